What follows belongs to an exercise in optimizing a design on an open flow for small area, a short achievable clock period and few clock cycles per item; a production flow would make more cautious choices.
Where RTL was checked, it was by simulation tests only, not by an equivalence proof against the original.
The runs stand in the order in which they began. Some may have run side by side, so a run need not build on the results above it, and the first need not be the original design.
The series may have gaps, and a smaller design here may also do less where the tests do not look.
Function not checked in run 2: the RTL went through the layout flow alone.

===== design.v =====
module fp_multi_bb (
  input               aclk,
  input               areset,
  input               s_axis_a_tvalid,
  output              s_axis_a_tready,
  input      [31:0]   s_axis_a_tdata,
  input               s_axis_b_tvalid,
  output              s_axis_b_tready,
  input      [31:0]   s_axis_b_tdata,
  output reg          m_axis_result_tvalid,
  input               m_axis_result_tready,
  output reg [31:0]   m_axis_result_tdata
);
  wire        take = s_axis_a_tvalid && s_axis_b_tvalid &&
                     (!m_axis_result_tvalid || m_axis_result_tready);
  assign s_axis_a_tready = take;
  assign s_axis_b_tready = take;
  wire        sa = s_axis_a_tdata[31];
  wire [7:0]  ea = s_axis_a_tdata[30:23];
  wire [22:0] fa = s_axis_a_tdata[22:0];
  wire        sb = s_axis_b_tdata[31];
  wire [7:0]  eb = s_axis_b_tdata[30:23];
  wire [22:0] fb = s_axis_b_tdata[22:0];
  wire a_nan  = (ea == 8'hff) && (fa != 23'd0);
  wire b_nan  = (eb == 8'hff) && (fb != 23'd0);
  wire a_inf  = (ea == 8'hff) && (fa == 23'd0);
  wire b_inf  = (eb == 8'hff) && (fb == 23'd0);
  wire a_zero = (ea == 8'h00);
  wire b_zero = (eb == 8'h00);
  wire s      = sa ^ sb;
  wire [47:0] p = {1'b1, fa} * {1'b1, fb};
  wire [22:0] m_pre  = p[47] ? p[46:24] : p[45:23];
  wire        g      = p[47] ? p[23] : p[22];
  wire        st     = p[47] ? (|p[22:0]) : (|p[21:0]);
  wire        inc    = g && (st || m_pre[0]);
  wire [23:0] m_rnd  = {1'b0, m_pre} + {23'd0, inc};
  wire signed [10:0] e_res = $signed({3'b000, ea}) + $signed({3'b000, eb}) - 11'sd127
                           + $signed({10'd0, p[47]}) + $signed({10'd0, m_rnd[23]});
  reg [31:0] res;
  always @(*) begin
    if (a_nan || b_nan || (a_inf && b_zero) || (b_inf && a_zero))
      res = 32'h7fc00000;
    else if (a_inf || b_inf)
      res = {s, 8'hff, 23'd0};
    else if (a_zero || b_zero)
      res = {s, 31'd0};
    else if (e_res >= 11'sd255)
      res = {s, 8'hff, 23'd0};
    else if (e_res <= 11'sd0)
      res = {s, 31'd0};
    else
      res = {s, e_res[7:0], m_rnd[22:0]};
  end
  always @(posedge aclk or posedge areset) begin
    if (areset) begin
      m_axis_result_tvalid <= 1'b0;
    end else if (take) begin
      m_axis_result_tvalid <= 1'b1;
    end else if (m_axis_result_tready) begin
      m_axis_result_tvalid <= 1'b0;
    end
  end
  always @(posedge aclk) begin
    if (take) begin
      m_axis_result_tdata <= res;
    end
  end
endmodule
module fp_adder_bb (
  input               aclk,
  input               areset,
  input               s_axis_a_tvalid,
  output              s_axis_a_tready,
  input      [31:0]   s_axis_a_tdata,
  input               s_axis_b_tvalid,
  output              s_axis_b_tready,
  input      [31:0]   s_axis_b_tdata,
  output reg          m_axis_result_tvalid,
  input               m_axis_result_tready,
  output reg [31:0]   m_axis_result_tdata
);
  wire        take = s_axis_a_tvalid && s_axis_b_tvalid &&
                     (!m_axis_result_tvalid || m_axis_result_tready);
  assign s_axis_a_tready = take;
  assign s_axis_b_tready = take;
  wire        sa = s_axis_a_tdata[31];
  wire [7:0]  ea = s_axis_a_tdata[30:23];
  wire [22:0] fa = s_axis_a_tdata[22:0];
  wire        sb = s_axis_b_tdata[31];
  wire [7:0]  eb = s_axis_b_tdata[30:23];
  wire [22:0] fb = s_axis_b_tdata[22:0];
  wire a_nan  = (ea == 8'hff) && (fa != 23'd0);
  wire b_nan  = (eb == 8'hff) && (fb != 23'd0);
  wire a_inf  = (ea == 8'hff) && (fa == 23'd0);
  wire b_inf  = (eb == 8'hff) && (fb == 23'd0);
  wire a_zero = (ea == 8'h00);
  wire b_zero = (eb == 8'h00);
  wire        swap = {eb, fb} > {ea, fa};
  wire        sx = swap ? sb : sa;
  wire [7:0]  ex = swap ? eb : ea;
  wire [22:0] fx = swap ? fb : fa;
  wire        sy = swap ? sa : sb;
  wire [7:0]  ey = swap ? ea : eb;
  wire [22:0] fy = swap ? fa : fb;
  wire        sub = sx ^ sy;
  wire [7:0]  d = ex - ey;
  wire [26:0] x27 = {1'b1, fx, 3'b000};
  wire [26:0] y27_full = {1'b1, fy, 3'b000};
  wire [26:0] y27_sh = y27_full >> d;
  wire [26:0] lost_mask = ~(27'h7ffffff << d);
  wire        y_st = |(y27_full & lost_mask);
  wire [26:0] y27 = {y27_sh[26:1], y27_sh[0] | y_st};
  wire [27:0] sum = sub ? ({1'b0, x27} - {1'b0, y27}) : ({1'b0, x27} + {1'b0, y27});
  reg [4:0] lz;
  integer i;
  always @(*) begin
    lz = 5'd27;
    for (i = 0; i < 27; i = i + 1) begin
      if (sum[i]) lz = 5'd26 - i[4:0];
    end
  end
  wire [26:0] nrm_r = {sum[27:2], sum[1] | sum[0]};
  wire [26:0] nrm_l = sum[26:0] << lz;
  wire [26:0] nrm = sum[27] ? nrm_r : nrm_l;
  wire signed [10:0] e_nrm = sum[27] ? ($signed({3'b000, ex}) + 11'sd1)
                                     : ($signed({3'b000, ex}) - $signed({6'd0, lz}));
  wire [22:0] m_pre = nrm[25:3];
  wire        g     = nrm[2];
  wire        st    = nrm[1] | nrm[0];
  wire        inc   = g && (st || m_pre[0]);
  wire [23:0] m_rnd = {1'b0, m_pre} + {23'd0, inc};
  wire signed [10:0] e_res = e_nrm + $signed({10'd0, m_rnd[23]});
  reg [31:0] res;
  always @(*) begin
    if (a_nan || b_nan || (a_inf && b_inf && (sa != sb)))
      res = 32'h7fc00000;
    else if (a_inf)
      res = {sa, 8'hff, 23'd0};
    else if (b_inf)
      res = {sb, 8'hff, 23'd0};
    else if (a_zero && b_zero)
      res = {sa & sb, 31'd0};
    else if (a_zero)
      res = s_axis_b_tdata;
    else if (b_zero)
      res = s_axis_a_tdata;
    else if (sum == 28'd0)
      res = 32'h00000000;
    else if (e_res >= 11'sd255)
      res = {sx, 8'hff, 23'd0};
    else if (e_res <= 11'sd0)
      res = {sx, 31'd0};
    else
      res = {sx, e_res[7:0], m_rnd[22:0]};
  end
  always @(posedge aclk or posedge areset) begin
    if (areset) begin
      m_axis_result_tvalid <= 1'b0;
    end else if (take) begin
      m_axis_result_tvalid <= 1'b1;
    end else if (m_axis_result_tready) begin
      m_axis_result_tvalid <= 1'b0;
    end
  end
  always @(posedge aclk) begin
    if (take) begin
      m_axis_result_tdata <= res;
    end
  end
endmodule
module fp_multiply (
  input               ina_valid,
  output              ina_ready,
  input      [31:0]   ina_payload,
  input               inb_valid,
  output              inb_ready,
  input      [31:0]   inb_payload,
  output              out_valid,
  input               out_ready,
  output     [31:0]   out_payload,
  input               clk,
  input               reset
);
  wire                fp_multi_s_axis_a_tready;
  wire                fp_multi_s_axis_b_tready;
  wire                fp_multi_m_axis_result_tvalid;
  wire       [31:0]   fp_multi_m_axis_result_tdata;
  fp_multi_bb fp_multi (
    .aclk                    (clk                            ),  
    .areset                  (reset                          ),  
    .s_axis_a_tvalid         (ina_valid                      ),  
    .s_axis_a_tready         (fp_multi_s_axis_a_tready       ),  
    .s_axis_a_tdata          (ina_payload                    ),  
    .s_axis_b_tvalid         (inb_valid                      ),  
    .s_axis_b_tready         (fp_multi_s_axis_b_tready       ),  
    .s_axis_b_tdata          (inb_payload                    ),  
    .m_axis_result_tvalid    (fp_multi_m_axis_result_tvalid  ),  
    .m_axis_result_tready    (out_ready                      ),  
    .m_axis_result_tdata     (fp_multi_m_axis_result_tdata   )   
  );
  assign ina_ready = fp_multi_s_axis_a_tready;
  assign inb_ready = fp_multi_s_axis_b_tready;
  assign out_valid = fp_multi_m_axis_result_tvalid;
  assign out_payload = fp_multi_m_axis_result_tdata;
endmodule
module fp_adder (
  input               ina_valid,
  output              ina_ready,
  input      [31:0]   ina_payload,
  input               inb_valid,
  output              inb_ready,
  input      [31:0]   inb_payload,
  output              out_valid,
  input               out_ready,
  output     [31:0]   out_payload,
  input               clk,
  input               reset
);
  wire                fp_adder_64_s_axis_a_tready;
  wire                fp_adder_64_s_axis_b_tready;
  wire                fp_adder_64_m_axis_result_tvalid;
  wire       [31:0]   fp_adder_64_m_axis_result_tdata;
  fp_adder_bb fp_adder_64 (
    .aclk                    (clk                               ),  
    .areset                  (reset                             ),  
    .s_axis_a_tvalid         (ina_valid                         ),  
    .s_axis_a_tready         (fp_adder_64_s_axis_a_tready       ),  
    .s_axis_a_tdata          (ina_payload                       ),  
    .s_axis_b_tvalid         (inb_valid                         ),  
    .s_axis_b_tready         (fp_adder_64_s_axis_b_tready       ),  
    .s_axis_b_tdata          (inb_payload                       ),  
    .m_axis_result_tvalid    (fp_adder_64_m_axis_result_tvalid  ),  
    .m_axis_result_tready    (out_ready                         ),  
    .m_axis_result_tdata     (fp_adder_64_m_axis_result_tdata   )   
  );
  assign ina_ready = fp_adder_64_s_axis_a_tready;
  assign inb_ready = fp_adder_64_s_axis_b_tready;
  assign out_valid = fp_adder_64_m_axis_result_tvalid;
  assign out_payload = fp_adder_64_m_axis_result_tdata;
endmodule
module fp_acc (
  input               ina_valid,
  output reg          ina_ready,
  input      [31:0]   ina_payload,
  output reg          out_valid,
  input               out_ready,
  output     [31:0]   out_payload,
  input      [15:0]   par_acc_cnt,
  input               acc_enable,
  input               clk,
  input               reset
);
  wire                fp_adder_64_ina_valid;
  wire                fp_adder_64_inb_valid;
  reg                 fp_adder_64_out_ready;
  wire                fp_adder_64_ina_ready;
  wire                fp_adder_64_inb_ready;
  wire                fp_adder_64_out_valid;
  wire       [31:0]   fp_adder_64_out_payload;
  reg        [15:0]   accnt;
  reg        [15:0]   par_acc_cnt_1;
  reg        [31:0]   result;
  reg                 result_valid;
  wire                acc_fsm_wantExit;
  reg                 acc_fsm_wantStart;
  wire                acc_fsm_wantKill;
  reg        [2:0] acc_fsm_stateReg;
  reg        [2:0] acc_fsm_stateNext;
  wire                when_fp_acc_l64;
  wire                when_fp_acc_l73;
  wire                when_fp_acc_l81;
  wire                when_fp_acc_l90;
  fp_adder fp_adder_64 (
    .ina_valid      (fp_adder_64_ina_valid    ),  
    .ina_ready      (fp_adder_64_ina_ready    ),  
    .ina_payload    (ina_payload              ),  
    .inb_valid      (fp_adder_64_inb_valid    ),  
    .inb_ready      (fp_adder_64_inb_ready    ),  
    .inb_payload    (result                   ),  
    .out_valid      (fp_adder_64_out_valid    ),  
    .out_ready      (fp_adder_64_out_ready    ),  
    .out_payload    (fp_adder_64_out_payload  ),  
    .clk            (clk                      ),  
    .reset          (reset                    )   
  );
  always @(*) begin
    ina_ready = 1'b0;
    case(acc_fsm_stateReg)
      3'b001 : begin
      end
      3'b010 : begin
      end
      3'b011 : begin
        ina_ready = 1'b1;
      end
      3'b100 : begin
      end
      3'b101 : begin
      end
      3'b110 : begin
      end
      default : begin
      end
    endcase
  end
  assign fp_adder_64_ina_valid = (ina_valid && ina_ready);
  assign fp_adder_64_inb_valid = ((result_valid && ina_valid) && ina_ready);
  always @(*) begin
    fp_adder_64_out_ready = 1'b0;
    case(acc_fsm_stateReg)
      3'b001 : begin
      end
      3'b010 : begin
      end
      3'b011 : begin
      end
      3'b100 : begin
        fp_adder_64_out_ready = 1'b1;
      end
      3'b101 : begin
      end
      3'b110 : begin
      end
      default : begin
      end
    endcase
  end
  always @(*) begin
    out_valid = 1'b0;
    case(acc_fsm_stateReg)
      3'b001 : begin
      end
      3'b010 : begin
      end
      3'b011 : begin
      end
      3'b100 : begin
      end
      3'b101 : begin
      end
      3'b110 : begin
        out_valid = 1'b1;
      end
      default : begin
      end
    endcase
  end
  assign out_payload = result;
  assign acc_fsm_wantExit = 1'b0;
  always @(*) begin
    acc_fsm_wantStart = 1'b0;
    case(acc_fsm_stateReg)
      3'b001 : begin
      end
      3'b010 : begin
      end
      3'b011 : begin
      end
      3'b100 : begin
      end
      3'b101 : begin
      end
      3'b110 : begin
      end
      default : begin
        acc_fsm_wantStart = 1'b1;
      end
    endcase
  end
  assign acc_fsm_wantKill = 1'b0;
  always @(*) begin
    acc_fsm_stateNext = acc_fsm_stateReg;
    case(acc_fsm_stateReg)
      3'b001 : begin
        if(acc_enable) begin
          acc_fsm_stateNext = 3'b010;
        end
      end
      3'b010 : begin
        acc_fsm_stateNext = 3'b011;
      end
      3'b011 : begin
        if(when_fp_acc_l64) begin
          acc_fsm_stateNext = 3'b100;
        end
      end
      3'b100 : begin
        if(when_fp_acc_l73) begin
          acc_fsm_stateNext = 3'b101;
        end
      end
      3'b101 : begin
        if(when_fp_acc_l81) begin
          acc_fsm_stateNext = 3'b110;
        end else begin
          acc_fsm_stateNext = 3'b011;
        end
      end
      3'b110 : begin
        if(when_fp_acc_l90) begin
          acc_fsm_stateNext = 3'b001;
        end
      end
      default : begin
      end
    endcase
    if(acc_fsm_wantStart) begin
      acc_fsm_stateNext = 3'b001;
    end
    if(acc_fsm_wantKill) begin
      acc_fsm_stateNext = 3'b000;
    end
  end
  assign when_fp_acc_l64 = (ina_ready && ina_valid);
  assign when_fp_acc_l73 = (fp_adder_64_out_valid && fp_adder_64_out_ready);
  assign when_fp_acc_l81 = (accnt == par_acc_cnt_1);
  assign when_fp_acc_l90 = (out_valid && out_ready);
  always @(posedge clk or posedge reset) begin
    if(reset) begin
      accnt <= 16'h0;
      par_acc_cnt_1 <= 16'h0;
      result <= 32'h0;
      result_valid <= 1'b1;
      acc_fsm_stateReg <= 3'b000;
    end else begin
      acc_fsm_stateReg <= acc_fsm_stateNext;
      case(acc_fsm_stateReg)
        3'b001 : begin
        end
        3'b010 : begin
          par_acc_cnt_1 <= par_acc_cnt;
          accnt <= 16'h0;
          result <= 32'h0;
          result_valid <= 1'b1;
        end
        3'b011 : begin
          if(when_fp_acc_l64) begin
            accnt <= (accnt + 16'h0001);
            result_valid <= 1'b0;
          end
        end
        3'b100 : begin
          if(when_fp_acc_l73) begin
            result <= fp_adder_64_out_payload;
            result_valid <= 1'b1;
          end
        end
        3'b101 : begin
        end
        3'b110 : begin
        end
        default : begin
        end
      endcase
    end
  end
endmodule
module mac_acc_unit (
  input               io_ina_valid,
  output              io_ina_ready,
  input      [31:0]   io_ina_payload,
  input               io_inb_valid,
  output              io_inb_ready,
  input      [31:0]   io_inb_payload,
  output              io_out_valid,
  input               io_out_ready,
  output     [31:0]   io_out_payload,
  input               io_acc_enable,
  input      [15:0]   io_par_acc_cnt,
  input               clk,
  input               reset
);
  wire                multi_ina_ready;
  wire                multi_inb_ready;
  wire                multi_out_valid;
  wire       [31:0]   multi_out_payload;
  wire                acc_ina_ready;
  wire                acc_out_valid;
  wire       [31:0]   acc_out_payload;
  fp_multiply multi (
    .ina_valid      (io_ina_valid       ),  
    .ina_ready      (multi_ina_ready    ),  
    .ina_payload    (io_ina_payload     ),  
    .inb_valid      (io_inb_valid       ),  
    .inb_ready      (multi_inb_ready    ),  
    .inb_payload    (io_inb_payload     ),  
    .out_valid      (multi_out_valid    ),  
    .out_ready      (acc_ina_ready      ),  
    .out_payload    (multi_out_payload  ),  
    .clk            (clk                ),  
    .reset          (reset              )   
  );
  fp_acc acc (
    .ina_valid      (multi_out_valid    ),  
    .ina_ready      (acc_ina_ready      ),  
    .ina_payload    (multi_out_payload  ),  
    .out_valid      (acc_out_valid      ),  
    .out_ready      (io_out_ready       ),  
    .out_payload    (acc_out_payload    ),  
    .par_acc_cnt    (io_par_acc_cnt     ),  
    .acc_enable     (io_acc_enable      ),  
    .clk            (clk                ),  
    .reset          (reset              )   
  );
  assign io_ina_ready = multi_ina_ready;
  assign io_inb_ready = multi_inb_ready;
  assign io_out_valid = acc_out_valid;
  assign io_out_payload = acc_out_payload;
endmodule

===== run.sh =====
#!/bin/bash
# synth_recipe.tcl (not shown) runs the flow's synth.tcl, then flattens the netlist and writes it again
# the make line also repeats each setting of config.mk as NAME=value (left out here)
make -C /OpenROAD-flow-scripts/flow DESIGN_CONFIG=/design/flow/config.mk WORK_HOME=/design/flow/orfs CLKGATE_MAP_FILE= SYNTH_SCRIPT=/design/flow/synth_recipe.tcl finish

===== config.mk =====
export PLATFORM = sky130hd
export DESIGN_NAME = mac_acc_unit
export DESIGN_NICKNAME = mac_acc_unit
export VERILOG_FILES = /design/flow/design.v
export SDC_FILE = /design/flow/constraint.sdc
export NUM_CORES = 4
export LEC_CHECK = 0
export CAP_MARGIN = 20
export CORE_MARGIN = 2
export CORE_UTILIZATION = 40
export PLACE_DENSITY = 0.6
export SLEW_MARGIN = 20

===== constraint.sdc =====
create_clock -name core_clock -period 15.0 [get_ports {clk}]
set_input_delay 3.0000 -clock core_clock [delete_from_list [all_inputs] [get_ports {clk}]]
set_output_delay 3.0000 -clock core_clock [all_outputs]
set_load 0.01 [all_outputs]

==> summary.md, run 1 <==
| Metric | Value |
|---|---|
| Worst Setup Slack, final | `676 ps` |
| Worst-Margin Slew | `988 ps` |
| CTS tree | `built` |
| Fraction of layout cells with a size suffix above 1 | `under 10%` |
| Final Skew | `10.7 ps` |
| Sequential element share of the synthesized area | `around a tenth` |
| Post-route ant nets | `0` |
| Mapped Nets | `approximately 5500` |
| WHS | `459 ps` |
| Mapped Area | `37700 sq um` |
| Largest net degree at the start of global routing | `71` |
| Slew Limit Fails | `0` |
| Clock sink total | `~130` |
| Initial antenna violation count | `0` |
| Prevailing post-synth register cell | `dfrtp_1` |
| Starting Density | `between 40% and 50%` |
| Max frequency | `approximately 70 MHz` |
| Post-DP HPWL | `roughly 110000 um` |
| Final setup violation count | `0` |
| Outcome | `finished clean` |
| Number of synthesized flops with an enable pin | `64` |
| Die Ht | `between 300 and 400 um` |
| Die area | `~97000 sq um` |
| CTS Hold Bufs | `0` |
| Top-count cell post-synth | `inv_1` |
| Worst slack at placement | `-90.3 ps` |
| Placed inst area | `41700 sq um` |
| Pre-antenna DRT Iters | `7` |
| I/O Buffers | `120` |
| Final worst path period share | `between 90% and 100%` |
| Fraction of registers with async set/reset | `roughly 52%` |
| Clk slew on worst S/H paths | `60 ps` |
| Finished Cell Area | `~42000 sq um` |
| Crit Path Max Fanout | `32` |
| Syn Inst Count | `4653` |
| CP arrival | `14470 ps` |
| Tot GR Track Use | `between 20 and 30%` |
| Startpoint Class | `flop` |
| Area delta synth->final | `12.4%` |
| Vias after detailed routing | `approximately 35000` |
| Setup tns final | `0 ps` |
| First-pass GRT wire length | `between 200000 and 250000 um` |
| GRT Residual Overflow | `0` |
| Critical path's largest stage delay | `around 590 ps` |
| Root Buffer | `clkbuf_16` |
| Share of the synthesized area in the top cell type | `25.8%` |
| # diodes | `0` |
| Relative slew slack | `33.4%` |
| I/O pin cnt | `~120` |
| Top cells by area, synth | `fa_1, ha_1, inv_1, nand2_1, edfxtp_1` |
| # rows | `112` |
| Avg Inst Size Synth | `8.11 sq um` |
| Max Cap Violations | `0` |
| Final worst path period need | `14320 ps` |
| Cts bufs inserted | `17` |
| CP dominant cell by count | `a21oi_1` |
| Die Wd | `between 300 and 400 um` |
| Library cells used by synthesis | `between 100 and 150` |
| Post-synth top cells | `inv_1, nand2_1, fa_1, ha_1, nor2_1` |
| Final #Nets | `roughly 5700` |
| Hold Vio Cnt, Final | `0` |
| Slowest stage cell, crit path | `or4_1` |
| Via density | `a little under 6` |
| Drc violations | `0` |
| # fillers | `~9400` |
| Worst skew pair latency | `~430 ps` |
| Crit. End Element | `flop` |
| WP data required | `15140 ps` |
| Yosys reg bits | `about 130` |
| Vias in the first global route | `35300` |
| Max Root-Sink Buffers | `2` |
| Crit Path Class | `flop to flop` |
| Area of the core | `~93000 sq um` |
| CTS H-tree depth | `4` |
| GP Congestion | `1.01` |
| Synth area leader | `fa_1` |
| DRT Wirelength | `approximately 140000 um` |
| Syn. warnings | `3` |
| Worst Hold Class | `flop to flop` |
| WL/cell | `~22 um` |
| Starting DRC count in detailed routing | `3238` |
## metal layers
metal	global-route usage [%]	vias up	share of wire, %
li1	-	16100	-
met3	2.78	303	7.1
met1	36.8	17300	42
met4	12.8	0	5.2
met5	0	-	0
met2	45.3	1559	46
## layout by cell type (no fill, tap or decap), types with 29 or more instances in the layout
master	n
inv_1	673
nand2_1	566
fa_1	486
buf_4	295
ha_1	275
nor2_1	273
and2_1	244
a21oi_1	206
o21ai_0	190
clkdlybuf4s50_1	120
nor3_1	97
nand3_1	78
xnor2_1	77
xor2_1	76
mux2i_1	74
dfrtp_1	69
edfxtp_1	64
nand4_1	60
nor4_1	56
a211oi_1	56
a21o_1	52
a22o_1	40
o211ai_1	36
a31oi_1	36
mux2_2	30
nand2b_1	29
## logic make-up (layout without fill, tap and decap cells)
logic type               Yosys count  after routing  synth area share (%)
multiplexers                     119            119                  3.72
AND/OR/NAND/NOR                 1584           1584                  20.6
buffers and inverters            939           1137                  9.90
XOR/XNOR                         154            154                  3.57
flip-flops                       134            134                  9.74
AO/OA/AOI/OAI                    958            958                  17.5
adder cells (fa/ha/maj)          765            765                  35.0
## critical path, delay by kind of cell, from the launching register on
| family | cells | cell delay (ps) |
|---|---|---|
| DFF | 1 | 570 |
| and+or+nand+nor | 16 | 3850 |
| xor gates and xnor gates | 1 | 140 |
| adders and majority gates | 4 | 1150 |
| AOI/OAI and AO/OA | 31 | 6690 |
| buffers and inverters | 9 | 1580 |
## repair_timing
action,4_1_cts,5_1_grt
setup buffers,0,3
resized for setup,0,28
endpoints found under the setup margin,0,60
## layout make-up
class	count	area [sq um]	share of cell area, %
Multi-Input combinational cell	3580	30500	71.9
Sequential cell	134	3670	8.67
Timing Repair Buffer	425	3610	8.51
Inverter	680	2550	6.02
Tap cell	1254	1570	3.70
Clock buffer	19	433	1.02
Clock inverter	13	90.1	0.212
## final timing paths
kind / start / endpoint / slack (ps) / cells after the start
max: multi.fp_multi.m_axis_result_tdata[2] / flop / 680 / 61
min: flop / acc.result[1] / 460 / 1
max reg2reg: multi.fp_multi.m_axis_result_tdata[2] / flop / 680 / 61
min reg2reg: flop / acc.result[1] / 460 / 1
max in group asynchronous: reset / acc.result[19] / 11190 / 3
min in group asynchronous: reset / acc.par_acc_cnt_1[13] / 3190 / 3
## metrics by stage
step,util (%),cells
4_1_cts,45.2,6102
3_3_place_gp,44.7,6070
6_report,45.4,6105
3_5_place_dp,44.7,6070
2_1_floorplan,-,4653
5_1_grt,45.4,6105
## flip-flops by register name, summed over array words and instances (netlist names)
register,cells
acc.result_valid,1
acc.result,32
acc.par_acc_cnt_1,16
multi.fp_multi.m_axis_result_tvalid,1
acc.acc_fsm_stateReg,3
acc.fp_adder_64.fp_adder_64.m_axis_result_tvalid,1
acc.fp_adder_64.fp_adder_64.m_axis_result_tdata,32
acc.accnt,16
multi.fp_multi.m_axis_result_tdata,32
Testbench counts, summed over its fixed seeds: cycles 64,182, items 20,434.
Power of run 1 is not shown: default switching activity piles up to over one toggle a cycle in this logic, so the estimate is an artifact.
==> run 2, diff against run 1 <==
==> design.v (replaced) <==
module fp_mul_prod (
  input      [31:0]   a,
  input      [31:0]   b,
  output              s,
  output     [9:0]    esum,     
  output     [25:0]   ph,       
  output              pl,       
  output              cn,       
  output              ci,       
  output              cz        
);
  wire [7:0]  ea = a[30:23];
  wire [7:0]  eb = b[30:23];
  wire a_ff = &ea;
  wire b_ff = &eb;
  wire a_fz = ~|a[22:0];
  wire b_fz = ~|b[22:0];
  wire a_zero = ~|ea;
  wire b_zero = ~|eb;
  wire a_nan = a_ff & ~a_fz;
  wire b_nan = b_ff & ~b_fz;
  wire a_inf = a_ff & a_fz;
  wire b_inf = b_ff & b_fz;
  assign s = a[31] ^ b[31];
  assign esum = {2'b00, ea} + {2'b00, eb} - 10'd127;
  wire [47:0] p = {1'b1, a[22:0]} * {1'b1, b[22:0]};
  assign ph = p[47:22];
  assign pl = |p[21:0];
  assign cn = a_nan | b_nan | (a_inf & b_zero) | (b_inf & a_zero);
  assign ci = a_inf | b_inf;
  assign cz = a_zero | b_zero;
endmodule
module fp_mul_round (
  input               s,
  input      [9:0]    esum,
  input      [25:0]   ph,
  input               pl,
  input               cn,
  input               ci,
  input               cz,
  output     [31:0]   res,
  output              rz,
  output              ri,
  output              rn
);
  wire        hi    = ph[25];
  wire [22:0] m_pre = hi ? ph[24:2] : ph[23:1];
  wire        g     = hi ? ph[1] : ph[0];
  wire        st    = hi ? (ph[0] | pl) : pl;
  wire        inc   = g & (st | m_pre[0]);
  wire [23:0] m_rnd = {1'b0, m_pre} + {23'd0, inc};
  wire signed [9:0] e_res = $signed(esum) + $signed({9'd0, hi}) + $signed({9'd0, m_rnd[23]});
  wire ovf = ~e_res[9] & (e_res[8] | (&e_res[7:0]));
  wire unf = e_res[9] | ~|e_res[8:0];
  assign rn = cn;
  assign ri = ~cn & (ci | (~cz & ovf));
  assign rz = ~cn & ~ci & (cz | unf);
  assign res = rn ? 32'h7fc00000 :
               ri ? {s, 8'hff, 23'd0} :
               rz ? {s, 31'd0} :
                    {s, e_res[7:0], m_rnd[22:0]};
endmodule
module fp_add_core (
  input               sa,
  input      [7:0]    ea,
  input      [23:0]   ma,
  input               za,
  input               ia,
  input               na,
  input               sb,
  input      [7:0]    eb,
  input      [23:0]   mb,
  input               zb,
  input               ib,
  input               nb,
  output reg [31:0]   res,
  output reg          rz,
  output reg          ri,
  output reg          rn
);
  wire        swap = {eb, mb[22:0]} > {ea, ma[22:0]};
  wire [7:0]  d_ab = ea - eb;
  wire [7:0]  d_ba = eb - ea;
  wire [7:0]  d    = swap ? d_ba : d_ab;
  wire        sx = swap ? sb : sa;
  wire [7:0]  ex = swap ? eb : ea;
  wire [23:0] mx = swap ? mb : ma;
  wire [23:0] my = swap ? ma : mb;
  wire        sub = sa ^ sb;
  wire [26:0] x27 = {mx, 3'b000};
  wire [26:0] yf  = {my, 3'b000};
  wire        far = |d[7:5];
  wire [26:0] ysh = far ? 27'd0 : (yf >> d[4:0]);
  wire [26:0] lost_mask = far ? 27'h7ffffff : ~(27'h7ffffff << d[4:0]);
  wire        y_st = |(yf & lost_mask);
  wire [26:0] y27 = {ysh[26:1], ysh[0] | y_st};
  wire [27:0] sum = sub ? ({1'b0, x27} - {1'b0, y27}) : ({1'b0, x27} + {1'b0, y27});
  reg [4:0] lz;
  integer i;
  always @(*) begin
    lz = 5'd27;
    for (i = 0; i < 27; i = i + 1) begin
      if (sum[i]) lz = 5'd26 - i[4:0];
    end
  end
  wire [26:0] nrm_r = {sum[27:2], sum[1] | sum[0]};
  wire [26:0] nrm_l = sum[26:0] << lz;
  wire [26:0] nrm = sum[27] ? nrm_r : nrm_l;
  wire signed [9:0] e_nrm = sum[27] ? ($signed({2'b00, ex}) + 10'sd1)
                                    : ($signed({2'b00, ex}) - $signed({5'd0, lz}));
  wire [22:0] m_pre = nrm[25:3];
  wire        g     = nrm[2];
  wire        st    = nrm[1] | nrm[0];
  wire        inc   = g && (st || m_pre[0]);
  wire [23:0] m_rnd = {1'b0, m_pre} + {23'd0, inc};
  wire signed [9:0] e_res = e_nrm + $signed({9'd0, m_rnd[23]});
  always @(*) begin
    rz = 1'b0; ri = 1'b0; rn = 1'b0;
    if (na || nb || (ia && ib && (sa != sb))) begin
      res = 32'h7fc00000; rn = 1'b1;
    end else if (ia) begin
      res = {sa, 8'hff, 23'd0}; ri = 1'b1;
    end else if (ib) begin
      res = {sb, 8'hff, 23'd0}; ri = 1'b1;
    end else if (za && zb) begin
      res = {sa & sb, 31'd0}; rz = 1'b1;
    end else if (za) begin
      res = {sb, eb, mb[22:0]};
    end else if (zb) begin
      res = {sa, ea, ma[22:0]};
    end else if (sum == 28'd0) begin
      res = 32'h00000000; rz = 1'b1;
    end else if (e_res >= 10'sd255) begin
      res = {sx, 8'hff, 23'd0}; ri = 1'b1;
    end else if (e_res <= 10'sd0) begin
      res = {sx, 31'd0}; rz = 1'b1;
    end else begin
      res = {sx, e_res[7:0], m_rnd[22:0]};
    end
  end
endmodule
module mac_acc_unit (
  input               io_ina_valid,
  output              io_ina_ready,
  input      [31:0]   io_ina_payload,
  input               io_inb_valid,
  output              io_inb_ready,
  input      [31:0]   io_inb_payload,
  output              io_out_valid,
  input               io_out_ready,
  output     [31:0]   io_out_payload,
  input               io_acc_enable,
  input      [15:0]   io_par_acc_cnt,
  input               clk,
  input               reset
);
  reg         a_v, b_v;
  reg  [31:0] a_r, b_r;
  reg         m_v;
  reg         m_s;
  reg  [9:0]  m_e;
  reg  [25:0] m_ph;
  reg         m_pl, m_cn, m_ci, m_cz;
  reg         q_v;
  reg  [31:0] q_r;
  reg         q_z, q_i, q_n;
  reg         s_s;
  reg  [30:0] s_r;
  reg         s_z, s_i, s_n;
  reg         emp;         
  reg         js;          
  reg         acc_rdy;     
  reg         lastf;       
  reg         donef;       
  reg  [15:0] cnt;         
  reg         o_v;
  reg  [31:0] o_r;
  wire consume  = q_v & acc_rdy;
  wire m_adv    = m_v & (~q_v | acc_rdy);
  wire ab_adv   = a_v & b_v & (~m_v | ~q_v | acc_rdy);
  assign io_ina_ready = ~a_v | ab_adv;
  assign io_inb_ready = ~b_v | ab_adv;
  wire start    = ~js & io_acc_enable & ~o_v;
  wire complete = js & (donef | (consume & lastf));
  wire js_n     = (js & ~complete) | start;
  wire emp_n    = complete | (emp & ~consume);
  wire [15:0] cnt_n = complete ? 16'd0 : (cnt + {15'd0, consume});
  wire donef_n  = ~emp_n & (cnt_n == io_par_acc_cnt);
  wire lastf_n  = ((cnt_n + 16'd1) == io_par_acc_cnt);
  wire acc_rdy_n = emp_n | (js_n & ~donef_n);
  wire        p_s;
  wire [9:0]  p_e;
  wire [25:0] p_ph;
  wire        p_pl, p_cn, p_ci, p_cz;
  fp_mul_prod u_prod (
    .a(a_r), .b(b_r), .s(p_s), .esum(p_e), .ph(p_ph), .pl(p_pl),
    .cn(p_cn), .ci(p_ci), .cz(p_cz));
  wire [31:0] r_w;
  wire        r_z, r_i, r_n;
  fp_mul_round u_round (
    .s(m_s), .esum(m_e), .ph(m_ph), .pl(m_pl), .cn(m_cn), .ci(m_ci), .cz(m_cz),
    .res(r_w), .rz(r_z), .ri(r_i), .rn(r_n));
  wire [31:0] add_w;
  wire        add_z, add_i, add_n;
  fp_add_core u_add (
    .sa(q_r[31]), .ea(q_r[30:23]), .ma({~q_z, q_r[22:0]}), .za(q_z), .ia(q_i), .na(q_n),
    .sb(s_s), .eb(s_r[30:23]), .mb({~s_z, s_r[22:0]}), .zb(s_z), .ib(s_i), .nb(s_n),
    .res(add_w), .rz(add_z), .ri(add_i), .rn(add_n));
  always @(posedge clk or posedge reset) begin
    if (reset) begin
      a_v <= 1'b0;
      b_v <= 1'b0;
      m_v <= 1'b0;
      q_v <= 1'b0;
      emp <= 1'b1;
      js <= 1'b0;
      acc_rdy <= 1'b1;
      lastf <= 1'b0;
      donef <= 1'b0;
      cnt <= 16'd0;
      o_v <= 1'b0;
      s_s <= 1'b0;
      s_z <= 1'b1;
      s_i <= 1'b0;
      s_n <= 1'b0;
    end else begin
      if (io_ina_ready) a_v <= io_ina_valid;
      if (io_inb_ready) b_v <= io_inb_valid;
      if (ab_adv) m_v <= 1'b1; else if (m_adv) m_v <= 1'b0;
      if (m_adv) q_v <= 1'b1; else if (consume) q_v <= 1'b0;
      emp <= emp_n;
      js <= js_n;
      acc_rdy <= acc_rdy_n;
      lastf <= lastf_n;
      donef <= donef_n;
      cnt <= cnt_n;
      if (complete) o_v <= 1'b1; else if (io_out_ready) o_v <= 1'b0;
      if (complete) begin
        s_s <= 1'b0; s_z <= 1'b1; s_i <= 1'b0; s_n <= 1'b0;
      end else if (consume) begin
        s_s <= add_w[31]; s_z <= add_z; s_i <= add_i; s_n <= add_n;
      end
    end
  end
  always @(posedge clk) begin
    if (io_ina_ready) a_r <= io_ina_payload;
    if (io_inb_ready) b_r <= io_inb_payload;
    if (ab_adv) begin
      m_s <= p_s; m_e <= p_e; m_ph <= p_ph; m_pl <= p_pl;
      m_cn <= p_cn; m_ci <= p_ci; m_cz <= p_cz;
    end
    if (m_adv) begin
      q_r <= r_w; q_z <= r_z; q_i <= r_i; q_n <= r_n;
    end
    if (consume) begin
      s_r <= add_w[30:0];
    end
    if (complete) o_r <= consume ? add_w : {s_s, s_r};
  end
  assign io_out_valid = o_v;
  assign io_out_payload = o_r;
endmodule
==> summary.md, run 2 <==
| Metric | Value |
|---|---|
| CP delay by family, top | `compound AO/OA/AOI/OAI gates` |
| Final worst path period share | `a little over nine tenths` |
| DRT Wirelength | `approximately 130000 um` |
| Placed inst area | `approximately 44000 sq um` |
| Die Wd | `323 um` |
| Finished Layout Cells | `6110` |
| Post-DP HPWL | `105000 um` |
| Area delta synth->final | `10.5%` |
| Clock sink total | `between 200 and 250` |
| Vias after detailed routing | `~35000` |
| Via density | `5.71` |
| Cts bufs inserted | `31` |
| # rows | `about 120` |
| Hold Path End | `q_v` |
| Final worst path period need | `14060 ps` |
| Final #Nets | `between 5000 and 6000` |
| Initial antenna violation count | `2` |
| WHS | `487 ps` |
| Max frequency | `71.1 MHz` |
| Max Root-Sink Buffers | `3` |
| I/O pin cnt | `roughly 120` |
| Slack of the worst reg-to-reg path | `around 940 ps` |
| GRT Residual Overflow | `0` |
| Commonest non-fill, non-tap cell in the layout | `inv_1` |
| Hold Vio Cnt, Final | `0` |
| Area of the core | `slightly above 100000 sq um` |
| Outcome | `finished clean` |
| Tot GR Track Use | `25.9%` |
| Worst Reg-to-Reg Cells | `55` |
| Slowest stage cell, crit path | `nor3_4` |
| Worst-Margin Slew | `1100 ps` |
| CTS H-tree depth | `1` |
| CP arrival | `~15000 ps` |
| Library cells used by synthesis | `111` |
| # diodes | `0` |
| Worst r2r dst | `s_r[21]` |
| Die Ht | `323 um` |
| Largest net degree at the start of global routing | `55` |
| Final Util | `between 40 and 50%` |
| Most frequent cells in the layout | `inv_1, nand2_1, fa_1, ha_1, nor2_1` |
| CP dominant cell by count | `buf_4` |
| Slew Limit Fails | `0` |
| WP data required | `around 15000 ps` |
| Fraction of layout cells with a size suffix above 1 | `about 7.4%` |
| Relative slew slack | `a little over a quarter` |
| Final setup violation count | `0` |
| Final Skew | `roughly 56 ps` |
| Synth area leader | `fa_1` |
| Drc violations | `0` |
| Startpoint Class | `flop` |
| WL/cell | `about 22 um` |
| Prevailing post-synth register cell | `edfxtp_1` |
| Share of the synthesized area in the top cell type | `roughly a quarter` |
| Top cells by area, synth | `fa_1, edfxtp_1, ha_1, inv_1, nand2_1` |
| Fraction of registers with async set/reset | `12.9%` |
| I/O Buffers | `120` |
| Vias in the first global route | `34900` |
| Syn. warnings | `2` |
| Root Buffer | `clkbuf_16` |
| Avg Inst Size Synth | `approximately 8.7 sq um` |
| Sequential element share of the synthesized area | `between 10% and 20%` |
| Die area | `around 100000 sq um` |
| Clk slew on worst S/H paths | `around 60 ps` |
| Post-synth top cells | `inv_1, nand2_1, fa_1, ha_1, nor2_1` |
| Syn Inst Count | `between 4000 and 5000` |
| Starting Density | `~40%` |
| Number of synthesized flops with an enable pin | `203` |
| Worst Hold Class | `flop to flop` |
| Critical path's largest stage delay | `approximately 630 ps` |
| Starting DRC count in detailed routing | `3311` |
| Finished Cell Area | `45000 sq um` |
| CTS tree | `built` |
| Max Cap Violations | `0` |
| Buf/Inv on CP | `7` |
| Hold depth | `1` |
| Crit Path Max Fanout | `21` |
| Crit. End Element | `flop` |
| Startpoint of the worst register-to-register path | `s_r[29]` |
| Yosys reg bits | `233` |
| First-pass GRT wire length | `approximately 210000 um` |
| Crit Path Class | `flop to flop` |
| GP Congestion | `~1.0` |
| Hold wc startpoint | `m_v` |
| DP Cell Count | `~6100` |
| Worst skew pair latency | `640 ps` |
| Top-count cell post-synth | `inv_1` |
| Post-route ant nets | `0` |
| Mapped Nets | `5528` |
| Pre-antenna DRT Iters | `6` |
| Mapped Area | `approximately 40000 sq um` |
run 2: cell count changes in the layout (fill, tap and decap cells not counted), sizes merged, moves of 12 or more:
cell    previous run  this run
a211oi            60        48
a22o              40        11
and3              28        40
buf              305       144
clkbuf            19        34
dfrtp             69        27
edfxtp            64       203
mux2              31        43
mux2i             74       112
nor2             278       249
nor4              56        43
o21ai            201       171
xnor2             78       111
run 2: worst max-delay path by stage:
stage | startpoint | to | slack [ps] | depth (start not counted)
floorplan | s_r[25] | s_r[20] | 2420 | 57
global placement | s_r[25] | o_r[7] | 1060 | 52
detailed placement | s_r[25] | s_r[21] | 850 | 55
CTS | s_r[25] | s_r[21] | 770 | 55
global route | s_r[27] | o_r[27] | -20 | 54
finish | s_r[29] | s_r[21] | 940 | 55
run 2: kinds of logic (layout without fill, tap and decap cells):
group	after synthesis	after routing	share of synthesized area, %
AOI/OAI and AO/OA	835	835	14.0
buffers and inverters	929	1003	8.69
muxes	179	179	5.28
and+or+nand+nor	1540	1541	18.6
xor gates and xnor gates	176	176	3.80
DFF	233	233	16.8
adders and majority gates	775	775	32.8
run 2: area by class of cell:
| cell class | count | area (sq um) |
|---|---|---|
| inverter | 681 | 2560 |
| clock inverter | 24 | 369 |
| clock buffer | 34 | 787 |
| sequential | 233 | 6850 |
| tap | 1368 | 1710 |
| timing repair buffer | 264 | 2290 |
| fill | 10100 | 56400 |
| multi-input combinational | 3506 | 30400 |
run 2: metal layers:
layer  vias to the layer above  global-route usage, %  routed length [um]
li1                      15800                      -                   -
met1                     17200                   34.2               56000
met2                      1578                   42.4               61800
met3                       288                   3.60               10200
met4                         0                   11.3                6820
met5                         -                      0                   0
run 2: repair_timing:
action | CTS | global route
gates resized for setup | 0 | 12
hold buffers | 0 | 0
setup buffers | 0 | 0
endpoints found under the setup margin | 0 | 55
hold endpoints to repair | 0 | 0
run 2: metrics by stage:
stage / TNS, ps / setup WS (ps)
CTS: 0 / 771
global placement: 0 / 1060
finish: 0 / 937
global route: -19.8 / -19.8
floorplan: 0 / 2420
detailed placement: 0 / 850
Power of run 2 is left out for the same reason.
==> run 3, diff against run 2 <==
--- a/design.v
+++ b/design.v
@@ -23,7 +23,8 @@
   wire b_inf = b_ff & b_fz;
   assign s = a[31] ^ b[31];
   assign esum = {2'b00, ea} + {2'b00, eb} - 10'd127;
-  wire [47:0] p = {1'b1, a[22:0]} * {1'b1, b[22:0]};
+  wire [47:0] p;
+  booth24 u_mul (.a({1'b1, a[22:0]}), .b({1'b1, b[22:0]}), .p(p));
   assign ph = p[47:22];
   assign pl = |p[21:0];
   assign cn = a_nan | b_nan | (a_inf & b_zero) | (b_inf & a_zero);
@@ -60,6 +61,26 @@
                rz ? {s, 31'd0} :
                     {s, e_res[7:0], m_rnd[22:0]};
 endmodule
+module booth24 (input [23:0] a, input [23:0] b, output [47:0] p);
+  wire [26:0] bb = {2'b00, b, 1'b0};
+  reg  [47:0] acc;
+  integer i;
+  reg n, o, t;
+  reg [24:0] mag;
+  always @(*) begin
+    acc = 48'd0;
+    for (i = 0; i < 12; i = i + 1) begin
+      n = bb[2*i+2] & ~(bb[2*i+1] & bb[2*i]);
+      o = bb[2*i+1] ^ bb[2*i];
+      t = (bb[2*i+2] & ~bb[2*i+1] & ~bb[2*i]) | (~bb[2*i+2] & bb[2*i+1] & bb[2*i]);
+      mag = o ? {1'b0, a} : t ? {a, 1'b0} : 25'd0;
+      acc = acc + ({22'd0, ~n, mag ^ {25{n}}} << (2*i)) + ({47'd0, n} << (2*i));
+    end
+    acc = acc + ({24'd0, bb[24] ? a : 24'd0} << 24);
+    acc = acc + 48'h555556000000 ;
+  end
+  assign p = acc;
+endmodule
 module fp_add_core (
   input               sa,
   input      [7:0]    ea,
@@ -73,50 +94,83 @@
   input               zb,
   input               ib,
   input               nb,
+  input      [9:0]    v,        
+  input      [9:0]    nv,       
+  input      [7:0]    en,       
   output reg [31:0]   res,
   output reg          rz,
   output reg          ri,
-  output reg          rn
+  output reg          rn,
+  output reg [9:0]    vn,       
+  output reg [9:0]    nvn       
 );
-  wire        swap = {eb, mb[22:0]} > {ea, ma[22:0]};
-  wire [7:0]  d_ab = ea - eb;
-  wire [7:0]  d_ba = eb - ea;
-  wire [7:0]  d    = swap ? d_ba : d_ab;
-  wire        sx = swap ? sb : sa;
-  wire [7:0]  ex = swap ? eb : ea;
-  wire [23:0] mx = swap ? mb : ma;
-  wire [23:0] my = swap ? ma : mb;
-  wire        sub = sa ^ sb;
-  wire [26:0] x27 = {mx, 3'b000};
-  wire [26:0] yf  = {my, 3'b000};
-  wire        far = |d[7:5];
-  wire [26:0] ysh = far ? 27'd0 : (yf >> d[4:0]);
-  wire [26:0] lost_mask = far ? 27'h7ffffff : ~(27'h7ffffff << d[4:0]);
+  wire        sub  = sa ^ sb;
+  wire        a_ge = ~v[9];                     
+  wire [9:0]  d    = a_ge ? v : nv;             
+  wire        d0   = ~|v;
+  wire        d1   = (v == 10'd1) | (nv == 10'd1);
+  wire        near = sub & (d0 | d1);
+  wire [7:0]  emax = a_ge ? ea : eb;
+  wire        fsx = a_ge ? sa : sb;
+  wire [23:0] fmx = a_ge ? ma : mb;
+  wire [23:0] fmy = a_ge ? mb : ma;
+  wire [26:0] yf  = {fmy, 3'b000};
+  wire        dbig = |d[9:5];
+  wire [26:0] ysh = dbig ? 27'd0 : (yf >> d[4:0]);
+  wire [26:0] lost_mask = dbig ? 27'h7ffffff : ~(27'h7ffffff << d[4:0]);
   wire        y_st = |(yf & lost_mask);
   wire [26:0] y27 = {ysh[26:1], ysh[0] | y_st};
-  wire [27:0] sum = sub ? ({1'b0, x27} - {1'b0, y27}) : ({1'b0, x27} + {1'b0, y27});
-  reg [4:0] lz;
-  integer i;
+  wire [26:0] x27 = {fmx, 3'b000};
+  wire [27:0] fsum = {1'b0, x27} + ({1'b0, y27} ^ {28{sub}}) + {27'd0, sub};
+  reg  [22:0] f_pre;
+  reg         f_g, f_st;
   always @(*) begin
-    lz = 5'd27;
-    for (i = 0; i < 27; i = i + 1) begin
-      if (sum[i]) lz = 5'd26 - i[4:0];
+    if (fsum[27]) begin
+      f_pre = fsum[26:4]; f_g = fsum[3]; f_st = |fsum[2:0];
+    end else if (fsum[26]) begin
+      f_pre = fsum[25:3]; f_g = fsum[2]; f_st = |fsum[1:0];
+    end else begin
+      f_pre = fsum[24:2]; f_g = fsum[1]; f_st = fsum[0];
     end
   end
-  wire [26:0] nrm_r = {sum[27:2], sum[1] | sum[0]};
-  wire [26:0] nrm_l = sum[26:0] << lz;
-  wire [26:0] nrm = sum[27] ? nrm_r : nrm_l;
-  wire signed [9:0] e_nrm = sum[27] ? ($signed({2'b00, ex}) + 10'sd1)
-                                    : ($signed({2'b00, ex}) - $signed({5'd0, lz}));
-  wire [22:0] m_pre = nrm[25:3];
-  wire        g     = nrm[2];
-  wire        st    = nrm[1] | nrm[0];
-  wire        inc   = g && (st || m_pre[0]);
-  wire [23:0] m_rnd = {1'b0, m_pre} + {23'd0, inc};
-  wire signed [9:0] e_res = e_nrm + $signed({9'd0, m_rnd[23]});
+  wire        f_inc = f_g & (f_st | f_pre[0]);
+  wire [23:0] f_rnd = {1'b0, f_pre} + {23'd0, f_inc};
+  wire        f_cy  = f_rnd[23];
+  wire [9:0]  f_e   = {2'b00, emax} + (fsum[27] ? 10'd1 : fsum[26] ? 10'd0 : 10'h3ff);
+  wire [9:0]  f_er  = f_e + {9'd0, f_cy};
+  wire        f_ovf = ~f_er[9] & (f_er[8] | (&f_er[7:0]));
+  wire        f_unf = f_er[9] | ~|f_er[8:0];
+  wire [25:0] n_ab = {1'b0, ma, 1'b0} - (d0 ? {1'b0, mb, 1'b0} : {2'b00, mb});
+  wire [25:0] n_ba = {1'b0, mb, 1'b0} - (d0 ? {1'b0, ma, 1'b0} : {2'b00, ma});
+  wire        n_pick_a = d0 ? ~n_ab[25] : a_ge;
+  wire [24:0] nd  = n_pick_a ? n_ab[24:0] : n_ba[24:0];
+  wire        nsx = n_pick_a ? sa : sb;
+  wire [31:0] nd32 = {nd, 7'h7f};
+  wire        z16 = ~|nd32[31:16];
+  wire [15:0] t16 = z16 ? nd32[15:0] : nd32[31:16];
+  wire        z8  = ~|t16[15:8];
+  wire [7:0]  t8  = z8 ? t16[7:0] : t16[15:8];
+  wire        z4  = ~|t8[7:4];
+  wire [3:0]  t4  = z4 ? t8[3:0] : t8[7:4];
+  wire        z2  = ~|t4[3:2];
+  wire [1:0]  t2  = z2 ? t4[1:0] : t4[3:2];
+  wire        z1  = ~t2[1];
+  wire [4:0]  nlz = {z16, z8, z4, z2, z1};
+  wire [24:0] ns1 = z16 ? {nd[8:0], 16'd0} : nd;
+  wire [24:0] ns2 = z8  ? {ns1[16:0], 8'd0} : ns1;
+  wire [24:0] ns3 = z4  ? {ns2[20:0], 4'd0} : ns2;
+  wire [24:0] ns4 = z2  ? {ns3[22:0], 2'd0} : ns3;
+  wire [24:0] nsh = z1  ? {ns4[23:0], 1'd0} : ns4;
+  wire        n_inc = nd[0] & nd[1];                  
+  wire [22:0] n_m  = (nlz == 5'd0) ? (nd[23:1] + {22'd0, n_inc}) : nsh[23:1];
+  wire [9:0]  n_e  = {2'b00, emax} - {5'd0, nlz};
+  wire        n_zero = ~|nd;
+  wire        n_unf = n_e[9] | ~|n_e[8:0];
+  wire c_nan  = na | nb | (ia & ib & (sa != sb));
+  wire c_spec = c_nan | ia | ib | (za & zb);
   always @(*) begin
     rz = 1'b0; ri = 1'b0; rn = 1'b0;
-    if (na || nb || (ia && ib && (sa != sb))) begin
+    if (c_nan) begin
       res = 32'h7fc00000; rn = 1'b1;
     end else if (ia) begin
       res = {sa, 8'hff, 23'd0}; ri = 1'b1;
@@ -128,14 +182,47 @@
       res = {sb, eb, mb[22:0]};
     end else if (zb) begin
       res = {sa, ea, ma[22:0]};
-    end else if (sum == 28'd0) begin
-      res = 32'h00000000; rz = 1'b1;
-    end else if (e_res >= 10'sd255) begin
-      res = {sx, 8'hff, 23'd0}; ri = 1'b1;
-    end else if (e_res <= 10'sd0) begin
-      res = {sx, 31'd0}; rz = 1'b1;
+    end else if (near) begin
+      if (n_zero) begin
+        res = 32'h00000000; rz = 1'b1;
+      end else if (n_unf) begin
+        res = {nsx, 31'd0}; rz = 1'b1;
+      end else begin
+        res = {nsx, n_e[7:0], n_m};
+      end
+    end else begin
+      if (f_ovf) begin
+        res = {fsx, 8'hff, 23'd0}; ri = 1'b1;
+      end else if (f_unf) begin
+        res = {fsx, 31'd0}; rz = 1'b1;
+      end else begin
+        res = {fsx, f_er[7:0], f_rnd[22:0]};
+      end
+    end
+  end
+  wire [9:0] t  = {2'b00, en} - {2'b00, emax};
+  wire [9:0] nt = {2'b00, emax} - {2'b00, en};
+  wire [1:0] fsel = fsum[27] ? 2'd2 : fsum[26] ? 2'd1 : 2'd0;    
+  reg  [9:0] vf, nvf;
+  always @(*) begin
+    case ({fsel, f_cy})
+      3'b000:  begin vf = t + 10'd1;   nvf = nt - 10'd1; end
+      3'b001:  begin vf = t;           nvf = nt;         end
+      3'b010:  begin vf = t;           nvf = nt;         end
+      3'b011:  begin vf = t - 10'd1;   nvf = nt + 10'd1; end
+      3'b100:  begin vf = t - 10'd1;   nvf = nt + 10'd1; end
+      default: begin vf = t - 10'd2;   nvf = nt + 10'd2; end
+    endcase
+  end
+  always @(*) begin
+    if (za) begin
+      vn = {2'b00, en} - {2'b00, eb}; nvn = {2'b00, eb} - {2'b00, en};
+    end else if (zb) begin
+      vn = {2'b00, en} - {2'b00, ea}; nvn = {2'b00, ea} - {2'b00, en};
+    end else if (near) begin
+      vn = t + {5'd0, nlz}; nvn = nt - {5'd0, nlz};
     end else begin
-      res = {sx, e_res[7:0], m_rnd[22:0]};
+      vn = vf; nvn = nvf;
     end
   end
 endmodule
@@ -161,7 +248,11 @@
   reg  [9:0]  m_e;
   reg  [25:0] m_ph;
   reg         m_pl, m_cn, m_ci, m_cz;
+  reg         r_v;
+  reg  [31:0] r_r;
+  reg         r_z, r_i, r_n;
   reg         q_v;
+  reg  [9:0]  q_d, q_nd;   
   reg  [31:0] q_r;
   reg         q_z, q_i, q_n;
   reg         s_s;
@@ -176,8 +267,9 @@
   reg         o_v;
   reg  [31:0] o_r;
   wire consume  = q_v & acc_rdy;
-  wire m_adv    = m_v & (~q_v | acc_rdy);
-  wire ab_adv   = a_v & b_v & (~m_v | ~q_v | acc_rdy);
+  wire q_adv    = r_v & (~q_v | acc_rdy);
+  wire m_adv    = m_v & (~r_v | ~q_v | acc_rdy);
+  wire ab_adv   = a_v & b_v & (~m_v | ~r_v | ~q_v | acc_rdy);
   assign io_ina_ready = ~a_v | ab_adv;
   assign io_inb_ready = ~b_v | ab_adv;
   wire start    = ~js & io_acc_enable & ~o_v;
@@ -196,21 +288,24 @@
     .a(a_r), .b(b_r), .s(p_s), .esum(p_e), .ph(p_ph), .pl(p_pl),
     .cn(p_cn), .ci(p_ci), .cz(p_cz));
   wire [31:0] r_w;
-  wire        r_z, r_i, r_n;
+  wire        r_z_w, r_i_w, r_n_w;
   fp_mul_round u_round (
     .s(m_s), .esum(m_e), .ph(m_ph), .pl(m_pl), .cn(m_cn), .ci(m_ci), .cz(m_cz),
-    .res(r_w), .rz(r_z), .ri(r_i), .rn(r_n));
+    .res(r_w), .rz(r_z_w), .ri(r_i_w), .rn(r_n_w));
   wire [31:0] add_w;
   wire        add_z, add_i, add_n;
+  wire [9:0]  add_vn, add_nvn;
   fp_add_core u_add (
     .sa(q_r[31]), .ea(q_r[30:23]), .ma({~q_z, q_r[22:0]}), .za(q_z), .ia(q_i), .na(q_n),
     .sb(s_s), .eb(s_r[30:23]), .mb({~s_z, s_r[22:0]}), .zb(s_z), .ib(s_i), .nb(s_n),
-    .res(add_w), .rz(add_z), .ri(add_i), .rn(add_n));
+    .v(q_d), .nv(q_nd), .en(r_r[30:23]),
+    .res(add_w), .rz(add_z), .ri(add_i), .rn(add_n), .vn(add_vn), .nvn(add_nvn));
   always @(posedge clk or posedge reset) begin
     if (reset) begin
       a_v <= 1'b0;
       b_v <= 1'b0;
       m_v <= 1'b0;
+      r_v <= 1'b0;
       q_v <= 1'b0;
       emp <= 1'b1;
       js <= 1'b0;
@@ -227,7 +322,8 @@
       if (io_ina_ready) a_v <= io_ina_valid;
       if (io_inb_ready) b_v <= io_inb_valid;
       if (ab_adv) m_v <= 1'b1; else if (m_adv) m_v <= 1'b0;
-      if (m_adv) q_v <= 1'b1; else if (consume) q_v <= 1'b0;
+      if (m_adv) r_v <= 1'b1; else if (q_adv) r_v <= 1'b0;
+      if (q_adv) q_v <= 1'b1; else if (consume) q_v <= 1'b0;
       emp <= emp_n;
       js <= js_n;
       acc_rdy <= acc_rdy_n;
@@ -250,7 +346,16 @@
       m_cn <= p_cn; m_ci <= p_ci; m_cz <= p_cz;
     end
     if (m_adv) begin
-      q_r <= r_w; q_z <= r_z; q_i <= r_i; q_n <= r_n;
+      r_r <= r_w; r_z <= r_z_w; r_i <= r_i_w; r_n <= r_n_w;
+    end
+    if (q_adv) begin
+      q_r <= r_r; q_z <= r_z; q_i <= r_i; q_n <= r_n;
+    end
+    if (consume) begin
+      q_d <= add_vn; q_nd <= add_nvn;
+    end else if (q_adv) begin
+      q_d <= {2'b00, r_r[30:23]} - {2'b00, s_r[30:23]};
+      q_nd <= {2'b00, s_r[30:23]} - {2'b00, r_r[30:23]};
     end
     if (consume) begin
       s_r <= add_w[30:0];
--- a/config.mk
+++ b/config.mk
@@ -7,6 +7,7 @@
 export LEC_CHECK = 0
 export CAP_MARGIN = 20
 export CORE_MARGIN = 2
-export CORE_UTILIZATION = 40
-export PLACE_DENSITY = 0.6
+export CORE_UTILIZATION = 55
+export PLACE_DENSITY = 0.7
+export SETUP_SLACK_MARGIN = 5
 export SLEW_MARGIN = 20
==> summary.md, run 3 <==
| Metric | Value |
|---|---|
| Crit. End Element | `flop` |
| CTS Hold Bufs | `0` |
| Slowest stage cell, crit path | `fa_1` |
| Pre-antenna DRT Iters | `9` |
| Syn Inst Count | `~5500` |
| Final Skew | `38.9 ps` |
| Worst r2r dst | `m_ph[25]` |
| CP arrival | `between 10000 and 15000 ps` |
| # rows | `between 100 and 150` |
| WP data required | `15300 ps` |
| Library cells used by synthesis | `~110` |
| Via density | `approximately 7` |
| Hold Vio Cnt, Final | `0` |
| Worst-Margin Slew | `1170 ps` |
| I/O pin cnt | `approximately 120` |
| Startpoint Class | `flop` |
| Fraction of registers with async set/reset | `10.8%` |
| CP delay by family, top | `adder cells` |
| Sequential element share of the synthesized area | `between 10% and 20%` |
| Mapped Nets | `6199` |
| RSZ-0062 raised after global routing | `true` |
| Area delta synth->final | `17.2%` |
| Vias after detailed routing | `approximately 46000` |
| Worst skew pair latency | `between 500 and 600 ps` |
| Mapped Area | `roughly 46000 sq um` |
| Crit Path Max Fanout | `5` |
| Setup tns final | `0 ps` |
| Max Cap Violations | `0` |
| Avg Inst Size Synth | `8.44 sq um` |
| Final Util | `65.1%` |
| Critical path's largest stage delay | `between 500 and 600 ps` |
| Root Buffer | `clkbuf_16` |
| Starting Density | `between 50 and 60%` |
| Fraction of layout cells with a size suffix above 1 | `around 15%` |
| Most frequent cells in the layout | `nand2_1, inv_1, nor2_1, xnor2_1, ha_1` |
| Cts bufs inserted | `34` |
| Max frequency | `between 90 and 100 MHz` |
| Slew Limit Fails | `0` |
| Clock sink total | `288` |
| Post-DP HPWL | `approximately 130000 um` |
| Vias in the first global route | `43100` |
| CTS tree | `built` |
| Startpoint of the worst register-to-register path | `b_r[5]` |
| Hold depth | `0` |
| Number of synthesized flops with an enable pin | `257` |
| Final setup violation count | `0` |
| Prevailing post-synth register cell | `edfxtp_1` |
| Crit Path Class | `flop to flop` |
| Top cells by area, synth | `edfxtp_1, fa_1, ha_1, xnor2_1, xor2_1` |
| Slack of the worst reg-to-reg path | `between 4000 and 5000 ps` |
| Yosys reg bits | `~290` |
| Final worst path period need | `around 10000 ps` |
| Largest net degree at the start of global routing | `54` |
| GP Congestion | `just over 1` |
| Synth area leader | `edfxtp_1` |
| Top-count cell post-synth | `nand2_1` |
| Share of the synthesized area in the top cell type | `between 10% and 20%` |
| Die Ht | `294 um` |
| Buf/Inv on CP | `8` |
| GRT Residual Overflow | `0` |
| Max Root-Sink Buffers | `3` |
| Hold Path End | `q_z` |
| Final #Nets | `6342` |
| I/O Buffers | `120` |
| Syn. warnings | `3` |
| Relative slew slack | `just under 20%` |
| Initial antenna violation count | `5` |
| Die area | `about 87000 sq um` |
| Worst Hold Class | `flop to flop` |
| Drc violations | `0` |
| DRT Wirelength | `around 190000 um` |
| Tot GR Track Use | `41.1%` |
| Hold wc startpoint | `r_z` |
| Worst Reg-to-Reg Cells | `between 40 and 50` |
| Commonest non-fill, non-tap cell in the layout | `nand2_1` |
| Post-synth top cells | `nand2_1, ha_1, inv_1, xnor2_1, nor2_1` |
| Outcome | `finished clean` |
| Clk slew on worst S/H paths | `roughly 70 ps` |
| Die Wd | `294 um` |
| Post-route ant nets | `0` |
| Reg area | `around 8500 sq um` |
| Starting DRC count in detailed routing | `roughly 5000` |
| Final worst path period share | `~70%` |
| First-pass GRT wire length | `270000 um` |
| # fillers | `~6900` |
| Footprint of the multi-input gates | `roughly 37000 sq um` |
| CTS H-tree depth | `2` |
| Area of the core | `approximately 84000 sq um` |
| WL/cell | `approximately 28 um` |
[run 3: changes by cell type in the layout (fill, tap and decap cells not counted), moves of 51 or more]
cell,delta
inv_1,-326
fa_1,-258
and2_1,-216
xnor2_1,+211
xor2_1,+209
a22oi_1,+201
nand2_1,-164
buf_4,+129
o21ai_0,+92
nor2_1,+79
a21o_1,+59
edfxtp_1,+54
ha_4,+54
a21oi_1,+51
[run 3: what timing repair did]
| item | in CTS | in global routing |
|---|---|---|
| endpoints found under the hold margin | 0 | 0 |
| pin swaps | 120 | 111 |
| cloned | 12 | 11 |
| gates resized for setup | 289 | 220 |
| endpoints found under the setup margin | 95 | 84 |
| setup buffers | 96 | 105 |
[run 3: worst max path at each step]
stage	start	slack, ps	cells after the start	end
floorplan	b_r[15]	5000	45	m_ph[25]
global placement	b_r[15]	3220	41	m_ph[25]
detailed placement	b_r[15]	3170	41	m_ph[25]
CTS	b_r[5]	4980	41	m_ph[25]
global route	b_r[5]	4430	46	m_ph[25]
finish	b_r[5]	4660	41	m_ph[25]
[run 3: cell families (layout without fill, tap and decap cells)]
kind of cell    count (synthesis)  count (layout)  synth area share (%)
xor+xnor                      622             622                  11.7
other cells                     0               4                     0
simple gates                 1479            1479                  15.6
fa+ha+maj                     620             620                  20.7
compound gates               1507            1508                  21.7
flops                         288             288                  18.3
buf+inv                       733             900                  6.18
mux                           244             244                  5.73
[run 3: area by class of cell]
class,count,share of cell area (%)
inverters,371,2.61
diodes,4,0.0184
clock buffers,38,1.64
well taps,1080,2.49
multi-input cells,4473,68.4
clock inverters,23,0.548
flip-flops and latches,288,15.6
repair buffers,468,8.66
[run 3: per-layer routing]
layer  global-route usage, %  routed length, um
met4                    34.5              20300
met2                    65.6              82700
met5                       0                 25
met3                    7.99              18700
met1                    47.8              65600
[run 3: metrics by stage]
stage	cell area (sq um)	setup WS, ps	hold WS [ps]	std cells
6_report	54400	4660	405	6745
5_1_grt	54300	4430	416	6741
4_1_cts	52300	4980	404	6625
3_5_place_dp	48500	3170	405	6456
3_3_place_gp	48500	3220	400	6456
2_1_floorplan	46400	5000	400	5493
Testbench counts for the RTL of run 3, summed over its fixed seeds: cycles 21,443, items 20,434.
Power of run 3 is left out for the same reason.
==> run 4, diff against run 3 <==
==> flow/run.sh (new file) <==
#!/bin/bash
set -euo pipefail
bash standard.sh synth > synth.log 2>&1
bash standard.sh SETUP_SLACK_MARGIN=8 finish > layout.log 2>&1
==> standard.sh (new file) <==
#!/bin/bash
# synth_recipe.tcl (not shown) runs the flow's synth.tcl, then flattens the netlist and writes it again
# the make line also repeats each setting of config.mk as NAME=value (left out here)
make -C /OpenROAD-flow-scripts/flow DESIGN_CONFIG=/design/flow/config.mk WORK_HOME=/design/flow/orfs CLKGATE_MAP_FILE= SYNTH_SCRIPT=/design/flow/synth_recipe.tcl "${@:-finish}"
removed: run.sh
==> summary.md, run 4 <==
| Metric | Value |
|---|---|
| Post-route ant nets | `0` |
| Final setup violation count | `0` |
| Relative slew slack | `16.0%` |
| Worst Hold Class | `flop to flop` |
| Synth area leader | `edfxtp_1` |
| Fraction of registers with async set/reset | `around 11%` |
| Vias after detailed routing | `47700` |
| Fraction of layout cells with a size suffix above 1 | `between 20 and 30%` |
| Post-synth top cells | `nand2_1, ha_1, inv_1, xnor2_1, nor2_1` |
| Final worst path period share | `68.3%` |
| Setup tns final | `0 ps` |
| Crit. End Element | `flop` |
| Outcome | `finished clean` |
| Prevailing post-synth register cell | `edfxtp_1` |
| Slowest stage cell, crit path | `fa_1` |
| Area of the core | `between 80000 and 90000 sq um` |
| I/O Buffers | `120` |
| Final #Nets | `around 6600` |
| Slew Limit Fails | `0` |
| Worst-Margin Slew | `between 1000 and 1500 ps` |
| Clock sink total | `288` |
| Mapped Area | `46400 sq um` |
| CTS tree | `built` |
| Die Wd | `294 um` |
| Starting DRC count in detailed routing | `~5700` |
| Tot GR Track Use | `a little over two fifths` |
| Syn Inst Count | `5493` |
| Final worst path period need | `just over 10000 ps` |
| Vias in the first global route | `between 40000 and 50000` |
| Top cells by area, synth | `edfxtp_1, fa_1, ha_1, xnor2_1, xor2_1` |
| Initial antenna violation count | `6` |
| Avg Inst Size Synth | `8.44 sq um` |
| CTS Hold Bufs | `0` |
| Die area | `a little under 90000 sq um` |
| GRT Residual Overflow | `0` |
| # rows | `around 110` |
| Final Skew | `about 30 ps` |
| First-pass GRT wire length | `281000 um` |
| Max Root-Sink Buffers | `3` |
| Cts bufs inserted | `40` |
| I/O pin cnt | `about 120` |
| Sequential element share of the synthesized area | `18.3%` |
| Area delta synth->final | `28.9%` |
| Crit Path Class | `flop to flop` |
| WP data required | `roughly 15000 ps` |
| RSZ-0062 raised after global routing | `true` |
| Hold Vio Cnt, Final | `0` |
| Via density | `~6.8` |
| Max frequency | `between 90 and 100 MHz` |
| Max Cap Violations | `0` |
| Number of synthesized flops with an enable pin | `approximately 260` |
| Mapped Nets | `6199` |
| Worst skew pair latency | `around 600 ps` |
| Clk slew on worst S/H paths | `roughly 60 ps` |
| Drc violations | `0` |
| Top-count cell post-synth | `nand2_1` |
| Commonest non-fill, non-tap cell in the layout | `buf_4` |
| Largest net degree at the start of global routing | `between 60 and 70` |
| GP Congestion | `1.06` |
| Die Ht | `a little under 300 um` |
| Yosys reg bits | `approximately 290` |
| Pre-antenna DRT Iters | `8` |
| Startpoint Class | `flop` |
| CTS H-tree depth | `2` |
| WL/cell | `approximately 27 um` |
| Starting Density | `between 50 and 60%` |
| Crit Path Max Fanout | `11` |
| DRT Wirelength | `approximately 190000 um` |
| Post-DP HPWL | `roughly 130000 um` |
| Library cells used by synthesis | `approximately 110` |
| Most frequent cells in the layout | `buf_4, nand2_1, inv_1, nor2_1, xnor2_1` |
| Syn. warnings | `3` |
| Root Buffer | `clkbuf_16` |
| Critical path's largest stage delay | `roughly 570 ps` |
| CP arrival | `between 10000 and 15000 ps` |
| Share of the synthesized area in the top cell type | `16.6%` |
run 4: worst paths after layout:
kind                       slack [ps]  cells past startpoint        to    from
setup / recovery                 4750                     40  m_ph[25]  b_r[5]
max in group asynchronous       11810                      3       s_z   reset
hold / removal                    420                      0    q_r[8]  r_r[8]
hold reg to reg                   420                      0    q_r[8]  r_r[8]
min in group asynchronous        2800                      3     lastf   reset
setup reg to reg                 4750                     40  m_ph[25]  b_r[5]
run 4: metal layers:
metal / track usage, % / wire [um] / vias to the layer above
met5: 0 / 28 / -
met4: 33.0 / 18700 / 4
met3: 9.94 / 21700 / 1059
met2: 67.3 / 85500 / 3419
met1: 49.8 / 66900 / 22500
li1: - / - / 20700
run 4: repair_timing:
| item | in CTS | in global routing |
|---|---|---|
| setup buffers | 325 | 118 |
| resized for setup | 701 | 334 |
| gates cloned | 31 | 6 |
| setup endpoints to repair | 137 | 141 |
| pin swaps | 366 | 289 |
run 4: kinds of logic (layout without fill, tap and decap cells):
logic type      after synthesis  after routing  synth area share (%)
fa+ha+maj                   620            620                  20.7
compound gates             1507           1509                  21.7
flops                       288            288                  18.3
buf+inv                     733           1162                  6.18
xor+xnor                    622            622                  11.7
mux                         244            245                  5.73
simple gates               1479           1481                  15.6
other cells                   0              9                     0
run 4: stage by stage:
stage / worst slack [ps] / utilization (%) / std cells / cell area, sq um / hold slack [ps]
after floorplan: 5530 / - / 5493 / 47300 / 400
after global placement: 3580 / 58.7 / 6452 / 49100 / 401
after detailed placement: 3660 / 58.7 / 6453 / 49100 / 405
after CTS: 4970 / 68.3 / 6883 / 57000 / 419
after global routing: 4440 / 71.5 / 7007 / 59800 / 424
final: 4750 / 71.5 / 7016 / 59800 / 420
run 4: critical path, delay by kind of cell (launching register included):
kind | cells | cell delay (ps)
adders and majority gates | 10 | 4290
AOI/OAI and AO/OA | 16 | 2850
buffers and inverters | 8 | 930
and+or+nand+nor | 3 | 920
DFF | 1 | 520
xor gates and xnor gates | 3 | 420
run 4: final cells by class:
cell class              count  area [sq um]
repair buffers            717          7050
diodes                      9          22.5
well taps                1080          1350
flip-flops and latches    288          8500
fillers                  6189         23800
clock buffers              51          1080
inverters                 371          1450
clock inverters            23           254
multi-input cells        4477         40100
Power of run 4 is left out for the same reason.
==> run 5, diff against run 4 <==
--- a/design.v
+++ b/design.v
@@ -63,23 +63,965 @@
 endmodule
 module booth24 (input [23:0] a, input [23:0] b, output [47:0] p);
   wire [26:0] bb = {2'b00, b, 1'b0};
-  reg  [47:0] acc;
-  integer i;
-  reg n, o, t;
-  reg [24:0] mag;
-  always @(*) begin
-    acc = 48'd0;
-    for (i = 0; i < 12; i = i + 1) begin
-      n = bb[2*i+2] & ~(bb[2*i+1] & bb[2*i]);
-      o = bb[2*i+1] ^ bb[2*i];
-      t = (bb[2*i+2] & ~bb[2*i+1] & ~bb[2*i]) | (~bb[2*i+2] & bb[2*i+1] & bb[2*i]);
-      mag = o ? {1'b0, a} : t ? {a, 1'b0} : 25'd0;
-      acc = acc + ({22'd0, ~n, mag ^ {25{n}}} << (2*i)) + ({47'd0, n} << (2*i));
-    end
-    acc = acc + ({24'd0, bb[24] ? a : 24'd0} << 24);
-    acc = acc + 48'h555556000000 ;
-  end
-  assign p = acc;
+  wire n0 = bb[2] & ~(bb[1] & bb[0]);
+  wire o0 = bb[1] ^ bb[0];
+  wire t0 = (bb[2] & ~bb[1] & ~bb[0]) | (~bb[2] & bb[1] & bb[0]);
+  wire w0 = ((o0 & a[0])) ^ n0;
+  wire w1 = ((o0 & a[1]) | (t0 & a[0])) ^ n0;
+  wire w2 = ((o0 & a[2]) | (t0 & a[1])) ^ n0;
+  wire w3 = ((o0 & a[3]) | (t0 & a[2])) ^ n0;
+  wire w4 = ((o0 & a[4]) | (t0 & a[3])) ^ n0;
+  wire w5 = ((o0 & a[5]) | (t0 & a[4])) ^ n0;
+  wire w6 = ((o0 & a[6]) | (t0 & a[5])) ^ n0;
+  wire w7 = ((o0 & a[7]) | (t0 & a[6])) ^ n0;
+  wire w8 = ((o0 & a[8]) | (t0 & a[7])) ^ n0;
+  wire w9 = ((o0 & a[9]) | (t0 & a[8])) ^ n0;
+  wire w10 = ((o0 & a[10]) | (t0 & a[9])) ^ n0;
+  wire w11 = ((o0 & a[11]) | (t0 & a[10])) ^ n0;
+  wire w12 = ((o0 & a[12]) | (t0 & a[11])) ^ n0;
+  wire w13 = ((o0 & a[13]) | (t0 & a[12])) ^ n0;
+  wire w14 = ((o0 & a[14]) | (t0 & a[13])) ^ n0;
+  wire w15 = ((o0 & a[15]) | (t0 & a[14])) ^ n0;
+  wire w16 = ((o0 & a[16]) | (t0 & a[15])) ^ n0;
+  wire w17 = ((o0 & a[17]) | (t0 & a[16])) ^ n0;
+  wire w18 = ((o0 & a[18]) | (t0 & a[17])) ^ n0;
+  wire w19 = ((o0 & a[19]) | (t0 & a[18])) ^ n0;
+  wire w20 = ((o0 & a[20]) | (t0 & a[19])) ^ n0;
+  wire w21 = ((o0 & a[21]) | (t0 & a[20])) ^ n0;
+  wire w22 = ((o0 & a[22]) | (t0 & a[21])) ^ n0;
+  wire w23 = ((o0 & a[23]) | (t0 & a[22])) ^ n0;
+  wire w24 = ((t0 & a[23])) ^ n0;
+  wire n1 = bb[4] & ~(bb[3] & bb[2]);
+  wire o1 = bb[3] ^ bb[2];
+  wire t1 = (bb[4] & ~bb[3] & ~bb[2]) | (~bb[4] & bb[3] & bb[2]);
+  wire w25 = ((o1 & a[0])) ^ n1;
+  wire w26 = ((o1 & a[1]) | (t1 & a[0])) ^ n1;
+  wire w27 = ((o1 & a[2]) | (t1 & a[1])) ^ n1;
+  wire w28 = ((o1 & a[3]) | (t1 & a[2])) ^ n1;
+  wire w29 = ((o1 & a[4]) | (t1 & a[3])) ^ n1;
+  wire w30 = ((o1 & a[5]) | (t1 & a[4])) ^ n1;
+  wire w31 = ((o1 & a[6]) | (t1 & a[5])) ^ n1;
+  wire w32 = ((o1 & a[7]) | (t1 & a[6])) ^ n1;
+  wire w33 = ((o1 & a[8]) | (t1 & a[7])) ^ n1;
+  wire w34 = ((o1 & a[9]) | (t1 & a[8])) ^ n1;
+  wire w35 = ((o1 & a[10]) | (t1 & a[9])) ^ n1;
+  wire w36 = ((o1 & a[11]) | (t1 & a[10])) ^ n1;
+  wire w37 = ((o1 & a[12]) | (t1 & a[11])) ^ n1;
+  wire w38 = ((o1 & a[13]) | (t1 & a[12])) ^ n1;
+  wire w39 = ((o1 & a[14]) | (t1 & a[13])) ^ n1;
+  wire w40 = ((o1 & a[15]) | (t1 & a[14])) ^ n1;
+  wire w41 = ((o1 & a[16]) | (t1 & a[15])) ^ n1;
+  wire w42 = ((o1 & a[17]) | (t1 & a[16])) ^ n1;
+  wire w43 = ((o1 & a[18]) | (t1 & a[17])) ^ n1;
+  wire w44 = ((o1 & a[19]) | (t1 & a[18])) ^ n1;
+  wire w45 = ((o1 & a[20]) | (t1 & a[19])) ^ n1;
+  wire w46 = ((o1 & a[21]) | (t1 & a[20])) ^ n1;
+  wire w47 = ((o1 & a[22]) | (t1 & a[21])) ^ n1;
+  wire w48 = ((o1 & a[23]) | (t1 & a[22])) ^ n1;
+  wire w49 = ((t1 & a[23])) ^ n1;
+  wire n2 = bb[6] & ~(bb[5] & bb[4]);
+  wire o2 = bb[5] ^ bb[4];
+  wire t2 = (bb[6] & ~bb[5] & ~bb[4]) | (~bb[6] & bb[5] & bb[4]);
+  wire w50 = ((o2 & a[0])) ^ n2;
+  wire w51 = ((o2 & a[1]) | (t2 & a[0])) ^ n2;
+  wire w52 = ((o2 & a[2]) | (t2 & a[1])) ^ n2;
+  wire w53 = ((o2 & a[3]) | (t2 & a[2])) ^ n2;
+  wire w54 = ((o2 & a[4]) | (t2 & a[3])) ^ n2;
+  wire w55 = ((o2 & a[5]) | (t2 & a[4])) ^ n2;
+  wire w56 = ((o2 & a[6]) | (t2 & a[5])) ^ n2;
+  wire w57 = ((o2 & a[7]) | (t2 & a[6])) ^ n2;
+  wire w58 = ((o2 & a[8]) | (t2 & a[7])) ^ n2;
+  wire w59 = ((o2 & a[9]) | (t2 & a[8])) ^ n2;
+  wire w60 = ((o2 & a[10]) | (t2 & a[9])) ^ n2;
+  wire w61 = ((o2 & a[11]) | (t2 & a[10])) ^ n2;
+  wire w62 = ((o2 & a[12]) | (t2 & a[11])) ^ n2;
+  wire w63 = ((o2 & a[13]) | (t2 & a[12])) ^ n2;
+  wire w64 = ((o2 & a[14]) | (t2 & a[13])) ^ n2;
+  wire w65 = ((o2 & a[15]) | (t2 & a[14])) ^ n2;
+  wire w66 = ((o2 & a[16]) | (t2 & a[15])) ^ n2;
+  wire w67 = ((o2 & a[17]) | (t2 & a[16])) ^ n2;
+  wire w68 = ((o2 & a[18]) | (t2 & a[17])) ^ n2;
+  wire w69 = ((o2 & a[19]) | (t2 & a[18])) ^ n2;
+  wire w70 = ((o2 & a[20]) | (t2 & a[19])) ^ n2;
+  wire w71 = ((o2 & a[21]) | (t2 & a[20])) ^ n2;
+  wire w72 = ((o2 & a[22]) | (t2 & a[21])) ^ n2;
+  wire w73 = ((o2 & a[23]) | (t2 & a[22])) ^ n2;
+  wire w74 = ((t2 & a[23])) ^ n2;
+  wire n3 = bb[8] & ~(bb[7] & bb[6]);
+  wire o3 = bb[7] ^ bb[6];
+  wire t3 = (bb[8] & ~bb[7] & ~bb[6]) | (~bb[8] & bb[7] & bb[6]);
+  wire w75 = ((o3 & a[0])) ^ n3;
+  wire w76 = ((o3 & a[1]) | (t3 & a[0])) ^ n3;
+  wire w77 = ((o3 & a[2]) | (t3 & a[1])) ^ n3;
+  wire w78 = ((o3 & a[3]) | (t3 & a[2])) ^ n3;
+  wire w79 = ((o3 & a[4]) | (t3 & a[3])) ^ n3;
+  wire w80 = ((o3 & a[5]) | (t3 & a[4])) ^ n3;
+  wire w81 = ((o3 & a[6]) | (t3 & a[5])) ^ n3;
+  wire w82 = ((o3 & a[7]) | (t3 & a[6])) ^ n3;
+  wire w83 = ((o3 & a[8]) | (t3 & a[7])) ^ n3;
+  wire w84 = ((o3 & a[9]) | (t3 & a[8])) ^ n3;
+  wire w85 = ((o3 & a[10]) | (t3 & a[9])) ^ n3;
+  wire w86 = ((o3 & a[11]) | (t3 & a[10])) ^ n3;
+  wire w87 = ((o3 & a[12]) | (t3 & a[11])) ^ n3;
+  wire w88 = ((o3 & a[13]) | (t3 & a[12])) ^ n3;
+  wire w89 = ((o3 & a[14]) | (t3 & a[13])) ^ n3;
+  wire w90 = ((o3 & a[15]) | (t3 & a[14])) ^ n3;
+  wire w91 = ((o3 & a[16]) | (t3 & a[15])) ^ n3;
+  wire w92 = ((o3 & a[17]) | (t3 & a[16])) ^ n3;
+  wire w93 = ((o3 & a[18]) | (t3 & a[17])) ^ n3;
+  wire w94 = ((o3 & a[19]) | (t3 & a[18])) ^ n3;
+  wire w95 = ((o3 & a[20]) | (t3 & a[19])) ^ n3;
+  wire w96 = ((o3 & a[21]) | (t3 & a[20])) ^ n3;
+  wire w97 = ((o3 & a[22]) | (t3 & a[21])) ^ n3;
+  wire w98 = ((o3 & a[23]) | (t3 & a[22])) ^ n3;
+  wire w99 = ((t3 & a[23])) ^ n3;
+  wire n4 = bb[10] & ~(bb[9] & bb[8]);
+  wire o4 = bb[9] ^ bb[8];
+  wire t4 = (bb[10] & ~bb[9] & ~bb[8]) | (~bb[10] & bb[9] & bb[8]);
+  wire w100 = ((o4 & a[0])) ^ n4;
+  wire w101 = ((o4 & a[1]) | (t4 & a[0])) ^ n4;
+  wire w102 = ((o4 & a[2]) | (t4 & a[1])) ^ n4;
+  wire w103 = ((o4 & a[3]) | (t4 & a[2])) ^ n4;
+  wire w104 = ((o4 & a[4]) | (t4 & a[3])) ^ n4;
+  wire w105 = ((o4 & a[5]) | (t4 & a[4])) ^ n4;
+  wire w106 = ((o4 & a[6]) | (t4 & a[5])) ^ n4;
+  wire w107 = ((o4 & a[7]) | (t4 & a[6])) ^ n4;
+  wire w108 = ((o4 & a[8]) | (t4 & a[7])) ^ n4;
+  wire w109 = ((o4 & a[9]) | (t4 & a[8])) ^ n4;
+  wire w110 = ((o4 & a[10]) | (t4 & a[9])) ^ n4;
+  wire w111 = ((o4 & a[11]) | (t4 & a[10])) ^ n4;
+  wire w112 = ((o4 & a[12]) | (t4 & a[11])) ^ n4;
+  wire w113 = ((o4 & a[13]) | (t4 & a[12])) ^ n4;
+  wire w114 = ((o4 & a[14]) | (t4 & a[13])) ^ n4;
+  wire w115 = ((o4 & a[15]) | (t4 & a[14])) ^ n4;
+  wire w116 = ((o4 & a[16]) | (t4 & a[15])) ^ n4;
+  wire w117 = ((o4 & a[17]) | (t4 & a[16])) ^ n4;
+  wire w118 = ((o4 & a[18]) | (t4 & a[17])) ^ n4;
+  wire w119 = ((o4 & a[19]) | (t4 & a[18])) ^ n4;
+  wire w120 = ((o4 & a[20]) | (t4 & a[19])) ^ n4;
+  wire w121 = ((o4 & a[21]) | (t4 & a[20])) ^ n4;
+  wire w122 = ((o4 & a[22]) | (t4 & a[21])) ^ n4;
+  wire w123 = ((o4 & a[23]) | (t4 & a[22])) ^ n4;
+  wire w124 = ((t4 & a[23])) ^ n4;
+  wire n5 = bb[12] & ~(bb[11] & bb[10]);
+  wire o5 = bb[11] ^ bb[10];
+  wire t5 = (bb[12] & ~bb[11] & ~bb[10]) | (~bb[12] & bb[11] & bb[10]);
+  wire w125 = ((o5 & a[0])) ^ n5;
+  wire w126 = ((o5 & a[1]) | (t5 & a[0])) ^ n5;
+  wire w127 = ((o5 & a[2]) | (t5 & a[1])) ^ n5;
+  wire w128 = ((o5 & a[3]) | (t5 & a[2])) ^ n5;
+  wire w129 = ((o5 & a[4]) | (t5 & a[3])) ^ n5;
+  wire w130 = ((o5 & a[5]) | (t5 & a[4])) ^ n5;
+  wire w131 = ((o5 & a[6]) | (t5 & a[5])) ^ n5;
+  wire w132 = ((o5 & a[7]) | (t5 & a[6])) ^ n5;
+  wire w133 = ((o5 & a[8]) | (t5 & a[7])) ^ n5;
+  wire w134 = ((o5 & a[9]) | (t5 & a[8])) ^ n5;
+  wire w135 = ((o5 & a[10]) | (t5 & a[9])) ^ n5;
+  wire w136 = ((o5 & a[11]) | (t5 & a[10])) ^ n5;
+  wire w137 = ((o5 & a[12]) | (t5 & a[11])) ^ n5;
+  wire w138 = ((o5 & a[13]) | (t5 & a[12])) ^ n5;
+  wire w139 = ((o5 & a[14]) | (t5 & a[13])) ^ n5;
+  wire w140 = ((o5 & a[15]) | (t5 & a[14])) ^ n5;
+  wire w141 = ((o5 & a[16]) | (t5 & a[15])) ^ n5;
+  wire w142 = ((o5 & a[17]) | (t5 & a[16])) ^ n5;
+  wire w143 = ((o5 & a[18]) | (t5 & a[17])) ^ n5;
+  wire w144 = ((o5 & a[19]) | (t5 & a[18])) ^ n5;
+  wire w145 = ((o5 & a[20]) | (t5 & a[19])) ^ n5;
+  wire w146 = ((o5 & a[21]) | (t5 & a[20])) ^ n5;
+  wire w147 = ((o5 & a[22]) | (t5 & a[21])) ^ n5;
+  wire w148 = ((o5 & a[23]) | (t5 & a[22])) ^ n5;
+  wire w149 = ((t5 & a[23])) ^ n5;
+  wire n6 = bb[14] & ~(bb[13] & bb[12]);
+  wire o6 = bb[13] ^ bb[12];
+  wire t6 = (bb[14] & ~bb[13] & ~bb[12]) | (~bb[14] & bb[13] & bb[12]);
+  wire w150 = ((o6 & a[0])) ^ n6;
+  wire w151 = ((o6 & a[1]) | (t6 & a[0])) ^ n6;
+  wire w152 = ((o6 & a[2]) | (t6 & a[1])) ^ n6;
+  wire w153 = ((o6 & a[3]) | (t6 & a[2])) ^ n6;
+  wire w154 = ((o6 & a[4]) | (t6 & a[3])) ^ n6;
+  wire w155 = ((o6 & a[5]) | (t6 & a[4])) ^ n6;
+  wire w156 = ((o6 & a[6]) | (t6 & a[5])) ^ n6;
+  wire w157 = ((o6 & a[7]) | (t6 & a[6])) ^ n6;
+  wire w158 = ((o6 & a[8]) | (t6 & a[7])) ^ n6;
+  wire w159 = ((o6 & a[9]) | (t6 & a[8])) ^ n6;
+  wire w160 = ((o6 & a[10]) | (t6 & a[9])) ^ n6;
+  wire w161 = ((o6 & a[11]) | (t6 & a[10])) ^ n6;
+  wire w162 = ((o6 & a[12]) | (t6 & a[11])) ^ n6;
+  wire w163 = ((o6 & a[13]) | (t6 & a[12])) ^ n6;
+  wire w164 = ((o6 & a[14]) | (t6 & a[13])) ^ n6;
+  wire w165 = ((o6 & a[15]) | (t6 & a[14])) ^ n6;
+  wire w166 = ((o6 & a[16]) | (t6 & a[15])) ^ n6;
+  wire w167 = ((o6 & a[17]) | (t6 & a[16])) ^ n6;
+  wire w168 = ((o6 & a[18]) | (t6 & a[17])) ^ n6;
+  wire w169 = ((o6 & a[19]) | (t6 & a[18])) ^ n6;
+  wire w170 = ((o6 & a[20]) | (t6 & a[19])) ^ n6;
+  wire w171 = ((o6 & a[21]) | (t6 & a[20])) ^ n6;
+  wire w172 = ((o6 & a[22]) | (t6 & a[21])) ^ n6;
+  wire w173 = ((o6 & a[23]) | (t6 & a[22])) ^ n6;
+  wire w174 = ((t6 & a[23])) ^ n6;
+  wire n7 = bb[16] & ~(bb[15] & bb[14]);
+  wire o7 = bb[15] ^ bb[14];
+  wire t7 = (bb[16] & ~bb[15] & ~bb[14]) | (~bb[16] & bb[15] & bb[14]);
+  wire w175 = ((o7 & a[0])) ^ n7;
+  wire w176 = ((o7 & a[1]) | (t7 & a[0])) ^ n7;
+  wire w177 = ((o7 & a[2]) | (t7 & a[1])) ^ n7;
+  wire w178 = ((o7 & a[3]) | (t7 & a[2])) ^ n7;
+  wire w179 = ((o7 & a[4]) | (t7 & a[3])) ^ n7;
+  wire w180 = ((o7 & a[5]) | (t7 & a[4])) ^ n7;
+  wire w181 = ((o7 & a[6]) | (t7 & a[5])) ^ n7;
+  wire w182 = ((o7 & a[7]) | (t7 & a[6])) ^ n7;
+  wire w183 = ((o7 & a[8]) | (t7 & a[7])) ^ n7;
+  wire w184 = ((o7 & a[9]) | (t7 & a[8])) ^ n7;
+  wire w185 = ((o7 & a[10]) | (t7 & a[9])) ^ n7;
+  wire w186 = ((o7 & a[11]) | (t7 & a[10])) ^ n7;
+  wire w187 = ((o7 & a[12]) | (t7 & a[11])) ^ n7;
+  wire w188 = ((o7 & a[13]) | (t7 & a[12])) ^ n7;
+  wire w189 = ((o7 & a[14]) | (t7 & a[13])) ^ n7;
+  wire w190 = ((o7 & a[15]) | (t7 & a[14])) ^ n7;
+  wire w191 = ((o7 & a[16]) | (t7 & a[15])) ^ n7;
+  wire w192 = ((o7 & a[17]) | (t7 & a[16])) ^ n7;
+  wire w193 = ((o7 & a[18]) | (t7 & a[17])) ^ n7;
+  wire w194 = ((o7 & a[19]) | (t7 & a[18])) ^ n7;
+  wire w195 = ((o7 & a[20]) | (t7 & a[19])) ^ n7;
+  wire w196 = ((o7 & a[21]) | (t7 & a[20])) ^ n7;
+  wire w197 = ((o7 & a[22]) | (t7 & a[21])) ^ n7;
+  wire w198 = ((o7 & a[23]) | (t7 & a[22])) ^ n7;
+  wire w199 = ((t7 & a[23])) ^ n7;
+  wire n8 = bb[18] & ~(bb[17] & bb[16]);
+  wire o8 = bb[17] ^ bb[16];
+  wire t8 = (bb[18] & ~bb[17] & ~bb[16]) | (~bb[18] & bb[17] & bb[16]);
+  wire w200 = ((o8 & a[0])) ^ n8;
+  wire w201 = ((o8 & a[1]) | (t8 & a[0])) ^ n8;
+  wire w202 = ((o8 & a[2]) | (t8 & a[1])) ^ n8;
+  wire w203 = ((o8 & a[3]) | (t8 & a[2])) ^ n8;
+  wire w204 = ((o8 & a[4]) | (t8 & a[3])) ^ n8;
+  wire w205 = ((o8 & a[5]) | (t8 & a[4])) ^ n8;
+  wire w206 = ((o8 & a[6]) | (t8 & a[5])) ^ n8;
+  wire w207 = ((o8 & a[7]) | (t8 & a[6])) ^ n8;
+  wire w208 = ((o8 & a[8]) | (t8 & a[7])) ^ n8;
+  wire w209 = ((o8 & a[9]) | (t8 & a[8])) ^ n8;
+  wire w210 = ((o8 & a[10]) | (t8 & a[9])) ^ n8;
+  wire w211 = ((o8 & a[11]) | (t8 & a[10])) ^ n8;
+  wire w212 = ((o8 & a[12]) | (t8 & a[11])) ^ n8;
+  wire w213 = ((o8 & a[13]) | (t8 & a[12])) ^ n8;
+  wire w214 = ((o8 & a[14]) | (t8 & a[13])) ^ n8;
+  wire w215 = ((o8 & a[15]) | (t8 & a[14])) ^ n8;
+  wire w216 = ((o8 & a[16]) | (t8 & a[15])) ^ n8;
+  wire w217 = ((o8 & a[17]) | (t8 & a[16])) ^ n8;
+  wire w218 = ((o8 & a[18]) | (t8 & a[17])) ^ n8;
+  wire w219 = ((o8 & a[19]) | (t8 & a[18])) ^ n8;
+  wire w220 = ((o8 & a[20]) | (t8 & a[19])) ^ n8;
+  wire w221 = ((o8 & a[21]) | (t8 & a[20])) ^ n8;
+  wire w222 = ((o8 & a[22]) | (t8 & a[21])) ^ n8;
+  wire w223 = ((o8 & a[23]) | (t8 & a[22])) ^ n8;
+  wire w224 = ((t8 & a[23])) ^ n8;
+  wire n9 = bb[20] & ~(bb[19] & bb[18]);
+  wire o9 = bb[19] ^ bb[18];
+  wire t9 = (bb[20] & ~bb[19] & ~bb[18]) | (~bb[20] & bb[19] & bb[18]);
+  wire w225 = ((o9 & a[0])) ^ n9;
+  wire w226 = ((o9 & a[1]) | (t9 & a[0])) ^ n9;
+  wire w227 = ((o9 & a[2]) | (t9 & a[1])) ^ n9;
+  wire w228 = ((o9 & a[3]) | (t9 & a[2])) ^ n9;
+  wire w229 = ((o9 & a[4]) | (t9 & a[3])) ^ n9;
+  wire w230 = ((o9 & a[5]) | (t9 & a[4])) ^ n9;
+  wire w231 = ((o9 & a[6]) | (t9 & a[5])) ^ n9;
+  wire w232 = ((o9 & a[7]) | (t9 & a[6])) ^ n9;
+  wire w233 = ((o9 & a[8]) | (t9 & a[7])) ^ n9;
+  wire w234 = ((o9 & a[9]) | (t9 & a[8])) ^ n9;
+  wire w235 = ((o9 & a[10]) | (t9 & a[9])) ^ n9;
+  wire w236 = ((o9 & a[11]) | (t9 & a[10])) ^ n9;
+  wire w237 = ((o9 & a[12]) | (t9 & a[11])) ^ n9;
+  wire w238 = ((o9 & a[13]) | (t9 & a[12])) ^ n9;
+  wire w239 = ((o9 & a[14]) | (t9 & a[13])) ^ n9;
+  wire w240 = ((o9 & a[15]) | (t9 & a[14])) ^ n9;
+  wire w241 = ((o9 & a[16]) | (t9 & a[15])) ^ n9;
+  wire w242 = ((o9 & a[17]) | (t9 & a[16])) ^ n9;
+  wire w243 = ((o9 & a[18]) | (t9 & a[17])) ^ n9;
+  wire w244 = ((o9 & a[19]) | (t9 & a[18])) ^ n9;
+  wire w245 = ((o9 & a[20]) | (t9 & a[19])) ^ n9;
+  wire w246 = ((o9 & a[21]) | (t9 & a[20])) ^ n9;
+  wire w247 = ((o9 & a[22]) | (t9 & a[21])) ^ n9;
+  wire w248 = ((o9 & a[23]) | (t9 & a[22])) ^ n9;
+  wire w249 = ((t9 & a[23])) ^ n9;
+  wire n10 = bb[22] & ~(bb[21] & bb[20]);
+  wire o10 = bb[21] ^ bb[20];
+  wire t10 = (bb[22] & ~bb[21] & ~bb[20]) | (~bb[22] & bb[21] & bb[20]);
+  wire w250 = ((o10 & a[0])) ^ n10;
+  wire w251 = ((o10 & a[1]) | (t10 & a[0])) ^ n10;
+  wire w252 = ((o10 & a[2]) | (t10 & a[1])) ^ n10;
+  wire w253 = ((o10 & a[3]) | (t10 & a[2])) ^ n10;
+  wire w254 = ((o10 & a[4]) | (t10 & a[3])) ^ n10;
+  wire w255 = ((o10 & a[5]) | (t10 & a[4])) ^ n10;
+  wire w256 = ((o10 & a[6]) | (t10 & a[5])) ^ n10;
+  wire w257 = ((o10 & a[7]) | (t10 & a[6])) ^ n10;
+  wire w258 = ((o10 & a[8]) | (t10 & a[7])) ^ n10;
+  wire w259 = ((o10 & a[9]) | (t10 & a[8])) ^ n10;
+  wire w260 = ((o10 & a[10]) | (t10 & a[9])) ^ n10;
+  wire w261 = ((o10 & a[11]) | (t10 & a[10])) ^ n10;
+  wire w262 = ((o10 & a[12]) | (t10 & a[11])) ^ n10;
+  wire w263 = ((o10 & a[13]) | (t10 & a[12])) ^ n10;
+  wire w264 = ((o10 & a[14]) | (t10 & a[13])) ^ n10;
+  wire w265 = ((o10 & a[15]) | (t10 & a[14])) ^ n10;
+  wire w266 = ((o10 & a[16]) | (t10 & a[15])) ^ n10;
+  wire w267 = ((o10 & a[17]) | (t10 & a[16])) ^ n10;
+  wire w268 = ((o10 & a[18]) | (t10 & a[17])) ^ n10;
+  wire w269 = ((o10 & a[19]) | (t10 & a[18])) ^ n10;
+  wire w270 = ((o10 & a[20]) | (t10 & a[19])) ^ n10;
+  wire w271 = ((o10 & a[21]) | (t10 & a[20])) ^ n10;
+  wire w272 = ((o10 & a[22]) | (t10 & a[21])) ^ n10;
+  wire w273 = ((o10 & a[23]) | (t10 & a[22])) ^ n10;
+  wire w274 = ((t10 & a[23])) ^ n10;
+  wire n11 = bb[24] & ~(bb[23] & bb[22]);
+  wire o11 = bb[23] ^ bb[22];
+  wire t11 = (bb[24] & ~bb[23] & ~bb[22]) | (~bb[24] & bb[23] & bb[22]);
+  wire w275 = ((o11 & a[0])) ^ n11;
+  wire w276 = ((o11 & a[1]) | (t11 & a[0])) ^ n11;
+  wire w277 = ((o11 & a[2]) | (t11 & a[1])) ^ n11;
+  wire w278 = ((o11 & a[3]) | (t11 & a[2])) ^ n11;
+  wire w279 = ((o11 & a[4]) | (t11 & a[3])) ^ n11;
+  wire w280 = ((o11 & a[5]) | (t11 & a[4])) ^ n11;
+  wire w281 = ((o11 & a[6]) | (t11 & a[5])) ^ n11;
+  wire w282 = ((o11 & a[7]) | (t11 & a[6])) ^ n11;
+  wire w283 = ((o11 & a[8]) | (t11 & a[7])) ^ n11;
+  wire w284 = ((o11 & a[9]) | (t11 & a[8])) ^ n11;
+  wire w285 = ((o11 & a[10]) | (t11 & a[9])) ^ n11;
+  wire w286 = ((o11 & a[11]) | (t11 & a[10])) ^ n11;
+  wire w287 = ((o11 & a[12]) | (t11 & a[11])) ^ n11;
+  wire w288 = ((o11 & a[13]) | (t11 & a[12])) ^ n11;
+  wire w289 = ((o11 & a[14]) | (t11 & a[13])) ^ n11;
+  wire w290 = ((o11 & a[15]) | (t11 & a[14])) ^ n11;
+  wire w291 = ((o11 & a[16]) | (t11 & a[15])) ^ n11;
+  wire w292 = ((o11 & a[17]) | (t11 & a[16])) ^ n11;
+  wire w293 = ((o11 & a[18]) | (t11 & a[17])) ^ n11;
+  wire w294 = ((o11 & a[19]) | (t11 & a[18])) ^ n11;
+  wire w295 = ((o11 & a[20]) | (t11 & a[19])) ^ n11;
+  wire w296 = ((o11 & a[21]) | (t11 & a[20])) ^ n11;
+  wire w297 = ((o11 & a[22]) | (t11 & a[21])) ^ n11;
+  wire w298 = ((o11 & a[23]) | (t11 & a[22])) ^ n11;
+  wire w299 = ((t11 & a[23])) ^ n11;
+  wire w300 = bb[24] & a[0];
+  wire w301 = bb[24] & a[1];
+  wire w302 = bb[24] & a[2];
+  wire w303 = bb[24] & a[3];
+  wire w304 = bb[24] & a[4];
+  wire w305 = bb[24] & a[5];
+  wire w306 = bb[24] & a[6];
+  wire w307 = bb[24] & a[7];
+  wire w308 = bb[24] & a[8];
+  wire w309 = bb[24] & a[9];
+  wire w310 = bb[24] & a[10];
+  wire w311 = bb[24] & a[11];
+  wire w312 = bb[24] & a[12];
+  wire w313 = bb[24] & a[13];
+  wire w314 = bb[24] & a[14];
+  wire w315 = bb[24] & a[15];
+  wire w316 = bb[24] & a[16];
+  wire w317 = bb[24] & a[17];
+  wire w318 = bb[24] & a[18];
+  wire w319 = bb[24] & a[19];
+  wire w320 = bb[24] & a[20];
+  wire w321 = bb[24] & a[21];
+  wire w322 = bb[24] & a[22];
+  wire w323 = bb[24] & a[23];
+  wire w324 = ~n0 ^ w48;
+  wire w325 = ~n0 & w48;
+  wire w326 = w49 ^ w72;
+  wire w327 = w49 & w72;
+  wire w328 = w16 ^ w39;
+  wire w329 = w16 & w39;
+  wire w330 = w17 ^ w40;
+  wire w331 = w17 & w40;
+  wire w332 = w18 ^ w41 ^ w64;
+  wire w333 = (w18 & w41) | (w18 & w64) | (w41 & w64);
+  wire w334 = w87 ^ w110;
+  wire w335 = w87 & w110;
+  wire w336 = w19 ^ w42 ^ w65;
+  wire w337 = (w19 & w42) | (w19 & w65) | (w42 & w65);
+  wire w338 = w88 ^ w111;
+  wire w339 = w88 & w111;
+  wire w340 = w20 ^ w43 ^ w66;
+  wire w341 = (w20 & w43) | (w20 & w66) | (w43 & w66);
+  wire w342 = w89 ^ w112 ^ w135;
+  wire w343 = (w89 & w112) | (w89 & w135) | (w112 & w135);
+  wire w344 = w158 ^ w181;
+  wire w345 = w158 & w181;
+  wire w346 = w21 ^ w44 ^ w67;
+  wire w347 = (w21 & w44) | (w21 & w67) | (w44 & w67);
+  wire w348 = w90 ^ w113 ^ w136;
+  wire w349 = (w90 & w113) | (w90 & w136) | (w113 & w136);
+  wire w350 = w159 ^ w182;
+  wire w351 = w159 & w182;
+  wire w352 = w22 ^ w45 ^ w68;
+  wire w353 = (w22 & w45) | (w22 & w68) | (w45 & w68);
+  wire w354 = w91 ^ w114 ^ w137;
+  wire w355 = (w91 & w114) | (w91 & w137) | (w114 & w137);
+  wire w356 = w160 ^ w183 ^ w206;
+  wire w357 = (w160 & w183) | (w160 & w206) | (w183 & w206);
+  wire w358 = w229 ^ w252;
+  wire w359 = w229 & w252;
+  wire w360 = w23 ^ w46 ^ w69;
+  wire w361 = (w23 & w46) | (w23 & w69) | (w46 & w69);
+  wire w362 = w92 ^ w115 ^ w138;
+  wire w363 = (w92 & w115) | (w92 & w138) | (w115 & w138);
+  wire w364 = w161 ^ w184 ^ w207;
+  wire w365 = (w161 & w184) | (w161 & w207) | (w184 & w207);
+  wire w366 = w230 ^ w253;
+  wire w367 = w230 & w253;
+  wire w368 = w24 ^ w47 ^ w70;
+  wire w369 = (w24 & w47) | (w24 & w70) | (w47 & w70);
+  wire w370 = w93 ^ w116 ^ w139;
+  wire w371 = (w93 & w116) | (w93 & w139) | (w116 & w139);
+  wire w372 = w162 ^ w185 ^ w208;
+  wire w373 = (w162 & w185) | (w162 & w208) | (w185 & w208);
+  wire w374 = w231 ^ w254 ^ w277;
+  wire w375 = (w231 & w254) | (w231 & w277) | (w254 & w277);
+  wire w376 = w324 ^ w71 ^ w94;
+  wire w377 = (w324 & w71) | (w324 & w94) | (w71 & w94);
+  wire w378 = w117 ^ w140 ^ w163;
+  wire w379 = (w117 & w140) | (w117 & w163) | (w140 & w163);
+  wire w380 = w186 ^ w209 ^ w232;
+  wire w381 = (w186 & w209) | (w186 & w232) | (w209 & w232);
+  wire w382 = w255 ^ w278 ^ w301;
+  wire w383 = (w255 & w278) | (w255 & w301) | (w278 & w301);
+  wire w384 = w325 ^ w326 ^ w95;
+  wire w385 = (w325 & w326) | (w325 & w95) | (w326 & w95);
+  wire w386 = w118 ^ w141 ^ w164;
+  wire w387 = (w118 & w141) | (w118 & w164) | (w141 & w164);
+  wire w388 = w187 ^ w210 ^ w233;
+  wire w389 = (w187 & w210) | (w187 & w233) | (w210 & w233);
+  wire w390 = w256 ^ w279 ^ w302;
+  wire w391 = (w256 & w279) | (w256 & w302) | (w279 & w302);
+  wire w392 = w327 ^ ~n1 ^ w73;
+  wire w393 = (w327 & ~n1) | (w327 & w73) | (~n1 & w73);
+  wire w394 = w96 ^ w119 ^ w142;
+  wire w395 = (w96 & w119) | (w96 & w142) | (w119 & w142);
+  wire w396 = w165 ^ w188 ^ w211;
+  wire w397 = (w165 & w188) | (w165 & w211) | (w188 & w211);
+  wire w398 = w234 ^ w257 ^ w280;
+  wire w399 = (w234 & w257) | (w234 & w280) | (w257 & w280);
+  wire w400 = w74 ^ w97 ^ w120;
+  wire w401 = (w74 & w97) | (w74 & w120) | (w97 & w120);
+  wire w402 = w143 ^ w166 ^ w189;
+  wire w403 = (w143 & w166) | (w143 & w189) | (w166 & w189);
+  wire w404 = w212 ^ w235 ^ w258;
+  wire w405 = (w212 & w235) | (w212 & w258) | (w235 & w258);
+  wire w406 = w281 ^ w304;
+  wire w407 = w281 & w304;
+  wire w408 = ~n2 ^ w98 ^ w121;
+  wire w409 = (~n2 & w98) | (~n2 & w121) | (w98 & w121);
+  wire w410 = w144 ^ w167 ^ w190;
+  wire w411 = (w144 & w167) | (w144 & w190) | (w167 & w190);
+  wire w412 = w213 ^ w236 ^ w259;
+  wire w413 = (w213 & w236) | (w213 & w259) | (w236 & w259);
+  wire w414 = w99 ^ w122 ^ w145;
+  wire w415 = (w99 & w122) | (w99 & w145) | (w122 & w145);
+  wire w416 = w168 ^ w191 ^ w214;
+  wire w417 = (w168 & w191) | (w168 & w214) | (w191 & w214);
+  wire w418 = w237 ^ w260;
+  wire w419 = w237 & w260;
+  wire w420 = ~n3 ^ w123 ^ w146;
+  wire w421 = (~n3 & w123) | (~n3 & w146) | (w123 & w146);
+  wire w422 = w169 ^ w192 ^ w215;
+  wire w423 = (w169 & w192) | (w169 & w215) | (w192 & w215);
+  wire w424 = w124 ^ w147 ^ w170;
+  wire w425 = (w124 & w147) | (w124 & w170) | (w147 & w170);
+  wire w426 = w193 ^ w216;
+  wire w427 = w193 & w216;
+  wire w428 = ~n4 ^ w148 ^ w171;
+  wire w429 = (~n4 & w148) | (~n4 & w171) | (w148 & w171);
+  wire w430 = w149 ^ w172;
+  wire w431 = w149 & w172;
+  wire w432 = w10 ^ w33;
+  wire w433 = w10 & w33;
+  wire w434 = w11 ^ w34;
+  wire w435 = w11 & w34;
+  wire w436 = w12 ^ w35 ^ w58;
+  wire w437 = (w12 & w35) | (w12 & w58) | (w35 & w58);
+  wire w438 = w81 ^ w104;
+  wire w439 = w81 & w104;
+  wire w440 = w13 ^ w36 ^ w59;
+  wire w441 = (w13 & w36) | (w13 & w59) | (w36 & w59);
+  wire w442 = w82 ^ w105;
+  wire w443 = w82 & w105;
+  wire w444 = w14 ^ w37 ^ w60;
+  wire w445 = (w14 & w37) | (w14 & w60) | (w37 & w60);
+  wire w446 = w83 ^ w106 ^ w129;
+  wire w447 = (w83 & w106) | (w83 & w129) | (w106 & w129);
+  wire w448 = w152 ^ w175;
+  wire w449 = w152 & w175;
+  wire w450 = w15 ^ w38 ^ w61;
+  wire w451 = (w15 & w38) | (w15 & w61) | (w38 & w61);
+  wire w452 = w84 ^ w107 ^ w130;
+  wire w453 = (w84 & w107) | (w84 & w130) | (w107 & w130);
+  wire w454 = w153 ^ w176;
+  wire w455 = w153 & w176;
+  wire w456 = w328 ^ w62 ^ w85;
+  wire w457 = (w328 & w62) | (w328 & w85) | (w62 & w85);
+  wire w458 = w108 ^ w131 ^ w154;
+  wire w459 = (w108 & w131) | (w108 & w154) | (w131 & w154);
+  wire w460 = w177 ^ w200 ^ n8;
+  wire w461 = (w177 & w200) | (w177 & n8) | (w200 & n8);
+  wire w462 = w329 ^ w330 ^ w63;
+  wire w463 = (w329 & w330) | (w329 & w63) | (w330 & w63);
+  wire w464 = w86 ^ w109 ^ w132;
+  wire w465 = (w86 & w109) | (w86 & w132) | (w109 & w132);
+  wire w466 = w155 ^ w178 ^ w201;
+  wire w467 = (w155 & w178) | (w155 & w201) | (w178 & w201);
+  wire w468 = w331 ^ w332 ^ w334;
+  wire w469 = (w331 & w332) | (w331 & w334) | (w332 & w334);
+  wire w470 = w133 ^ w156 ^ w179;
+  wire w471 = (w133 & w156) | (w133 & w179) | (w156 & w179);
+  wire w472 = w202 ^ w225 ^ n9;
+  wire w473 = (w202 & w225) | (w202 & n9) | (w225 & n9);
+  wire w474 = w333 ^ w335 ^ w336;
+  wire w475 = (w333 & w335) | (w333 & w336) | (w335 & w336);
+  wire w476 = w338 ^ w134 ^ w157;
+  wire w477 = (w338 & w134) | (w338 & w157) | (w134 & w157);
+  wire w478 = w180 ^ w203 ^ w226;
+  wire w479 = (w180 & w203) | (w180 & w226) | (w203 & w226);
+  wire w480 = w337 ^ w339 ^ w340;
+  wire w481 = (w337 & w339) | (w337 & w340) | (w339 & w340);
+  wire w482 = w342 ^ w344 ^ w204;
+  wire w483 = (w342 & w344) | (w342 & w204) | (w344 & w204);
+  wire w484 = w227 ^ w250 ^ n10;
+  wire w485 = (w227 & w250) | (w227 & n10) | (w250 & n10);
+  wire w486 = w341 ^ w343 ^ w345;
+  wire w487 = (w341 & w343) | (w341 & w345) | (w343 & w345);
+  wire w488 = w346 ^ w348 ^ w350;
+  wire w489 = (w346 & w348) | (w346 & w350) | (w348 & w350);
+  wire w490 = w205 ^ w228 ^ w251;
+  wire w491 = (w205 & w228) | (w205 & w251) | (w228 & w251);
+  wire w492 = w347 ^ w349 ^ w351;
+  wire w493 = (w347 & w349) | (w347 & w351) | (w349 & w351);
+  wire w494 = w352 ^ w354 ^ w356;
+  wire w495 = (w352 & w354) | (w352 & w356) | (w354 & w356);
+  wire w496 = w358 ^ w275 ^ n11;
+  wire w497 = (w358 & w275) | (w358 & n11) | (w275 & n11);
+  wire w498 = w353 ^ w355 ^ w357;
+  wire w499 = (w353 & w355) | (w353 & w357) | (w355 & w357);
+  wire w500 = w359 ^ w360 ^ w362;
+  wire w501 = (w359 & w360) | (w359 & w362) | (w360 & w362);
+  wire w502 = w364 ^ w366 ^ w276;
+  wire w503 = (w364 & w366) | (w364 & w276) | (w366 & w276);
+  wire w504 = w361 ^ w363 ^ w365;
+  wire w505 = (w361 & w363) | (w361 & w365) | (w363 & w365);
+  wire w506 = w367 ^ w368 ^ w370;
+  wire w507 = (w367 & w368) | (w367 & w370) | (w368 & w370);
+  wire w508 = w372 ^ w374 ^ w300;
+  wire w509 = (w372 & w374) | (w372 & w300) | (w374 & w300);
+  wire w510 = w369 ^ w371 ^ w373;
+  wire w511 = (w369 & w371) | (w369 & w373) | (w371 & w373);
+  wire w512 = w375 ^ w376 ^ w378;
+  wire w513 = (w375 & w376) | (w375 & w378) | (w376 & w378);
+  wire w514 = w380 ^ w382 ^ 1'b1;
+  wire w515 = (w380 & w382) | (w380 & 1'b1) | (w382 & 1'b1);
+  wire w516 = w377 ^ w379 ^ w381;
+  wire w517 = (w377 & w379) | (w377 & w381) | (w379 & w381);
+  wire w518 = w383 ^ w384 ^ w386;
+  wire w519 = (w383 & w384) | (w383 & w386) | (w384 & w386);
+  wire w520 = w388 ^ w390 ^ 1'b1;
+  wire w521 = (w388 & w390) | (w388 & 1'b1) | (w390 & 1'b1);
+  wire w522 = w385 ^ w387 ^ w389;
+  wire w523 = (w385 & w387) | (w385 & w389) | (w387 & w389);
+  wire w524 = w391 ^ w392 ^ w394;
+  wire w525 = (w391 & w392) | (w391 & w394) | (w392 & w394);
+  wire w526 = w396 ^ w398 ^ w303;
+  wire w527 = (w396 & w398) | (w396 & w303) | (w398 & w303);
+  wire w528 = w393 ^ w395 ^ w397;
+  wire w529 = (w393 & w395) | (w393 & w397) | (w395 & w397);
+  wire w530 = w399 ^ w400 ^ w402;
+  wire w531 = (w399 & w400) | (w399 & w402) | (w400 & w402);
+  wire w532 = w404 ^ w406 ^ 1'b1;
+  wire w533 = (w404 & w406) | (w404 & 1'b1) | (w406 & 1'b1);
+  wire w534 = w401 ^ w403 ^ w405;
+  wire w535 = (w401 & w403) | (w401 & w405) | (w403 & w405);
+  wire w536 = w407 ^ w408 ^ w410;
+  wire w537 = (w407 & w408) | (w407 & w410) | (w408 & w410);
+  wire w538 = w412 ^ w282 ^ w305;
+  wire w539 = (w412 & w282) | (w412 & w305) | (w282 & w305);
+  wire w540 = w409 ^ w411 ^ w413;
+  wire w541 = (w409 & w411) | (w409 & w413) | (w411 & w413);
+  wire w542 = w414 ^ w416 ^ w418;
+  wire w543 = (w414 & w416) | (w414 & w418) | (w416 & w418);
+  wire w544 = w283 ^ w306 ^ 1'b1;
+  wire w545 = (w283 & w306) | (w283 & 1'b1) | (w306 & 1'b1);
+  wire w546 = w415 ^ w417 ^ w419;
+  wire w547 = (w415 & w417) | (w415 & w419) | (w417 & w419);
+  wire w548 = w420 ^ w422 ^ w238;
+  wire w549 = (w420 & w422) | (w420 & w238) | (w422 & w238);
+  wire w550 = w261 ^ w284 ^ w307;
+  wire w551 = (w261 & w284) | (w261 & w307) | (w284 & w307);
+  wire w552 = w421 ^ w423 ^ w424;
+  wire w553 = (w421 & w423) | (w421 & w424) | (w423 & w424);
+  wire w554 = w426 ^ w239 ^ w262;
+  wire w555 = (w426 & w239) | (w426 & w262) | (w239 & w262);
+  wire w556 = w285 ^ w308 ^ 1'b1;
+  wire w557 = (w285 & w308) | (w285 & 1'b1) | (w308 & 1'b1);
+  wire w558 = w425 ^ w427 ^ w428;
+  wire w559 = (w425 & w427) | (w425 & w428) | (w427 & w428);
+  wire w560 = w194 ^ w217 ^ w240;
+  wire w561 = (w194 & w217) | (w194 & w240) | (w217 & w240);
+  wire w562 = w263 ^ w286 ^ w309;
+  wire w563 = (w263 & w286) | (w263 & w309) | (w286 & w309);
+  wire w564 = w429 ^ w430 ^ w195;
+  wire w565 = (w429 & w430) | (w429 & w195) | (w430 & w195);
+  wire w566 = w218 ^ w241 ^ w264;
+  wire w567 = (w218 & w241) | (w218 & w264) | (w241 & w264);
+  wire w568 = w287 ^ w310 ^ 1'b1;
+  wire w569 = (w287 & w310) | (w287 & 1'b1) | (w310 & 1'b1);
+  wire w570 = w431 ^ ~n5 ^ w173;
+  wire w571 = (w431 & ~n5) | (w431 & w173) | (~n5 & w173);
+  wire w572 = w196 ^ w219 ^ w242;
+  wire w573 = (w196 & w219) | (w196 & w242) | (w219 & w242);
+  wire w574 = w265 ^ w288 ^ w311;
+  wire w575 = (w265 & w288) | (w265 & w311) | (w288 & w311);
+  wire w576 = w174 ^ w197 ^ w220;
+  wire w577 = (w174 & w197) | (w174 & w220) | (w197 & w220);
+  wire w578 = w243 ^ w266 ^ w289;
+  wire w579 = (w243 & w266) | (w243 & w289) | (w266 & w289);
+  wire w580 = w312 ^ 1'b1;
+  wire w581 = w312 & 1'b1;
+  wire w582 = ~n6 ^ w198 ^ w221;
+  wire w583 = (~n6 & w198) | (~n6 & w221) | (w198 & w221);
+  wire w584 = w244 ^ w267 ^ w290;
+  wire w585 = (w244 & w267) | (w244 & w290) | (w267 & w290);
+  wire w586 = w199 ^ w222 ^ w245;
+  wire w587 = (w199 & w222) | (w199 & w245) | (w222 & w245);
+  wire w588 = w268 ^ w291;
+  wire w589 = w268 & w291;
+  wire w590 = ~n7 ^ w223 ^ w246;
+  wire w591 = (~n7 & w223) | (~n7 & w246) | (w223 & w246);
+  wire w592 = w224 ^ w247;
+  wire w593 = w224 & w247;
+  wire w594 = w6 ^ w29;
+  wire w595 = w6 & w29;
+  wire w596 = w7 ^ w30;
+  wire w597 = w7 & w30;
+  wire w598 = w8 ^ w31 ^ w54;
+  wire w599 = (w8 & w31) | (w8 & w54) | (w31 & w54);
+  wire w600 = w77 ^ w100;
+  wire w601 = w77 & w100;
+  wire w602 = w9 ^ w32 ^ w55;
+  wire w603 = (w9 & w32) | (w9 & w55) | (w32 & w55);
+  wire w604 = w78 ^ w101;
+  wire w605 = w78 & w101;
+  wire w606 = w432 ^ w56 ^ w79;
+  wire w607 = (w432 & w56) | (w432 & w79) | (w56 & w79);
+  wire w608 = w102 ^ w125 ^ n5;
+  wire w609 = (w102 & w125) | (w102 & n5) | (w125 & n5);
+  wire w610 = w433 ^ w434 ^ w57;
+  wire w611 = (w433 & w434) | (w433 & w57) | (w434 & w57);
+  wire w612 = w80 ^ w103 ^ w126;
+  wire w613 = (w80 & w103) | (w80 & w126) | (w103 & w126);
+  wire w614 = w435 ^ w436 ^ w438;
+  wire w615 = (w435 & w436) | (w435 & w438) | (w436 & w438);
+  wire w616 = w127 ^ w150 ^ n6;
+  wire w617 = (w127 & w150) | (w127 & n6) | (w150 & n6);
+  wire w618 = w437 ^ w439 ^ w440;
+  wire w619 = (w437 & w439) | (w437 & w440) | (w439 & w440);
+  wire w620 = w442 ^ w128 ^ w151;
+  wire w621 = (w442 & w128) | (w442 & w151) | (w128 & w151);
+  wire w622 = w441 ^ w443 ^ w444;
+  wire w623 = (w441 & w443) | (w441 & w444) | (w443 & w444);
+  wire w624 = w446 ^ w448 ^ n7;
+  wire w625 = (w446 & w448) | (w446 & n7) | (w448 & n7);
+  wire w626 = w445 ^ w447 ^ w449;
+  wire w627 = (w445 & w447) | (w445 & w449) | (w447 & w449);
+  wire w628 = w450 ^ w452 ^ w454;
+  wire w629 = (w450 & w452) | (w450 & w454) | (w452 & w454);
+  wire w630 = w451 ^ w453 ^ w455;
+  wire w631 = (w451 & w453) | (w451 & w455) | (w453 & w455);
+  wire w632 = w456 ^ w458 ^ w460;
+  wire w633 = (w456 & w458) | (w456 & w460) | (w458 & w460);
+  wire w634 = w457 ^ w459 ^ w461;
+  wire w635 = (w457 & w459) | (w457 & w461) | (w459 & w461);
+  wire w636 = w462 ^ w464 ^ w466;
+  wire w637 = (w462 & w464) | (w462 & w466) | (w464 & w466);
+  wire w638 = w463 ^ w465 ^ w467;
+  wire w639 = (w463 & w465) | (w463 & w467) | (w465 & w467);
+  wire w640 = w468 ^ w470 ^ w472;
+  wire w641 = (w468 & w470) | (w468 & w472) | (w470 & w472);
+  wire w642 = w469 ^ w471 ^ w473;
+  wire w643 = (w469 & w471) | (w469 & w473) | (w471 & w473);
+  wire w644 = w474 ^ w476 ^ w478;
+  wire w645 = (w474 & w476) | (w474 & w478) | (w476 & w478);
+  wire w646 = w475 ^ w477 ^ w479;
+  wire w647 = (w475 & w477) | (w475 & w479) | (w477 & w479);
+  wire w648 = w480 ^ w482 ^ w484;
+  wire w649 = (w480 & w482) | (w480 & w484) | (w482 & w484);
+  wire w650 = w481 ^ w483 ^ w485;
+  wire w651 = (w481 & w483) | (w481 & w485) | (w483 & w485);
+  wire w652 = w486 ^ w488 ^ w490;
+  wire w653 = (w486 & w488) | (w486 & w490) | (w488 & w490);
+  wire w654 = w487 ^ w489 ^ w491;
+  wire w655 = (w487 & w489) | (w487 & w491) | (w489 & w491);
+  wire w656 = w492 ^ w494 ^ w496;
+  wire w657 = (w492 & w494) | (w492 & w496) | (w494 & w496);
+  wire w658 = w493 ^ w495 ^ w497;
+  wire w659 = (w493 & w495) | (w493 & w497) | (w495 & w497);
+  wire w660 = w498 ^ w500 ^ w502;
+  wire w661 = (w498 & w500) | (w498 & w502) | (w500 & w502);
+  wire w662 = w499 ^ w501 ^ w503;
+  wire w663 = (w499 & w501) | (w499 & w503) | (w501 & w503);
+  wire w664 = w504 ^ w506 ^ w508;
+  wire w665 = (w504 & w506) | (w504 & w508) | (w506 & w508);
+  wire w666 = w505 ^ w507 ^ w509;
+  wire w667 = (w505 & w507) | (w505 & w509) | (w507 & w509);
+  wire w668 = w510 ^ w512 ^ w514;
+  wire w669 = (w510 & w512) | (w510 & w514) | (w512 & w514);
+  wire w670 = w511 ^ w513 ^ w515;
+  wire w671 = (w511 & w513) | (w511 & w515) | (w513 & w515);
+  wire w672 = w516 ^ w518 ^ w520;
+  wire w673 = (w516 & w518) | (w516 & w520) | (w518 & w520);
+  wire w674 = w517 ^ w519 ^ w521;
+  wire w675 = (w517 & w519) | (w517 & w521) | (w519 & w521);
+  wire w676 = w522 ^ w524 ^ w526;
+  wire w677 = (w522 & w524) | (w522 & w526) | (w524 & w526);
+  wire w678 = w523 ^ w525 ^ w527;
+  wire w679 = (w523 & w525) | (w523 & w527) | (w525 & w527);
+  wire w680 = w528 ^ w530 ^ w532;
+  wire w681 = (w528 & w530) | (w528 & w532) | (w530 & w532);
+  wire w682 = w529 ^ w531 ^ w533;
+  wire w683 = (w529 & w531) | (w529 & w533) | (w531 & w533);
+  wire w684 = w534 ^ w536 ^ w538;
+  wire w685 = (w534 & w536) | (w534 & w538) | (w536 & w538);
+  wire w686 = w535 ^ w537 ^ w539;
+  wire w687 = (w535 & w537) | (w535 & w539) | (w537 & w539);
+  wire w688 = w540 ^ w542 ^ w544;
+  wire w689 = (w540 & w542) | (w540 & w544) | (w542 & w544);
+  wire w690 = w541 ^ w543 ^ w545;
+  wire w691 = (w541 & w543) | (w541 & w545) | (w543 & w545);
+  wire w692 = w546 ^ w548 ^ w550;
+  wire w693 = (w546 & w548) | (w546 & w550) | (w548 & w550);
+  wire w694 = w547 ^ w549 ^ w551;
+  wire w695 = (w547 & w549) | (w547 & w551) | (w549 & w551);
+  wire w696 = w552 ^ w554 ^ w556;
+  wire w697 = (w552 & w554) | (w552 & w556) | (w554 & w556);
+  wire w698 = w553 ^ w555 ^ w557;
+  wire w699 = (w553 & w555) | (w553 & w557) | (w555 & w557);
+  wire w700 = w558 ^ w560 ^ w562;
+  wire w701 = (w558 & w560) | (w558 & w562) | (w560 & w562);
+  wire w702 = w559 ^ w561 ^ w563;
+  wire w703 = (w559 & w561) | (w559 & w563) | (w561 & w563);
+  wire w704 = w564 ^ w566 ^ w568;
+  wire w705 = (w564 & w566) | (w564 & w568) | (w566 & w568);
+  wire w706 = w565 ^ w567 ^ w569;
+  wire w707 = (w565 & w567) | (w565 & w569) | (w567 & w569);
+  wire w708 = w570 ^ w572 ^ w574;
+  wire w709 = (w570 & w572) | (w570 & w574) | (w572 & w574);
+  wire w710 = w571 ^ w573 ^ w575;
+  wire w711 = (w571 & w573) | (w571 & w575) | (w573 & w575);
+  wire w712 = w576 ^ w578 ^ w580;
+  wire w713 = (w576 & w578) | (w576 & w580) | (w578 & w580);
+  wire w714 = w577 ^ w579 ^ w581;
+  wire w715 = (w577 & w579) | (w577 & w581) | (w579 & w581);
+  wire w716 = w582 ^ w584 ^ w313;
+  wire w717 = (w582 & w584) | (w582 & w313) | (w584 & w313);
+  wire w718 = w583 ^ w585 ^ w586;
+  wire w719 = (w583 & w585) | (w583 & w586) | (w585 & w586);
+  wire w720 = w588 ^ w314 ^ 1'b1;
+  wire w721 = (w588 & w314) | (w588 & 1'b1) | (w314 & 1'b1);
+  wire w722 = w587 ^ w589 ^ w590;
+  wire w723 = (w587 & w589) | (w587 & w590) | (w589 & w590);
+  wire w724 = w269 ^ w292 ^ w315;
+  wire w725 = (w269 & w292) | (w269 & w315) | (w292 & w315);
+  wire w726 = w591 ^ w592 ^ w270;
+  wire w727 = (w591 & w592) | (w591 & w270) | (w592 & w270);
+  wire w728 = w293 ^ w316 ^ 1'b1;
+  wire w729 = (w293 & w316) | (w293 & 1'b1) | (w316 & 1'b1);
+  wire w730 = w593 ^ ~n8 ^ w248;
+  wire w731 = (w593 & ~n8) | (w593 & w248) | (~n8 & w248);
+  wire w732 = w271 ^ w294 ^ w317;
+  wire w733 = (w271 & w294) | (w271 & w317) | (w294 & w317);
+  wire w734 = w249 ^ w272 ^ w295;
+  wire w735 = (w249 & w272) | (w249 & w295) | (w272 & w295);
+  wire w736 = w318 ^ 1'b1;
+  wire w737 = w318 & 1'b1;
+  wire w738 = ~n9 ^ w273 ^ w296;
+  wire w739 = (~n9 & w273) | (~n9 & w296) | (w273 & w296);
+  wire w740 = w274 ^ w297;
+  wire w741 = w274 & w297;
+  wire w742 = w4 ^ w27;
+  wire w743 = w4 & w27;
+  wire w744 = w5 ^ w28;
+  wire w745 = w5 & w28;
+  wire w746 = w594 ^ w52 ^ w75;
+  wire w747 = (w594 & w52) | (w594 & w75) | (w52 & w75);
+  wire w748 = w595 ^ w596 ^ w53;
+  wire w749 = (w595 & w596) | (w595 & w53) | (w596 & w53);
+  wire w750 = w597 ^ w598 ^ w600;
+  wire w751 = (w597 & w598) | (w597 & w600) | (w598 & w600);
+  wire w752 = w599 ^ w601 ^ w602;
+  wire w753 = (w599 & w601) | (w599 & w602) | (w601 & w602);
+  wire w754 = w603 ^ w605 ^ w606;
+  wire w755 = (w603 & w605) | (w603 & w606) | (w605 & w606);
+  wire w756 = w607 ^ w609 ^ w610;
+  wire w757 = (w607 & w609) | (w607 & w610) | (w609 & w610);
+  wire w758 = w611 ^ w613 ^ w614;
+  wire w759 = (w611 & w613) | (w611 & w614) | (w613 & w614);
+  wire w760 = w615 ^ w617 ^ w618;
+  wire w761 = (w615 & w617) | (w615 & w618) | (w617 & w618);
+  wire w762 = w619 ^ w621 ^ w622;
+  wire w763 = (w619 & w621) | (w619 & w622) | (w621 & w622);
+  wire w764 = w623 ^ w625 ^ w626;
+  wire w765 = (w623 & w625) | (w623 & w626) | (w625 & w626);
+  wire w766 = w627 ^ w629 ^ w630;
+  wire w767 = (w627 & w629) | (w627 & w630) | (w629 & w630);
+  wire w768 = w631 ^ w633 ^ w634;
+  wire w769 = (w631 & w633) | (w631 & w634) | (w633 & w634);
+  wire w770 = w635 ^ w637 ^ w638;
+  wire w771 = (w635 & w637) | (w635 & w638) | (w637 & w638);
+  wire w772 = w639 ^ w641 ^ w642;
+  wire w773 = (w639 & w641) | (w639 & w642) | (w641 & w642);
+  wire w774 = w643 ^ w645 ^ w646;
+  wire w775 = (w643 & w645) | (w643 & w646) | (w645 & w646);
+  wire w776 = w647 ^ w649 ^ w650;
+  wire w777 = (w647 & w649) | (w647 & w650) | (w649 & w650);
+  wire w778 = w651 ^ w653 ^ w654;
+  wire w779 = (w651 & w653) | (w651 & w654) | (w653 & w654);
+  wire w780 = w655 ^ w657 ^ w658;
+  wire w781 = (w655 & w657) | (w655 & w658) | (w657 & w658);
+  wire w782 = w659 ^ w661 ^ w662;
+  wire w783 = (w659 & w661) | (w659 & w662) | (w661 & w662);
+  wire w784 = w663 ^ w665 ^ w666;
+  wire w785 = (w663 & w665) | (w663 & w666) | (w665 & w666);
+  wire w786 = w667 ^ w669 ^ w670;
+  wire w787 = (w667 & w669) | (w667 & w670) | (w669 & w670);
+  wire w788 = w671 ^ w673 ^ w674;
+  wire w789 = (w671 & w673) | (w671 & w674) | (w673 & w674);
+  wire w790 = w675 ^ w677 ^ w678;
+  wire w791 = (w675 & w677) | (w675 & w678) | (w677 & w678);
+  wire w792 = w679 ^ w681 ^ w682;
+  wire w793 = (w679 & w681) | (w679 & w682) | (w681 & w682);
+  wire w794 = w683 ^ w685 ^ w686;
+  wire w795 = (w683 & w685) | (w683 & w686) | (w685 & w686);
+  wire w796 = w687 ^ w689 ^ w690;
+  wire w797 = (w687 & w689) | (w687 & w690) | (w689 & w690);
+  wire w798 = w691 ^ w693 ^ w694;
+  wire w799 = (w691 & w693) | (w691 & w694) | (w693 & w694);
+  wire w800 = w695 ^ w697 ^ w698;
+  wire w801 = (w695 & w697) | (w695 & w698) | (w697 & w698);
+  wire w802 = w699 ^ w701 ^ w702;
+  wire w803 = (w699 & w701) | (w699 & w702) | (w701 & w702);
+  wire w804 = w703 ^ w705 ^ w706;
+  wire w805 = (w703 & w705) | (w703 & w706) | (w705 & w706);
+  wire w806 = w707 ^ w709 ^ w710;
+  wire w807 = (w707 & w709) | (w707 & w710) | (w709 & w710);
+  wire w808 = w711 ^ w713 ^ w714;
+  wire w809 = (w711 & w713) | (w711 & w714) | (w713 & w714);
+  wire w810 = w715 ^ w717 ^ w718;
+  wire w811 = (w715 & w717) | (w715 & w718) | (w717 & w718);
+  wire w812 = w719 ^ w721 ^ w722;
+  wire w813 = (w719 & w721) | (w719 & w722) | (w721 & w722);
+  wire w814 = w723 ^ w725 ^ w726;
+  wire w815 = (w723 & w725) | (w723 & w726) | (w725 & w726);
+  wire w816 = w727 ^ w729 ^ w730;
+  wire w817 = (w727 & w729) | (w727 & w730) | (w729 & w730);
+  wire w818 = w731 ^ w733 ^ w734;
+  wire w819 = (w731 & w733) | (w731 & w734) | (w733 & w734);
+  wire w820 = w735 ^ w737 ^ w738;
+  wire w821 = (w735 & w737) | (w735 & w738) | (w737 & w738);
+  wire w822 = w739 ^ w740 ^ w320;
+  wire w823 = (w739 & w740) | (w739 & w320) | (w740 & w320);
+  wire w824 = w741 ^ ~n10 ^ w298;
+  wire w825 = (w741 & ~n10) | (w741 & w298) | (~n10 & w298);
+  wire w826 = w299 ^ w322;
+  wire w827 = w299 & w322;
+  wire w828 = w2 ^ w25;
+  wire w829 = w2 & w25;
+  wire w830 = w3 ^ w26;
+  wire w831 = w3 & w26;
+  wire w832 = w742 ^ w50 ^ n2;
+  wire w833 = (w742 & w50) | (w742 & n2) | (w50 & n2);
+  wire w834 = w743 ^ w744 ^ w51;
+  wire w835 = (w743 & w744) | (w743 & w51) | (w744 & w51);
+  wire w836 = w745 ^ w746 ^ n3;
+  wire w837 = (w745 & w746) | (w745 & n3) | (w746 & n3);
+  wire w838 = w747 ^ w748 ^ w76;
+  wire w839 = (w747 & w748) | (w747 & w76) | (w748 & w76);
+  wire w840 = w749 ^ w750 ^ n4;
+  wire w841 = (w749 & w750) | (w749 & n4) | (w750 & n4);
+  wire w842 = w751 ^ w752 ^ w604;
+  wire w843 = (w751 & w752) | (w751 & w604) | (w752 & w604);
+  wire w844 = w753 ^ w754 ^ w608;
+  wire w845 = (w753 & w754) | (w753 & w608) | (w754 & w608);
+  wire w846 = w755 ^ w756 ^ w612;
+  wire w847 = (w755 & w756) | (w755 & w612) | (w756 & w612);
+  wire w848 = w757 ^ w758 ^ w616;
+  wire w849 = (w757 & w758) | (w757 & w616) | (w758 & w616);
+  wire w850 = w759 ^ w760 ^ w620;
+  wire w851 = (w759 & w760) | (w759 & w620) | (w760 & w620);
+  wire w852 = w761 ^ w762 ^ w624;
+  wire w853 = (w761 & w762) | (w761 & w624) | (w762 & w624);
+  wire w854 = w763 ^ w764 ^ w628;
+  wire w855 = (w763 & w764) | (w763 & w628) | (w764 & w628);
+  wire w856 = w765 ^ w766 ^ w632;
+  wire w857 = (w765 & w766) | (w765 & w632) | (w766 & w632);
+  wire w858 = w767 ^ w768 ^ w636;
+  wire w859 = (w767 & w768) | (w767 & w636) | (w768 & w636);
+  wire w860 = w769 ^ w770 ^ w640;
+  wire w861 = (w769 & w770) | (w769 & w640) | (w770 & w640);
+  wire w862 = w771 ^ w772 ^ w644;
+  wire w863 = (w771 & w772) | (w771 & w644) | (w772 & w644);
+  wire w864 = w773 ^ w774 ^ w648;
+  wire w865 = (w773 & w774) | (w773 & w648) | (w774 & w648);
+  wire w866 = w775 ^ w776 ^ w652;
+  wire w867 = (w775 & w776) | (w775 & w652) | (w776 & w652);
+  wire w868 = w777 ^ w778 ^ w656;
+  wire w869 = (w777 & w778) | (w777 & w656) | (w778 & w656);
+  wire w870 = w779 ^ w780 ^ w660;
+  wire w871 = (w779 & w780) | (w779 & w660) | (w780 & w660);
+  wire w872 = w781 ^ w782 ^ w664;
+  wire w873 = (w781 & w782) | (w781 & w664) | (w782 & w664);
+  wire w874 = w783 ^ w784 ^ w668;
+  wire w875 = (w783 & w784) | (w783 & w668) | (w784 & w668);
+  wire w876 = w785 ^ w786 ^ w672;
+  wire w877 = (w785 & w786) | (w785 & w672) | (w786 & w672);
+  wire w878 = w787 ^ w788 ^ w676;
+  wire w879 = (w787 & w788) | (w787 & w676) | (w788 & w676);
+  wire w880 = w789 ^ w790 ^ w680;
+  wire w881 = (w789 & w790) | (w789 & w680) | (w790 & w680);
+  wire w882 = w791 ^ w792 ^ w684;
+  wire w883 = (w791 & w792) | (w791 & w684) | (w792 & w684);
+  wire w884 = w793 ^ w794 ^ w688;
+  wire w885 = (w793 & w794) | (w793 & w688) | (w794 & w688);
+  wire w886 = w795 ^ w796 ^ w692;
+  wire w887 = (w795 & w796) | (w795 & w692) | (w796 & w692);
+  wire w888 = w797 ^ w798 ^ w696;
+  wire w889 = (w797 & w798) | (w797 & w696) | (w798 & w696);
+  wire w890 = w799 ^ w800 ^ w700;
+  wire w891 = (w799 & w800) | (w799 & w700) | (w800 & w700);
+  wire w892 = w801 ^ w802 ^ w704;
+  wire w893 = (w801 & w802) | (w801 & w704) | (w802 & w704);
+  wire w894 = w803 ^ w804 ^ w708;
+  wire w895 = (w803 & w804) | (w803 & w708) | (w804 & w708);
+  wire w896 = w805 ^ w806 ^ w712;
+  wire w897 = (w805 & w806) | (w805 & w712) | (w806 & w712);
+  wire w898 = w807 ^ w808 ^ w716;
+  wire w899 = (w807 & w808) | (w807 & w716) | (w808 & w716);
+  wire w900 = w809 ^ w810 ^ w720;
+  wire w901 = (w809 & w810) | (w809 & w720) | (w810 & w720);
+  wire w902 = w811 ^ w812 ^ w724;
+  wire w903 = (w811 & w812) | (w811 & w724) | (w812 & w724);
+  wire w904 = w813 ^ w814 ^ w728;
+  wire w905 = (w813 & w814) | (w813 & w728) | (w814 & w728);
+  wire w906 = w815 ^ w816 ^ w732;
+  wire w907 = (w815 & w816) | (w815 & w732) | (w816 & w732);
+  wire w908 = w817 ^ w818 ^ w736;
+  wire w909 = (w817 & w818) | (w817 & w736) | (w818 & w736);
+  wire w910 = w819 ^ w820 ^ w319;
+  wire w911 = (w819 & w820) | (w819 & w319) | (w820 & w319);
+  wire w912 = w821 ^ w822 ^ 1'b1;
+  wire w913 = (w821 & w822) | (w821 & 1'b1) | (w822 & 1'b1);
+  wire w914 = w823 ^ w824 ^ w321;
+  wire w915 = (w823 & w824) | (w823 & w321) | (w824 & w321);
+  wire w916 = w825 ^ w826 ^ 1'b1;
+  wire w917 = (w825 & w826) | (w825 & 1'b1) | (w826 & 1'b1);
+  wire w918 = w827 ^ ~n11 ^ w323;
+  wire w919 = (w827 & ~n11) | (w827 & w323) | (~n11 & w323);
+  wire [47:0] r0 = {w917, w915, w913, w911, w909, w907, w905, w903, w901, w899, w897, w895, w893, w891, w889, w887, w885, w883, w881, w879, w877, w875, w873, w871, w869, w867, w865, w863, w861, w859, w857, w855, w853, w851, w849, w847, w845, w843, w841, w839, w837, w835, w833, w831, w829, w828, w1, w0};
+  wire [47:0] r1 = {w918, w916, w914, w912, w910, w908, w906, w904, w902, w900, w898, w896, w894, w892, w890, w888, w886, w884, w882, w880, w878, w876, w874, w872, w870, w868, w866, w864, w862, w860, w858, w856, w854, w852, w850, w848, w846, w844, w842, w840, w838, w836, w834, w832, w830, n1, 1'b0, n0};
+  assign p = r0 + r1;
 endmodule
 module fp_add_core (
   input               sa,
@@ -94,26 +1036,29 @@
   input               zb,
   input               ib,
   input               nb,
-  input      [9:0]    v,        
-  input      [9:0]    nv,       
+  input      [9:0]    d,        
+  input               a_ge,     
+  input               b_gt,     
+  input               d0,       
+  input               d1,       
   input      [7:0]    en,       
+  input      [9:0]    dz,       
+  input               dz_ge,    
   output reg [31:0]   res,
   output reg          rz,
   output reg          ri,
   output reg          rn,
-  output reg [9:0]    vn,       
-  output reg [9:0]    nvn       
+  output     [9:0]    dn,       
+  output              dn_ge,    
+  output              dn0,      
+  output              dn1       
 );
   wire        sub  = sa ^ sb;
-  wire        a_ge = ~v[9];                     
-  wire [9:0]  d    = a_ge ? v : nv;             
-  wire        d0   = ~|v;
-  wire        d1   = (v == 10'd1) | (nv == 10'd1);
   wire        near = sub & (d0 | d1);
-  wire [7:0]  emax = a_ge ? ea : eb;
-  wire        fsx = a_ge ? sa : sb;
+  wire [7:0]  emax = b_gt ? eb : ea;
+  wire        fsx = b_gt ? sb : sa;
   wire [23:0] fmx = a_ge ? ma : mb;
-  wire [23:0] fmy = a_ge ? mb : ma;
+  wire [23:0] fmy = b_gt ? ma : mb;
   wire [26:0] yf  = {fmy, 3'b000};
   wire        dbig = |d[9:5];
   wire [26:0] ysh = dbig ? 27'd0 : (yf >> d[4:0]);
@@ -121,7 +1066,8 @@
   wire        y_st = |(yf & lost_mask);
   wire [26:0] y27 = {ysh[26:1], ysh[0] | y_st};
   wire [26:0] x27 = {fmx, 3'b000};
-  wire [27:0] fsum = {1'b0, x27} + ({1'b0, y27} ^ {28{sub}}) + {27'd0, sub};
+  wire [28:0] fs2  = {1'b0, x27, 1'b1} + {sub, y27 ^ {27{sub}}, sub};
+  wire [27:0] fsum = fs2[28:1];
   reg  [22:0] f_pre;
   reg         f_g, f_st;
   always @(*) begin
@@ -200,31 +1146,37 @@
       end
     end
   end
-  wire [9:0] t  = {2'b00, en} - {2'b00, emax};
-  wire [9:0] nt = {2'b00, emax} - {2'b00, en};
+  wire [7:0] ebase = zb ? ea : emax;
+  wire [9:0] t  = {2'b00, en} - {2'b00, ebase};
+  wire [9:0] nt = {2'b00, ebase} - {2'b00, en};
   wire [1:0] fsel = fsum[27] ? 2'd2 : fsum[26] ? 2'd1 : 2'd0;    
   reg  [9:0] vf, nvf;
   always @(*) begin
-    case ({fsel, f_cy})
-      3'b000:  begin vf = t + 10'd1;   nvf = nt - 10'd1; end
-      3'b001:  begin vf = t;           nvf = nt;         end
-      3'b010:  begin vf = t;           nvf = nt;         end
-      3'b011:  begin vf = t - 10'd1;   nvf = nt + 10'd1; end
-      3'b100:  begin vf = t - 10'd1;   nvf = nt + 10'd1; end
-      default: begin vf = t - 10'd2;   nvf = nt + 10'd2; end
+    case ({zb, fsel, f_cy})
+      4'b0000: begin vf = t + 10'd1;   nvf = nt - 10'd1; end
+      4'b0011: begin vf = t - 10'd1;   nvf = nt + 10'd1; end
+      4'b0100: begin vf = t - 10'd1;   nvf = nt + 10'd1; end
+      4'b0101: begin vf = t - 10'd2;   nvf = nt + 10'd2; end
+      default: begin vf = t;           nvf = nt;         end
     endcase
   end
+  reg  [9:0] dm;
+  reg        dm_ge;
   always @(*) begin
     if (za) begin
-      vn = {2'b00, en} - {2'b00, eb}; nvn = {2'b00, eb} - {2'b00, en};
-    end else if (zb) begin
-      vn = {2'b00, en} - {2'b00, ea}; nvn = {2'b00, ea} - {2'b00, en};
-    end else if (near) begin
-      vn = t + {5'd0, nlz}; nvn = nt - {5'd0, nlz};
+      dm = dz; dm_ge = dz_ge;
+    end else if (near & ~zb) begin
+      dm_ge = ~t[9] | (nt <= {5'd0, nlz});
+      dm = dm_ge ? t + {5'd0, nlz} : nt - {5'd0, nlz};
     end else begin
-      vn = vf; nvn = nvf;
+      dm_ge = ~vf[9];
+      dm = vf[9] ? nvf : vf;
     end
   end
+  assign dn = dm;
+  assign dn_ge = dm_ge;
+  assign dn0 = ~|dm;
+  assign dn1 = (dm == 10'd1);
 endmodule
 module mac_acc_unit (
   input               io_ina_valid,
@@ -252,7 +1204,9 @@
   reg  [31:0] r_r;
   reg         r_z, r_i, r_n;
   reg         q_v;
-  reg  [9:0]  q_d, q_nd;   
+  reg  [9:0]  q_d;         
+  reg         q_ge, q_lt;  
+  reg         q_d0, q_d1;  
   reg  [31:0] q_r;
   reg         q_z, q_i, q_n;
   reg         s_s;
@@ -294,12 +1248,17 @@
     .res(r_w), .rz(r_z_w), .ri(r_i_w), .rn(r_n_w));
   wire [31:0] add_w;
   wire        add_z, add_i, add_n;
-  wire [9:0]  add_vn, add_nvn;
+  wire [9:0]  add_dn;
+  wire        add_dn_ge, add_dn0, add_dn1;
+  wire [9:0]  rs_d  = {2'b00, r_r[30:23]} - {2'b00, s_r[30:23]};
+  wire [9:0]  rs_nd = {2'b00, s_r[30:23]} - {2'b00, r_r[30:23]};
+  wire [9:0]  rs_abs = rs_d[9] ? rs_nd : rs_d;
   fp_add_core u_add (
     .sa(q_r[31]), .ea(q_r[30:23]), .ma({~q_z, q_r[22:0]}), .za(q_z), .ia(q_i), .na(q_n),
     .sb(s_s), .eb(s_r[30:23]), .mb({~s_z, s_r[22:0]}), .zb(s_z), .ib(s_i), .nb(s_n),
-    .v(q_d), .nv(q_nd), .en(r_r[30:23]),
-    .res(add_w), .rz(add_z), .ri(add_i), .rn(add_n), .vn(add_vn), .nvn(add_nvn));
+    .d(q_d), .a_ge(q_ge), .b_gt(q_lt), .d0(q_d0), .d1(q_d1), .en(r_r[30:23]),
+    .dz(rs_abs), .dz_ge(~rs_d[9]),
+    .res(add_w), .rz(add_z), .ri(add_i), .rn(add_n), .dn(add_dn), .dn_ge(add_dn_ge), .dn0(add_dn0), .dn1(add_dn1));
   always @(posedge clk or posedge reset) begin
     if (reset) begin
       a_v <= 1'b0;
@@ -352,10 +1311,11 @@
       q_r <= r_r; q_z <= r_z; q_i <= r_i; q_n <= r_n;
     end
     if (consume) begin
-      q_d <= add_vn; q_nd <= add_nvn;
+      q_d <= add_dn; q_ge <= add_dn_ge; q_lt <= ~add_dn_ge;
+      q_d0 <= add_dn0; q_d1 <= add_dn1;
     end else if (q_adv) begin
-      q_d <= {2'b00, r_r[30:23]} - {2'b00, s_r[30:23]};
-      q_nd <= {2'b00, s_r[30:23]} - {2'b00, r_r[30:23]};
+      q_d <= rs_abs; q_ge <= ~rs_d[9]; q_lt <= rs_d[9];
+      q_d0 <= ~|rs_abs; q_d1 <= (rs_abs == 10'd1);
     end
     if (consume) begin
       s_r <= add_w[30:0];
==> run.sh (new file) <==
#!/bin/bash
# synth_recipe.tcl (not shown) runs the flow's synth.tcl, then flattens the netlist and writes it again
# the make line also repeats each setting of config.mk as NAME=value (left out here)
make -C /OpenROAD-flow-scripts/flow DESIGN_CONFIG=/design/flow/config.mk WORK_HOME=/design/flow/orfs CLKGATE_MAP_FILE= SYNTH_SCRIPT=/design/flow/synth_recipe.tcl finish
removed: flow/run.sh
removed: standard.sh
==> summary.md, run 5 <==
| Metric | Value |
|---|---|
| Outcome | `finished clean` |
| Worst-Margin Slew | `between 1000 and 1500 ps` |
| Drc violations | `0` |
| Final #Nets | `5596` |
| Initial antenna violation count | `1` |
| Fraction of registers with async set/reset | `a little over a tenth` |
| Prevailing post-synth register cell | `edfxtp_1` |
| I/O pin cnt | `121` |
| Hold Vio Cnt, Final | `0` |
| Area of the core | `roughly 77000 sq um` |
| Share of the synthesized area in the top cell type | `between 10% and 20%` |
| Cts bufs inserted | `37` |
| Post-synth top cells | `inv_1, xnor2_1, nand2_1, a21oi_1, nor2_1` |
| CTS Hold Bufs | `0` |
| Final worst path period need | `9710 ps` |
| RSZ-0062 raised after global routing | `false` |
| Mapped Area | `between 40000 and 50000 sq um` |
| First-pass GRT wire length | `roughly 230000 um` |
| CTS H-tree depth | `2` |
| Setup tns final | `0 ps` |
| Syn Inst Count | `between 4000 and 5000` |
| Clock sink total | `~280` |
| Post-DP HPWL | `roughly 110000 um` |
| Placed inst area | `roughly 45000 sq um` |
| CP dominant cell by count | `nor2_1` |
| WL/cell | `roughly 25 um` |
| Top cells by area, synth | `edfxtp_1, fa_1, ha_1, xnor2_1, a22oi_1` |
| Max Root-Sink Buffers | `3` |
| CP arrival | `10020 ps` |
| Synth area leader | `edfxtp_1` |
| Crit Path Class | `flop to flop` |
| Final setup violation count | `0` |
| Library cells used by synthesis | `roughly 100` |
| Die area | `between 80000 and 90000 sq um` |
| Slew Limit Fails | `0` |
| Via density | `between 6 and 7` |
| Vias after detailed routing | `a little under 40000` |
| Slowest stage cell, crit path | `edfxtp_1` |
| CTS tree | `built` |
| Clk slew on worst S/H paths | `around 60 ps` |
| GRT Residual Overflow | `0` |
| Max frequency | `~100 MHz` |
| Finished Cell Area | `roughly 48000 sq um` |
| Avg Inst Size Synth | `slightly below 9 sq um` |
| # rows | `roughly 100` |
| Sequential element share of the synthesized area | `around a fifth` |
| Tot GR Track Use | `between 30% and 40%` |
| Starting DRC count in detailed routing | `about 4600` |
| DRT Wirelength | `between 150000 and 200000 um` |
| Worst skew pair latency | `between 500 and 600 ps` |
| Starting Density | `between 50 and 60%` |
| Critical path's largest stage delay | `780 ps` |
| Commonest non-fill, non-tap cell in the layout | `xnor2_1` |
| Final worst path period share | `between 60% and 70%` |
| Post-route ant nets | `0` |
| WP data required | `between 15000 and 20000 ps` |
| Crit. End Element | `flop` |
| Crit Path Max Fanout | `18` |
| Most frequent cells in the layout | `xnor2_1, inv_1, nand2_1, a21oi_1, nor2_1` |
| Final Skew | `around 27 ps` |
| Die Ht | `between 200 and 300 um` |
| Worst Hold Class | `flop to flop` |
| Number of synthesized flops with an enable pin | `252` |
| Yosys reg bits | `roughly 280` |
| Startpoint Class | `flop` |
| Mapped Nets | `roughly 5600` |
| Vias in the first global route | `between 30000 and 40000` |
| Area delta synth->final | `11.1%` |
| GP Congestion | `slightly above 1` |
| Syn. warnings | `2` |
| Die Wd | `roughly 280 um` |
| Relative slew slack | `roughly a quarter` |
| Fraction of layout cells with a size suffix above 1 | `between 10% and 20%` |
| Max Cap Violations | `0` |
| Root Buffer | `clkbuf_16` |
| Pre-antenna DRT Iters | `8` |
| I/O Buffers | `120` |
| Largest net degree at the start of global routing | `58` |
[run 5: cell families after synthesis]
group,synth area share [%]
buffers and inverters,6.32
adders and majority gates,19.7
and+or+nand+nor,13.8
xor gates and xnor gates,11.7
DFF,19.4
AOI/OAI and AO/OA,21.1
muxes,8.01
[run 5: final timing paths]
| path | from | to | slack [ps] | cells past startpoint |
|---|---|---|---|---|
| setup reg to reg | s_r[14] | o_r[5] | 5290 | 40 |
| hold reg to reg | r_r[14] | q_r[14] | 400 | 0 |
| min in group asynchronous | reset | cnt[15] | 2830 | 3 |
| max in group asynchronous | reset | acc_rdy | 11830 | 3 |
| hold / removal | r_r[14] | q_r[14] | 400 | 0 |
| setup / recovery | s_r[14] | o_r[5] | 5290 | 40 |
[run 5: cell type report]
cell class | count | area (sq um)
diodes | 1 | 2.50
multi-input cells | 3954 | 32500
repair buffers | 323 | 3040
inverters | 386 | 1480
clock buffers | 46 | 970
clock inverters | 21 | 260
repair inverters | 3 | 20.0
well taps | 1040 | 1300
flip-flops and latches | 283 | 8350
fillers | 6835 | 29600
[run 5: timing repair]
| item | CTS | global route |
|---|---|---|
| setup endpoints to repair | 76 | 72 |
| setup buffers | 10 | 75 |
| pin swaps | 6 | 14 |
| gates cloned | 5 | 4 |
| resized for setup | 41 | 85 |
[run 5: through the flow]
step | utilization, % | hold slack [ps] | setup slack, ps | instances
after CTS | 60.4 | 396 | 4990 | 5977
after detailed placement | 58.4 | 405 | 3340 | 5895
final | 61.8 | 402 | 5290 | 6057
after global placement | 58.4 | 401 | 3410 | 5895
after global routing | 61.8 | 409 | 4820 | 6056
after floorplan | - | 400 | 5320 | 4947
[run 5: layer usage]
| metal | up-vias | global-route usage [%] | wire length (um) |
|---|---|---|---|
| li1 | 17900 | - | - |
| met1 | 18800 | 47.2 | 58900 |
| met2 | 2376 | 56.9 | 67100 |
| met3 | 608 | 6.61 | 14800 |
| met4 | 2 | 20.4 | 10900 |
| met5 | - | 0 | 8 |
[run 5: worst max-delay path: cells and delay by family (launching register included)]
kind	cells	cell delay (ps)
adder cells (fa/ha/maj)	3	1230
multiplexers	4	1710
AO/OA/AOI/OAI	15	3320
AND/OR/NAND/NOR	10	1380
buffers and inverters	5	760
flip-flops	1	780
XOR/XNOR	3	240
Testbench counts for the RTL of run 5, summed over its fixed seeds: cycles 21,443, items 20,434.
Power of run 5 is left out for the same reason.
==> run 6, diff against run 5 <==
--- a/design.v
+++ b/design.v
@@ -1068,28 +1068,33 @@
   wire [26:0] x27 = {fmx, 3'b000};
   wire [28:0] fs2  = {1'b0, x27, 1'b1} + {sub, y27 ^ {27{sub}}, sub};
   wire [27:0] fsum = fs2[28:1];
-  reg  [22:0] f_pre;
-  reg         f_g, f_st;
-  always @(*) begin
-    if (fsum[27]) begin
-      f_pre = fsum[26:4]; f_g = fsum[3]; f_st = |fsum[2:0];
-    end else if (fsum[26]) begin
-      f_pre = fsum[25:3]; f_g = fsum[2]; f_st = |fsum[1:0];
-    end else begin
-      f_pre = fsum[24:2]; f_g = fsum[1]; f_st = fsum[0];
-    end
-  end
-  wire        f_inc = f_g & (f_st | f_pre[0]);
-  wire [23:0] f_rnd = {1'b0, f_pre} + {23'd0, f_inc};
-  wire        f_cy  = f_rnd[23];
-  wire [9:0]  f_e   = {2'b00, emax} + (fsum[27] ? 10'd1 : fsum[26] ? 10'd0 : 10'h3ff);
-  wire [9:0]  f_er  = f_e + {9'd0, f_cy};
-  wire        f_ovf = ~f_er[9] & (f_er[8] | (&f_er[7:0]));
-  wire        f_unf = f_er[9] | ~|f_er[8:0];
-  wire [25:0] n_ab = {1'b0, ma, 1'b0} - (d0 ? {1'b0, mb, 1'b0} : {2'b00, mb});
-  wire [25:0] n_ba = {1'b0, mb, 1'b0} - (d0 ? {1'b0, ma, 1'b0} : {2'b00, ma});
-  wire        n_pick_a = d0 ? ~n_ab[25] : a_ge;
-  wire [24:0] nd  = n_pick_a ? n_ab[24:0] : n_ba[24:0];
+  wire        selA = fsum[27];
+  wire        selB = ~fsum[27] & fsum[26];
+  wire        selC = ~fsum[27] & ~fsum[26];
+  wire        incA = fsum[3] & ((|fsum[2:0]) | fsum[4]);
+  wire        incB = fsum[2] & ((|fsum[1:0]) | fsum[3]);
+  wire        incC = fsum[1] & (fsum[0] | fsum[2]);
+  wire [23:0] rndA = {1'b0, fsum[26:4]} + {23'd0, incA};
+  wire [23:0] rndB = {1'b0, fsum[25:3]} + {23'd0, incB};
+  wire [23:0] rndC = {1'b0, fsum[24:2]} + {23'd0, incC};
+  wire [22:0] f_man = ({23{selA}} & rndA[22:0]) | ({23{selB}} & rndB[22:0]) | ({23{selC}} & rndC[22:0]);
+  wire        fdm1 = selC & ~rndC[23];
+  wire        fd0  = (selC & rndC[23]) | (selB & ~rndB[23]);
+  wire        fd1  = (selB & rndB[23]) | (selA & ~rndA[23]);
+  wire        fd2  = selA & rndA[23];
+  wire [9:0]  em1 = {2'b00, emax} - 10'd1;
+  wire [9:0]  ep1 = {2'b00, emax} + 10'd1;
+  wire [9:0]  ep2 = {2'b00, emax} + 10'd2;
+  wire [7:0]  f_exp = ({8{fdm1}} & em1[7:0]) | ({8{fd0}} & emax) | ({8{fd1}} & ep1[7:0]) | ({8{fd2}} & ep2[7:0]);
+  wire        f_ovf = (fd1 & (emax == 8'd254)) | (fd2 & (emax >= 8'd253));
+  wire        f_unf = (fdm1 & (emax == 8'd1)) | (fd0 & (emax == 8'd0));
+  wire [24:0] n_ab0 = {1'b0, ma} - {1'b0, mb};           
+  wire [24:0] n_ba0 = {1'b0, mb} - {1'b0, ma};
+  wire [25:0] n_ab1 = {1'b0, ma, 1'b0} - {2'b00, mb};    
+  wire [25:0] n_ba1 = {1'b0, mb, 1'b0} - {2'b00, ma};    
+  wire        n_pick_a = d0 ? ~n_ab0[24] : a_ge;
+  wire [24:0] nd  = d0 ? (n_ab0[24] ? {n_ba0[23:0], 1'b0} : {n_ab0[23:0], 1'b0})
+                       : (a_ge ? n_ab1[24:0] : n_ba1[24:0]);
   wire        nsx = n_pick_a ? sa : sb;
   wire [31:0] nd32 = {nd, 7'h7f};
   wire        z16 = ~|nd32[31:16];
@@ -1111,7 +1116,7 @@
   wire [22:0] n_m  = (nlz == 5'd0) ? (nd[23:1] + {22'd0, n_inc}) : nsh[23:1];
   wire [9:0]  n_e  = {2'b00, emax} - {5'd0, nlz};
   wire        n_zero = ~|nd;
-  wire        n_unf = n_e[9] | ~|n_e[8:0];
+  wire        n_unf = ~|emax[7:5] & (emax[4:0] <= nlz);    
   wire c_nan  = na | nb | (ia & ib & (sa != sb));
   wire c_spec = c_nan | ia | ib | (za & zb);
   always @(*) begin
@@ -1142,41 +1147,37 @@
       end else if (f_unf) begin
         res = {fsx, 31'd0}; rz = 1'b1;
       end else begin
-        res = {fsx, f_er[7:0], f_rnd[22:0]};
+        res = {fsx, f_exp, f_man};
       end
     end
   end
   wire [7:0] ebase = zb ? ea : emax;
-  wire [9:0] t  = {2'b00, en} - {2'b00, ebase};
-  wire [9:0] nt = {2'b00, ebase} - {2'b00, en};
-  wire [1:0] fsel = fsum[27] ? 2'd2 : fsum[26] ? 2'd1 : 2'd0;    
-  reg  [9:0] vf, nvf;
-  always @(*) begin
-    case ({zb, fsel, f_cy})
-      4'b0000: begin vf = t + 10'd1;   nvf = nt - 10'd1; end
-      4'b0011: begin vf = t - 10'd1;   nvf = nt + 10'd1; end
-      4'b0100: begin vf = t - 10'd1;   nvf = nt + 10'd1; end
-      4'b0101: begin vf = t - 10'd2;   nvf = nt + 10'd2; end
-      default: begin vf = t;           nvf = nt;         end
-    endcase
-  end
-  reg  [9:0] dm;
-  reg        dm_ge;
-  always @(*) begin
-    if (za) begin
-      dm = dz; dm_ge = dz_ge;
-    end else if (near & ~zb) begin
-      dm_ge = ~t[9] | (nt <= {5'd0, nlz});
-      dm = dm_ge ? t + {5'd0, nlz} : nt - {5'd0, nlz};
-    end else begin
-      dm_ge = ~vf[9];
-      dm = vf[9] ? nvf : vf;
-    end
-  end
-  assign dn = dm;
-  assign dn_ge = dm_ge;
-  assign dn0 = ~|dm;
-  assign dn1 = (dm == 10'd1);
+  wire [9:0] t   = {2'b00, en} - {2'b00, ebase};
+  wire [9:0] nt  = {2'b00, ebase} - {2'b00, en};
+  wire [9:0] tm1 = t + 10'd1,  ntm1 = nt - 10'd1;      
+  wire [9:0] tp1 = t - 10'd1,  ntp1 = nt + 10'd1;      
+  wire [9:0] tp2 = t - 10'd2,  ntp2 = nt + 10'd2;      
+  wire [9:0] am1 = tm1[9] ? ntm1 : tm1;
+  wire [9:0] a0  = t[9]   ? nt   : t;
+  wire [9:0] ap1 = tp1[9] ? ntp1 : tp1;
+  wire [9:0] ap2 = tp2[9] ? ntp2 : tp2;
+  wire [9:0] tn  = t + {5'd0, nlz};
+  wire [9:0] ntn = nt - {5'd0, nlz};
+  wire [9:0] an  = tn[9] ? ntn : tn;
+  wire       s_z  = za;
+  wire       s_n  = ~za & near & ~zb;
+  wire       s_f  = ~za & ~s_n;
+  wire       s_m1 = s_f & ~zb & fdm1;
+  wire       s_0  = s_f & (zb | fd0);
+  wire       s_p1 = s_f & ~zb & fd1;
+  wire       s_p2 = s_f & ~zb & fd2;
+  assign dn = ({10{s_z}} & dz) | ({10{s_n}} & an) | ({10{s_m1}} & am1) | ({10{s_0}} & a0) |
+              ({10{s_p1}} & ap1) | ({10{s_p2}} & ap2);
+  assign dn_ge = (s_z & dz_ge) | (s_n & ~tn[9]) | (s_m1 & ~tm1[9]) | (s_0 & ~t[9]) |
+                 (s_p1 & ~tp1[9]) | (s_p2 & ~tp2[9]);
+  assign dn0 = (s_z & ~|dz) | (s_n & ~|tn) | (s_m1 & ~|tm1) | (s_0 & ~|t) | (s_p1 & ~|tp1) | (s_p2 & ~|tp2);
+  assign dn1 = (s_z & (dz == 10'd1)) | (s_n & (an == 10'd1)) | (s_m1 & (am1 == 10'd1)) | (s_0 & (a0 == 10'd1)) |
+               (s_p1 & (ap1 == 10'd1)) | (s_p2 & (ap2 == 10'd1));
 endmodule
 module mac_acc_unit (
   input               io_ina_valid,
==> summary.md, run 6 <==
| Metric | Value |
|---|---|
| Outcome | `finished clean` |
| Die Ht | `between 200 and 300 um` |
| Worst skew pair latency | `620 ps` |
| Root Buffer | `clkbuf_16` |
| Hold Vio Cnt, Final | `0` |
| Slack of the worst reg-to-reg path | `~5300 ps` |
| Yosys reg bits | `283` |
| I/O Buffers | `120` |
| Largest net degree at the start of global routing | `63` |
| Tot GR Track Use | `slightly below 40%` |
| Final setup violation count | `0` |
| CP arrival | `10140 ps` |
| CTS tree | `built` |
| Syn Inst Count | `between 5000 and 6000` |
| Slew Limit Fails | `0` |
| Syn. warnings | `2` |
| Max Root-Sink Buffers | `3` |
| Startpoint Class | `flop` |
| Relative slew slack | `12.0%` |
| Most frequent cells in the layout | `inv_1, nand2_1, xnor2_1, nor2_1, a21oi_1` |
| Crit Path Max Fanout | `20` |
| Fraction of layout cells with a size suffix above 1 | `under 10%` |
| GP Congestion | `around 1.1` |
| First-pass GRT wire length | `~260000 um` |
| Worst-Margin Slew | `about 1300 ps` |
| I/O pin cnt | `about 120` |
| Vias after detailed routing | `around 45000` |
| Crit Path Class | `flop to flop` |
| Via density | `about 6.7` |
| Synth area leader | `edfxtp_1` |
| Final worst path period share | `64.5%` |
| Top-count cell post-synth | `inv_1` |
| Cts bufs inserted | `38` |
| Top cells by area, synth | `edfxtp_1, fa_1, ha_1, xnor2_1, a22oi_1` |
| Number of synthesized flops with an enable pin | `between 200 and 300` |
| Starting Density | `approximately 56%` |
| DRT Wirelength | `about 180000 um` |
| Max Cap Violations | `0` |
| Post-route ant nets | `0` |
| Clk slew on worst S/H paths | `60 ps` |
| Setup tns final | `0 ps` |
| Library cells used by synthesis | `~110` |
| Final #Nets | `roughly 6200` |
| Vias in the first global route | `between 40000 and 50000` |
| Final worst path period need | `9670 ps` |
| Avg Inst Size Synth | `just over 8 sq um` |
| RSZ-0062 raised after global routing | `false` |
| Share of the synthesized area in the top cell type | `approximately 16%` |
| Worst Hold Class | `flop to flop` |
| Prevailing post-synth register cell | `edfxtp_1` |
| # rows | `about 110` |
| Initial antenna violation count | `3` |
| Mapped Area | `approximately 46000 sq um` |
| Post-DP HPWL | `around 140000 um` |
| Die Wd | `between 200 and 300 um` |
| Fraction of registers with async set/reset | `roughly 11%` |
| Slowest stage cell, crit path | `edfxtp_1` |
| Critical path's largest stage delay | `about 580 ps` |
| Area of the core | `about 84000 sq um` |
| WP data required | `approximately 15000 ps` |
| Max frequency | `~100 MHz` |
| Area delta synth->final | `8.25%` |
| Clock sink total | `approximately 280` |
| Final Skew | `roughly 37 ps` |
| Footprint of the multi-input gates | `35200 sq um` |
| Crit. End Element | `flop` |
| GRT Residual Overflow | `0` |
| Starting DRC count in detailed routing | `about 5200` |
| Post-synth top cells | `inv_1, nand2_1, xnor2_1, nor2_1, a21oi_1` |
| Mapped Nets | `roughly 6300` |
| Reg area | `roughly 8300 sq um` |
| CTS H-tree depth | `2` |
| Die area | `a little under 90000 sq um` |
| Sequential element share of the synthesized area | `between 10% and 20%` |
| # fillers | `roughly 7600` |
| WL/cell | `approximately 26 um` |
| Commonest non-fill, non-tap cell in the layout | `inv_1` |
| Drc violations | `0` |
| Pre-antenna DRT Iters | `8` |
==> run 6: per-stage QoR <==
stage | instance area (sq um) | worst slack, ps | std cells | utilization (%) | hold slack, ps
after floorplan | 46500 | 6990 | 5633 | - | 400
after global placement | 48800 | 3920 | 6670 | 58.4 | 400
after detailed placement | 48800 | 3540 | 6670 | 58.4 | 405
after CTS | 50100 | 4940 | 6739 | 59.9 | 418
after global routing | 50300 | 5000 | 6746 | 60.1 | 433
final | 50300 | 5330 | 6747 | 60.1 | 418
==> run 6: layout make-up <==
cell class,instances,share of cell area [%]
clock inverters,19,0.415
flip-flops and latches,283,16.6
inverters,485,3.64
repair buffers,268,4.60
diodes,1,0.00498
multi-input cells,4508,69.9
well taps,1134,2.82
clock buffers,49,2.03
==> run 6: kinds of logic (layout without fill, tap and decap cells) <==
family / count (synthesis) / after routing / share of synthesized area (%)
xor+xnor: 618 / 618 / 11.6
flops: 283 / 283 / 18.0
simple gates: 1529 / 1529 / 15.9
mux: 218 / 218 / 5.74
buf+inv: 842 / 821 / 6.89
fa+ha+maj: 570 / 570 / 19.4
compound gates: 1573 / 1573 / 22.4
other cells: 0 / 1 / 0
==> run 6: metal layers <==
metal  up-vias  share of wire (%)  GRT usage [%]  routed length (um)
li1      20100                  -              -                   -
met1     21500                 39           51.7               68500
met2      2754                 43           60.7               75600
met3       648                 11           7.59               18700
met4         4                7.3           23.9               12900
met5         -              0.018              0                  32
==> run 6: final timing paths <==
path,start,to,depth (start not counted)
hold / removal,r_r[31],q_r[31],0
setup / recovery,s_r[0],o_r[28],36
min in group asynchronous,reset,js,2
hold reg to reg,r_r[31],q_r[31],0
max in group asynchronous,reset,q_v,2
setup reg to reg,s_r[0],o_r[28],36
==> run 6: critical path, delay by kind of cell (launching register included) <==
family                     cells  cell delay [ps]
DFF                            1              580
adders and majority gates      3              880
buffers and inverters          7             1610
xor gates and xnor gates       1              170
AOI/OAI and AO/OA             17             4490
and+or+nand+nor                8             1770
==> run 6: repair_timing <==
action | 4_1_cts | 5_1_grt
hold buffers | 0 | 0
pin swaps | 1 | 1
endpoints found under the setup margin | 76 | 75
buffers inserted | 1 | 7
gates resized for setup | 12 | 22
Testbench counts for the RTL of run 6, summed over its fixed seeds: cycles 21,443, items 20,434.
Power of run 6 is left out for the same reason.
==> run 7, diff against run 6 <==
--- a/design.v
+++ b/design.v
@@ -42,7 +42,8 @@
   output     [31:0]   res,
   output              rz,
   output              ri,
-  output              rn
+  output              rn,
+  output     [7:0]    en        
 );
   wire        hi    = ph[25];
   wire [22:0] m_pre = hi ? ph[24:2] : ph[23:1];
@@ -51,6 +52,9 @@
   wire        inc   = g & (st | m_pre[0]);
   wire [23:0] m_rnd = {1'b0, m_pre} + {23'd0, inc};
   wire signed [9:0] e_res = $signed(esum) + $signed({9'd0, hi}) + $signed({9'd0, m_rnd[23]});
+  wire        cy    = inc & (&m_pre);
+  wire [7:0]  en_hi = esum[7:0] + 8'd1;
+  assign en = (hi ? en_hi : esum[7:0]) + {7'd0, cy};
   wire ovf = ~e_res[9] & (e_res[8] | (&e_res[7:0]));
   wire unf = e_res[9] | ~|e_res[8:0];
   assign rn = cn;
@@ -1114,42 +1118,41 @@
   wire [24:0] nsh = z1  ? {ns4[23:0], 1'd0} : ns4;
   wire        n_inc = nd[0] & nd[1];                  
   wire [22:0] n_m  = (nlz == 5'd0) ? (nd[23:1] + {22'd0, n_inc}) : nsh[23:1];
-  wire [9:0]  n_e  = {2'b00, emax} - {5'd0, nlz};
+  wire [7:0]  e8  = emax - 8'd8;
+  wire [7:0]  e16 = emax - 8'd16;
+  wire [7:0]  e24 = emax - 8'd24;
+  wire [7:0]  eh  = z16 ? (z8 ? e24 : e16) : (z8 ? e8 : emax);
+  wire [4:0]  ehm = z16 ? (z8 ? e24[7:3] - 5'd1 : e16[7:3] - 5'd1) : (z8 ? e8[7:3] - 5'd1 : emax[7:3] - 5'd1);
+  wire [3:0]  el  = {1'b0, eh[2:0]} - {1'b0, z4, z2, z1};
+  wire [7:0]  n_e = {el[3] ? ehm : eh[7:3], el[2:0]};
   wire        n_zero = ~|nd;
   wire        n_unf = ~|emax[7:5] & (emax[4:0] <= nlz);    
   wire c_nan  = na | nb | (ia & ib & (sa != sb));
   wire c_spec = c_nan | ia | ib | (za & zb);
+  wire k_nan  = c_nan;
+  wire k_ia   = ~c_nan & ia;
+  wire k_ib   = ~c_nan & ~ia & ib;
+  wire k_zz   = ~c_nan & ~ia & ~ib & za & zb;
+  wire k_cb   = ~c_spec & za;                  
+  wire k_ca   = ~c_spec & ~za & zb;            
+  wire k_near = ~c_spec & ~za & ~zb & near;
+  wire k_far  = ~c_spec & ~za & ~zb & ~near;
+  wire        n_ok   = ~n_zero & ~n_unf;
+  wire [31:0] n_word = {nsx & ~n_zero, {8{n_ok}} & n_e, {23{n_ok}} & n_m};
+  wire        f_ok   = ~f_ovf & ~f_unf;
+  wire [31:0] f_word = {fsx, {8{f_ovf}} | ({8{~f_unf}} & f_exp), {23{f_ok}} & f_man};
   always @(*) begin
-    rz = 1'b0; ri = 1'b0; rn = 1'b0;
-    if (c_nan) begin
-      res = 32'h7fc00000; rn = 1'b1;
-    end else if (ia) begin
-      res = {sa, 8'hff, 23'd0}; ri = 1'b1;
-    end else if (ib) begin
-      res = {sb, 8'hff, 23'd0}; ri = 1'b1;
-    end else if (za && zb) begin
-      res = {sa & sb, 31'd0}; rz = 1'b1;
-    end else if (za) begin
-      res = {sb, eb, mb[22:0]};
-    end else if (zb) begin
-      res = {sa, ea, ma[22:0]};
-    end else if (near) begin
-      if (n_zero) begin
-        res = 32'h00000000; rz = 1'b1;
-      end else if (n_unf) begin
-        res = {nsx, 31'd0}; rz = 1'b1;
-      end else begin
-        res = {nsx, n_e[7:0], n_m};
-      end
-    end else begin
-      if (f_ovf) begin
-        res = {fsx, 8'hff, 23'd0}; ri = 1'b1;
-      end else if (f_unf) begin
-        res = {fsx, 31'd0}; rz = 1'b1;
-      end else begin
-        res = {fsx, f_exp, f_man};
-      end
-    end
+    res = ({32{k_nan}} & 32'h7fc00000) |
+          ({32{k_ia}}  & {sa, 8'hff, 23'd0}) |
+          ({32{k_ib}}  & {sb, 8'hff, 23'd0}) |
+          ({32{k_zz}}  & {sa & sb, 31'd0}) |
+          ({32{k_cb}}  & {sb, eb, mb[22:0]}) |
+          ({32{k_ca}}  & {sa, ea, ma[22:0]}) |
+          ({32{k_near}} & n_word) |
+          ({32{k_far}} & f_word);
+    rn = k_nan;
+    ri = k_ia | k_ib | (k_far & f_ovf);
+    rz = k_zz | (k_near & ~n_ok) | (k_far & f_unf);
   end
   wire [7:0] ebase = zb ? ea : emax;
   wire [9:0] t   = {2'b00, en} - {2'b00, ebase};
@@ -1161,9 +1164,17 @@
   wire [9:0] a0  = t[9]   ? nt   : t;
   wire [9:0] ap1 = tp1[9] ? ntp1 : tp1;
   wire [9:0] ap2 = tp2[9] ? ntp2 : tp2;
-  wire [9:0] tn  = t + {5'd0, nlz};
-  wire [9:0] ntn = nt - {5'd0, nlz};
-  wire [9:0] an  = tn[9] ? ntn : tn;
+  wire [9:0] ut8   = t + 10'd8,   ut16  = t + 10'd16,  ut24  = t + 10'd24;
+  wire [9:0] unt8  = nt - 10'd8,  unt16 = nt - 10'd16, unt24 = nt - 10'd24;
+  wire [9:0] th   = z16 ? (z8 ? ut24 : ut16) : (z8 ? ut8 : t);
+  wire [9:0] nth  = z16 ? (z8 ? unt24 : unt16) : (z8 ? unt8 : nt);
+  wire [6:0] thp  = z16 ? (z8 ? ut24[9:3] + 7'd1 : ut16[9:3] + 7'd1) : (z8 ? ut8[9:3] + 7'd1 : t[9:3] + 7'd1);
+  wire [6:0] nthm = z16 ? (z8 ? unt24[9:3] - 7'd1 : unt16[9:3] - 7'd1) : (z8 ? unt8[9:3] - 7'd1 : nt[9:3] - 7'd1);
+  wire [3:0] tl   = {1'b0, th[2:0]} + {1'b0, z4, z2, z1};
+  wire [3:0] ntl  = {1'b0, nth[2:0]} - {1'b0, z4, z2, z1};
+  wire [9:0] tn   = {tl[3] ? thp : th[9:3], tl[2:0]};
+  wire [9:0] ntn  = {ntl[3] ? nthm : nth[9:3], ntl[2:0]};
+  wire [9:0] an   = tn[9] ? ntn : tn;
   wire       s_z  = za;
   wire       s_n  = ~za & near & ~zb;
   wire       s_f  = ~za & ~s_n;
@@ -1201,9 +1212,6 @@
   reg  [9:0]  m_e;
   reg  [25:0] m_ph;
   reg         m_pl, m_cn, m_ci, m_cz;
-  reg         r_v;
-  reg  [31:0] r_r;
-  reg         r_z, r_i, r_n;
   reg         q_v;
   reg  [9:0]  q_d;         
   reg         q_ge, q_lt;  
@@ -1222,9 +1230,8 @@
   reg         o_v;
   reg  [31:0] o_r;
   wire consume  = q_v & acc_rdy;
-  wire q_adv    = r_v & (~q_v | acc_rdy);
-  wire m_adv    = m_v & (~r_v | ~q_v | acc_rdy);
-  wire ab_adv   = a_v & b_v & (~m_v | ~r_v | ~q_v | acc_rdy);
+  wire q_adv    = m_v & (~q_v | acc_rdy);
+  wire ab_adv   = a_v & b_v & (~m_v | ~q_v | acc_rdy);
   assign io_ina_ready = ~a_v | ab_adv;
   assign io_inb_ready = ~b_v | ab_adv;
   wire start    = ~js & io_acc_enable & ~o_v;
@@ -1244,20 +1251,21 @@
     .cn(p_cn), .ci(p_ci), .cz(p_cz));
   wire [31:0] r_w;
   wire        r_z_w, r_i_w, r_n_w;
+  wire [7:0]  r_en;
   fp_mul_round u_round (
     .s(m_s), .esum(m_e), .ph(m_ph), .pl(m_pl), .cn(m_cn), .ci(m_ci), .cz(m_cz),
-    .res(r_w), .rz(r_z_w), .ri(r_i_w), .rn(r_n_w));
+    .res(r_w), .rz(r_z_w), .ri(r_i_w), .rn(r_n_w), .en(r_en));
   wire [31:0] add_w;
   wire        add_z, add_i, add_n;
   wire [9:0]  add_dn;
   wire        add_dn_ge, add_dn0, add_dn1;
-  wire [9:0]  rs_d  = {2'b00, r_r[30:23]} - {2'b00, s_r[30:23]};
-  wire [9:0]  rs_nd = {2'b00, s_r[30:23]} - {2'b00, r_r[30:23]};
+  wire [9:0]  rs_d  = {2'b00, r_en} - {2'b00, s_r[30:23]};
+  wire [9:0]  rs_nd = {2'b00, s_r[30:23]} - {2'b00, r_en};
   wire [9:0]  rs_abs = rs_d[9] ? rs_nd : rs_d;
   fp_add_core u_add (
     .sa(q_r[31]), .ea(q_r[30:23]), .ma({~q_z, q_r[22:0]}), .za(q_z), .ia(q_i), .na(q_n),
     .sb(s_s), .eb(s_r[30:23]), .mb({~s_z, s_r[22:0]}), .zb(s_z), .ib(s_i), .nb(s_n),
-    .d(q_d), .a_ge(q_ge), .b_gt(q_lt), .d0(q_d0), .d1(q_d1), .en(r_r[30:23]),
+    .d(q_d), .a_ge(q_ge), .b_gt(q_lt), .d0(q_d0), .d1(q_d1), .en(r_en),
     .dz(rs_abs), .dz_ge(~rs_d[9]),
     .res(add_w), .rz(add_z), .ri(add_i), .rn(add_n), .dn(add_dn), .dn_ge(add_dn_ge), .dn0(add_dn0), .dn1(add_dn1));
   always @(posedge clk or posedge reset) begin
@@ -1265,7 +1273,6 @@
       a_v <= 1'b0;
       b_v <= 1'b0;
       m_v <= 1'b0;
-      r_v <= 1'b0;
       q_v <= 1'b0;
       emp <= 1'b1;
       js <= 1'b0;
@@ -1281,8 +1288,7 @@
     end else begin
       if (io_ina_ready) a_v <= io_ina_valid;
       if (io_inb_ready) b_v <= io_inb_valid;
-      if (ab_adv) m_v <= 1'b1; else if (m_adv) m_v <= 1'b0;
-      if (m_adv) r_v <= 1'b1; else if (q_adv) r_v <= 1'b0;
+      if (ab_adv) m_v <= 1'b1; else if (q_adv) m_v <= 1'b0;
       if (q_adv) q_v <= 1'b1; else if (consume) q_v <= 1'b0;
       emp <= emp_n;
       js <= js_n;
@@ -1305,11 +1311,8 @@
       m_s <= p_s; m_e <= p_e; m_ph <= p_ph; m_pl <= p_pl;
       m_cn <= p_cn; m_ci <= p_ci; m_cz <= p_cz;
     end
-    if (m_adv) begin
-      r_r <= r_w; r_z <= r_z_w; r_i <= r_i_w; r_n <= r_n_w;
-    end
     if (q_adv) begin
-      q_r <= r_r; q_z <= r_z; q_i <= r_i; q_n <= r_n;
+      q_r <= r_w; q_z <= r_z_w; q_i <= r_i_w; q_n <= r_n_w;
     end
     if (consume) begin
       q_d <= add_dn; q_ge <= add_dn_ge; q_lt <= ~add_dn_ge;
==> flow/run.sh (new file) <==
#!/bin/bash
set -euo pipefail
bash standard.sh synth > synth.log 2>&1
bash standard.sh SETUP_SLACK_MARGIN=9 finish > layout.log 2>&1
==> standard.sh (new file) <==
#!/bin/bash
# synth_recipe.tcl (not shown) runs the flow's synth.tcl, then flattens the netlist and writes it again
# the make line also repeats each setting of config.mk as NAME=value (left out here)
make -C /OpenROAD-flow-scripts/flow DESIGN_CONFIG=/design/flow/config.mk WORK_HOME=/design/flow/orfs CLKGATE_MAP_FILE= SYNTH_SCRIPT=/design/flow/synth_recipe.tcl "${@:-finish}"
--- a/config.mk
+++ b/config.mk
@@ -11,3 +11,4 @@
 export PLACE_DENSITY = 0.7
 export SETUP_SLACK_MARGIN = 5
 export SLEW_MARGIN = 20
+export TNS_END_PERCENT = 0
removed: run.sh
==> summary.md, run 7 <==
| Metric | Value |
|---|---|
| Outcome | `finished clean` |
| Sequential element share of the synthesized area | `roughly 16%` |
| WP data required | `about 15000 ps` |
| Die Wd | `a little under 300 um` |
| Setup tns final | `0 ps` |
| Via density | `6.72` |
| Final Skew | `about 22 ps` |
| Hold Vio Cnt, Final | `0` |
| Slowest stage cell, crit path | `edfxtp_1` |
| Library cells used by synthesis | `around 120` |
| Crit. End Element | `flop` |
| Crit Path Class | `flop to flop` |
| Post-synth top cells | `nand2_1, xnor2_1, inv_1, nor2_1, ha_1` |
| Worst skew pair latency | `approximately 610 ps` |
| Relative slew slack | `14.9%` |
| Final setup violation count | `0` |
| Mapped Nets | `about 6400` |
| WL/cell | `~26 um` |
| Final #Nets | `6586` |
| CTS H-tree depth | `1` |
| Max Cap Violations | `0` |
| Max frequency | `between 100 and 150 MHz` |
| Area delta synth->final | `15.4%` |
| # rows | `approximately 110` |
| RSZ-0062 raised after global routing | `true` |
| Starting Density | `between 50% and 60%` |
| Prevailing post-synth register cell | `edfxtp_1` |
| Root Buffer | `clkbuf_16` |
| Critical path's largest stage delay | `~640 ps` |
| CP arrival | `slightly below 8000 ps` |
| Post-DP HPWL | `between 100000 and 150000 um` |
| Final Util | `a little under two thirds` |
| CTS tree | `built` |
| Final worst path period share | `~50%` |
| Clock sink total | `~250` |
| Slew Limit Fails | `0` |
| CTS Hold Bufs | `0` |
| Most frequent cells in the layout | `xnor2_1, nand2_1, inv_1, nor2_1, buf_4` |
| CP dominant cell by count | `buf_4` |
| Yosys reg bits | `about 250` |
| Starting DRC count in detailed routing | `between 6000 and 7000` |
| Commonest non-fill, non-tap cell in the layout | `xnor2_1` |
| Syn. warnings | `2` |
| WHS | `roughly 470 ps` |
| Die area | `just under 90000 sq um` |
| GP Congestion | `~1.1` |
| Vias in the first global route | `44600` |
| Fraction of layout cells with a size suffix above 1 | `14.0%` |
| Clk slew on worst S/H paths | `about 70 ps` |
| I/O pin cnt | `approximately 120` |
| DRT Wirelength | `between 150000 and 200000 um` |
| Top cells by area, synth | `edfxtp_1, fa_1, ha_1, xnor2_1, a22oi_1` |
| Cts bufs inserted | `30` |
| Share of the synthesized area in the top cell type | `13.9%` |
| Die Ht | `approximately 300 um` |
| Initial antenna violation count | `6` |
| Pre-antenna DRT Iters | `7` |
| I/O Buffers | `120` |
| Drc violations | `0` |
| Tot GR Track Use | `40.9%` |
| Largest net degree at the start of global routing | `93` |
| GRT Residual Overflow | `0` |
| Worst Hold Class | `flop to flop` |
| Startpoint Class | `flop` |
| Max Root-Sink Buffers | `3` |
| Final worst path period need | `around 7400 ps` |
| First-pass GRT wire length | `between 200000 and 300000 um` |
| Vias after detailed routing | `between 40000 and 50000` |
| Post-route ant nets | `0` |
| Crit Path Max Fanout | `11` |
| Avg Inst Size Synth | `8.14 sq um` |
| Area of the core | `between 80000 and 90000 sq um` |
| Synth area leader | `edfxtp_1` |
| # fillers | `7468` |
| Syn Inst Count | `roughly 5800` |
| Mapped Area | `46900 sq um` |
| Fraction of registers with async set/reset | `between 10 and 15%` |
| Worst-Margin Slew | `approximately 1300 ps` |
| Number of synthesized flops with an enable pin | `roughly 220` |
## run 7: cell count changes in the layout (fill, tap and decap cells not counted), sizes merged, moves of 26 or more
cell / before / now
xnor2: 421 / 455
nand3: 122 / 168
inv: 485 / 434
edfxtp: 252 / 217
buf: 148 / 357
mux2: 66 / 40
## run 7: cell families after synthesis
group | count (synthesis) | share of synthesized area (%)
fa+ha+maj | 589 | 19.8
flops | 247 | 15.5
xor+xnor | 640 | 12.0
simple gates | 1647 | 17.0
buf+inv | 803 | 6.61
compound gates | 1618 | 23.6
mux | 213 | 5.49
## run 7: area by class of cell
| class | count | area [sq um] | share of cell area, % |
|---|---|---|---|
| Inverter | 442 | 1700 | 3.15 |
| Clock buffer | 36 | 795 | 1.47 |
| Timing Repair inverter | 2 | 16.3 | 0.0301 |
| Clock inverter | 20 | 133 | 0.245 |
| Tap cell | 1144 | 1430 | 2.65 |
| Timing Repair Buffer | 481 | 4340 | 8.02 |
| Multi-Input combinational cell | 4710 | 38400 | 71.0 |
| Sequential cell | 247 | 7270 | 13.4 |
| Antenna cell | 5 | 12.5 | 0.0231 |
## run 7: path summary, 6_finish.rpt
path / from / slack, ps / cells past startpoint / to
setup / recovery: s_r[20] / 7560 / 33 / q_d1
max in group asynchronous: reset / 11840 / 3 / s_z
setup reg to reg: s_r[20] / 7560 / 33 / q_d1
hold reg to reg: m_v / 470 / 2 / q_v
hold / removal: m_v / 470 / 2 / q_v
min in group asynchronous: reset / 2800 / 3 / js
## run 7: through the flow
stage	instances	setup slack, ps	area [sq um]
after detailed placement	6791	5260	49300
after global routing	7084	7410	54100
after CTS	7014	7630	52600
final	7087	7560	54100
after floorplan	5757	7780	47100
after global placement	6791	5470	49300
## run 7: what timing repair did
action | in CTS | in global routing
setup buffers | 158 | 67
pin swaps | 69 | 94
cloned | 9 | 1
endpoints found under the setup margin | 139 | 137
resized for setup | 235 | 186
## run 7: metal layers
| metal | GRT usage (%) | wire, um | vias up |
|---|---|---|---|
| met5 | 0.166 | 21 | - |
| met4 | 26.6 | 14300 | 4 |
| met3 | 6.72 | 19200 | 641 |
| met2 | 64.7 | 82600 | 3107 |
| met1 | 52.0 | 69700 | 22700 |
| li1 | - | - | 21200 |
## run 7: worst max-delay path, delay by kind of cell (launching register included)
kind / cells / cell delay [ps]
AO/OA/AOI/OAI: 12 / 2440
AND/OR/NAND/NOR: 7 / 1600
buffers and inverters: 10 / 1370
adder cells (fa/ha/maj): 2 / 710
flip-flops: 1 / 640
multiplexers: 2 / 400
Testbench counts for the RTL of run 7, summed over its fixed seeds: cycles 21,435, items 20,434.
Power of run 7 is left out for the same reason.
==> run 8, diff against run 7 <==
==> flow/run.sh (replaced) <==
#!/bin/bash
set -euo pipefail
bash standard.sh synth > synth.log 2>&1
bash standard.sh SETUP_SLACK_MARGIN=8 finish > layout.log 2>&1
--- a/config.mk
+++ b/config.mk
@@ -7,8 +7,8 @@
 export LEC_CHECK = 0
 export CAP_MARGIN = 20
 export CORE_MARGIN = 2
-export CORE_UTILIZATION = 55
-export PLACE_DENSITY = 0.7
+export CORE_UTILIZATION = 60
+export PLACE_DENSITY = 0.75
 export SETUP_SLACK_MARGIN = 5
 export SLEW_MARGIN = 20
 export TNS_END_PERCENT = 0
==> summary.md, run 8 <==
| Metric | Value |
|---|---|
| Yosys reg bits | `approximately 250` |
| Initial antenna violation count | `8` |
| Startpoint of the worst register-to-register path | `q_d[1]` |
| CP cell instances | `buf_4, clkinvlp_4, mux2_4, o21ai_2, o22a_1, a21oi_1, nor4_2, a21oi_2, nor4_2, ha_2, inv_1, or4_4, a2111oi_4, and4_4, nand3_4, nor4b_4, nand3_2, nor4b_4, mux2_4, o21ai_4, buf_12, a21bo_2, a221o_1, o32a_1` |
| Final #Nets | `roughly 6600` |
| Crit Path Max Fanout | `25` |
| Max frequency | `roughly 130 MHz` |
| Worst Setup SP | `q_d[1]` |
| Clock sink total | `247` |
| Worst-Margin Slew | `roughly 1200 ps` |
| Slowest stage cell, crit path | `or4_4` |
| Mapped Nets | `6429` |
| Outcome | `finished clean` |
| Avg Inst Size Synth | `~8 sq um` |
| Mapped Area | `about 47000 sq um` |
| Vias in the first global route | `~46000` |
| Hold Vio Cnt, Final | `0` |
| Final worst path period need | `around 7600 ps` |
| Post-route ant nets | `0` |
| Root Buffer | `clkbuf_16` |
| Pre-antenna DRT Iters | `9` |
| Area delta synth->final | `14.5%` |
| RSZ-0062 raised after global routing | `true` |
| Fraction of registers with async set/reset | `about an eighth` |
| Final Skew | `31.9 ps` |
| Drc violations | `0` |
| Most frequent cells in the layout | `xnor2_1, nand2_1, inv_1, nor2_1, buf_4` |
| Hold wc startpoint | `m_v` |
| Share of the synthesized area in the top cell type | `roughly 14%` |
| Syn Inst Count | `5757` |
| GRT Residual Overflow | `0` |
| CTS Hold Bufs | `0` |
| Startpoint Class | `flop` |
| Prevailing post-synth register cell | `edfxtp_1` |
| Largest net degree at the start of global routing | `80` |
| First-pass GRT wire length | `276000 um` |
| Number of synthesized flops with an enable pin | `approximately 220` |
| Commonest non-fill, non-tap cell in the layout | `xnor2_1` |
| Starting Density | `60.5%` |
| CP arrival | `7910 ps` |
| Final setup violation count | `0` |
| Final worst path period share | `just over 50%` |
| Cts bufs inserted | `34` |
| Die Ht | `284 um` |
| CTS tree | `built` |
| I/O pin cnt | `about 120` |
| Max Cap Violations | `0` |
| Critical path's largest stage delay | `580 ps` |
| WL/cell | `between 20 and 30 um` |
| Top cells by area, synth | `edfxtp_1, fa_1, ha_1, xnor2_1, a22oi_1` |
| Die area | `roughly 80000 sq um` |
| Setup tns final | `0 ps` |
| Max Root-Sink Buffers | `3` |
| I/O Buffers | `120` |
| Post-DP HPWL | `136000 um` |
| Relative slew slack | `a little over a fifth` |
| WP data required | `~15000 ps` |
| Crit. End Element | `flop` |
| Fraction of layout cells with a size suffix above 1 | `~13%` |
| Syn. warnings | `2` |
| Library cells used by synthesis | `approximately 120` |
| Reg area | `7270 sq um` |
| Die Wd | `about 280 um` |
| Footprint of the multi-input gates | `between 30000 and 40000 sq um` |
| CTS H-tree depth | `2` |
| Via density | `6.97` |
| Tot GR Track Use | `a little over two fifths` |
| Slew Limit Fails | `0` |
| Sequential element share of the synthesized area | `between 15 and 20%` |
| GP Congestion | `about 1.1` |
| Crit Path Class | `flop to flop` |
| Post-synth top cells | `nand2_1, xnor2_1, inv_1, nor2_1, ha_1` |
| Synth area leader | `edfxtp_1` |
| # fillers | `around 6300` |
| Starting DRC count in detailed routing | `6924` |
| Area of the core | `about 77000 sq um` |
| Slack of the worst reg-to-reg path | `roughly 7400 ps` |
| Vias after detailed routing | `about 49000` |
| Worst Hold Class | `flop to flop` |
| Worst skew pair latency | `between 500 and 600 ps` |
| DRT Wirelength | `between 150000 and 200000 um` |
| Clk slew on worst S/H paths | `approximately 60 ps` |
| # rows | `102` |
-- run 8: cell counts after synthesis --
No cell type changed its count.
-- run 8: final timing paths --
check,cells past startpoint,end
setup / recovery,24,o_r[23]
hold / removal,2,q_v
setup reg to reg,24,o_r[23]
hold reg to reg,2,q_v
max in group asynchronous,3,s_z
min in group asynchronous,3,cnt[4]
-- run 8: cell families (layout without fill, tap and decap cells) --
| group | after synthesis | in the layout | share of synthesized area, % |
|---|---|---|---|
| flip-flops | 247 | 247 | 15.5 |
| XOR/XNOR | 640 | 640 | 12.0 |
| buffers and inverters | 803 | 965 | 6.61 |
| adder cells (fa/ha/maj) | 589 | 589 | 19.8 |
| other | 0 | 4 | 0 |
| AND/OR/NAND/NOR | 1647 | 1647 | 17.0 |
| AO/OA/AOI/OAI | 1618 | 1620 | 23.6 |
| multiplexers | 213 | 213 | 5.49 |
-- run 8: what timing repair did --
action | CTS | global route
gates cloned | 8 | 2
setup buffers | 117 | 88
resized for setup | 211 | 135
setup endpoints to repair | 98 | 115
pin swaps | 66 | 80
-- run 8: layout make-up --
class / instances / area share [%]
tap: 1040 / 2.43
timing repair inverter: 3 / 0.0396
clock inverter: 23 / 0.424
antenna: 4 / 0.0187
sequential: 247 / 13.6
multi-input combinational: 4709 / 71.1
clock buffer: 38 / 1.65
timing repair buffer: 459 / 7.59
inverter: 442 / 3.15
-- run 8: critical path, delay by kind of cell (launching register included) --
kind	cells	cell delay [ps]
muxes	2	640
AOI/OAI and AO/OA	9	2040
adders and majority gates	1	300
buffers and inverters	4	1090
and+or+nand+nor	8	2870
DFF	1	340
-- run 8: layer usage --
layer	vias up	global-route usage, %	routed length [um]
met5	-	0.417	87
met4	10	26.6	14200
met3	849	11.0	23200
met2	3544	68.0	80500
met1	23000	55.3	67900
li1	21100	-	-
-- run 8: metrics by stage --
stage	hold WS, ps	utilization [%]	cell area, sq um	std cells	setup slack, ps
final	475	69.3	53700	6965	7350
after CTS	475	67.5	52300	6871	7520
after detailed placement	462	63.4	49100	6685	4960
after floorplan	435	-	47100	5757	7780
after global placement	447	63.4	49100	6685	5170
after global routing	496	69.3	53600	6962	7170
Power of run 8 is left out for the same reason.
==> run 9, diff against run 8 <==
--- a/design.v
+++ b/design.v
@@ -1174,7 +1174,10 @@
   wire [3:0] ntl  = {1'b0, nth[2:0]} - {1'b0, z4, z2, z1};
   wire [9:0] tn   = {tl[3] ? thp : th[9:3], tl[2:0]};
   wire [9:0] ntn  = {ntl[3] ? nthm : nth[9:3], ntl[2:0]};
-  wire [9:0] an   = tn[9] ? ntn : tn;
+  wire       n_ge = nt[9] | ~|nt | (~|nt[9:5] & (nlz >= nt[4:0]));
+  wire       n_z0 = ~|nt[9:5] & (nlz == nt[4:0]);
+  wire       n_z1 = (~|ntp1[9:5] & (nlz == ntp1[4:0])) | (~|ntm1[9:5] & (nlz == ntm1[4:0]));
+  wire [9:0] an   = n_ge ? tn : ntn;
   wire       s_z  = za;
   wire       s_n  = ~za & near & ~zb;
   wire       s_f  = ~za & ~s_n;
@@ -1184,10 +1187,10 @@
   wire       s_p2 = s_f & ~zb & fd2;
   assign dn = ({10{s_z}} & dz) | ({10{s_n}} & an) | ({10{s_m1}} & am1) | ({10{s_0}} & a0) |
               ({10{s_p1}} & ap1) | ({10{s_p2}} & ap2);
-  assign dn_ge = (s_z & dz_ge) | (s_n & ~tn[9]) | (s_m1 & ~tm1[9]) | (s_0 & ~t[9]) |
+  assign dn_ge = (s_z & dz_ge) | (s_n & n_ge) | (s_m1 & ~tm1[9]) | (s_0 & ~t[9]) |
                  (s_p1 & ~tp1[9]) | (s_p2 & ~tp2[9]);
-  assign dn0 = (s_z & ~|dz) | (s_n & ~|tn) | (s_m1 & ~|tm1) | (s_0 & ~|t) | (s_p1 & ~|tp1) | (s_p2 & ~|tp2);
-  assign dn1 = (s_z & (dz == 10'd1)) | (s_n & (an == 10'd1)) | (s_m1 & (am1 == 10'd1)) | (s_0 & (a0 == 10'd1)) |
+  assign dn0 = (s_z & ~|dz) | (s_n & n_z0) | (s_m1 & ~|tm1) | (s_0 & ~|t) | (s_p1 & ~|tp1) | (s_p2 & ~|tp2);
+  assign dn1 = (s_z & (dz == 10'd1)) | (s_n & n_z1) | (s_m1 & (am1 == 10'd1)) | (s_0 & (a0 == 10'd1)) |
                (s_p1 & (ap1 == 10'd1)) | (s_p2 & (ap2 == 10'd1));
 endmodule
 module mac_acc_unit (
@@ -1263,7 +1266,7 @@
   wire [9:0]  rs_nd = {2'b00, s_r[30:23]} - {2'b00, r_en};
   wire [9:0]  rs_abs = rs_d[9] ? rs_nd : rs_d;
   fp_add_core u_add (
-    .sa(q_r[31]), .ea(q_r[30:23]), .ma({~q_z, q_r[22:0]}), .za(q_z), .ia(q_i), .na(q_n),
+    .sa(q_r[31]), .ea(q_r[30:23]), .ma({~q_z, q_r[22:0]}), .za(q_z | donef), .ia(q_i & ~donef), .na(q_n & ~donef),
     .sb(s_s), .eb(s_r[30:23]), .mb({~s_z, s_r[22:0]}), .zb(s_z), .ib(s_i), .nb(s_n),
     .d(q_d), .a_ge(q_ge), .b_gt(q_lt), .d0(q_d0), .d1(q_d1), .en(r_en),
     .dz(rs_abs), .dz_ge(~rs_d[9]),
@@ -1324,7 +1327,7 @@
     if (consume) begin
       s_r <= add_w[30:0];
     end
-    if (complete) o_r <= consume ? add_w : {s_s, s_r};
+    if (complete) o_r <= add_w;
   end
   assign io_out_valid = o_v;
   assign io_out_payload = o_r;
==> flow/run.sh (replaced) <==
#!/bin/bash
set -euo pipefail
bash standard.sh synth > synth.log 2>&1
bash standard.sh SETUP_SLACK_MARGIN=9 finish > layout.log 2>&1
--- a/config.mk
+++ b/config.mk
@@ -7,8 +7,8 @@
 export LEC_CHECK = 0
 export CAP_MARGIN = 20
 export CORE_MARGIN = 2
-export CORE_UTILIZATION = 60
-export PLACE_DENSITY = 0.75
+export CORE_UTILIZATION = 55
+export PLACE_DENSITY = 0.7
 export SETUP_SLACK_MARGIN = 5
 export SLEW_MARGIN = 20
 export TNS_END_PERCENT = 0
==> summary.md, run 9 <==
| Metric | Value |
|---|---|
| Synth area leader | `edfxtp_1` |
| Commonest non-fill, non-tap cell in the layout | `nand2_1` |
| Syn Inst Count | `~5700` |
| Hold Vio Cnt, Final | `0` |
| Clk slew on worst S/H paths | `roughly 60 ps` |
| Synth Area in Compound Gates | `about 23%` |
| DRT Wirelength | `roughly 190000 um` |
| Die area | `between 80000 and 90000 sq um` |
| Fraction of layout cells with a size suffix above 1 | `approximately an eighth` |
| Critical path's largest stage delay | `approximately 450 ps` |
| Starting DRC count in detailed routing | `approximately 5600` |
| Max frequency | `roughly 130 MHz` |
| Post-Synth XOR/XNOR Area | `about an eighth` |
| Via density | `~6.7` |
| Outcome | `finished clean` |
| Final Skew | `between 30 and 40 ps` |
| Startpoint Class | `flop` |
| GRT Residual Overflow | `0` |
| Die Ht | `between 200 and 300 um` |
| Area delta synth->final | `13.9%` |
| WP data required | `approximately 15000 ps` |
| Clock sink total | `between 200 and 250` |
| Drc violations | `0` |
| CP dominant cell by count | `nor2_1` |
| Yosys reg bits | `around 250` |
| Prevailing post-synth register cell | `edfxtp_1` |
| Starting Density | `between 50% and 60%` |
| WL/cell | `~27 um` |
| Fraction of registers with async set/reset | `roughly an eighth` |
| Root Buffer | `clkbuf_16` |
| I/O Buffers | `120` |
| Area of the core | `~84000 sq um` |
| Hold depth | `2` |
| Initial antenna violation count | `5` |
| Post-synth top cells | `nand2_1, xnor2_1, inv_1, nor2_1, a21oi_1` |
| Slew Limit Fails | `0` |
| Setup tns final | `0 ps` |
| Mapped Nets | `roughly 6400` |
| Die Wd | `approximately 300 um` |
| Final worst path period need | `between 7000 and 8000 ps` |
| Slowest stage cell, crit path | `a2111oi_0` |
| Final Util | `63.4%` |
| Largest net degree at the start of global routing | `75` |
| # rows | `~110` |
| Post-route ant nets | `0` |
| Post-DP HPWL | `between 100000 and 150000 um` |
| Cts bufs inserted | `34` |
| Mapped Area | `46600 sq um` |
| Sequential element share of the synthesized area | `between 10% and 20%` |
| Relative slew slack | `around a fifth` |
| # fillers | `~7500` |
| Tot GR Track Use | `41.9%` |
| Final setup violation count | `0` |
| Top cells by area, synth | `edfxtp_1, fa_1, ha_1, xnor2_1, a22oi_1` |
| Synthesized-area fraction occupied by adder cells | `between 20% and 30%` |
| RSZ-0062 raised after global routing | `true` |
| Final worst path period share | `50.6%` |
| Worst Setup Slack, final | `7410 ps` |
| CTS tree | `built` |
| Number of synthesized flops with an enable pin | `217` |
| Post-synthesis mux area share | `5.94%` |
| CP arrival | `7870 ps` |
| Crit Path Class | `flop to flop` |
| Simple-Gate Fraction of Synth Area | `16.6%` |
| Largest family of logic cells by synthesized area | `compound AO/OA/AOI/OAI gates` |
| Max Cap Violations | `0` |
| Syn. warnings | `2` |
| Most frequent cells in the layout | `nand2_1, xnor2_1, inv_1, nor2_1, a21oi_1` |
| Worst skew pair latency | `about 600 ps` |
| Vias in the first global route | `~44000` |
| Worst slack at placement | `4060 ps` |
| Final #Nets | `6466` |
| Max Root-Sink Buffers | `3` |
| Share of the synthesized area in the top cell type | `14.0%` |
| I/O pin cnt | `about 120` |
| Worst Reg-to-Reg Cells | `29` |
| Worst-Margin Slew | `approximately 1200 ps` |
| First-pass GRT wire length | `278000 um` |
| Crit Path Max Fanout | `32` |
| CTS H-tree depth | `2` |
| Worst Hold Class | `flop to flop` |
| Vias after detailed routing | `around 47000` |
| Top-count cell post-synth | `nand2_1` |
| Library cells used by synthesis | `about 120` |
| Crit. End Element | `flop` |
| Pre-antenna DRT Iters | `7` |
| Avg Inst Size Synth | `roughly 8.2 sq um` |
| GP Congestion | `1.14` |
## run 9: cell types whose count changed after synthesis, sizes merged, moves of 13 or more
cell / before / now
a22oi: 268 / 284
a21oi: 326 / 352
nand2: 455 / 487
and3: 68 / 43
nor4: 60 / 37
o21ai: 302 / 289
a2111oi: 20 / 7
nor3: 138 / 113
nand3: 168 / 145
xor2: 185 / 206
nand2b: 55 / 69
a211oi: 61 / 48
## run 9: per-layer routing
layer | wire, um | part of all wire (%) | up-vias | global-route usage (%)
met5 | 33 | 0.018 | - | 0
met1 | 70400 | 38 | 22400 | 51.7
met2 | 81700 | 44 | 2907 | 65.3
met3 | 19800 | 11 | 740 | 10.0
li1 | - | - | 20600 | -
met4 | 15100 | 8.1 | 4 | 27.8
## run 9: final cells by class
cell class	count	area, sq um	area share [%]
clock buffers	35	855	1.61
multi-input cells	4656	37700	71.0
repair inverters	2	21.3	0.0400
diodes	2	5.00	0.00942
well taps	1134	1420	2.67
repair buffers	408	3690	6.94
inverters	439	1710	3.21
clock inverters	27	439	0.827
flip-flops and latches	247	7270	13.7
## run 9: critical path: cells and delay by family, from the launching register on
family | cells | cell delay, ps
AOI/OAI and AO/OA | 9 | 2440
xor gates and xnor gates | 1 | 250
adders and majority gates | 1 | 280
buffers and inverters | 3 | 600
DFF | 1 | 410
and+or+nand+nor | 15 | 3280
## run 9: worst paths after layout
| check | slack, ps | endpoint | from |
|---|---|---|---|
| min in group asynchronous | 2820 | cnt[15] | reset |
| max in group asynchronous | 11780 | s_z | reset |
| setup reg to reg | 7410 | q_d1 | q_lt |
| hold reg to reg | 500 | q_v | m_v |
| hold / removal | 500 | q_v | m_v |
| setup / recovery | 7410 | q_d1 | q_lt |
## run 9: logic make-up after synthesis
group | Yosys count
simple gates | 1607
compound gates | 1568
buf+inv | 800
xor+xnor | 668
fa+ha+maj | 595
flops | 247
mux | 213
## run 9: repair_timing
action | in CTS | in global routing
resized for setup | 266 | 35
gates cloned | 11 | 0
hold buffers | 0 | 0
pin swaps | 60 | 25
setup endpoints to repair | 129 | 130
buffers inserted | 140 | 17
## run 9: stage by stage
step	area, sq um	cells	hold WS, ps
finish	53100	6950	500
global route	53100	6948	558
CTS	52800	6930	494
detailed placement	49000	6717	463
global placement	49000	6716	457
floorplan	46800	5698	435
Testbench counts for the RTL of run 9, summed over its fixed seeds: cycles 21,435, items 20,434.
Power of run 9 is left out for the same reason.
==> run 10, diff against run 9 <==
--- a/design.v
+++ b/design.v
@@ -1174,10 +1174,7 @@
   wire [3:0] ntl  = {1'b0, nth[2:0]} - {1'b0, z4, z2, z1};
   wire [9:0] tn   = {tl[3] ? thp : th[9:3], tl[2:0]};
   wire [9:0] ntn  = {ntl[3] ? nthm : nth[9:3], ntl[2:0]};
-  wire       n_ge = nt[9] | ~|nt | (~|nt[9:5] & (nlz >= nt[4:0]));
-  wire       n_z0 = ~|nt[9:5] & (nlz == nt[4:0]);
-  wire       n_z1 = (~|ntp1[9:5] & (nlz == ntp1[4:0])) | (~|ntm1[9:5] & (nlz == ntm1[4:0]));
-  wire [9:0] an   = n_ge ? tn : ntn;
+  wire [9:0] an   = tn[9] ? ntn : tn;
   wire       s_z  = za;
   wire       s_n  = ~za & near & ~zb;
   wire       s_f  = ~za & ~s_n;
@@ -1187,10 +1184,10 @@
   wire       s_p2 = s_f & ~zb & fd2;
   assign dn = ({10{s_z}} & dz) | ({10{s_n}} & an) | ({10{s_m1}} & am1) | ({10{s_0}} & a0) |
               ({10{s_p1}} & ap1) | ({10{s_p2}} & ap2);
-  assign dn_ge = (s_z & dz_ge) | (s_n & n_ge) | (s_m1 & ~tm1[9]) | (s_0 & ~t[9]) |
+  assign dn_ge = (s_z & dz_ge) | (s_n & ~tn[9]) | (s_m1 & ~tm1[9]) | (s_0 & ~t[9]) |
                  (s_p1 & ~tp1[9]) | (s_p2 & ~tp2[9]);
-  assign dn0 = (s_z & ~|dz) | (s_n & n_z0) | (s_m1 & ~|tm1) | (s_0 & ~|t) | (s_p1 & ~|tp1) | (s_p2 & ~|tp2);
-  assign dn1 = (s_z & (dz == 10'd1)) | (s_n & n_z1) | (s_m1 & (am1 == 10'd1)) | (s_0 & (a0 == 10'd1)) |
+  assign dn0 = (s_z & ~|dz) | (s_n & ~|tn) | (s_m1 & ~|tm1) | (s_0 & ~|t) | (s_p1 & ~|tp1) | (s_p2 & ~|tp2);
+  assign dn1 = (s_z & (dz == 10'd1)) | (s_n & (an == 10'd1)) | (s_m1 & (am1 == 10'd1)) | (s_0 & (a0 == 10'd1)) |
                (s_p1 & (ap1 == 10'd1)) | (s_p2 & (ap2 == 10'd1));
 endmodule
 module mac_acc_unit (
@@ -1266,7 +1263,7 @@
   wire [9:0]  rs_nd = {2'b00, s_r[30:23]} - {2'b00, r_en};
   wire [9:0]  rs_abs = rs_d[9] ? rs_nd : rs_d;
   fp_add_core u_add (
-    .sa(q_r[31]), .ea(q_r[30:23]), .ma({~q_z, q_r[22:0]}), .za(q_z | donef), .ia(q_i & ~donef), .na(q_n & ~donef),
+    .sa(q_r[31]), .ea(q_r[30:23]), .ma({~q_z, q_r[22:0]}), .za(q_z), .ia(q_i), .na(q_n),
     .sb(s_s), .eb(s_r[30:23]), .mb({~s_z, s_r[22:0]}), .zb(s_z), .ib(s_i), .nb(s_n),
     .d(q_d), .a_ge(q_ge), .b_gt(q_lt), .d0(q_d0), .d1(q_d1), .en(r_en),
     .dz(rs_abs), .dz_ge(~rs_d[9]),
@@ -1327,7 +1324,7 @@
     if (consume) begin
       s_r <= add_w[30:0];
     end
-    if (complete) o_r <= add_w;
+    if (complete) o_r <= consume ? add_w : {s_s, s_r};
   end
   assign io_out_valid = o_v;
   assign io_out_payload = o_r;
--- a/config.mk
+++ b/config.mk
@@ -7,8 +7,8 @@
 export LEC_CHECK = 0
 export CAP_MARGIN = 20
 export CORE_MARGIN = 2
-export CORE_UTILIZATION = 55
-export PLACE_DENSITY = 0.7
+export CORE_UTILIZATION = 45
+export PLACE_DENSITY = 0.65
 export SETUP_SLACK_MARGIN = 5
 export SLEW_MARGIN = 20
 export TNS_END_PERCENT = 0
==> summary.md, run 10 <==
| Metric | Value |
|---|---|
| Drc violations | `0` |
| Final setup violation count | `0` |
| Syn Inst Count | `roughly 5800` |
| GRT Residual Overflow | `0` |
| Mapped Nets | `6429` |
| Commonest non-fill, non-tap cell in the layout | `xnor2_1` |
| Cts bufs inserted | `35` |
| Final Skew | `between 30 and 40 ps` |
| Slowest stage cell, crit path | `a2111oi_1` |
| First-pass GRT wire length | `289000 um` |
| Die Wd | `327 um` |
| Fraction of layout cells with a size suffix above 1 | `about 14%` |
| Vias in the first global route | `roughly 45000` |
| Starting Density | `45.3%` |
| Final worst path period share | `about half` |
| WP data required | `between 15000 and 20000 ps` |
| Footprint of the multi-input gates | `38300 sq um` |
| Crit Path Class | `flop to flop` |
| Most frequent cells in the layout | `xnor2_1, nand2_1, inv_1, nor2_1, buf_4` |
| CTS tree | `built` |
| Setup tns final | `0 ps` |
| Mapped Area | `46900 sq um` |
| Slack of the worst reg-to-reg path | `between 7000 and 8000 ps` |
| Starting DRC count in detailed routing | `5639` |
| DRT Wirelength | `around 200000 um` |
| Share of the synthesized area in the top cell type | `approximately 14%` |
| Die Ht | `about 330 um` |
| Die area | `~110000 sq um` |
| GP Congestion | `between 1 and 1.5` |
| Final #Nets | `6617` |
| Hold Vio Cnt, Final | `0` |
| Startpoint Class | `flop` |
| Crit. End Element | `flop` |
| Fraction of registers with async set/reset | `between 10% and 20%` |
| Via density | `roughly 6.5` |
| Top cells by area, synth | `edfxtp_1, fa_1, ha_1, xnor2_1, a22oi_1` |
| Vias after detailed routing | `around 47000` |
| Max Cap Violations | `0` |
| Clk slew on worst S/H paths | `about 60 ps` |
| Root Buffer | `clkbuf_16` |
| Clock sink total | `~250` |
| Number of synthesized flops with an enable pin | `217` |
| Post-route ant nets | `0` |
| Synth area leader | `edfxtp_1` |
| Max Root-Sink Buffers | `3` |
| Crit Path Max Fanout | `13` |
| Post-DP HPWL | `roughly 150000 um` |
| Post-synth top cells | `nand2_1, xnor2_1, inv_1, nor2_1, ha_1` |
| # fillers | `around 9800` |
| Relative slew slack | `about a quarter` |
| Largest net degree at the start of global routing | `80` |
| Worst-Margin Slew | `between 1000 and 1500 ps` |
| Pre-antenna DRT Iters | `10` |
| CP arrival | `around 8000 ps` |
| Avg Inst Size Synth | `about 8.1 sq um` |
| Syn. warnings | `2` |
| Area of the core | `roughly 100000 sq um` |
| I/O pin cnt | `around 120` |
| Worst skew pair latency | `~600 ps` |
| Critical path's largest stage delay | `730 ps` |
| Area delta synth->final | `16.7%` |
| WL/cell | `26.5 um` |
| RSZ-0062 raised after global routing | `true` |
| Tot GR Track Use | `about a third` |
| Worst Hold Class | `flop to flop` |
| # rows | `roughly 120` |
| CTS H-tree depth | `2` |
| I/O Buffers | `between 100 and 150` |
| Library cells used by synthesis | `between 100 and 150` |
| Prevailing post-synth register cell | `edfxtp_1` |
| Final worst path period need | `approximately 7600 ps` |
| Outcome | `finished clean` |
| Initial antenna violation count | `3` |
| Yosys reg bits | `around 250` |
| Reg area | `between 7000 and 8000 sq um` |
| Slew Limit Fails | `0` |
| Max frequency | `132 MHz` |
| Sequential element share of the synthesized area | `between 10% and 20%` |
run 10: layer usage:
layer	vias up	global-route usage [%]	wire length, um
met3	567	4.98	17100
li1	21200	-	-
met4	4	16.7	11400
met5	-	0	30
met1	22900	46.0	77600
met2	2711	57.2	88500
run 10: final timing paths:
check	from	to	cells past startpoint
setup / recovery	q_r[4]	o_r[2]	28
hold / removal	m_v	q_v	2
setup reg to reg	q_r[4]	o_r[2]	28
hold reg to reg	m_v	q_v	2
max in group asynchronous	reset	s_z	3
min in group asynchronous	reset	cnt[10]	3
run 10: kinds of logic (layout without fill, tap and decap cells):
| logic type | Yosys count | in the layout | share of synthesized area (%) |
|---|---|---|---|
| muxes | 213 | 213 | 5.49 |
| AOI/OAI and AO/OA | 1618 | 1620 | 23.6 |
| xor gates and xnor gates | 640 | 640 | 12.0 |
| and+or+nand+nor | 1647 | 1647 | 17.0 |
| buffers and inverters | 803 | 1013 | 6.61 |
| adders and majority gates | 589 | 589 | 19.8 |
| DFF | 247 | 247 | 15.5 |
| other | 0 | 2 | 0 |
run 10: stage by stage:
step           hold WS [ps]  area [sq um]  worst slack (ps)  utilization, %  std cells
2_1_floorplan           435         47100              7780               -       5757
3_3_place_gp            478         49600              3390            47.9       7030
3_5_place_dp            491         49600              3980            47.9       7031
4_1_cts                 506         53100              7340            51.3       7249
5_1_grt                 551         54700              7230            52.9       7349
6_report                500         54700              7430            52.9       7351
run 10: area by class of cell:
| class | count | share of cell area, % |
|---|---|---|
| clock buffers | 38 | 1.62 |
| repair buffers | 508 | 8.29 |
| well taps | 1380 | 3.16 |
| repair inverters | 2 | 0.0297 |
| clock inverters | 23 | 0.471 |
| flip-flops and latches | 247 | 13.3 |
| multi-input cells | 4709 | 70.0 |
| diodes | 2 | 0.00914 |
| inverters | 442 | 3.10 |
run 10: timing repair:
| action | 4_1_cts | 5_1_grt |
|---|---|---|
| hold buffers | 0 | 0 |
| cloned | 9 | 1 |
| gates resized for setup | 219 | 162 |
| pin swaps | 71 | 75 |
| buffers inserted | 148 | 99 |
| endpoints found under the setup margin | 140 | 138 |
run 10: worst max-delay path, delay by kind of cell, from the launching register on:
| family | cells | cell delay (ps) |
|---|---|---|
| AOI/OAI and AO/OA | 11 | 3080 |
| muxes | 1 | 150 |
| DFF | 1 | 480 |
| and+or+nand+nor | 8 | 1900 |
| buffers and inverters | 6 | 1030 |
| adders and majority gates | 2 | 750 |
Testbench counts for the RTL of run 10, summed over its fixed seeds: cycles 21,435, items 20,434.
Power of run 10 is left out for the same reason.
==> run 11, diff against run 10 <==
--- a/design.v
+++ b/design.v
@@ -1227,21 +1227,34 @@
   reg         lastf;       
   reg         donef;       
   reg  [15:0] cnt;         
+  reg         overf;       
+  reg         sv;          
+  reg  [31:0] st_r;
+  reg         st_z, st_i, st_n;
   reg         o_v;
   reg  [31:0] o_r;
   wire consume  = q_v & acc_rdy;
-  wire q_adv    = m_v & (~q_v | acc_rdy);
-  wire ab_adv   = a_v & b_v & (~m_v | ~q_v | acc_rdy);
+  wire restore  = js & overf;
+  wire q_free   = ~q_v | acc_rdy;
+  wire q_adv_s  = sv & ~q_v & ~restore;               
+  wire q_adv    = m_v & ~sv & q_free & ~restore;      
+  wire ab_adv   = a_v & b_v & (~m_v | (~sv & q_free & ~restore));
+  wire spec2    = consume & ~js & ~emp;               
   assign io_ina_ready = ~a_v | ab_adv;
   assign io_inb_ready = ~b_v | ab_adv;
   wire start    = ~js & io_acc_enable & ~o_v;
-  wire complete = js & (donef | (consume & lastf));
+  wire done_j   = js & (donef | (consume & lastf));  
+  wire complete = done_j | restore;                  
   wire js_n     = (js & ~complete) | start;
   wire emp_n    = complete | (emp & ~consume);
   wire [15:0] cnt_n = complete ? 16'd0 : (cnt + {15'd0, consume});
   wire donef_n  = ~emp_n & (cnt_n == io_par_acc_cnt);
   wire lastf_n  = ((cnt_n + 16'd1) == io_par_acc_cnt);
-  wire acc_rdy_n = emp_n | (js_n & ~donef_n);
+  wire overf_n  = (cnt_n == 16'd2) & (io_par_acc_cnt == 16'd1);
+  wire o_v_n    = complete | (o_v & ~io_out_ready);
+  wire sv_n     = restore ? q_v : (sv & ~q_adv_s);
+  wire acc_rdy_n = emp_n | (js_n & ~donef_n & ~overf_n) |
+                   (~js_n & (cnt_n == 16'd1) & ~o_v_n & ~sv_n);
   wire        p_s;
   wire [9:0]  p_e;
   wire [25:0] p_ph;
@@ -1259,8 +1272,9 @@
   wire        add_z, add_i, add_n;
   wire [9:0]  add_dn;
   wire        add_dn_ge, add_dn0, add_dn1;
-  wire [9:0]  rs_d  = {2'b00, r_en} - {2'b00, s_r[30:23]};
-  wire [9:0]  rs_nd = {2'b00, s_r[30:23]} - {2'b00, r_en};
+  wire [7:0]  q_en  = sv ? st_r[30:23] : r_en;        
+  wire [9:0]  rs_d  = {2'b00, q_en} - {2'b00, s_r[30:23]};
+  wire [9:0]  rs_nd = {2'b00, s_r[30:23]} - {2'b00, q_en};
   wire [9:0]  rs_abs = rs_d[9] ? rs_nd : rs_d;
   fp_add_core u_add (
     .sa(q_r[31]), .ea(q_r[30:23]), .ma({~q_z, q_r[22:0]}), .za(q_z), .ia(q_i), .na(q_n),
@@ -1280,6 +1294,8 @@
       lastf <= 1'b0;
       donef <= 1'b0;
       cnt <= 16'd0;
+      overf <= 1'b0;
+      sv <= 1'b0;
       o_v <= 1'b0;
       s_s <= 1'b0;
       s_z <= 1'b1;
@@ -1289,14 +1305,16 @@
       if (io_ina_ready) a_v <= io_ina_valid;
       if (io_inb_ready) b_v <= io_inb_valid;
       if (ab_adv) m_v <= 1'b1; else if (q_adv) m_v <= 1'b0;
-      if (q_adv) q_v <= 1'b1; else if (consume) q_v <= 1'b0;
+      if (restore | q_adv | q_adv_s) q_v <= 1'b1; else if (consume) q_v <= 1'b0;
+      sv <= sv_n;
+      overf <= overf_n;
       emp <= emp_n;
       js <= js_n;
       acc_rdy <= acc_rdy_n;
       lastf <= lastf_n;
       donef <= donef_n;
       cnt <= cnt_n;
-      if (complete) o_v <= 1'b1; else if (io_out_ready) o_v <= 1'b0;
+      o_v <= o_v_n;
       if (complete) begin
         s_s <= 1'b0; s_z <= 1'b1; s_i <= 1'b0; s_n <= 1'b0;
       end else if (consume) begin
@@ -1311,20 +1329,25 @@
       m_s <= p_s; m_e <= p_e; m_ph <= p_ph; m_pl <= p_pl;
       m_cn <= p_cn; m_ci <= p_ci; m_cz <= p_cz;
     end
-    if (q_adv) begin
+    if (restore | q_adv_s) begin
+      q_r <= st_r; q_z <= st_z; q_i <= st_i; q_n <= st_n;
+    end else if (q_adv) begin
       q_r <= r_w; q_z <= r_z_w; q_i <= r_i_w; q_n <= r_n_w;
     end
+    if (restore | spec2) begin
+      st_r <= q_r; st_z <= q_z; st_i <= q_i; st_n <= q_n;
+    end
     if (consume) begin
       q_d <= add_dn; q_ge <= add_dn_ge; q_lt <= ~add_dn_ge;
       q_d0 <= add_dn0; q_d1 <= add_dn1;
-    end else if (q_adv) begin
+    end else if (q_adv | q_adv_s) begin
       q_d <= rs_abs; q_ge <= ~rs_d[9]; q_lt <= rs_d[9];
       q_d0 <= ~|rs_abs; q_d1 <= (rs_abs == 10'd1);
     end
     if (consume) begin
       s_r <= add_w[30:0];
     end
-    if (complete) o_r <= consume ? add_w : {s_s, s_r};
+    if (done_j | spec2) o_r <= (done_j & consume) ? add_w : {s_s, s_r};
   end
   assign io_out_valid = o_v;
   assign io_out_payload = o_r;
--- a/config.mk
+++ b/config.mk
@@ -7,8 +7,8 @@
 export LEC_CHECK = 0
 export CAP_MARGIN = 20
 export CORE_MARGIN = 2
-export CORE_UTILIZATION = 45
-export PLACE_DENSITY = 0.65
+export CORE_UTILIZATION = 55
+export PLACE_DENSITY = 0.7
 export SETUP_SLACK_MARGIN = 5
 export SLEW_MARGIN = 20
 export TNS_END_PERCENT = 0
==> summary.md, run 11 <==
| Metric | Value |
|---|---|
| Outcome | `finished clean` |
| Worst Reg-to-Reg Cells | `25` |
| Clk slew on worst S/H paths | `~60 ps` |
| Footprint of the multi-input gates | `38500 sq um` |
| Startpoint Class | `flop` |
| CTS tree | `built` |
| CP dominant cell by count | `nand2_1` |
| Share of the synthesized area in the top cell type | `about 16%` |
| Avg Inst Size Synth | `about 8.4 sq um` |
| CP arrival | `between 7000 and 8000 ps` |
| Worst skew pair latency | `just under 600 ps` |
| Startpoint of the worst register-to-register path | `q_d[2]` |
| RSZ-0062 raised after global routing | `true` |
| Hold Path End | `st_n` |
| Final #Nets | `around 6600` |
| Relative slew slack | `~29%` |
| Slowest stage cell, crit path | `nor2_1` |
| Slew Limit Fails | `0` |
| Fraction of registers with async set/reset | `between 10% and 20%` |
| I/O Buffers | `120` |
| Clock sink total | `around 280` |
| # rows | `108` |
| Worst-Margin Slew | `between 1000 and 1500 ps` |
| Starting Density | `between 50% and 60%` |
| Die Wd | `300 um` |
| Worst Setup SP | `q_d[2]` |
| WL/cell | `27.3 um` |
| Worst slack at placement | `5080 ps` |
| Pre-antenna DRT Iters | `9` |
| CP delay by family, top | `compound AO/OA/AOI/OAI gates` |
| Library cells used by synthesis | `roughly 130` |
| Die Ht | `300 um` |
| Max Cap Violations | `0` |
| Commonest non-fill, non-tap cell in the layout | `xnor2_1` |
| Largest net degree at the start of global routing | `56` |
| GP Congestion | `~1` |
| Post-route ant nets | `0` |
| DRT Wirelength | `between 150000 and 200000 um` |
| Fraction of layout cells with a size suffix above 1 | `between 15 and 20%` |
| Die area | `about 90000 sq um` |
| Vias in the first global route | `45400` |
| Syn Inst Count | `between 5000 and 6000` |
| Number of synthesized flops with an enable pin | `approximately 250` |
| Initial antenna violation count | `3` |
| Post-DP HPWL | `about 140000 um` |
| Setup tns final | `0 ps` |
| Final worst path period share | `between 50% and 60%` |
| Vias after detailed routing | `~48000` |
| Slack of the worst reg-to-reg path | `about 7400 ps` |
| Synth area leader | `edfxtp_1` |
| Final setup violation count | `0` |
| Mapped Area | `between 40000 and 50000 sq um` |
| First-pass GRT wire length | `286000 um` |
| Prevailing post-synth register cell | `edfxtp_1` |
| Hold wc startpoint | `q_n` |
| Yosys reg bits | `between 200 and 300` |
| Crit Path Max Fanout | `24` |
| Most frequent cells in the layout | `xnor2_1, nand2_1, inv_1, nor2_1, buf_4` |
| CTS H-tree depth | `2` |
| Crit. End Element | `flop` |
| Root Buffer | `clkbuf_16` |
| Max frequency | `around 130 MHz` |
| Hold depth | `0` |
| Final worst path period need | `about 7600 ps` |
| Hold Vio Cnt, Final | `0` |
| Post-synth top cells | `xnor2_1, nand2_1, inv_1, nor2_1, ha_1` |
| # fillers | `7426` |
| Tot GR Track Use | `about two fifths` |
| Sequential element share of the synthesized area | `~17%` |
| Mapped Nets | `approximately 6400` |
| GRT Residual Overflow | `0` |
| Worst r2r dst | `o_r[3]` |
| Top-count cell post-synth | `xnor2_1` |
| Reg area | `roughly 8400 sq um` |
| Top cells by area, synth | `edfxtp_1, fa_1, ha_1, xnor2_1, a22oi_1` |
| Via density | `around 6.7` |
| Drc violations | `0` |
| Syn. warnings | `2` |
| WP data required | `between 15000 and 20000 ps` |
| I/O pin cnt | `roughly 120` |
| Starting DRC count in detailed routing | `approximately 6700` |
| Worst Hold Class | `flop to flop` |
| Critical path's largest stage delay | `between 700 and 800 ps` |
| Buf/Inv on CP | `3` |
| Area of the core | `86600 sq um` |
| Cts bufs inserted | `37` |
| Max Root-Sink Buffers | `3` |
| Worst Setup Slack, final | `about 7400 ps` |
| Crit Path Class | `flop to flop` |
| Final Skew | `23.8 ps` |
| Area delta synth->final | `16.5%` |
[run 11: changes by cell type in the layout (fill, tap and decap cells not counted), moves of 13 or more]
cell      change
a211oi_1     -13
a221oi_1     -15
a32o_1       +13
and3_1       -22
buf_4        -18
edfxtp_1     +35
mux2_2       +21
mux2i_1      -31
nand3_1      -24
nor2_1       -53
nor3_1       -20
[run 11: kinds of logic (layout without fill, tap and decap cells)]
kind of cell	after synthesis	count (layout)	share of synthesized area (%)
other cells	0	2	0
compound gates	1615	1616	23.5
mux	208	208	5.31
flops	284	284	17.4
xor+xnor	655	655	12.1
buf+inv	817	1037	6.67
fa+ha+maj	595	595	19.5
simple gates	1532	1533	15.6
[run 11: final cells by class]
cell class | count | share of cell area (%)
Antenna cell | 2 | 0.00894
Clock buffer | 51 | 1.88
Clock inverter | 17 | 0.364
Inverter | 457 | 3.14
Multi-Input combinational cell | 4607 | 68.7
Sequential cell | 284 | 15.0
Tap cell | 1155 | 2.58
Timing Repair Buffer | 509 | 8.27
Timing Repair inverter | 3 | 0.0335
[run 11: routing by layer]
| metal | share of wire, % | vias to the layer above | track usage [%] | routed length [um] |
|---|---|---|---|---|
| met3 | 11 | 766 | 8.15 | 21100 |
| met2 | 44 | 3156 | 66.1 | 85900 |
| li1 | - | 21000 | - | - |
| met5 | 0.0036 | - | 0 | 7 |
| met4 | 7.0 | 2 | 22.6 | 13600 |
| met1 | 38 | 22800 | 53.5 | 72700 |
[run 11: worst reg2reg max path: stages, from the launching register on]
cell and delay (ps):
edfxtp_1 450, buf_4 270, nor2_1 800, a221oi_1 350
nor4_1 460, o21ai_0 240, a211oi_2 190, o221a_2 270
ha_4 210, nand2_1 110, a2111oi_4 470, o31ai_4 140
a211oi_4 360, o21ai_4 170, xor2_4 220, and4bb_2 380
nand2_2 120, o41ai_4 310, buf_6 190, nand2_1 90
mux2i_2 240, a21oi_4 170, buf_8 210, a222oi_1 450
o31ai_1 160, mux2_2 300
[run 11: what timing repair did]
item	4_1_cts	5_1_grt
hold buffers	0	0
pin swaps	71	84
gates cloned	15	3
gates resized for setup	266	159
setup buffers	173	75
endpoints found under the setup margin	108	113
[run 11: worst max-delay path by stage]
stage	to	slack (ps)	cells after the start
global placement	q_d1	5270	32
floorplan	q_d1	7770	37
CTS	q_d1	7630	35
finish	o_r[3]	7410	25
detailed placement	q_d1	5080	32
global route	q_d1	7440	32
[run 11: per-stage QoR]
step	cell area (sq um)	hold WS, ps	util (%)	cells
6_report	56000	531	64.6	7085
2_1_floorplan	48200	452	-	5706
3_5_place_dp	50400	491	58.2	6747
5_1_grt	55900	553	64.6	7083
4_1_cts	54600	527	63.0	7003
3_3_place_gp	50400	498	58.2	6747
Testbench counts for the RTL of run 11, summed over its fixed seeds: cycles 20,541, items 20,434.
Power of run 11 is left out for the same reason.
==> run 12, diff against run 11 <==
--- a/design.v
+++ b/design.v
@@ -1043,8 +1043,6 @@
   input      [9:0]    d,        
   input               a_ge,     
   input               b_gt,     
-  input               d0,       
-  input               d1,       
   input      [7:0]    en,       
   input      [9:0]    dz,       
   input               dz_ge,    
@@ -1053,11 +1051,11 @@
   output reg          ri,
   output reg          rn,
   output     [9:0]    dn,       
-  output              dn_ge,    
-  output              dn0,      
-  output              dn1       
+  output              dn_ge     
 );
   wire        sub  = sa ^ sb;
+  wire        d0   = ~|d;
+  wire        d1   = (d == 10'd1);
   wire        near = sub & (d0 | d1);
   wire [7:0]  emax = b_gt ? eb : ea;
   wire        fsx = b_gt ? sb : sa;
@@ -1186,9 +1184,6 @@
               ({10{s_p1}} & ap1) | ({10{s_p2}} & ap2);
   assign dn_ge = (s_z & dz_ge) | (s_n & ~tn[9]) | (s_m1 & ~tm1[9]) | (s_0 & ~t[9]) |
                  (s_p1 & ~tp1[9]) | (s_p2 & ~tp2[9]);
-  assign dn0 = (s_z & ~|dz) | (s_n & ~|tn) | (s_m1 & ~|tm1) | (s_0 & ~|t) | (s_p1 & ~|tp1) | (s_p2 & ~|tp2);
-  assign dn1 = (s_z & (dz == 10'd1)) | (s_n & (an == 10'd1)) | (s_m1 & (am1 == 10'd1)) | (s_0 & (a0 == 10'd1)) |
-               (s_p1 & (ap1 == 10'd1)) | (s_p2 & (ap2 == 10'd1));
 endmodule
 module mac_acc_unit (
   input               io_ina_valid,
@@ -1215,7 +1210,6 @@
   reg         q_v;
   reg  [9:0]  q_d;         
   reg         q_ge, q_lt;  
-  reg         q_d0, q_d1;  
   reg  [31:0] q_r;
   reg         q_z, q_i, q_n;
   reg         s_s;
@@ -1227,34 +1221,21 @@
   reg         lastf;       
   reg         donef;       
   reg  [15:0] cnt;         
-  reg         overf;       
-  reg         sv;          
-  reg  [31:0] st_r;
-  reg         st_z, st_i, st_n;
   reg         o_v;
   reg  [31:0] o_r;
   wire consume  = q_v & acc_rdy;
-  wire restore  = js & overf;
-  wire q_free   = ~q_v | acc_rdy;
-  wire q_adv_s  = sv & ~q_v & ~restore;               
-  wire q_adv    = m_v & ~sv & q_free & ~restore;      
-  wire ab_adv   = a_v & b_v & (~m_v | (~sv & q_free & ~restore));
-  wire spec2    = consume & ~js & ~emp;               
+  wire q_adv    = m_v & (~q_v | acc_rdy);
+  wire ab_adv   = a_v & b_v & (~m_v | ~q_v | acc_rdy);
   assign io_ina_ready = ~a_v | ab_adv;
   assign io_inb_ready = ~b_v | ab_adv;
   wire start    = ~js & io_acc_enable & ~o_v;
-  wire done_j   = js & (donef | (consume & lastf));  
-  wire complete = done_j | restore;                  
+  wire complete = js & (donef | (consume & lastf));
   wire js_n     = (js & ~complete) | start;
   wire emp_n    = complete | (emp & ~consume);
   wire [15:0] cnt_n = complete ? 16'd0 : (cnt + {15'd0, consume});
   wire donef_n  = ~emp_n & (cnt_n == io_par_acc_cnt);
   wire lastf_n  = ((cnt_n + 16'd1) == io_par_acc_cnt);
-  wire overf_n  = (cnt_n == 16'd2) & (io_par_acc_cnt == 16'd1);
-  wire o_v_n    = complete | (o_v & ~io_out_ready);
-  wire sv_n     = restore ? q_v : (sv & ~q_adv_s);
-  wire acc_rdy_n = emp_n | (js_n & ~donef_n & ~overf_n) |
-                   (~js_n & (cnt_n == 16'd1) & ~o_v_n & ~sv_n);
+  wire acc_rdy_n = emp_n | (js_n & ~donef_n);
   wire        p_s;
   wire [9:0]  p_e;
   wire [25:0] p_ph;
@@ -1271,17 +1252,16 @@
   wire [31:0] add_w;
   wire        add_z, add_i, add_n;
   wire [9:0]  add_dn;
-  wire        add_dn_ge, add_dn0, add_dn1;
-  wire [7:0]  q_en  = sv ? st_r[30:23] : r_en;        
-  wire [9:0]  rs_d  = {2'b00, q_en} - {2'b00, s_r[30:23]};
-  wire [9:0]  rs_nd = {2'b00, s_r[30:23]} - {2'b00, q_en};
+  wire        add_dn_ge;
+  wire [9:0]  rs_d  = {2'b00, r_en} - {2'b00, s_r[30:23]};
+  wire [9:0]  rs_nd = {2'b00, s_r[30:23]} - {2'b00, r_en};
   wire [9:0]  rs_abs = rs_d[9] ? rs_nd : rs_d;
   fp_add_core u_add (
     .sa(q_r[31]), .ea(q_r[30:23]), .ma({~q_z, q_r[22:0]}), .za(q_z), .ia(q_i), .na(q_n),
     .sb(s_s), .eb(s_r[30:23]), .mb({~s_z, s_r[22:0]}), .zb(s_z), .ib(s_i), .nb(s_n),
-    .d(q_d), .a_ge(q_ge), .b_gt(q_lt), .d0(q_d0), .d1(q_d1), .en(r_en),
+    .d(q_d), .a_ge(q_ge), .b_gt(q_lt), .en(r_en),
     .dz(rs_abs), .dz_ge(~rs_d[9]),
-    .res(add_w), .rz(add_z), .ri(add_i), .rn(add_n), .dn(add_dn), .dn_ge(add_dn_ge), .dn0(add_dn0), .dn1(add_dn1));
+    .res(add_w), .rz(add_z), .ri(add_i), .rn(add_n), .dn(add_dn), .dn_ge(add_dn_ge));
   always @(posedge clk or posedge reset) begin
     if (reset) begin
       a_v <= 1'b0;
@@ -1294,8 +1274,6 @@
       lastf <= 1'b0;
       donef <= 1'b0;
       cnt <= 16'd0;
-      overf <= 1'b0;
-      sv <= 1'b0;
       o_v <= 1'b0;
       s_s <= 1'b0;
       s_z <= 1'b1;
@@ -1305,16 +1283,14 @@
       if (io_ina_ready) a_v <= io_ina_valid;
       if (io_inb_ready) b_v <= io_inb_valid;
       if (ab_adv) m_v <= 1'b1; else if (q_adv) m_v <= 1'b0;
-      if (restore | q_adv | q_adv_s) q_v <= 1'b1; else if (consume) q_v <= 1'b0;
-      sv <= sv_n;
-      overf <= overf_n;
+      if (q_adv) q_v <= 1'b1; else if (consume) q_v <= 1'b0;
       emp <= emp_n;
       js <= js_n;
       acc_rdy <= acc_rdy_n;
       lastf <= lastf_n;
       donef <= donef_n;
       cnt <= cnt_n;
-      o_v <= o_v_n;
+      if (complete) o_v <= 1'b1; else if (io_out_ready) o_v <= 1'b0;
       if (complete) begin
         s_s <= 1'b0; s_z <= 1'b1; s_i <= 1'b0; s_n <= 1'b0;
       end else if (consume) begin
@@ -1329,25 +1305,18 @@
       m_s <= p_s; m_e <= p_e; m_ph <= p_ph; m_pl <= p_pl;
       m_cn <= p_cn; m_ci <= p_ci; m_cz <= p_cz;
     end
-    if (restore | q_adv_s) begin
-      q_r <= st_r; q_z <= st_z; q_i <= st_i; q_n <= st_n;
-    end else if (q_adv) begin
+    if (q_adv) begin
       q_r <= r_w; q_z <= r_z_w; q_i <= r_i_w; q_n <= r_n_w;
     end
-    if (restore | spec2) begin
-      st_r <= q_r; st_z <= q_z; st_i <= q_i; st_n <= q_n;
-    end
     if (consume) begin
       q_d <= add_dn; q_ge <= add_dn_ge; q_lt <= ~add_dn_ge;
-      q_d0 <= add_dn0; q_d1 <= add_dn1;
-    end else if (q_adv | q_adv_s) begin
+    end else if (q_adv) begin
       q_d <= rs_abs; q_ge <= ~rs_d[9]; q_lt <= rs_d[9];
-      q_d0 <= ~|rs_abs; q_d1 <= (rs_abs == 10'd1);
     end
     if (consume) begin
       s_r <= add_w[30:0];
     end
-    if (done_j | spec2) o_r <= (done_j & consume) ? add_w : {s_s, s_r};
+    if (complete) o_r <= consume ? add_w : {s_s, s_r};
   end
   assign io_out_valid = o_v;
   assign io_out_payload = o_r;
==> summary.md, run 12 <==
| Metric | Value |
|---|---|
| Post-synth top cells | `nand2_1, xnor2_1, inv_1, nor2_1, a21oi_1` |
| Syn Inst Count | `between 5000 and 6000` |
| Starting Density | `between 50% and 60%` |
| I/O pin cnt | `121` |
| Post-route ant nets | `0` |
| Final worst path period share | `51.4%` |
| Number of synthesized flops with an enable pin | `around 220` |
| Synth area leader | `edfxtp_1` |
| Yosys reg bits | `around 250` |
| WP data required | `between 15000 and 20000 ps` |
| Worst skew pair latency | `just over 600 ps` |
| Area delta synth->final | `20.6%` |
| Share of the synthesized area in the top cell type | `14.2%` |
| Syn. warnings | `2` |
| Final Skew | `about 35 ps` |
| Library cells used by synthesis | `94` |
| Hold depth | `2` |
| Relative slew slack | `-77.4%` |
| Final worst path period need | `just under 8000 ps` |
| Fraction of registers with async set/reset | `12.2%` |
| Cts bufs inserted | `34` |
| DRT Wirelength | `around 200000 um` |
| Die Wd | `292 um` |
| Initial antenna violation count | `8` |
| Crit Path Max Fanout | `64` |
| Slowest stage cell, crit path | `o21ai_0` |
| # rows | `roughly 110` |
| Commonest non-fill, non-tap cell in the layout | `nand2_1` |
| WL/cell | `between 20 and 30 um` |
| Hold Vio Cnt, Final | `0` |
| GP Congestion | `between 1 and 1.5` |
| Critical path's largest stage delay | `2050 ps` |
| CTS H-tree depth | `2` |
| Fraction of layout cells with a size suffix above 1 | `about 18%` |
| GRT Residual Overflow | `0` |
| Outcome | `failed layout checks` |
| Final #Nets | `approximately 6600` |
| Vias in the first global route | `45700` |
| Worst Reg-to-Reg Cells | `22` |
| Buf/Inv on CP | `4` |
| Vias after detailed routing | `a little under 50000` |
| CTS tree | `built` |
| Post-DP HPWL | `approximately 130000 um` |
| CP cell instances | `buf_4, buf_4, o21ai_0, ha_4, nand2_1, nor2_1, nor3_2, o2bb2ai_4, o21a_2, o21a_2, o31a_1, xor2_1, buf_6, or3_4, o41ai_4, nand3_2, o21ai_4, a21oi_4, buf_12, a222oi_1, o21ai_1, mux2_2` |
| Pre-antenna DRT Iters | `13` |
| Mapped Area | `between 40000 and 50000 sq um` |
| Most frequent cells in the layout | `nand2_1, xnor2_1, inv_1, buf_4, nor2_1` |
| # fillers | `6779` |
| Top cells by area, synth | `edfxtp_1, fa_1, ha_1, xnor2_1, a22oi_1` |
| Die area | `around 85000 sq um` |
| Largest net degree at the start of global routing | `72` |
| RSZ-0062 raised after global routing | `true` |
| Violated checks | `capacitance limit, slew limit` |
| Setup tns final | `0 ps` |
| Mapped Nets | `between 6000 and 7000` |
| Area of the core | `slightly above 80000 sq um` |
| Drc violations | `0` |
| Clock sink total | `245` |
| Clk slew on worst S/H paths | `roughly 60 ps` |
| Worst Hold Class | `flop to flop` |
| CP delay by family, top | `compound AO/OA/AOI/OAI gates` |
| Sequential element share of the synthesized area | `between 10% and 20%` |
| Tot GR Track Use | `between 40% and 50%` |
| CP arrival | `between 8000 and 9000 ps` |
| Crit Path Class | `flop to flop` |
| Top-count cell post-synth | `nand2_1` |
| Via density | `about 6.9` |
| Max Root-Sink Buffers | `3` |
| Max frequency | `about 130 MHz` |
| CP Depth | `22` |
| Die Ht | `approximately 290 um` |
| First-pass GRT wire length | `approximately 280000 um` |
| Final setup violation count | `0` |
| Starting DRC count in detailed routing | `roughly 6600` |
| Avg Inst Size Synth | `roughly 8 sq um` |
| Footprint of the multi-input gates | `37800 sq um` |
| Reg area | `around 7200 sq um` |
| Startpoint Class | `flop` |
| Crit. End Element | `flop` |
| Max Cap Violations | `1` |
| Root Buffer | `clkbuf_16` |
| I/O Buffers | `120` |
| Slew Limit Fails | `2` |
| Worst-Margin Slew | `~2600 ps` |
| Prevailing post-synth register cell | `edfxtp_1` |
==> run 12: cell count changes after synthesis, moves of 13 or more <==
cell	change
nor2_1	+14
a21oi_1	+28
a21o_1	-24
a211oi_1	+25
a31oi_1	+13
nor2b_1	+13
edfxtp_1	-37
xnor2_1	-13
nand3_1	+24
buf_2	-31
clkbuf_1	+31
xor2_1	+23
==> run 12: kinds of logic after synthesis <==
group | synth area share (%)
AO/OA/AOI/OAI | 23.1
XOR/XNOR | 12.7
buffers and inverters | 6.74
flip-flops | 15.8
adder cells (fa/ha/maj) | 20.3
AND/OR/NAND/NOR | 16.4
multiplexers | 4.90
==> run 12: cell type report <==
type	count	share of cell area, %
repair buffers	595	10.2
multi-input cells	4571	68.9
flip-flops and latches	245	13.1
clock buffers	44	1.64
diodes	4	0.0182
inverters	458	3.24
clock inverters	18	0.415
well taps	1070	2.44
==> run 12: metrics by stage <==
step / instances / worst slack [ps] / hold slack [ps] / utilization (%) / instance area [sq um]
after floorplan: 5616 / 8120 / 435 / - / 45700
after global placement: 6592 / 5670 / 455 / 58.4 / 47900
after detailed placement: 6592 / 5370 / 464 / 58.4 / 47900
after CTS: 6880 / 8040 / 477 / 64.6 / 52900
after global routing: 7001 / 7220 / 489 / 66.9 / 54900
final: 7005 / 7300 / 475 / 66.9 / 54900
==> run 12: final timing paths <==
path / from / to / slack (ps)
max in group asynchronous: reset / s_z / 11820
min reg2reg: m_v / q_v / 480
min in group asynchronous: reset / cnt[14] / 2810
max reg2reg: q_ge / o_r[1] / 7300
min: m_v / q_v / 480
max: q_ge / o_r[1] / 7300
==> run 12: routing by layer <==
| metal | track usage (%) | vias to the layer above | wire length, um |
|---|---|---|---|
| li1 | - | 20700 | - |
| met1 | 51.3 | 22700 | 68500 |
| met2 | 67.8 | 3610 | 83700 |
| met3 | 13.1 | 1142 | 24700 |
| met4 | 31.8 | 6 | 19500 |
| met5 | 0 | - | 28 |
==> run 12: repair_timing <==
| action | CTS | global route |
|---|---|---|
| pin swaps | 118 | 120 |
| gates resized for setup | 426 | 194 |
| buffers inserted | 206 | 111 |
| endpoints found under the setup margin | 136 | 134 |
| cloned | 20 | 8 |
| hold buffers | 0 | 0 |
==> run 12: worst register-to-register path: cells and delay by family (launching register included) <==
family          cells  cell delay (ps)
compound gates     10             4350
mux                 1              300
simple gates        5              860
flops               1              360
buf+inv             4              970
fa+ha+maj           1              400
xor+xnor            1              200
Testbench counts for the RTL of run 12, summed over its fixed seeds: cycles 21,435, items 20,434.
Power of run 12 is left out for the same reason.
==> run 13, diff against run 12 <==
--- a/design.v
+++ b/design.v
@@ -1222,20 +1222,33 @@
   reg         donef;       
   reg  [15:0] cnt;         
   reg         o_v;
+  reg         overf;       
+  reg         sv;          
+  reg  [31:0] st_r;
+  reg         st_z, st_i, st_n;
   reg  [31:0] o_r;
   wire consume  = q_v & acc_rdy;
-  wire q_adv    = m_v & (~q_v | acc_rdy);
-  wire ab_adv   = a_v & b_v & (~m_v | ~q_v | acc_rdy);
+  wire restore  = js & overf;
+  wire q_free   = ~q_v | acc_rdy;
+  wire q_adv_s  = sv & ~q_v & ~restore;               
+  wire q_adv    = m_v & ~sv & q_free & ~restore;      
+  wire ab_adv   = a_v & b_v & (~m_v | (~sv & q_free & ~restore));
+  wire spec2    = consume & ~js & ~emp;               
   assign io_ina_ready = ~a_v | ab_adv;
   assign io_inb_ready = ~b_v | ab_adv;
   wire start    = ~js & io_acc_enable & ~o_v;
-  wire complete = js & (donef | (consume & lastf));
+  wire done_j   = js & (donef | (consume & lastf));  
+  wire complete = done_j | restore;                  
   wire js_n     = (js & ~complete) | start;
   wire emp_n    = complete | (emp & ~consume);
   wire [15:0] cnt_n = complete ? 16'd0 : (cnt + {15'd0, consume});
   wire donef_n  = ~emp_n & (cnt_n == io_par_acc_cnt);
   wire lastf_n  = ((cnt_n + 16'd1) == io_par_acc_cnt);
-  wire acc_rdy_n = emp_n | (js_n & ~donef_n);
+  wire overf_n  = (cnt_n == 16'd2) & (io_par_acc_cnt == 16'd1);
+  wire o_v_n    = complete | (o_v & ~io_out_ready);
+  wire sv_n     = restore ? q_v : (sv & ~q_adv_s);
+  wire acc_rdy_n = emp_n | (js_n & ~donef_n & ~overf_n) |
+                   (~js_n & (cnt_n == 16'd1) & ~o_v_n & ~sv_n);
   wire        p_s;
   wire [9:0]  p_e;
   wire [25:0] p_ph;
@@ -1253,8 +1266,9 @@
   wire        add_z, add_i, add_n;
   wire [9:0]  add_dn;
   wire        add_dn_ge;
-  wire [9:0]  rs_d  = {2'b00, r_en} - {2'b00, s_r[30:23]};
-  wire [9:0]  rs_nd = {2'b00, s_r[30:23]} - {2'b00, r_en};
+  wire [7:0]  q_en  = sv ? st_r[30:23] : r_en;        
+  wire [9:0]  rs_d  = {2'b00, q_en} - {2'b00, s_r[30:23]};
+  wire [9:0]  rs_nd = {2'b00, s_r[30:23]} - {2'b00, q_en};
   wire [9:0]  rs_abs = rs_d[9] ? rs_nd : rs_d;
   fp_add_core u_add (
     .sa(q_r[31]), .ea(q_r[30:23]), .ma({~q_z, q_r[22:0]}), .za(q_z), .ia(q_i), .na(q_n),
@@ -1274,6 +1288,8 @@
       lastf <= 1'b0;
       donef <= 1'b0;
       cnt <= 16'd0;
+      overf <= 1'b0;
+      sv <= 1'b0;
       o_v <= 1'b0;
       s_s <= 1'b0;
       s_z <= 1'b1;
@@ -1283,14 +1299,16 @@
       if (io_ina_ready) a_v <= io_ina_valid;
       if (io_inb_ready) b_v <= io_inb_valid;
       if (ab_adv) m_v <= 1'b1; else if (q_adv) m_v <= 1'b0;
-      if (q_adv) q_v <= 1'b1; else if (consume) q_v <= 1'b0;
+      if (restore | q_adv | q_adv_s) q_v <= 1'b1; else if (consume) q_v <= 1'b0;
+      sv <= sv_n;
+      overf <= overf_n;
       emp <= emp_n;
       js <= js_n;
       acc_rdy <= acc_rdy_n;
       lastf <= lastf_n;
       donef <= donef_n;
       cnt <= cnt_n;
-      if (complete) o_v <= 1'b1; else if (io_out_ready) o_v <= 1'b0;
+      o_v <= o_v_n;
       if (complete) begin
         s_s <= 1'b0; s_z <= 1'b1; s_i <= 1'b0; s_n <= 1'b0;
       end else if (consume) begin
@@ -1305,18 +1323,23 @@
       m_s <= p_s; m_e <= p_e; m_ph <= p_ph; m_pl <= p_pl;
       m_cn <= p_cn; m_ci <= p_ci; m_cz <= p_cz;
     end
-    if (q_adv) begin
+    if (restore | q_adv_s) begin
+      q_r <= st_r; q_z <= st_z; q_i <= st_i; q_n <= st_n;
+    end else if (q_adv) begin
       q_r <= r_w; q_z <= r_z_w; q_i <= r_i_w; q_n <= r_n_w;
     end
+    if (restore | spec2) begin
+      st_r <= q_r; st_z <= q_z; st_i <= q_i; st_n <= q_n;
+    end
     if (consume) begin
       q_d <= add_dn; q_ge <= add_dn_ge; q_lt <= ~add_dn_ge;
-    end else if (q_adv) begin
+    end else if (q_adv | q_adv_s) begin
       q_d <= rs_abs; q_ge <= ~rs_d[9]; q_lt <= rs_d[9];
     end
     if (consume) begin
       s_r <= add_w[30:0];
     end
-    if (complete) o_r <= consume ? add_w : {s_s, s_r};
+    if (done_j | spec2) o_r <= (done_j & consume) ? add_w : {s_s, s_r};
   end
   assign io_out_valid = o_v;
   assign io_out_payload = o_r;
==> summary.md, run 13 <==
| Metric | Value |
|---|---|
| Avg Inst Size Synth | `approximately 8.3 sq um` |
| Startpoint Class | `flop` |
| CTS tree | `built` |
| Slack of the worst reg-to-reg path | `around 7300 ps` |
| Hold Vio Cnt, Final | `0` |
| Hold depth | `2` |
| Worst-Margin Slew | `1230 ps` |
| Cts bufs inserted | `38` |
| Sequential element share of the synthesized area | `approximately 17%` |
| Prevailing post-synth register cell | `edfxtp_1` |
| Crit. End Element | `flop` |
| Fraction of registers with async set/reset | `11.3%` |
| Final #Nets | `about 6500` |
| Vias after detailed routing | `between 40000 and 50000` |
| Drc violations | `0` |
| Final setup violation count | `0` |
| Initial antenna violation count | `4` |
| GRT Residual Overflow | `0` |
| Max frequency | `130 MHz` |
| Slew Limit Fails | `0` |
| Setup tns final | `0 ps` |
| Hold Path End | `q_z` |
| First-pass GRT wire length | `about 280000 um` |
| Crit Path Max Fanout | `14` |
| Mapped Area | `between 40000 and 50000 sq um` |
| Via density | `roughly 6.7` |
| Worst Reg-to-Reg Cells | `28` |
| Worst Hold Class | `flop to flop` |
| Buf/Inv on CP | `3` |
| Share of the synthesized area in the top cell type | `around 16%` |
| Pre-antenna DRT Iters | `7` |
| Largest net degree at the start of global routing | `between 50 and 60` |
| Yosys reg bits | `approximately 280` |
| Relative slew slack | `17.0%` |
| # fillers | `a little under 8000` |
| I/O pin cnt | `121` |
| Number of synthesized flops with an enable pin | `250` |
| Synth area leader | `edfxtp_1` |
| Starting Density | `55.4%` |
| Clock sink total | `between 200 and 300` |
| # rows | `approximately 110` |
| Post-route ant nets | `0` |
| Final worst path period need | `roughly 7700 ps` |
| Top-count cell post-synth | `nand2_1` |
| Crit Path Class | `flop to flop` |
| Root Buffer | `clkbuf_16` |
| CP Depth | `28` |
| Vias in the first global route | `44700` |
| Die area | `89400 sq um` |
| Die Wd | `roughly 300 um` |
| Syn. warnings | `2` |
| Max Root-Sink Buffers | `3` |
| CTS H-tree depth | `2` |
| Max Cap Violations | `0` |
| Clk slew on worst S/H paths | `60 ps` |
| CP dominant cell by count | `mux2_4` |
| RSZ-0062 raised after global routing | `true` |
| GP Congestion | `1.03` |
| Area of the core | `86500 sq um` |
| Syn Inst Count | `5779` |
| Die Ht | `~300 um` |
| Post-DP HPWL | `around 140000 um` |
| I/O Buffers | `120` |
| Hold wc startpoint | `st_z` |
| Tot GR Track Use | `approximately two fifths` |
| CTS Hold Bufs | `0` |
| Starting DRC count in detailed routing | `approximately 6200` |
| CP arrival | `8090 ps` |
| Slowest stage cell, crit path | `or4_4` |
| Final worst path period share | `~51%` |
| Mapped Nets | `roughly 6400` |
| DRT Wirelength | `between 150000 and 200000 um` |
| WL/cell | `26.9 um` |
| Area delta synth->final | `11.7%` |
| Commonest non-fill, non-tap cell in the layout | `nand2_1` |
| Critical path's largest stage delay | `roughly 580 ps` |
| Outcome | `finished clean` |
| Worst r2r dst | `o_r[8]` |
| Post-synth top cells | `nand2_1, xnor2_1, inv_1, a21oi_1, nor2_1` |
| Top cells by area, synth | `edfxtp_1, fa_1, ha_1, xnor2_1, a22oi_1` |
| Worst skew pair latency | `620 ps` |
| Fraction of layout cells with a size suffix above 1 | `around 11%` |
| Most frequent cells in the layout | `nand2_1, xnor2_1, inv_1, a21oi_1, nor2_1` |
| Final Skew | `40.1 ps` |
| Library cells used by synthesis | `between 100 and 150` |
| CP delay by family, top | `compound AO/OA/AOI/OAI gates` |
| Startpoint of the worst register-to-register path | `q_lt` |
| WP data required | `15380 ps` |
==> run 13: cell types whose count changed after synthesis, sizes merged, moves of 11 or more <==
cell,previous run,this run
edfxtp,215,250
a22o,18,31
nor2b,61,50
nor3,124,107
mux2,53,85
mux2i,107,127
o31ai,13,32
nand3,165,151
or3,27,42
a2111oi,18,32
o21ai,285,323
a31oi,66,51
nor2,372,343
buf,51,73
==> run 13: kinds of logic (layout without fill, tap and decap cells) <==
kind of cell | after synthesis | after routing | synth area share (%)
muxes | 228 | 228 | 5.41
AOI/OAI and AO/OA | 1679 | 1679 | 23.9
and+or+nand+nor | 1524 | 1524 | 15.4
other | 0 | 1 | 0
buffers and inverters | 825 | 887 | 6.61
xor gates and xnor gates | 653 | 653 | 12.0
adders and majority gates | 588 | 588 | 19.4
DFF | 282 | 282 | 17.4
==> run 13: worst max-delay path by stage <==
stage / startpoint / endpoint / slack [ps]
after floorplan: q_lt / o_r[22] / 7920
after global placement: q_r[0] / o_r[22] / 5540
after detailed placement: q_r[0] / o_r[22] / 5300
after CTS: q_d[8] / o_r[8] / 7560
after global routing: q_d[8] / o_r[8] / 7030
final: q_lt / o_r[8] / 7290
==> run 13: per-stage QoR <==
stage | hold WS [ps] | setup slack [ps] | util, % | cells | area (sq um)
after detailed placement | 518 | 5300 | 58.2 | 6815 | 50400
after CTS | 532 | 7560 | 61.6 | 6993 | 53300
after global routing | 554 | 7030 | 61.8 | 6996 | 53500
final | 534 | 7290 | 61.8 | 6997 | 53500
after floorplan | 464 | 7920 | - | 5779 | 48100
after global placement | 504 | 5540 | 58.2 | 6815 | 50400
==> run 13: area by class of cell <==
cell class | count | area (sq um) | share of cell area, %
diodes | 1 | 2.50 | 0.00468
clock buffers | 45 | 1060 | 1.98
inverters | 452 | 1710 | 3.21
multi-input cells | 4672 | 37400 | 70.0
clock inverters | 25 | 318 | 0.595
flip-flops and latches | 282 | 8310 | 15.5
repair inverters | 1 | 5.00 | 0.00936
repair buffers | 364 | 3200 | 5.98
well taps | 1155 | 1450 | 2.70
==> run 13: what timing repair did <==
action	in CTS	in global routing
buffers inserted	105	2
resized for setup	150	23
cloned	3	1
setup endpoints to repair	128	136
pin swaps	39	8
==> run 13: tightest hold or removal path, delay by kind of cell, from the launching register on <==
| family | cells | cell delay (ps) |
|---|---|---|
| compound gates | 1 | 60 |
| flops | 1 | 320 |
| simple gates | 1 | 40 |
==> run 13: routing by layer <==
| layer | global-route usage, % | vias to the layer above | part of all wire, % |
|---|---|---|---|
| met1 | 53.4 | 22600 | 39 |
| met3 | 8.01 | 655 | 10 |
| met2 | 63.9 | 2928 | 44 |
| met4 | 23.8 | 4 | 7.1 |
| li1 | - | 20900 | - |
| met5 | 0 | - | 0.013 |
Testbench counts for the RTL of run 13, summed over its fixed seeds: cycles 20,541, items 20,434.
Power of run 13 is left out for the same reason.
==> run 14, diff against run 13 <==
==> design.v: back to that of run 12 <==
--- a/config.mk
+++ b/config.mk
@@ -7,8 +7,8 @@
 export LEC_CHECK = 0
 export CAP_MARGIN = 20
 export CORE_MARGIN = 2
-export CORE_UTILIZATION = 55
-export PLACE_DENSITY = 0.7
+export CORE_UTILIZATION = 50
+export PLACE_DENSITY = 0.65
 export SETUP_SLACK_MARGIN = 5
 export SLEW_MARGIN = 20
 export TNS_END_PERCENT = 0
==> summary.md, run 14 <==
| Metric | Value |
|---|---|
| Outcome | `finished clean` |
| Initial antenna violation count | `8` |
| Commonest non-fill, non-tap cell in the layout | `nand2_1` |
| Top-count cell post-synth | `nand2_1` |
| CTS tree | `built` |
| Number of synthesized flops with an enable pin | `around 220` |
| Vias after detailed routing | `roughly 46000` |
| Footprint of the multi-input gates | `roughly 37000 sq um` |
| Drc violations | `0` |
| Worst skew pair latency | `roughly 650 ps` |
| Mapped Nets | `roughly 6300` |
| Final worst path period share | `between 40% and 50%` |
| Max frequency | `about 140 MHz` |
| # fillers | `8110` |
| Area of the core | `between 90000 and 100000 sq um` |
| Final Skew | `22.6 ps` |
| Area delta synth->final | `16.8%` |
| Crit Path Max Fanout | `12` |
| Avg Inst Size Synth | `between 8 and 9 sq um` |
| Starting DRC count in detailed routing | `a little over 6000` |
| Crit Path Class | `flop to flop` |
| Cts bufs inserted | `31` |
| Hold Vio Cnt, Final | `0` |
| Sequential element share of the synthesized area | `15.8%` |
| Yosys reg bits | `between 200 and 250` |
| GP Congestion | `1.06` |
| Synth area leader | `edfxtp_1` |
| GRT Residual Overflow | `0` |
| Largest net degree at the start of global routing | `between 80 and 90` |
| Library cells used by synthesis | `94` |
| Worst-Margin Slew | `between 1000 and 1500 ps` |
| Post-synth top cells | `nand2_1, xnor2_1, inv_1, nor2_1, a21oi_1` |
| Tot GR Track Use | `between 30 and 40%` |
| Reg area | `between 7000 and 8000 sq um` |
| Via density | `~6.6` |
| CTS Hold Bufs | `0` |
| CTS H-tree depth | `1` |
| Mapped Area | `45500 sq um` |
| Syn Inst Count | `5616` |
| Syn. warnings | `2` |
| Die area | `93400 sq um` |
| Setup tns final | `0 ps` |
| Startpoint Class | `flop` |
| Die Ht | `slightly above 300 um` |
| Clock sink total | `245` |
| Post-route ant nets | `0` |
| Final #Nets | `between 6000 and 7000` |
| Max Root-Sink Buffers | `3` |
| WP data required | `15510 ps` |
| Share of the synthesized area in the top cell type | `between 10% and 20%` |
| Worst Hold Class | `flop to flop` |
| # rows | `110` |
| I/O pin cnt | `121` |
| Slack of the worst reg-to-reg path | `7760 ps` |
| Root Buffer | `clkbuf_16` |
| Vias in the first global route | `between 40000 and 50000` |
| Slew Limit Fails | `0` |
| Die Wd | `slightly above 300 um` |
| Relative slew slack | `about a quarter` |
| Fraction of registers with async set/reset | `about an eighth` |
| Top cells by area, synth | `edfxtp_1, fa_1, ha_1, xnor2_1, a22oi_1` |
| Final worst path period need | `a little over 7000 ps` |
| DRT Wirelength | `186000 um` |
| WL/cell | `between 20 and 30 um` |
| Clk slew on worst S/H paths | `around 60 ps` |
| Post-DP HPWL | `approximately 130000 um` |
| Crit. End Element | `flop` |
| Max Cap Violations | `0` |
| CP arrival | `around 7800 ps` |
| Starting Density | `approximately half` |
| I/O Buffers | `120` |
| Pre-antenna DRT Iters | `9` |
| Fraction of layout cells with a size suffix above 1 | `14.7%` |
| Final setup violation count | `0` |
| First-pass GRT wire length | `about 280000 um` |
| RSZ-0062 raised after global routing | `true` |
| Prevailing post-synth register cell | `edfxtp_1` |
| Most frequent cells in the layout | `nand2_1, xnor2_1, inv_1, nor2_1, a21oi_1` |
## run 14: worst paths after layout
kind	from	end	cells after the start
worst max-delay path	q_d[9]	o_r[5]	26
worst min-delay path	js	js	2
worst max register to register	q_d[9]	o_r[5]	26
worst min register to register	js	js	2
max in group asynchronous	reset	s_z	3
min in group asynchronous	reset	cnt[15]	3
## run 14: metrics by stage
stage                     worst slack, ps  utilization, %  cell area, sq um  cells  hold WS, ps
final                                7760            58.9             53100   6985          529
after global routing                 7510            58.9             53100   6984          580
after CTS                            8020            58.5             52700   6965          530
after detailed placement             4770            53.3             48000   6695          514
after global placement               5000            53.3             48000   6695          512
after floorplan                      8120               -             45700   5616          435
## run 14: logic make-up (layout without fill, tap and decap cells)
logic type,count (synthesis),count (layout),share of synthesized area (%)
xor+xnor,658,658,12.7
compound gates,1569,1571,23.1
fa+ha+maj,585,585,20.3
buf+inv,804,994,6.74
mux,185,185,4.90
other cells,0,1,0
flops,245,245,15.8
simple gates,1570,1570,16.4
## run 14: critical path, stage by stage (launching register included)
cell and delay [ps]:
edfxtp_1 390, or4_4 660, nor2_4 150, buf_8 160, o21ai_1 120, a21oi_1 180
a21oi_1 100, nor4_2 420, o22ai_2 150, nor4_4 400, ha_4 270, inv_2 90
nand4_1 170, o2bb2ai_4 240, o21a_1 240, o21a_2 270, xnor2_4 230, nand4_4 160
or4_4 500, or4b_1 540, a22o_4 320, a22o_1 260, a21o_4 260, a21o_4 240
a211oi_4 280, or3_1 160, mux2_2 150
## run 14: layout make-up
type / instances / share of cell area, %
Multi-Input combinational cell: 4569 / 70.0
Sequential cell: 245 / 13.6
Timing Repair Buffer: 477 / 8.33
Inverter: 458 / 3.38
Tap cell: 1176 / 2.77
Clock buffer: 44 / 1.70
Clock inverter: 14 / 0.240
Timing Repair inverter: 1 / 0.0141
Antenna cell: 1 / 0.00471
## run 14: timing repair
| item | CTS | global route |
|---|---|---|
| endpoints found under the setup margin | 138 | 134 |
| gates resized for setup | 405 | 55 |
| buffers inserted | 199 | 19 |
| pin swaps | 111 | 16 |
| gates cloned | 13 | 0 |
## run 14: layer usage
layer | routed length (um) | share of wire [%] | global-route usage, % | vias to the layer above
li1 | - | - | - | 20500
met1 | 69100 | 37 | 48.1 | 22100
met2 | 81800 | 44 | 61.2 | 3047
met3 | 20400 | 11 | 8.45 | 737
met4 | 14700 | 7.9 | 25.4 | 8
met5 | 60 | 0.032 | 0 | -
Testbench counts for the RTL of run 14, summed over its fixed seeds: cycles 21,435, items 20,434.
Power of run 14 is left out for the same reason.
==> run 15, diff against run 14 <==
==> design.v: back to that of run 13 <==
==> summary.md, run 15 <==
| Metric | Value |
|---|---|
| Crit Path Max Fanout | `7` |
| Reg area | `8310 sq um` |
| Final worst path period share | `52.1%` |
| Syn Inst Count | `roughly 5800` |
| Post-DP HPWL | `140000 um` |
| Die area | `about 98000 sq um` |
| Footprint of the multi-input gates | `approximately 38000 sq um` |
| Number of synthesized flops with an enable pin | `250` |
| # rows | `around 110` |
| Die Wd | `313 um` |
| Vias after detailed routing | `46800` |
| Mapped Area | `approximately 48000 sq um` |
| GRT Residual Overflow | `0` |
| Final worst path period need | `approximately 7800 ps` |
| Hold Vio Cnt, Final | `0` |
| Top cells by area, synth | `edfxtp_1, fa_1, ha_1, xnor2_1, a22oi_1` |
| WHS | `approximately 520 ps` |
| Most frequent cells in the layout | `nand2_1, xnor2_1, inv_1, nor2_1, a21oi_1` |
| First-pass GRT wire length | `approximately 280000 um` |
| Worst skew pair latency | `around 630 ps` |
| Commonest non-fill, non-tap cell in the layout | `nand2_1` |
| Slew Limit Fails | `0` |
| Worst Setup SP | `q_d[7]` |
| GP Congestion | `about 1.0` |
| CP arrival | `roughly 8000 ps` |
| Worst-Margin Slew | `between 1000 and 1500 ps` |
| Worst slack at placement | `approximately 5100 ps` |
| Mapped Nets | `~6400` |
| Area delta synth->final | `13.0%` |
| Crit. End Element | `flop` |
| Via density | `roughly 6.5` |
| Die Ht | `approximately 310 um` |
| Setup tns final | `0 ps` |
| CTS tree | `built` |
| # fillers | `~8800` |
| Critical path's largest stage delay | `590 ps` |
| Post-synth top cells | `nand2_1, xnor2_1, inv_1, a21oi_1, nor2_1` |
| Pre-antenna DRT Iters | `9` |
| CTS H-tree depth | `2` |
| Tot GR Track Use | `around 37%` |
| Crit Path Class | `flop to flop` |
| Clk slew on worst S/H paths | `about 60 ps` |
| Clock sink total | `between 200 and 300` |
| Final Skew | `roughly 40 ps` |
| Top-count cell post-synth | `nand2_1` |
| RSZ-0062 raised after global routing | `true` |
| I/O Buffers | `120` |
| Fraction of layout cells with a size suffix above 1 | `between 10% and 20%` |
| Synth area leader | `edfxtp_1` |
| Max Cap Violations | `0` |
| Relative slew slack | `slightly above 10%` |
| CP dominant cell by count | `or4_4` |
| Syn. warnings | `2` |
| Prevailing post-synth register cell | `edfxtp_1` |
| Final setup violation count | `0` |
| Yosys reg bits | `roughly 280` |
| Post-route ant nets | `0` |
| I/O pin cnt | `roughly 120` |
| DRT Wirelength | `roughly 190000 um` |
| Outcome | `finished clean` |
| Initial antenna violation count | `4` |
| Starting DRC count in detailed routing | `around 5600` |
| WL/cell | `26.4 um` |
| Max Root-Sink Buffers | `3` |
| # diodes | `0` |
| Library cells used by synthesis | `about 110` |
| Largest net degree at the start of global routing | `50` |
| Max frequency | `approximately 130 MHz` |
| Final #Nets | `around 6500` |
| Fraction of registers with async set/reset | `between 10 and 15%` |
| Vias in the first global route | `around 44000` |
| Startpoint of the worst register-to-register path | `q_d[7]` |
| Startpoint Class | `flop` |
| Share of the synthesized area in the top cell type | `between 10% and 20%` |
| Root Buffer | `clkbuf_16` |
| WP data required | `between 15000 and 20000 ps` |
| Drc violations | `0` |
| Worst Setup Slack, final | `7190 ps` |
| Hold wc startpoint | `st_r[14]` |
| Avg Inst Size Synth | `8.28 sq um` |
| Slowest stage cell, crit path | `a222oi_1` |
| Sequential element share of the synthesized area | `about 17%` |
| Area of the core | `about 95000 sq um` |
| Worst Hold Class | `flop to flop` |
| Starting Density | `between 50% and 60%` |
| Cts bufs inserted | `35` |
-- run 15: changes by cell type after synthesis, sizes merged, moves of 17 or more --
| cell | previous run | this run |
|---|---|---|
| buf | 51 | 73 |
| edfxtp | 215 | 250 |
| mux2 | 53 | 85 |
| mux2i | 107 | 127 |
| nor2 | 372 | 343 |
| nor3 | 124 | 107 |
| o21ai | 285 | 323 |
| o31ai | 13 | 32 |
-- run 15: final timing paths --
kind / to / slack, ps / depth (start not counted)
min in group asynchronous: q_v / 2780 / 3
worst max-delay path: o_r[8] / 7190 / 29
worst min-delay path: q_r[14] / 520 / 1
worst max register to register: o_r[8] / 7190 / 29
worst min register to register: q_r[14] / 520 / 1
max in group asynchronous: acc_rdy / 11840 / 3
-- run 15: layout make-up --
type                            instances  share of cell area [%]
Clock inverter                         20                   0.425
Multi-Input combinational cell       4673                    69.8
Sequential cell                       282                    15.4
Clock buffer                           40                    1.65
Tap cell                             1265                    2.92
Timing Repair inverter                  1                  0.0139
Inverter                              452                    3.16
Timing Repair Buffer                  411                    6.65
-- run 15: kinds of logic (layout without fill, tap and decap cells) --
family          after synthesis  after routing  share of synthesized area [%]
flops                       282            282                           17.4
xor+xnor                    653            653                           12.0
mux                         228            228                           5.41
buf+inv                     825            924                           6.61
fa+ha+maj                   588            588                           19.4
compound gates             1679           1680                           23.9
simple gates               1524           1524                           15.4
-- run 15: stage by stage --
stage	util, %	area (sq um)	cells
2_1_floorplan	-	48100	5779
3_3_place_gp	53.2	50500	6926
3_5_place_dp	53.2	50500	6927
4_1_cts	55.8	53000	7074
5_1_grt	57.0	54100	7144
6_report	57.0	54100	7144
-- run 15: repair_timing --
item	4_1_cts	5_1_grt
setup endpoints to repair	137	136
setup buffers	83	68
resized for setup	143	113
pin swaps	46	53
hold buffers	0	0
gates cloned	4	2
-- run 15: layer usage --
metal | global-route usage [%] | up-vias | wire (um)
li1 | - | 21000 | -
met1 | 48.4 | 22500 | 74500
met2 | 57.3 | 2656 | 82500
met3 | 7.54 | 544 | 18900
met4 | 22.0 | 4 | 12900
met5 | 0 | - | 48
-- run 15: worst max-delay path, delay by kind of cell (launching register included) --
kind,cells,cell delay (ps)
and+or+nand+nor,12,3150
buffers and inverters,1,200
adders and majority gates,1,260
muxes,2,680
DFF,1,350
AOI/OAI and AO/OA,12,2750
xor gates and xnor gates,1,190
Testbench counts for the RTL of run 15, summed over its fixed seeds: cycles 20,541, items 20,434.
Power of run 15 is left out for the same reason.
==> run 16, diff against run 15 <==
==> design.v: back to that of run 12 <==
--- a/config.mk
+++ b/config.mk
@@ -8,7 +8,7 @@
 export CAP_MARGIN = 20
 export CORE_MARGIN = 2
 export CORE_UTILIZATION = 50
-export PLACE_DENSITY = 0.65
+export PLACE_DENSITY = 0.6
 export SETUP_SLACK_MARGIN = 5
 export SLEW_MARGIN = 20
 export TNS_END_PERCENT = 0
==> summary.md, run 16 <==
| Metric | Value |
|---|---|
| Outcome | `finished clean` |
| Max Root-Sink Buffers | `3` |
| GRT Residual Overflow | `0` |
| Vias after detailed routing | `roughly 45000` |
| Max Cap Violations | `0` |
| I/O pin cnt | `between 100 and 150` |
| Starting DRC count in detailed routing | `5352` |
| Share of the synthesized area in the top cell type | `between 10% and 20%` |
| Die area | `93400 sq um` |
| Die Wd | `approximately 310 um` |
| I/O Buffers | `120` |
| Finished Layout Cells | `slightly below 7000` |
| DRT Wirelength | `188000 um` |
| Clk slew on worst S/H paths | `roughly 60 ps` |
| Prevailing post-synth register cell | `edfxtp_1` |
| Relative slew slack | `around a tenth` |
| First-pass GRT wire length | `277000 um` |
| Mapped Area | `around 45000 sq um` |
| Most frequent cells in the layout | `nand2_1, xnor2_1, inv_1, nor2_1, a21oi_1` |
| Library cells used by synthesis | `94` |
| # rows | `110` |
| Finished Cell Area | `~53000 sq um` |
| Synth area leader | `edfxtp_1` |
| Slew Limit Fails | `0` |
| Fraction of layout cells with a size suffix above 1 | `15.8%` |
| Sequential element share of the synthesized area | `15.8%` |
| Critical path's largest stage delay | `530 ps` |
| Placed inst area | `between 40000 and 50000 sq um` |
| Number of synthesized flops with an enable pin | `approximately 220` |
| Largest net degree at the start of global routing | `68` |
| CP arrival | `between 7000 and 8000 ps` |
| Starting Density | `between 50% and 60%` |
| Final worst path period need | `a little over 7000 ps` |
| Avg Inst Size Synth | `approximately 8 sq um` |
| Vias in the first global route | `43800` |
| Syn Inst Count | `between 5000 and 6000` |
| Startpoint Class | `flop` |
| Setup tns final | `0 ps` |
| Final #Nets | `between 6000 and 7000` |
| Clock sink total | `around 250` |
| CTS tree | `built` |
| Worst-Margin Slew | `between 1000 and 1500 ps` |
| Hold Vio Cnt, Final | `0` |
| Top cells by area, synth | `edfxtp_1, fa_1, ha_1, xnor2_1, a22oi_1` |
| Crit Path Max Fanout | `18` |
| Commonest non-fill, non-tap cell in the layout | `nand2_1` |
| Die Ht | `~310 um` |
| Buf/Inv on CP | `6` |
| Max frequency | `140 MHz` |
| Post-route ant nets | `0` |
| GP Congestion | `a little over 1` |
| WL/cell | `27.1 um` |
| Worst skew pair latency | `between 600 and 700 ps` |
| Slowest stage cell, crit path | `or3b_2` |
| Final worst path period share | `between 40% and 50%` |
| CTS H-tree depth | `1` |
| Post-synth top cells | `nand2_1, xnor2_1, inv_1, nor2_1, a21oi_1` |
| Cts bufs inserted | `31` |
| Crit. End Element | `flop` |
| Worst Hold Class | `flop to flop` |
| Pre-antenna DRT Iters | `6` |
| Final setup violation count | `0` |
| CP dominant cell by count | `nand2_1` |
| Drc violations | `0` |
| DP Cell Count | `between 6000 and 7000` |
| CP delay by family, top | `simple AND/OR/NAND/NOR gates` |
| Post-DP HPWL | `between 100000 and 150000 um` |
| # diodes | `0` |
| WP data required | `between 15000 and 20000 ps` |
| Syn. warnings | `2` |
| Area of the core | `around 90000 sq um` |
| Area delta synth->final | `17.6%` |
| Final Skew | `approximately 45 ps` |
| Via density | `between 6 and 7` |
| Fraction of registers with async set/reset | `roughly an eighth` |
| Crit Path Class | `flop to flop` |
| RSZ-0062 raised after global routing | `true` |
| Mapped Nets | `between 6000 and 7000` |
| Worst slack at placement | `5300 ps` |
| Initial antenna violation count | `0` |
| Root Buffer | `clkbuf_16` |
| Tot GR Track Use | `between 30% and 40%` |
| Yosys reg bits | `between 200 and 250` |
| Worst Setup Slack, final | `roughly 7900 ps` |
| Top-count cell post-synth | `nand2_1` |
-- run 16: repair_timing --
item,in CTS,in global routing
cloned,10,9
setup buffers,131,71
resized for setup,353,239
setup endpoints to repair,138,137
pin swaps,72,106
hold buffers,0,0
-- run 16: metal layers --
layer | vias up | global-route usage [%] | wire length [um]
li1 | 20400 | - | -
met1 | 21900 | 48.1 | 71500
met2 | 2555 | 62.8 | 85600
met3 | 638 | 6.20 | 16600
met4 | 0 | 24.0 | 14600
met5 | - | 0 | 0
-- run 16: cell type report --
type,count,area [sq um]
well taps,1176,1470
repair buffers,454,4280
clock buffers,33,783
inverters,458,1780
fillers,8190,36700
clock inverters,21,219
multi-input cells,4570,37700
flip-flops and latches,245,7210
repair inverters,1,7.51
-- run 16: stage by stage --
stage	hold WS, ps	util [%]
2_1_floorplan	435	-
3_3_place_gp	452	53.2
3_5_place_dp	467	53.2
4_1_cts	483	57.4
5_1_grt	507	59.3
6_report	482	59.3
-- run 16: kinds of logic (layout without fill, tap and decap cells) --
group                    after synthesis  count (layout)  synth area share, %
flip-flops                           245             245                 15.8
AO/OA/AOI/OAI                       1569            1570                 23.1
adder cells (fa/ha/maj)              585             585                 20.3
multiplexers                         185             185                 4.90
buffers and inverters                804             967                 6.74
XOR/XNOR                             658             658                 12.7
AND/OR/NAND/NOR                     1570            1572                 16.4
-- run 16: final timing paths --
| kind | to | from | slack, ps | cells past startpoint |
|---|---|---|---|---|
| worst min register to register | q_v | m_v | 480 | 2 |
| worst max register to register | q_d[7] | s_r[4] | 7880 | 29 |
| min in group asynchronous | cnt[9] | reset | 2780 | 3 |
| max in group asynchronous | s_z | reset | 11830 | 3 |
| worst max-delay path | q_d[7] | s_r[4] | 7880 | 29 |
| worst min-delay path | q_v | m_v | 480 | 2 |
-- run 16: worst reg2reg max path, delay by kind of cell, from the launching register on --
family,cells,cell delay (ps)
simple gates,9,2210
compound gates,9,1910
buf+inv,6,1070
fa+ha+maj,2,550
flops,1,520
xor+xnor,2,400
mux,1,300
Testbench counts for the RTL of run 16, summed over its fixed seeds: cycles 21,435, items 20,434.
Power of run 16 is left out for the same reason.
==> run 17, diff against run 16 <==
--- a/config.mk
+++ b/config.mk
@@ -7,7 +7,7 @@
 export LEC_CHECK = 0
 export CAP_MARGIN = 20
 export CORE_MARGIN = 2
-export CORE_UTILIZATION = 50
+export CORE_UTILIZATION = 45
 export PLACE_DENSITY = 0.6
 export SETUP_SLACK_MARGIN = 5
 export SLEW_MARGIN = 20
==> summary.md, run 17 <==
| Metric | Value |
|---|---|
| Die Ht | `about 320 um` |
| Met2 usage | `between 50% and 60%` |
| Avg Inst Size Synth | `about 8.1 sq um` |
| GP Congestion | `~1.0` |
| Placed inst area | `about 48000 sq um` |
| WHS | `approximately 480 ps` |
| Fraction of registers with async set/reset | `between 10% and 20%` |
| Finished Cell Area | `54400 sq um` |
| DRT Wirelength | `about 200000 um` |
| Max Root-Sink Buffers | `3` |
| Hold Vio Cnt, Final | `0` |
| Yosys reg bits | `between 200 and 250` |
| Mapped Area | `about 45000 sq um` |
| Post-DP HPWL | `about 140000 um` |
| Post-synth top cells | `nand2_1, xnor2_1, inv_1, nor2_1, a21oi_1` |
| Prevailing post-synth register cell | `edfxtp_1` |
| Crit Path Class | `flop to flop` |
| Max Cap Violations | `0` |
| RSZ-0062 raised after global routing | `true` |
| I/O pin cnt | `around 120` |
| Busiest grt layer | `met2` |
| Starting DRC count in detailed routing | `around 5400` |
| Syn Inst Count | `~5600` |
| Area delta synth->final | `19.6%` |
| # fillers | `9487` |
| Max frequency | `140 MHz` |
| Commonest non-fill, non-tap cell in the layout | `nand2_1` |
| Via density | `roughly 6.5` |
| Worst Hold Class | `flop to flop` |
| Die area | `approximately 100000 sq um` |
| Synth area leader | `edfxtp_1` |
| WL/cell | `27.1 um` |
| CP arrival | `7450 ps` |
| Slew Limit Fails | `0` |
| Initial antenna violation count | `2` |
| Largest net degree at the start of global routing | `65` |
| Area of the core | `~100000 sq um` |
| Drc violations | `0` |
| Startpoint Class | `flop` |
| Vias after detailed routing | `46400` |
| # rows | `approximately 120` |
| Number of synthesized flops with an enable pin | `215` |
| Top-count cell post-synth | `nand2_1` |
| Post-route ant nets | `0` |
| Library cells used by synthesis | `94` |
| Outcome | `finished clean` |
| Starting Density | `between 40% and 50%` |
| Worst skew pair latency | `about 610 ps` |
| Die Wd | `approximately 320 um` |
| Pre-antenna DRT Iters | `8` |
| Sequential element share of the synthesized area | `15.8%` |
| Worst-Margin Slew | `between 1000 and 1500 ps` |
| Clk slew on worst S/H paths | `roughly 70 ps` |
| Most frequent cells in the layout | `nand2_1, xnor2_1, inv_1, nor2_1, buf_4` |
| Final worst path period share | `between 40 and 50%` |
| Share of the synthesized area in the top cell type | `14.2%` |
| CTS H-tree depth | `2` |
| CTS tree | `built` |
| Cts bufs inserted | `35` |
| GRT Residual Overflow | `0` |
| Fraction of layout cells with a size suffix above 1 | `16.8%` |
| WP data required | `roughly 15000 ps` |
| Clock sink total | `245` |
| Crit. End Element | `flop` |
| Final #Nets | `around 6500` |
| Final Skew | `37.3 ps` |
| Syn. warnings | `2` |
| Mapped Nets | `between 6000 and 7000` |
| GR Layer Usage met3 | `around 6.7%` |
| Setup tns final | `0 ps` |
| Final worst path period need | `about 7100 ps` |
| I/O Buffers | `between 100 and 150` |
| Crit Path Max Fanout | `7` |
| First-pass GRT wire length | `~290000 um` |
| Root Buffer | `clkbuf_16` |
| Relative slew slack | `between 20% and 30%` |
| Reg area | `7210 sq um` |
| Tot GR Track Use | `between 30% and 40%` |
| Top cells by area, synth | `edfxtp_1, fa_1, ha_1, xnor2_1, a22oi_1` |
| Vias in the first global route | `about 44000` |
| Met1 GRT Util | `between 40% and 50%` |
| Final setup violation count | `0` |
| Footprint of the multi-input gates | `37700 sq um` |
[run 17: kinds of logic (layout without fill, tap and decap cells)]
group / Yosys count / in the layout / synth area share [%]
and+or+nand+nor: 1570 / 1570 / 16.4
adders and majority gates: 585 / 585 / 20.3
buffers and inverters: 804 / 1056 / 6.74
xor gates and xnor gates: 658 / 658 / 12.7
DFF: 245 / 245 / 15.8
other: 0 / 1 / 0
AOI/OAI and AO/OA: 1569 / 1573 / 23.1
muxes: 185 / 185 / 4.90
[run 17: cell type report]
type                    instances  share of cell area [%]
inverters                     458                    3.25
clock inverters                19                   0.260
multi-input cells            4571                    69.3
repair buffers                533                    9.13
clock buffers                  45                    1.80
flip-flops and latches        245                    13.3
repair inverters                1                  0.0138
diodes                          1                 0.00460
well taps                    1298                    2.99
[run 17: worst paths after layout]
check	endpoint	start	cells after the start	slack (ps)
max	q_d[8]	s_r[12]	25	7870
min	q_v	m_v	2	480
max reg2reg	q_d[8]	s_r[12]	25	7870
min reg2reg	q_v	m_v	2	480
max in group asynchronous	s_z	reset	3	11790
min in group asynchronous	cnt[14]	reset	3	2810
[run 17: critical path, cell delays in order, from the launching register on]
cell and delay, ps:
edfxtp_1 580, buf_4 250, buf_4 150, mux4_2 490, mux2i_2 330, mux4_2 300, o21ai_0 80, nand2_1 100
xnor2_1 140, ha_2 390, a21o_1 270, nor3_2 270, o2bb2ai_4 180, o21ai_2 110, a21oi_1 240, xnor2_2 190
nand4_4 160, or4_4 590, or4b_4 560, a22o_4 300, a21oi_4 160, nor2_2 110, and3_1 200, or4_1 470
a21oi_1 170, a21oi_1 90
[run 17: per-stage QoR]
step	utilization (%)	std cells	worst slack, ps
2_1_floorplan	-	5616	8120
3_3_place_gp	48.2	6819	5220
3_5_place_dp	48.2	6819	5030
4_1_cts	52.7	7078	7950
5_1_grt	54.3	7170	7710
6_report	54.3	7171	7870
[run 17: repair_timing]
item	CTS	global route
gates cloned	16	3
gates resized for setup	373	207
setup endpoints to repair	129	132
pin swaps	90	102
hold buffers	0	0
buffers inserted	179	89
[run 17: layer usage]
metal  up-vias  share of wire (%)
li1      20600                  -
met1     22400                 39
met2      2737                 44
met3       692                9.9
met4         0                7.3
met5         -                  0
Power of run 17 is left out for the same reason.

==> static timing again, ports no longer ideal <==
The results above use ideal ports. As a check the final layouts listed here were re-extracted and re-timed, cells and wires unchanged.
Step 1 (the two cells are an assumption about what drives the block):
set clk [get_ports {clk}]
set_driving_cell -lib_cell sky130_fd_sc_hd__clkbuf_16 $clk
set_driving_cell -lib_cell sky130_fd_sc_hd__buf_2 [delete_from_list [all_inputs] $clk]
Step 2, shift: input delay + t, output delay - t, t = (earliest + latest rising clock arrival at the registers) / 2. This alone moves slack from input paths to output paths.
Three values: no drivers, after step 1, after step 2; two values: the first two.
run | shift t [ns] | setup WS [ns] | hold WS [ns]
run 1 | 0.462 | 0.676 / 0.676 / 0.389 | 0.459 / 0.459 / 0.459
run 2 | 0.674 | 0.937 / 0.937 / 0.937 | 0.487 / 0.487 / 0.487
run 3 | 0.627 | 4.663 / 4.663 / 4.663 | 0.405 / 0.405 / 0.405
run 4 | 0.657 | 4.752 / 4.752 / 4.752 | 0.420 / 0.420 / 0.420
run 5 | 0.639 | 5.293 / 5.293 / 5.293 | 0.402 / 0.402 / 0.402
run 6 | 0.672 | 5.329 / 5.329 / 5.329 | 0.418 / 0.418 / 0.418
run 7 | 0.669 | 7.560 / 7.560 / 7.560 | 0.474 / 0.474 / 0.474
run 8 | 0.619 | 7.354 / 7.354 / 7.354 | 0.475 / 0.475 / 0.475
run 9 | 0.658 | 7.414 / 7.414 / 7.414 | 0.500 / 0.500 / 0.500
run 10 | 0.656 | 7.428 / 7.428 / 7.428 | 0.500 / 0.500 / 0.500
run 11 | 0.653 | 7.415 / 7.415 / 7.415 | 0.531 / 0.531 / 0.531
run 12 | 0.667 | 7.297 / 7.297 / 7.297 | 0.475 / 0.475 / 0.475
run 13 | 0.670 | 7.286 / 7.286 / 7.286 | 0.534 / 0.534 / 0.534
run 14 | 0.708 | 7.756 / 7.756 / 7.756 | 0.529 / 0.529 / 0.529
run 15 | 0.688 | 7.189 / 7.189 / 7.189 | 0.524 / 0.524 / 0.524
run 16 | 0.691 | 7.877 / 7.877 / 7.877 | 0.482 / 0.482 / 0.482
run 17 | 0.664 | 7.866 / 7.866 / 7.866 | 0.483 / 0.483 / 0.483
The setup slack of run 1, which loses most, moves by 0.000 ns with the drivers and by -0.287 ns with both steps.
